What follows belongs to an exercise in optimizing a design on an open flow for small area, a short achievable clock period and few clock cycles per item; a production flow would make more cautious choices. Function was checked by simulation only, so behaviour that the tests miss may differ from the original. The runs stand in the order in which they began. Some may have run side by side, so a run need not build on the results above it, and the first need not be the original design. Not every run is shown, and edits may drop behaviour that the tests do not exercise. Power figures rest on the tool's default switching activity, not on a simulated workload.

`flow/design.v`:
```
`timescale 1ns / 1ps
module mltp (
  input S, CLK, Clr,
  input [7:0] Binput, Qinput,
  output reg [7:0] A, Q,
  output reg R  
);
  always @(posedge CLK)
    if (S) {A, Q} <= Binput * Qinput;
  always @(posedge CLK or negedge Clr)
    if (~Clr) R <= 1'b0;
    else if (S) R <= 1'b1;
endmodule
```
`flow/run.sh`:
```
#!/bin/bash
# synth_recipe.tcl (not shown) runs the flow's synth.tcl, then flattens the netlist and writes it again
# the make line also repeats each setting of config.mk as NAME=value (left out here)
make -C /OpenROAD-flow-scripts/flow DESIGN_CONFIG=/design/flow/config.mk WORK_HOME=/design/flow/orfs CLKGATE_MAP_FILE= SYNTH_SCRIPT=/design/flow/synth_recipe.tcl finish
```
`flow/config.mk`:
```
export PLATFORM = sky130hd
export DESIGN_NAME = mltp
export DESIGN_NICKNAME = mltp
export VERILOG_FILES = /design/flow/design.v
export SDC_FILE = /design/flow/constraint.sdc
export NUM_CORES = 4
export LEC_CHECK = 0
export CAP_MARGIN = 20
export CORE_MARGIN = 2
export CORE_UTILIZATION = 40
export SLEW_MARGIN = 20
```
`flow/constraint.sdc`:
```
create_clock -name core_clock -period 5.0 [get_ports {CLK}]
set_input_delay 1.0000 -clock core_clock [delete_from_list [all_inputs] [get_ports {CLK}]]
set_output_delay 1.0000 -clock core_clock [all_outputs]
set_load 0.01 [all_outputs]
```
==> results of run 1 <==
[stage by stage]
step                cells  hold slack, ns    TNS (ns)
floorplan             261           0.512           0
global placement      411           0.453       -2.50
detailed placement    411           0.460       -2.84
CTS                   415           0.481           0
global route          415           0.506  -0.0000946
finish                415           0.476           0
[what timing repair did]
action | 4_1_cts | 5_1_grt
resized for setup | 11 | 16
buffers inserted | 0 | 0
endpoints found under the setup margin | 6 | 6
endpoints found under the hold margin | 0 | 0
pin swaps | 1 | 4
[cell usage in the layout (no fill, tap or decap), drive strengths merged, types with 7 or more instances in the layout]
cell type and n:
inv 49, and2 48, buf 38, fa 36, ha 36, clkdlybuf4s50 23, nand2 23, edfxtp 16
xnor2 7
[path summary, 6_finish.rpt]
kind | end | depth (start not counted)
min in group asynchronous | R | 1
hold / removal | R | 1
setup reg to reg | R | 1
max in group asynchronous | R | 1
hold reg to reg | R | 1
setup / recovery | A[3] | 16
[flip-flops by register name, indices dropped and copies added, names as in the netlist]
| name | flops |
|---|---|
| A | 8 |
| R | 1 |
| Q | 8 |
[worst max-delay path: stages]
cell and delay, ns:
dlygate4sd2_1 0.31, and2_4 0.17, fa_1 0.50, inv_1 0.05
fa_1 0.48, inv_1 0.06, fa_1 0.53, inv_1 0.06
fa_1 0.52, inv_1 0.04, ha_1 0.30, and2_4 0.16
a221oi_4 0.28, nand2_1 0.11, a31oi_1 0.21, xnor2_1 0.08
[power breakdown]
part           switching, mW  internal [mW]
combinational          0.444          0.523
clock                 0.0561         0.0562
sequential            0.0129          0.241
[kinds of logic after synthesis]
| kind of cell | Yosys count |
|---|---|
| DFF | 17 |
| AOI/OAI and AO/OA | 23 |
| xor gates and xnor gates | 11 |
| and+or+nand+nor | 89 |
| buffers and inverters | 49 |
| adders and majority gates | 72 |
[layer usage]
layer / share of wire / global-route usage
met5: 0 / 0
met3: 0.026 / 0.0272
met4: 0.0059 / 0.0216
met1: 0.43 / 0.201
met2: 0.54 / 0.291
[area by class of cell]
cell class,count,area [µm²],area share
clock buffer,3,41.3,0.0120
multi-input combinational,195,1980,0.576
inverter,49,184,0.0536
clock inverter,1,7.51,0.00219
tap,77,96.3,0.0281
timing repair buffer,73,618,0.180
sequential,17,505,0.147
==> run_results.csv, run 1 <==
group,metric,value,unit
status,outcome,"complete, no violations",
yosys,syn-cell-area,0.00262,mm²
timing,tightest_slew,0.792,ns
power_and_ir_drop,p_leak,1.72,nW
power_and_ir_drop,p_total,1.33,mW
critical_path,r2r_slack,4.22,ns
placement,routabilityCongestion,0.790,
grt,overflow,0,
yosys,yosys_warnings,1,
die,ioPinCount,36,
critical_path,r2r_start,"R",
yosys,yosysMostFrequentCell,"inv_1",
routing,avgViaCountPerCell,4.85,
grt,grt_pass1_wl,9.34,mm
finish,syn_to_final_growth,30.9,%
grt,track_usage,0.159,
critical_path,end_kind,"flip-flop",
yosys,synth_compound_area_frac,0.0655,
timing,slew_headroom,0.470,
yosys,ys_seq_area_frac,0.193,
critical_path,critPathMaxFanout,5,
yosys,async_flop_share,0.0588,
die,die_area,0.00721,mm²
yosys,syn_area_per_cell,10.0,µm²
yosys,yosys.area_share.adder,0.447,
cts,clock_latency,0.26,ns
timing,slew_viol_final,0,
timing,timing.final.crit_share,0.965,
cts,htreeDepth,1,
timing,hold_viol,0,
cts,cts.clk_slew.worst_paths,0.08,ns
finish,stdcell_area,0.00343,mm²
placement,pre_cts_ws,-0.459,ns
cts,hold_buffers,0,
yosys,yosys.area.top_type,"fa_1",
finish,antennaDiodeCount,0,
timing,skew,0,ns
grt,first_global_vias,2167,
finish,nFillCells,582,
routing,drtIter0Drc,47,
routing,wl,5.30,mm
yosys,synth_top_family_by_area,"adder cells",
routing,wl_per_cell,12.8,µm
cts,cts_sinks,17,
power_and_ir_drop,pwr_density_cell,389,mW/mm²
die,core_area,0.00635,mm²
job,cap_violations,0,
yosys,synth_top_area_frac,0.275,
placement,placement.cell_area,0.00335,mm²
grt,grt_start_max_net_pins,18,
yosys,synth_nets,352,
yosys,yosys_most_used_dff,"edfxtp_1",
critical_path,required,5.02,ns
routing,drcViolationCount,0,
placement,numPortBuffers,35,
die,fp.dieW,84.9,µm
finish,fin_util,0.540,
grt,antenna_found_initial,0,
routing,postRouteAntennaNets,0,
yosys,ys_top_cells_by_area,"fa_1 (28%), edfxtp_1 (18%), ha_1 (17%), and2_1 (11%), inv_1 (7.0%)",
timing,fin_ws,0.174,ns
finish,fin_nets,430,
yosys,synth_edf_count,16,
cts,ctsLongestPathBuffers,2,
routing,vias,2012,
die,rows,29,
worst_hold_path,hold_start,"R",
die,die_y,84.9,µm
cts,cts-root-buf,"clkbuf_8",
critical_path,cp-startpoint,"Binput[4]",
yosys,yosysUniqueCellTypes,31,
yosys,synth_common_cells,"inv_1 (49), and2_1 (47), fa_1 (36), ha_1 (36), nand2_1 (23)",
critical_path,critical_path_class,"input pin to flip-flop",
yosys,yosys.area_share.simple,0.187,
cts,cts_tree,"yes",
routing,detail_route.first_pass.iterations,4,
cts,numCtsBuffers,3,
critical_path,startpoint_type,"input pin",
power_and_ir_drop,max-vdd-ir-drop,207,µV
placement,hpwl,4.64,mm
timing,setup_viol,0,
timing,max_clock_freq,207,MHz
worst_hold_path,hold_path.class,"flip-flop to flip-flop",
timing,period_needed,4.83,ns
yosys,synth-seq-cells,17,
yosys,synth-xor-area-share,0.0368,
die,initial_utilization,0.412,
yosys,synth_mux_area_frac,0,
critical_path,arrival,4.85,ns
finish,drive_gt1_frac,0.172,
yosys,synthCells,261,
Testbench counts, summed over its fixed seeds: cycles 2,048, products 2,048.
==> run 2, diff against run 1 <==
==> flow/design.v (replaced) <==
`timescale 1ns / 1ps
module mltp (
  input S, CLK, Clr,
  input [7:0] Binput, Qinput,
  output [7:0] A, Q,
  output reg R  
);
  reg [7:0] B, M;
  always @(posedge CLK)
    if (S) begin
      B <= Binput;
      M <= Qinput;
    end
  assign {A, Q} = B * M;
  always @(posedge CLK or negedge Clr)
    if (~Clr) R <= 1'b0;
    else if (S) R <= 1'b1;
endmodule
==> run_results.csv, run 2 <==
group,metric,value,unit
grt,grt_pass1_wl,9.22,mm
routing,wl_per_cell,12.2,µm
critical_path,critical_path_class,"flip-flop to output port",
timing,timing.final.crit_share,1.06,
routing,drtIter0Drc,40,
yosys,synth_edf_count,16,
yosys,synth_top_area_frac,0.275,
timing,fin_ws,-0.287,ns
power_and_ir_drop,p_total,2.15,mW
cts,htreeDepth,1,
routing,vias,1991,
critical_path,end_kind,"output port",
critical_path,startpoint_type,"flip-flop",
routing,wl,5.28,mm
cts,ctsLongestPathBuffers,2,
timing,grt_setup_unrepaired,"yes",
yosys,synth-xor-area-share,0.0368,
yosys,ys_seq_area_frac,0.193,
timing,slew_viol_final,0,
cts,numCtsBuffers,3,
die,fp.dieW,84.9,µm
die,initial_utilization,0.412,
finish,antennaDiodeCount,0,
yosys,synthCells,261,
timing,slew_headroom,0.530,
power_and_ir_drop,intPower,1.24,mW
routing,postRouteAntennaNets,0,
power_and_ir_drop,p_leak,1.82,nW
finish,fin_nets,448,
yosys,synth_compound_area_frac,0.0655,
timing,skew,0,ns
yosys,async_flop_share,0.0588,
power_and_ir_drop,seqPwrFrac,0.084,
finish,mostFrequentLayoutCells,"buf_4 (45), inv_1 (41), and2_1 (39)",
power_and_ir_drop,p_comb_frac,0.870,
grt,overflow,0,
finish,final_common_cell,"buf_4",
critical_path,crit_path_frequent_cell,"fa_1",
yosys,synth_common_cells,"inv_1 (49), and2_1 (47), fa_1 (36), ha_1 (36), nand2_1 (23)",
status,outcome,"complete, but fails checks",
yosys,yosys.area_share.simple,0.187,
critical_path,required,4.00,ns
yosys,syn-cell-area,0.00262,mm²
yosys,synth_nets,352,
placement,routabilityCongestion,0.820,
yosys,yosysMostFrequentCell,"inv_1",
cts,cts.clk_slew.worst_paths,0.06,ns
worst_hold_path,hold_path.class,"flip-flop to flip-flop",
yosys,syn_area_per_cell,10.0,µm²
grt,track_usage,0.153,
yosys,yosys_most_used_dff,"edfxtp_1",
power_and_ir_drop,max-vdd-ir-drop,700,µV
die,die_y,84.9,µm
critical_path,arrival,4.29,ns
placement,hpwl,4.41,mm
placement,numPortBuffers,35,
yosys,yosys_warnings,1,
routing,detail_route.first_pass.iterations,4,
timing,tightest_slew,0.703,ns
power_and_ir_drop,pwr_density_cell,576,mW/mm²
power_and_ir_drop,p_sw,905,µW
die,rows,29,
power_and_ir_drop,clock_power_share,0.045,
grt,grt_start_max_net_pins,18,
cts,cts-root-buf,"clkbuf_8",
critical_path,cp-startpoint,"M[2]",
worst_hold_path,hold_start,"R",
cts,cts_tree,"yes",
status,so_faults,"setup timing",
critical_path,r2r_start,"R",
job,cap_violations,0,
timing,hold_viol,0,
cts,cts_sinks,17,
critical_path,path_buf_inv,5,
timing,max_clock_freq,189,MHz
grt,antenna_found_initial,0,
critical_path,critPathMaxStageDelay,0.54,ns
critical_path,crit_path_cell_trace,"and2_4 -> fa_1 -> inv_2 -> fa_1 -> inv_1 -> fa_1 -> inv_1 -> fa_1 -> inv_2 -> ha_4 -> and2_4 -> a221oi_4 -> nand3_2 -> and3_1 -> a211oi_2 -> buf_2",
power_and_ir_drop,switching_share,0.421,
routing,drcViolationCount,0,
timing,tns,-1.30,ns
critical_path,critPathMaxFanout,3,
critical_path,cp_top_family,"adder cells",
die,ioPinCount,36,
yosys,synth_top_family_by_area,"adder cells",
grt,first_global_vias,2143,
timing,setup_viol,7,
yosys,yosysUniqueCellTypes,31,
yosys,yosys.area_share.adder,0.447,
timing,period_needed,5.29,ns
die,core_area,0.00635,mm²
yosys,yosys.area.top_type,"fa_1",
cts,clock_latency,0.24,ns
die,die_area,0.00721,mm²
yosys,synth_mux_area_frac,0,
yosys,ys_top_cells_by_area,"fa_1 (28%), edfxtp_1 (18%), ha_1 (17%), and2_1 (11%), inv_1 (7.0%)",
finish,drive_gt1_frac,0.326,
finish,syn_to_final_growth,42.5,%
yosys,synth-seq-cells,17,
routing,avgViaCountPerCell,4.60,
critical_path,crit_slowest_cell,"fa_1",
run 2: cell types whose count changed in the layout (fill, tap and decap cells not counted), moves of 7 or more:
cell and change:
buf_2 +9, buf_4 +7, buf_6 +11, inv_1 -8
inv_2 +8
run 2: path summary, 6_finish.rpt:
path | to | slack [ns] | cells past startpoint
min in group asynchronous | R | 0.89 | 1
max in group asynchronous | R | 4.02 | 1
max | A[7] | -0.29 | 16
min | R | 0.48 | 1
min reg2reg | R | 0.48 | 1
max reg2reg | R | 4.22 | 1
run 2: repair_timing:
action	CTS	global route
buffers inserted	12	0
resized for setup	77	17
hold endpoints to repair	0	0
pin swaps	45	21
endpoints found under the setup margin	11	10
hold buffers	0	0
run 2: cell type report:
type                    instances  area [µm²]
clock buffers                   4        45.0
fillers                       535        2620
inverters                      49         184
multi-input cells             195        2140
flip-flops and latches         17         505
well taps                      77        96.3
repair buffers                 91         764
run 2: kinds of logic (layout without fill, tap and decap cells):
kind of cell / after synthesis / after routing
compound gates: 23 / 23
xor+xnor: 11 / 11
simple gates: 89 / 89
flops: 17 / 17
buf+inv: 49 / 144
fa+ha+maj: 72 / 72
run 2: power by group through the flow:
stage                     registers (mW)  logic (mW)  clock network [mW]
final                              0.181        1.87              0.0971
after global placement             0.185        1.69                   0
after floorplan                    0.183       0.968                   0
after CTS                          0.181        1.79              0.0996
after detailed placement           0.185        1.72                   0
after global routing               0.183        2.08               0.107
run 2: routing by layer:
| layer | vias to the layer above | global-route usage | wire (µm) |
|---|---|---|---|
| met3 | 0 | 0.00875 | 122 |
| li1 | 1026 | - | - |
| met1 | 932 | 0.198 | 2430 |
| met5 | - | 0 | 0 |
| met4 | 0 | 0.0130 | 0 |
| met2 | 33 | 0.291 | 2730 |
run 2: stage by stage:
step                utilization  cell area [µm²]  setup slack [ns]  cells  hold slack, ns
floorplan                     -             2650            0.0227    261           0.512
CTS                       0.576             3660            -0.318    434           0.479
detailed placement        0.541             3440            -0.603    419           0.454
global route              0.588             3730            -0.439    433           0.511
finish                    0.588             3730            -0.287    433           0.479
global placement          0.541             3440            -0.595    419           0.452
Testbench counts for the RTL of run 2, summed over its fixed seeds: cycles 2,048, products 2,048.
==> run 3, diff against run 2 <==
==> flow/design.v (replaced) <==
`timescale 1ns / 1ps
module mltp (
  input S, CLK, Clr,
  input [7:0] Binput, Qinput,
  output [7:0] A, Q,
  output reg R  
);
  wire pp0_0, pp0_1, pp0_2, pp0_3, pp0_4, pp0_5, pp0_6, pp0_7, pp1_0, pp1_1, pp1_2, pp1_3, pp1_4, pp1_5, pp1_6, pp1_7, pp2_0, pp2_1, pp2_2, pp2_3, pp2_4, pp2_5, pp2_6, pp2_7, pp3_0, pp3_1, pp3_2, pp3_3, pp3_4, pp3_5, pp3_6, pp3_7, pp4_0, pp4_1, pp4_2, pp4_3, pp4_4, pp4_5, pp4_6, pp4_7, pp5_0, pp5_1, pp5_2, pp5_3, pp5_4, pp5_5, pp5_6, pp5_7, pp6_0, pp6_1, pp6_2, pp6_3, pp6_4, pp6_5, pp6_6, pp6_7, pp7_0, pp7_1, pp7_2, pp7_3, pp7_4, pp7_5, pp7_6, pp7_7, s1, c2, s3, c4, s5, c6, s7, c8, s9, c10, s11, c12, s13, c14, s15, c16, s17, c18, s19, c20, s21, c22, s23, c24, s25, c26, s27, c28, s29, c30, s31, c32, s33, c34, s35, c36, s37, c38, s39, c40, s41, c42, s43, c44, s45, c46, s47, c48, s49, c50, s51, c52, s53, c54, s55, c56, s57, c58, s59, c60, s61, c62, s63, c64, s65, c66, s67, c68, s69, c70, s71, c72, s73, c74, s75, c76, s77, c78, s79, c80, s81, c82, s83, c84, s85, c86, s87, c88, s89, c90, s91, c92, s93, c94;
  assign pp0_0 = Binput[0] & Qinput[0];
  assign pp0_1 = Binput[0] & Qinput[1];
  assign pp0_2 = Binput[0] & Qinput[2];
  assign pp0_3 = Binput[0] & Qinput[3];
  assign pp0_4 = Binput[0] & Qinput[4];
  assign pp0_5 = Binput[0] & Qinput[5];
  assign pp0_6 = Binput[0] & Qinput[6];
  assign pp0_7 = Binput[0] & Qinput[7];
  assign pp1_0 = Binput[1] & Qinput[0];
  assign pp1_1 = Binput[1] & Qinput[1];
  assign pp1_2 = Binput[1] & Qinput[2];
  assign pp1_3 = Binput[1] & Qinput[3];
  assign pp1_4 = Binput[1] & Qinput[4];
  assign pp1_5 = Binput[1] & Qinput[5];
  assign pp1_6 = Binput[1] & Qinput[6];
  assign pp1_7 = Binput[1] & Qinput[7];
  assign pp2_0 = Binput[2] & Qinput[0];
  assign pp2_1 = Binput[2] & Qinput[1];
  assign pp2_2 = Binput[2] & Qinput[2];
  assign pp2_3 = Binput[2] & Qinput[3];
  assign pp2_4 = Binput[2] & Qinput[4];
  assign pp2_5 = Binput[2] & Qinput[5];
  assign pp2_6 = Binput[2] & Qinput[6];
  assign pp2_7 = Binput[2] & Qinput[7];
  assign pp3_0 = Binput[3] & Qinput[0];
  assign pp3_1 = Binput[3] & Qinput[1];
  assign pp3_2 = Binput[3] & Qinput[2];
  assign pp3_3 = Binput[3] & Qinput[3];
  assign pp3_4 = Binput[3] & Qinput[4];
  assign pp3_5 = Binput[3] & Qinput[5];
  assign pp3_6 = Binput[3] & Qinput[6];
  assign pp3_7 = Binput[3] & Qinput[7];
  assign pp4_0 = Binput[4] & Qinput[0];
  assign pp4_1 = Binput[4] & Qinput[1];
  assign pp4_2 = Binput[4] & Qinput[2];
  assign pp4_3 = Binput[4] & Qinput[3];
  assign pp4_4 = Binput[4] & Qinput[4];
  assign pp4_5 = Binput[4] & Qinput[5];
  assign pp4_6 = Binput[4] & Qinput[6];
  assign pp4_7 = Binput[4] & Qinput[7];
  assign pp5_0 = Binput[5] & Qinput[0];
  assign pp5_1 = Binput[5] & Qinput[1];
  assign pp5_2 = Binput[5] & Qinput[2];
  assign pp5_3 = Binput[5] & Qinput[3];
  assign pp5_4 = Binput[5] & Qinput[4];
  assign pp5_5 = Binput[5] & Qinput[5];
  assign pp5_6 = Binput[5] & Qinput[6];
  assign pp5_7 = Binput[5] & Qinput[7];
  assign pp6_0 = Binput[6] & Qinput[0];
  assign pp6_1 = Binput[6] & Qinput[1];
  assign pp6_2 = Binput[6] & Qinput[2];
  assign pp6_3 = Binput[6] & Qinput[3];
  assign pp6_4 = Binput[6] & Qinput[4];
  assign pp6_5 = Binput[6] & Qinput[5];
  assign pp6_6 = Binput[6] & Qinput[6];
  assign pp6_7 = Binput[6] & Qinput[7];
  assign pp7_0 = Binput[7] & Qinput[0];
  assign pp7_1 = Binput[7] & Qinput[1];
  assign pp7_2 = Binput[7] & Qinput[2];
  assign pp7_3 = Binput[7] & Qinput[3];
  assign pp7_4 = Binput[7] & Qinput[4];
  assign pp7_5 = Binput[7] & Qinput[5];
  assign pp7_6 = Binput[7] & Qinput[6];
  assign pp7_7 = Binput[7] & Qinput[7];
  assign s1 = pp0_2 ^ pp1_1;
  assign c2 = pp0_2 & pp1_1;
  assign s3 = pp0_3 ^ pp1_2 ^ pp2_1;
  assign c4 = (pp0_3 & pp1_2) | (pp2_1 & (pp0_3 ^ pp1_2));
  assign s5 = pp3_0 ^ c2;
  assign c6 = pp3_0 & c2;
  assign s7 = pp0_4 ^ pp1_3 ^ pp2_2;
  assign c8 = (pp0_4 & pp1_3) | (pp2_2 & (pp0_4 ^ pp1_3));
  assign s9 = pp3_1 ^ pp4_0 ^ c4;
  assign c10 = (pp3_1 & pp4_0) | (c4 & (pp3_1 ^ pp4_0));
  assign s11 = c6 ^ s7;
  assign c12 = c6 & s7;
  assign s13 = pp0_5 ^ pp1_4 ^ pp2_3;
  assign c14 = (pp0_5 & pp1_4) | (pp2_3 & (pp0_5 ^ pp1_4));
  assign s15 = pp3_2 ^ pp4_1 ^ pp5_0;
  assign c16 = (pp3_2 & pp4_1) | (pp5_0 & (pp3_2 ^ pp4_1));
  assign s17 = c8 ^ s13 ^ s15;
  assign c18 = (c8 & s13) | (s15 & (c8 ^ s13));
  assign s19 = c12 ^ c10;
  assign c20 = c12 & c10;
  assign s21 = pp0_6 ^ pp1_5 ^ pp2_4;
  assign c22 = (pp0_6 & pp1_5) | (pp2_4 & (pp0_6 ^ pp1_5));
  assign s23 = pp3_3 ^ pp4_2 ^ pp5_1;
  assign c24 = (pp3_3 & pp4_2) | (pp5_1 & (pp3_3 ^ pp4_2));
  assign s25 = pp6_0 ^ c14 ^ c16;
  assign c26 = (pp6_0 & c14) | (c16 & (pp6_0 ^ c14));
  assign s27 = s21 ^ s23 ^ c18;
  assign c28 = (s21 & s23) | (c18 & (s21 ^ s23));
  assign s29 = s25 ^ c20;
  assign c30 = s25 & c20;
  assign s31 = pp0_7 ^ pp1_6 ^ pp2_5;
  assign c32 = (pp0_7 & pp1_6) | (pp2_5 & (pp0_7 ^ pp1_6));
  assign s33 = pp3_4 ^ pp4_3 ^ pp5_2;
  assign c34 = (pp3_4 & pp4_3) | (pp5_2 & (pp3_4 ^ pp4_3));
  assign s35 = pp6_1 ^ pp7_0 ^ c22;
  assign c36 = (pp6_1 & pp7_0) | (c22 & (pp6_1 ^ pp7_0));
  assign s37 = c24 ^ s31 ^ s33;
  assign c38 = (c24 & s31) | (s33 & (c24 ^ s31));
  assign s39 = c26 ^ s35 ^ s37;
  assign c40 = (c26 & s35) | (s37 & (c26 ^ s35));
  assign s41 = c28 ^ c30;
  assign c42 = c28 & c30;
  assign s43 = pp1_7 ^ pp2_6 ^ pp3_5;
  assign c44 = (pp1_7 & pp2_6) | (pp3_5 & (pp1_7 ^ pp2_6));
  assign s45 = pp4_4 ^ pp5_3 ^ pp6_2;
  assign c46 = (pp4_4 & pp5_3) | (pp6_2 & (pp4_4 ^ pp5_3));
  assign s47 = pp7_1 ^ c32 ^ c34;
  assign c48 = (pp7_1 & c32) | (c34 & (pp7_1 ^ c32));
  assign s49 = s43 ^ s45 ^ c36;
  assign c50 = (s43 & s45) | (c36 & (s43 ^ s45));
  assign s51 = c38 ^ s47 ^ s49;
  assign c52 = (c38 & s47) | (s49 & (c38 ^ s47));
  assign s53 = c40 ^ c42;
  assign c54 = c40 & c42;
  assign s55 = pp2_7 ^ pp3_6 ^ pp4_5;
  assign c56 = (pp2_7 & pp3_6) | (pp4_5 & (pp2_7 ^ pp3_6));
  assign s57 = pp5_4 ^ pp6_3 ^ pp7_2;
  assign c58 = (pp5_4 & pp6_3) | (pp7_2 & (pp5_4 ^ pp6_3));
  assign s59 = c44 ^ c46 ^ s55;
  assign c60 = (c44 & c46) | (s55 & (c44 ^ c46));
  assign s61 = s57 ^ c48 ^ s59;
  assign c62 = (s57 & c48) | (s59 & (s57 ^ c48));
  assign s63 = c50 ^ s61 ^ c52;
  assign c64 = (c50 & s61) | (c52 & (c50 ^ s61));
  assign s65 = pp3_7 ^ pp4_6 ^ pp5_5;
  assign c66 = (pp3_7 & pp4_6) | (pp5_5 & (pp3_7 ^ pp4_6));
  assign s67 = pp6_4 ^ pp7_3 ^ c56;
  assign c68 = (pp6_4 & pp7_3) | (c56 & (pp6_4 ^ pp7_3));
  assign s69 = c58 ^ s65 ^ s67;
  assign c70 = (c58 & s65) | (s67 & (c58 ^ s65));
  assign s71 = c60 ^ s69 ^ c62;
  assign c72 = (c60 & s69) | (c62 & (c60 ^ s69));
  assign s73 = pp4_7 ^ pp5_6 ^ pp6_5;
  assign c74 = (pp4_7 & pp5_6) | (pp6_5 & (pp4_7 ^ pp5_6));
  assign s75 = pp7_4 ^ c66 ^ s73;
  assign c76 = (pp7_4 & c66) | (s73 & (pp7_4 ^ c66));
  assign s77 = c68 ^ s75 ^ c70;
  assign c78 = (c68 & s75) | (c70 & (c68 ^ s75));
  assign s79 = pp5_7 ^ pp6_6 ^ pp7_5;
  assign c80 = (pp5_7 & pp6_6) | (pp7_5 & (pp5_7 ^ pp6_6));
  assign s81 = c74 ^ s79 ^ c76;
  assign c82 = (c74 & s79) | (c76 & (c74 ^ s79));
  assign s83 = pp6_7 ^ pp7_6 ^ c80;
  assign c84 = (pp6_7 & pp7_6) | (c80 & (pp6_7 ^ pp7_6));
  assign s85 = pp0_1 ^ pp1_0;
  assign c86 = pp0_1 & pp1_0;
  assign s87 = pp2_0 ^ c86 ^ s1;
  assign c88 = (pp2_0 & c86) | (s1 & (pp2_0 ^ c86));
  assign s89 = s3 ^ s5 ^ c88;
  assign c90 = (s3 & s5) | (c88 & (s3 ^ s5));
  assign s91 = s11 ^ s9 ^ c90;
  assign c92 = (s11 & s9) | (c90 & (s11 ^ s9));
  assign s93 = s17 ^ s19 ^ c92;
  assign c94 = (s17 & s19) | (c92 & (s17 ^ s19));
  reg r_lo0, r_lo1, r_lo2, r_lo3, r_lo4, r_lo5, r_cin, r_a6, r_b6, r_a7, r_b7, r_a8, r_b8, r_a9, r_b9, r_a10, r_b10, r_a11, r_b11, r_a12, r_b12, r_a13, r_b13, r_a14, r_b14;
  always @(posedge CLK)
    if (S) begin
      r_lo0 <= pp0_0;
      r_lo1 <= s85;
      r_lo2 <= s87;
      r_lo3 <= s89;
      r_lo4 <= s91;
      r_lo5 <= s93;
      r_cin <= c94;
      r_a6 <= s27;
      r_b6 <= s29;
      r_a7 <= s39;
      r_b7 <= s41;
      r_a8 <= s51;
      r_b8 <= s53;
      r_a9 <= c54;
      r_b9 <= s63;
      r_a10 <= s71;
      r_b10 <= c64;
      r_a11 <= s77;
      r_b11 <= c72;
      r_a12 <= s81;
      r_b12 <= c78;
      r_a13 <= s83;
      r_b13 <= c82;
      r_a14 <= pp7_7;
      r_b14 <= c84;
    end
  wire [9:0] hi = {1'b0, r_a14, r_a13, r_a12, r_a11, r_a10, r_a9, r_a8, r_a7, r_a6} + {1'b0, r_b14, r_b13, r_b12, r_b11, r_b10, r_b9, r_b8, r_b7, r_b6} + r_cin;
  assign {A, Q} = {hi, r_lo5, r_lo4, r_lo3, r_lo2, r_lo1, r_lo0};
  always @(posedge CLK or negedge Clr)
    if (~Clr) R <= 1'b0;
    else if (S) R <= 1'b1;
endmodule
==> run_results.csv, run 3 <==
group,metric,value,unit
status,outcome,"complete, no violations",
yosys,synth_nets,307,
grt,grt_pass1_wl,7.83,mm
timing,setup_viol,0,
cts,numCtsBuffers,3,
finish,mostFrequentLayoutCells,"inv_1 (45), nand2_1 (41), fa_1 (41)",
cts,hold_buffers,0,
yosys,yosys.area.top_type,"fa_1",
finish,register_area,776,µm²
critical_path,cp-startpoint,"Qinput[6]",
yosys,synthCells,231,
critical_path,arrival,3.84,ns
routing,postRouteAntennaNets,0,
finish,drive_gt1_frac,0.0303,
cts,cts-root-buf,"clkbuf_8",
timing,skew,0,ns
routing,vias,1615,
finish,nFillCells,607,
grt,first_global_vias,1723,
yosys,yosys_most_used_dff,"edfxtp_1",
timing,hold_viol,0,
die,initial_utilization,0.408,
placement,hpwl,3.62,mm
cts,htreeDepth,1,
timing,slew_viol_final,0,
die,fp.dieW,83.8,µm
cts,ctsLongestPathBuffers,2,
yosys,syn_area_per_cell,11.0,µm²
cts,cts.clk_slew.worst_paths,0.08,ns
placement,numPortBuffers,35,
grt,antenna_found_initial,0,
cts,clock_latency,0.26,ns
cts,cts_resized,0,
timing,tightest_slew,0.540,ns
yosys,synth_edf_count,25,
yosys,yosysMostFrequentCell,"inv_1",
die,rows,29,
yosys,synth_top_area_frac,0.323,
grt,overflow,0,
critical_path,r2r_slack,4.22,ns
finish,final_common_cell,"inv_1",
placement,placement.cell_area,0.00295,mm²
yosys,ys_top_cells_by_area,"fa_1 (32%), edfxtp_1 (29%), ha_1 (7.9%), inv_1 (6.6%), and2_1 (6.1%)",
job,cap_violations,0,
finish,multi_input_area,0.00156,mm²
critical_path,timing.rr.end,"R",
grt,track_usage,0.136,
critical_path,endpoint,"r_b9",
power_and_ir_drop,max-vdd-ir-drop,277,µV
cts,post_cts_buffers,0,
yosys,syn-cell-area,0.00254,mm²
finish,syn_to_final_growth,17.4,%
timing,grt_setup_unrepaired,"no",
yosys,yosys_warnings,1,
die,die_area,0.00702,mm²
routing,detail_route.first_pass.iterations,4,
yosys,ys_seq_area_frac,0.305,
routing,avgViaCountPerCell,4.74,
power_and_ir_drop,p_leak,1.33,nW
yosys,async_flop_share,0.0385,
routing,drcViolationCount,0,
timing,max_clock_freq,261,MHz
critical_path,end_kind,"flip-flop",
timing,timing.final.crit_share,0.767,
critical_path,critPathMaxFanout,8,
die,die_y,83.8,µm
finish,antennaDiodeCount,0,
cts,cts_tree,"yes",
yosys,synth_common_cells,"inv_1 (45), fa_1 (41), nand2_1 (41), and2_1 (25), edfxtp_1 (25)",
yosys,synth-seq-cells,26,
grt,grt_start_max_net_pins,27,
cts,cts_sinks,26,
critical_path,r2r_cells,1,
routing,drtIter0Drc,98,
worst_hold_path,hold_path.class,"flip-flop to flip-flop",
routing,wl_per_cell,12.8,µm
placement,routabilityCongestion,0.817,
critical_path,startpoint_type,"input pin",
yosys,yosysUniqueCellTypes,28,
finish,stdcell_area,0.00299,mm²
finish,fin_nets,341,
timing,period_needed,3.84,ns
die,ioPinCount,36,
timing,tns,0,ns
routing,wl,4.38,mm
critical_path,critical_path_class,"input pin to flip-flop",
critical_path,required,5.01,ns
timing,slew_headroom,0.640,
power_and_ir_drop,pwr_density_cell,344,mW/mm²
die,core_area,0.00624,mm²
critical_path,r2r_start,"R",
==> run 3: changes by cell type after synthesis, sizes merged, moves of 5 or more <==
| cell | previous run | this run |
|---|---|---|
| edfxtp | 16 | 25 |
| ha | 36 | 16 |
| and2 | 48 | 25 |
| fa | 36 | 41 |
| nand2 | 23 | 41 |
| buf | 0 | 6 |
==> run 3: kinds of logic (layout without fill, tap and decap cells) <==
| family | Yosys count | in the layout | share of synthesized area |
|---|---|---|---|
| flip-flops | 26 | 26 | 0.305 |
| buffers and inverters | 51 | 84 | 0.0841 |
| XOR/XNOR | 6 | 6 | 0.0207 |
| AO/OA/AOI/OAI | 17 | 17 | 0.0497 |
| adder cells (fa/ha/maj) | 57 | 57 | 0.401 |
| AND/OR/NAND/NOR | 74 | 74 | 0.140 |
==> run 3: metrics by stage <==
stage	worst slack [ns]	instances	hold slack (ns)	power (mW)	util
2_1_floorplan	1.61	231	0.512	0.685	-
3_3_place_gp	0.957	337	0.456	0.919	0.472
3_5_place_dp	0.881	337	0.460	0.928	0.472
4_1_cts	1.16	341	0.482	1.05	0.479
5_1_grt	1.02	341	0.500	1.12	0.479
6_report	1.16	341	0.478	1.03	0.479
==> run 3: worst max-delay path: stages <==
cell and delay (ns):
clkdlybuf4s50_1 0.56, and2_1 0.23, fa_1 0.42, inv_1 0.08, fa_1 0.15, inv_1 0.05
fa_1 0.47, inv_1 0.05, fa_1 0.36, inv_1 0.07, fa_1 0.40
==> run 3: worst min path at each step <==
stage          end  slack [ns]  cells past startpoint  startpoint
4_1_cts          R        0.48                      1           R
3_3_place_gp     R        0.46                      1           R
6_report         R        0.48                      1           R
5_1_grt          R        0.50                      1           R
2_1_floorplan    R        0.51                      1           R
3_5_place_dp     R        0.46                      1           R
==> run 3: layout make-up <==
class	instances	share of cell area
clock buffer	4	0.0151
timing repair buffer	35	0.116
sequential	26	0.260
multi-input combinational	154	0.521
inverter	45	0.0566
tap	77	0.0323
==> run 3: power by group <==
| part | switching [mW] | total (mW) | internal, mW |
|---|---|---|---|
| clock network | 0.0582 | 0.115 | 0.0569 |
| logic | 0.287 | 0.596 | 0.309 |
| registers | 0.0141 | 0.318 | 0.304 |
==> run 3: metal layers <==
metal / vias to the layer above / wire [µm] / global-route usage
met4: 0 / 61 / 0.0396
met5: - / 0 / 0
li1: 782 / - / -
met2: 29 / 2090 / 0.228
met3: 5 / 146 / 0.00791
met1: 799 / 2080 / 0.193
Testbench counts for the RTL of run 3, summed over its fixed seeds: cycles 2,048, products 2,048.
==> run 4, diff against run 3 <==
--- a/flow/design.v
+++ b/flow/design.v
@@ -71,98 +71,51 @@
   assign pp7_6 = Binput[7] & Qinput[6];
   assign pp7_7 = Binput[7] & Qinput[7];
-  assign s1 = pp0_2 ^ pp1_1;
-  assign c2 = pp0_2 & pp1_1;
-  assign s3 = pp0_3 ^ pp1_2 ^ pp2_1;
-  assign c4 = (pp0_3 & pp1_2) | (pp2_1 & (pp0_3 ^ pp1_2));
-  assign s5 = pp3_0 ^ c2;
-  assign c6 = pp3_0 & c2;
-  assign s7 = pp0_4 ^ pp1_3 ^ pp2_2;
-  assign c8 = (pp0_4 & pp1_3) | (pp2_2 & (pp0_4 ^ pp1_3));
-  assign s9 = pp3_1 ^ pp4_0 ^ c4;
-  assign c10 = (pp3_1 & pp4_0) | (c4 & (pp3_1 ^ pp4_0));
-  assign s11 = c6 ^ s7;
-  assign c12 = c6 & s7;
-  assign s13 = pp0_5 ^ pp1_4 ^ pp2_3;
-  assign c14 = (pp0_5 & pp1_4) | (pp2_3 & (pp0_5 ^ pp1_4));
-  assign s15 = pp3_2 ^ pp4_1 ^ pp5_0;
-  assign c16 = (pp3_2 & pp4_1) | (pp5_0 & (pp3_2 ^ pp4_1));
-  assign s17 = c8 ^ s13 ^ s15;
-  assign c18 = (c8 & s13) | (s15 & (c8 ^ s13));
-  assign s19 = c12 ^ c10;
-  assign c20 = c12 & c10;
-  assign s21 = pp0_6 ^ pp1_5 ^ pp2_4;
-  assign c22 = (pp0_6 & pp1_5) | (pp2_4 & (pp0_6 ^ pp1_5));
-  assign s23 = pp3_3 ^ pp4_2 ^ pp5_1;
-  assign c24 = (pp3_3 & pp4_2) | (pp5_1 & (pp3_3 ^ pp4_2));
-  assign s25 = pp6_0 ^ c14 ^ c16;
-  assign c26 = (pp6_0 & c14) | (c16 & (pp6_0 ^ c14));
-  assign s27 = s21 ^ s23 ^ c18;
-  assign c28 = (s21 & s23) | (c18 & (s21 ^ s23));
-  assign s29 = s25 ^ c20;
-  assign c30 = s25 & c20;
-  assign s31 = pp0_7 ^ pp1_6 ^ pp2_5;
-  assign c32 = (pp0_7 & pp1_6) | (pp2_5 & (pp0_7 ^ pp1_6));
-  assign s33 = pp3_4 ^ pp4_3 ^ pp5_2;
-  assign c34 = (pp3_4 & pp4_3) | (pp5_2 & (pp3_4 ^ pp4_3));
-  assign s35 = pp6_1 ^ pp7_0 ^ c22;
-  assign c36 = (pp6_1 & pp7_0) | (c22 & (pp6_1 ^ pp7_0));
-  assign s37 = c24 ^ s31 ^ s33;
-  assign c38 = (c24 & s31) | (s33 & (c24 ^ s31));
-  assign s39 = c26 ^ s35 ^ s37;
-  assign c40 = (c26 & s35) | (s37 & (c26 ^ s35));
-  assign s41 = c28 ^ c30;
-  assign c42 = c28 & c30;
-  assign s43 = pp1_7 ^ pp2_6 ^ pp3_5;
-  assign c44 = (pp1_7 & pp2_6) | (pp3_5 & (pp1_7 ^ pp2_6));
-  assign s45 = pp4_4 ^ pp5_3 ^ pp6_2;
-  assign c46 = (pp4_4 & pp5_3) | (pp6_2 & (pp4_4 ^ pp5_3));
-  assign s47 = pp7_1 ^ c32 ^ c34;
-  assign c48 = (pp7_1 & c32) | (c34 & (pp7_1 ^ c32));
-  assign s49 = s43 ^ s45 ^ c36;
-  assign c50 = (s43 & s45) | (c36 & (s43 ^ s45));
-  assign s51 = c38 ^ s47 ^ s49;
-  assign c52 = (c38 & s47) | (s49 & (c38 ^ s47));
-  assign s53 = c40 ^ c42;
-  assign c54 = c40 & c42;
-  assign s55 = pp2_7 ^ pp3_6 ^ pp4_5;
-  assign c56 = (pp2_7 & pp3_6) | (pp4_5 & (pp2_7 ^ pp3_6));
-  assign s57 = pp5_4 ^ pp6_3 ^ pp7_2;
-  assign c58 = (pp5_4 & pp6_3) | (pp7_2 & (pp5_4 ^ pp6_3));
-  assign s59 = c44 ^ c46 ^ s55;
-  assign c60 = (c44 & c46) | (s55 & (c44 ^ c46));
-  assign s61 = s57 ^ c48 ^ s59;
-  assign c62 = (s57 & c48) | (s59 & (s57 ^ c48));
-  assign s63 = c50 ^ s61 ^ c52;
-  assign c64 = (c50 & s61) | (c52 & (c50 ^ s61));
-  assign s65 = pp3_7 ^ pp4_6 ^ pp5_5;
-  assign c66 = (pp3_7 & pp4_6) | (pp5_5 & (pp3_7 ^ pp4_6));
-  assign s67 = pp6_4 ^ pp7_3 ^ c56;
-  assign c68 = (pp6_4 & pp7_3) | (c56 & (pp6_4 ^ pp7_3));
-  assign s69 = c58 ^ s65 ^ s67;
-  assign c70 = (c58 & s65) | (s67 & (c58 ^ s65));
-  assign s71 = c60 ^ s69 ^ c62;
-  assign c72 = (c60 & s69) | (c62 & (c60 ^ s69));
-  assign s73 = pp4_7 ^ pp5_6 ^ pp6_5;
-  assign c74 = (pp4_7 & pp5_6) | (pp6_5 & (pp4_7 ^ pp5_6));
-  assign s75 = pp7_4 ^ c66 ^ s73;
-  assign c76 = (pp7_4 & c66) | (s73 & (pp7_4 ^ c66));
-  assign s77 = c68 ^ s75 ^ c70;
-  assign c78 = (c68 & s75) | (c70 & (c68 ^ s75));
-  assign s79 = pp5_7 ^ pp6_6 ^ pp7_5;
-  assign c80 = (pp5_7 & pp6_6) | (pp7_5 & (pp5_7 ^ pp6_6));
-  assign s81 = c74 ^ s79 ^ c76;
-  assign c82 = (c74 & s79) | (c76 & (c74 ^ s79));
-  assign s83 = pp6_7 ^ pp7_6 ^ c80;
-  assign c84 = (pp6_7 & pp7_6) | (c80 & (pp6_7 ^ pp7_6));
-  assign s85 = pp0_1 ^ pp1_0;
-  assign c86 = pp0_1 & pp1_0;
-  assign s87 = pp2_0 ^ c86 ^ s1;
-  assign c88 = (pp2_0 & c86) | (s1 & (pp2_0 ^ c86));
-  assign s89 = s3 ^ s5 ^ c88;
-  assign c90 = (s3 & s5) | (c88 & (s3 ^ s5));
-  assign s91 = s11 ^ s9 ^ c90;
-  assign c92 = (s11 & s9) | (c90 & (s11 ^ s9));
-  assign s93 = s17 ^ s19 ^ c92;
-  assign c94 = (s17 & s19) | (c92 & (s17 ^ s19));
+  mltp_ha u_s1 (.a(pp0_2), .b(pp1_1), .s(s1), .co(c2));
+  mltp_fa u_s3 (.a(pp0_3), .b(pp1_2), .c(pp2_1), .s(s3), .co(c4));
+  mltp_ha u_s5 (.a(pp3_0), .b(c2), .s(s5), .co(c6));
+  mltp_fa u_s7 (.a(pp0_4), .b(pp1_3), .c(pp2_2), .s(s7), .co(c8));
+  mltp_fa u_s9 (.a(pp3_1), .b(pp4_0), .c(c4), .s(s9), .co(c10));
+  mltp_ha u_s11 (.a(c6), .b(s7), .s(s11), .co(c12));
+  mltp_fa u_s13 (.a(pp0_5), .b(pp1_4), .c(pp2_3), .s(s13), .co(c14));
+  mltp_fa u_s15 (.a(pp3_2), .b(pp4_1), .c(pp5_0), .s(s15), .co(c16));
+  mltp_fa u_s17 (.a(c8), .b(s13), .c(s15), .s(s17), .co(c18));
+  mltp_ha u_s19 (.a(c12), .b(c10), .s(s19), .co(c20));
+  mltp_fa u_s21 (.a(pp0_6), .b(pp1_5), .c(pp2_4), .s(s21), .co(c22));
+  mltp_fa u_s23 (.a(pp3_3), .b(pp4_2), .c(pp5_1), .s(s23), .co(c24));
+  mltp_fa u_s25 (.a(pp6_0), .b(c14), .c(c16), .s(s25), .co(c26));
+  mltp_fa u_s27 (.a(s21), .b(s23), .c(c18), .s(s27), .co(c28));
+  mltp_ha u_s29 (.a(s25), .b(c20), .s(s29), .co(c30));
+  mltp_fa u_s31 (.a(pp0_7), .b(pp1_6), .c(pp2_5), .s(s31), .co(c32));
+  mltp_fa u_s33 (.a(pp3_4), .b(pp4_3), .c(pp5_2), .s(s33), .co(c34));
+  mltp_fa u_s35 (.a(pp6_1), .b(pp7_0), .c(c22), .s(s35), .co(c36));
+  mltp_fa u_s37 (.a(c24), .b(s31), .c(s33), .s(s37), .co(c38));
+  mltp_fa u_s39 (.a(c26), .b(s35), .c(s37), .s(s39), .co(c40));
+  mltp_ha u_s41 (.a(c28), .b(c30), .s(s41), .co(c42));
+  mltp_fa u_s43 (.a(pp1_7), .b(pp2_6), .c(pp3_5), .s(s43), .co(c44));
+  mltp_fa u_s45 (.a(pp4_4), .b(pp5_3), .c(pp6_2), .s(s45), .co(c46));
+  mltp_fa u_s47 (.a(pp7_1), .b(c32), .c(c34), .s(s47), .co(c48));
+  mltp_fa u_s49 (.a(s43), .b(s45), .c(c36), .s(s49), .co(c50));
+  mltp_fa u_s51 (.a(c38), .b(s47), .c(s49), .s(s51), .co(c52));
+  mltp_ha u_s53 (.a(c40), .b(c42), .s(s53), .co(c54));
+  mltp_fa u_s55 (.a(pp2_7), .b(pp3_6), .c(pp4_5), .s(s55), .co(c56));
+  mltp_fa u_s57 (.a(pp5_4), .b(pp6_3), .c(pp7_2), .s(s57), .co(c58));
+  mltp_fa u_s59 (.a(c44), .b(c46), .c(s55), .s(s59), .co(c60));
+  mltp_fa u_s61 (.a(s57), .b(c48), .c(s59), .s(s61), .co(c62));
+  mltp_fa u_s63 (.a(c50), .b(s61), .c(c52), .s(s63), .co(c64));
+  mltp_fa u_s65 (.a(pp3_7), .b(pp4_6), .c(pp5_5), .s(s65), .co(c66));
+  mltp_fa u_s67 (.a(pp6_4), .b(pp7_3), .c(c56), .s(s67), .co(c68));
+  mltp_fa u_s69 (.a(c58), .b(s65), .c(s67), .s(s69), .co(c70));
+  mltp_fa u_s71 (.a(c60), .b(s69), .c(c62), .s(s71), .co(c72));
+  mltp_fa u_s73 (.a(pp4_7), .b(pp5_6), .c(pp6_5), .s(s73), .co(c74));
+  mltp_fa u_s75 (.a(pp7_4), .b(c66), .c(s73), .s(s75), .co(c76));
+  mltp_fa u_s77 (.a(c68), .b(s75), .c(c70), .s(s77), .co(c78));
+  mltp_fa u_s79 (.a(pp5_7), .b(pp6_6), .c(pp7_5), .s(s79), .co(c80));
+  mltp_fa u_s81 (.a(c74), .b(s79), .c(c76), .s(s81), .co(c82));
+  mltp_fa u_s83 (.a(pp6_7), .b(pp7_6), .c(c80), .s(s83), .co(c84));
+  mltp_ha u_s85 (.a(pp0_1), .b(pp1_0), .s(s85), .co(c86));
+  mltp_fa u_s87 (.a(pp2_0), .b(c86), .c(s1), .s(s87), .co(c88));
+  mltp_fa u_s89 (.a(s3), .b(s5), .c(c88), .s(s89), .co(c90));
+  mltp_fa u_s91 (.a(s11), .b(s9), .c(c90), .s(s91), .co(c92));
+  mltp_fa u_s93 (.a(s17), .b(s19), .c(c92), .s(s93), .co(c94));
   reg r_lo0, r_lo1, r_lo2, r_lo3, r_lo4, r_lo5, r_cin, r_a6, r_b6, r_a7, r_b7, r_a8, r_b8, r_a9, r_b9, r_a10, r_b10, r_a11, r_b11, r_a12, r_b12, r_a13, r_b13, r_a14, r_b14;
   always @(posedge CLK)
@@ -200,2 +153,10 @@
     else if (S) R <= 1'b1;
 endmodule
+module mltp_fa (input a, b, c, output s, co);
+  assign s = a ^ b ^ c;
+  assign co = (a & b) | (c & (a ^ b));
+endmodule
+module mltp_ha (input a, b, output s, co);
+  assign s = a ^ b;
+  assign co = a & b;
+endmodule
--- a/flow/config.mk
+++ b/flow/config.mk
@@ -10,2 +10,4 @@
 export CORE_UTILIZATION = 40
 export SLEW_MARGIN = 20
+export SYNTH_HIERARCHICAL = 1
+export SYNTH_MINIMUM_KEEP_SIZE = 0
==> run_results.csv, run 4 <==
group,metric,value,unit
power_and_ir_drop,p_total,1.03,mW
critical_path,crit_path_frequent_cell,"fa_1",
power_and_ir_drop,pwr_density_cell,352,mW/mm²
critical_path,crit_slowest_cell,"clkdlybuf4s50_1",
grt,first_global_vias,1406,
yosys,synth_compound_area_frac,0.0322,
grt,grt_pass1_wl,6.91,mm
critical_path,required,5.02,ns
yosys,syn-cell-area,0.00248,mm²
cts,hold_buffers,0,
grt,overflow,0,
grt,antenna_found_initial,0,
cts,cts_resized,0,
finish,drive_gt1_frac,0.0398,
yosys,yosysUniqueCellTypes,24,
placement,routabilityCongestion,0.808,
timing,grt_setup_unrepaired,"no",
cts,cts_sinks,26,
timing,timing.final.crit_share,0.776,
critical_path,crit_path_cell_trace,"clkdlybuf4s50_1 -> and2_1 -> fa_1 -> fa_1 -> fa_1 -> fa_1 -> fa_1",
timing,hold_viol,0,
critical_path,startpoint_type,"input pin",
power_and_ir_drop,seqPwrFrac,0.307,
die,die_y,82.8,µm
cts,clock_latency,0.27,ns
cts,post_cts_buffers,0,
finish,syn_to_final_growth,18.1,%
cts,cts-root-buf,"clkbuf_8",
finish,final_common_cell,"and2_1",
die,fp.dieW,82.8,µm
routing,postRouteAntennaNets,0,
power_and_ir_drop,p_sw,345,µW
finish,mostFrequentLayoutCells,"and2_1 (64), fa_1 (41), clkdlybuf4s50_1 (34)",
yosys,yosys_warnings,7,
critical_path,arrival,3.89,ns
power_and_ir_drop,p_leak,1.22,nW
yosys,yosys.area_share.simple,0.188,
power_and_ir_drop,p_comb_frac,0.561,
worst_hold_path,hold_path.class,"flip-flop to flip-flop",
cts,htreeDepth,1,
power_and_ir_drop,intPower,686,µW
yosys,ys_top_cells_by_area,"fa_1 (33%), edfxtp_1 (30%), and2_1 (16%), ha_1 (8.1%), buf_4 (1.8%)",
yosys,synth_nets,269,
yosys,synth_mux_area_frac,0,
yosys,synth_edf_count,25,
power_and_ir_drop,clock_power_share,0.132,
timing,skew,0,ns
die,ioPinCount,36,
routing,drcViolationCount,0,
yosys,synth_top_family_by_area,"adder cells",
timing,slew_headroom,0.635,
yosys,yosys_most_used_dff,"edfxtp_1",
yosys,synth-seq-cells,26,
critical_path,critPathMaxFanout,8,
routing,drtIter0Drc,43,
yosys,syn_area_per_cell,12.9,µm²
yosys,synth_top_area_frac,0.330,
placement,hpwl,3.40,mm
cts,cts.clk_slew.worst_paths,0.09,ns
finish,nFillCells,548,
job,cap_violations,0,
grt,grt_start_max_net_pins,27,
finish,antennaDiodeCount,0,
die,rows,28,
yosys,yosys.area_share.adder,0.411,
routing,vias,1435,
yosys,ys_seq_area_frac,0.312,
routing,wl,4.02,mm
timing,max_clock_freq,258,MHz
cts,ctsLongestPathBuffers,2,
critical_path,critical_path_class,"input pin to flip-flop",
timing,tightest_slew,0.548,ns
timing,tns,0,ns
cts,cts_tree,"yes",
power_and_ir_drop,max-vdd-ir-drop,210,µV
yosys,synthCells,193,
timing,setup_viol,0,
critical_path,critPathMaxStageDelay,0.51,ns
routing,avgViaCountPerCell,4.77,
finish,fin_nets,303,
die,initial_utilization,0.417,
critical_path,end_kind,"flip-flop",
cts,numCtsBuffers,3,
placement,numPortBuffers,35,
timing,slew_viol_final,0,
routing,wl_per_cell,13.3,µm
die,die_area,0.00686,mm²
yosys,yosysMostFrequentCell,"and2_1",
grt,track_usage,0.134,
die,core_area,0.00596,mm²
yosys,synth-xor-area-share,0.0247,
power_and_ir_drop,switching_share,0.335,
yosys,synth_common_cells,"and2_1 (64), fa_1 (41), edfxtp_1 (25), ha_1 (16), inv_1 (9)",
status,outcome,"complete, no violations",
routing,detail_route.first_pass.iterations,3,
yosys,yosys.area.top_type,"fa_1",
yosys,async_flop_share,0.0385,
timing,period_needed,3.88,ns
-- run 4: cell families (layout without fill, tap and decap cells) --
family,Yosys count,after routing
DFF,26,26
AOI/OAI and AO/OA,11,11
xor gates and xnor gates,7,7
and+or+nand+nor,77,77
buffers and inverters,15,48
adders and majority gates,57,57
-- run 4: power by group through the flow --
stage	sequential, mW	combinational, mW	clock (mW)
2_1_floorplan	0.318	0.354	0
3_5_place_dp	0.323	0.589	0
3_3_place_gp	0.322	0.579	0
5_1_grt	0.322	0.652	0.147
6_report	0.316	0.578	0.136
4_1_cts	0.318	0.589	0.139
-- run 4: final timing paths --
kind	from	end	slack, ns	cells after the start
worst max-delay path	Qinput[6]	r_b9	1.12	7
worst min-delay path	R	R	0.48	1
worst max register to register	R	R	4.22	1
worst min register to register	R	R	0.48	1
max in group asynchronous	Clr	R	4.04	1
min in group asynchronous	Clr	R	0.86	1
-- run 4: metal layers --
layer  global-route usage  vias up  routed length (µm)
met2                0.197       25                1720
met5                    0        -                   0
met1                0.211      713                2150
li1                     -      693                   -
met4               0.0492        0                  51
met3              0.00758        4                  93
-- run 4: modules after synthesis (local to each module, per instance) --
module	cells	flip-flops and latches	area [µm²]
mltp	146	26	1600
mltp_ha	1	0	12.5
mltp_fa	1	0	20.0
-- run 4: worst max-delay path: cells and delay by family --
kind | cells | cell delay, ns
buf+inv | 1 | 0.51
simple gates | 1 | 0.23
fa+ha+maj | 5 | 2.15
-- run 4: area by class of cell --
type | instances | area [µm²] | area share
Multi-Input combinational cell | 152 | 1630 | 0.555
Sequential cell | 26 | 776 | 0.265
Tap cell | 75 | 93.8 | 0.0320
Timing Repair Buffer | 35 | 345 | 0.118
Clock buffer | 4 | 55.1 | 0.0188
Inverter | 9 | 33.8 | 0.0115
-- run 4: through the flow --
step	hold slack (ns)	setup slack, ns	cells	area (µm²)	util
final	0.481	1.12	301	2930	0.492
after global routing	0.508	1.03	301	2930	0.492
after CTS	0.482	1.13	301	2940	0.493
after detailed placement	0.461	0.829	297	2880	0.484
after global placement	0.453	0.894	297	2880	0.484
after floorplan	0.512	1.53	193	2480	-
Testbench counts for the RTL of run 4, summed over its fixed seeds: cycles 2,048, products 2,048.
==> run 5, diff against run 4 <==
--- a/flow/config.mk
+++ b/flow/config.mk
@@ -9,4 +9,5 @@
 export CORE_MARGIN = 2
 export CORE_UTILIZATION = 40
+export SETUP_SLACK_MARGIN = 1.5
 export SLEW_MARGIN = 20
 export SYNTH_HIERARCHICAL = 1
==> run_results.csv, run 5 <==
group,metric,value,unit
power_and_ir_drop,p_leak,1.25,nW
die,die_y,82.8,µm
yosys,ys_seq_area_frac,0.312,
die,core_area,0.00596,mm²
critical_path,critPathMaxFanout,8,
yosys,yosysMostFrequentCell,"and2_1",
timing,period_needed,3.49,ns
grt,gr-usage-met1,0.217,
cts,cts-root-buf,"clkbuf_8",
routing,wl,4.03,mm
routing,postRouteAntennaNets,0,
timing,tns,0,ns
job,cap_violations,0,
grt,grt_pass1_wl,7.00,mm
yosys,synth_top_area_frac,0.330,
routing,detail_route.first_pass.iterations,4,
grt,grt_start_max_net_pins,27,
grt,first_global_vias,1415,
cts,ctsLongestPathBuffers,2,
routing,drtIter0Drc,45,
critical_path,r2r_slack,4.22,ns
yosys,yosys_most_used_dff,"edfxtp_1",
yosys,synth_edf_count,25,
critical_path,r2r_start,"R",
cts,cts_tree,"yes",
routing,vias,1439,
yosys,syn-cell-area,0.00248,mm²
cts,hold_buffers,0,
critical_path,critical_path_class,"input pin to flip-flop",
timing,skew,0,ns
cts,post_cts_buffers,0,
yosys,syn_area_per_cell,12.9,µm²
finish,final_common_cell,"and2_1",
cts,cts.clk_slew.worst_paths,0.09,ns
critical_path,startpoint_type,"input pin",
power_and_ir_drop,max-vdd-ir-drop,216,µV
yosys,synthCells,193,
yosys,yosys_warnings,7,
critical_path,endpoint,"r_b9",
yosys,synth_nets,269,
grt,track_usage,0.136,
worst_hold_path,hold_start,"R",
yosys,synth_common_cells,"and2_1 (64), fa_1 (41), edfxtp_1 (25), ha_1 (16), inv_1 (9)",
critical_path,end_kind,"flip-flop",
yosys,async_flop_share,0.0385,
timing,grt_setup_unrepaired,"yes",
yosys,ys_top_cells_by_area,"fa_1 (33%), edfxtp_1 (30%), and2_1 (16%), ha_1 (8.1%), buf_4 (1.8%)",
placement,placement.cell_area,0.00288,mm²
finish,stdcell_area,0.00292,mm²
timing,fin_ws,1.51,ns
timing,setup_viol,0,
cts,cts_sinks,26,
placement,pre_cts_ws,0.829,ns
grt,use_met3,0.00758,
die,die_area,0.00686,mm²
yosys,yosys.area.top_type,"fa_1",
finish,mostFrequentLayoutCells,"and2_1 (63), fa_1 (38), edfxtp_1 (25)",
grt,met2_usage,0.197,
power_and_ir_drop,pwr_density_cell,348,mW/mm²
die,ioPinCount,36,
finish,drive_gt1_frac,0.0619,
finish,fin_nets,303,
finish,syn_to_final_growth,17.7,%
worst_hold_path,hold_path.class,"flip-flop to flip-flop",
status,outcome,"complete, no violations",
placement,hpwl,3.40,mm
critical_path,cp-startpoint,"Binput[0]",
yosys,synth-seq-cells,26,
timing,slew_headroom,0.630,
critical_path,arrival,3.50,ns
placement,numPortBuffers,35,
cts,numCtsBuffers,3,
cts,htreeDepth,1,
timing,hold_viol,0,
critical_path,timing.rr.end,"R",
cts,clock_latency,0.27,ns
routing,drcViolationCount,0,
timing,tightest_slew,0.555,ns
timing,max_clock_freq,287,MHz
critical_path,required,5.02,ns
die,fp.dieW,82.8,µm
routing,wl_per_cell,13.4,µm
critical_path,r2r_cells,1,
timing,timing.final.crit_share,0.697,
routing,avgViaCountPerCell,4.78,
die,initial_utilization,0.417,
grt,antenna_found_initial,0,
yosys,yosysUniqueCellTypes,24,
die,rows,28,
grt,busiest_layer,"met1",
grt,overflow,0,
finish,antennaDiodeCount,0,
timing,slew_viol_final,0,
placement,routabilityCongestion,0.808,
run 5: cell type report:
type                    count  area, µm²
clock buffers               4       55.1
fillers                   555       3030
inverters                   9       33.8
multi-input cells         152       1640
flip-flops and latches     26        776
well taps                  75       93.8
repair buffers             35        327
run 5: Yosys stat by module, one instance, submodules excluded:
module | cells inside | cell area (µm²)
mltp_ha | 1 | 12.5
mltp | 146 | 1600
mltp_fa | 1 | 20.0
run 5: where the power goes:
group | total, mW | internal [mW] | leakage, nW | switching, mW
Clock | 0.136 | 0.0704 | 0.0288 | 0.0652
Sequential | 0.316 | 0.303 | 0.251 | 0.0130
Combinational | 0.565 | 0.298 | 0.969 | 0.267
Total | 1.02 | 0.672 | 1.25 | 0.345
run 5: per-layer routing:
metal | up-vias | share of wire | routed length, µm
met1 | 717 | 0.54 | 2160
met4 | 0 | 0.016 | 64
li1 | 693 | - | -
met2 | 24 | 0.43 | 1720
met3 | 5 | 0.022 | 89
met5 | - | 0 | 0
run 5: worst min-delay path by stage:
stage,endpoint,slack (ns),cells past startpoint
2_1_floorplan,R,0.51,1
3_3_place_gp,R,0.45,1
3_5_place_dp,R,0.46,1
4_1_cts,R,0.48,1
5_1_grt,R,0.51,1
6_report,R,0.48,1
run 5: what timing repair did:
action                                 4_1_cts  5_1_grt
setup endpoints to repair                   11        4
endpoints found under the hold margin        0        0
gates resized for setup                     20        7
run 5: cells by family after synthesis:
logic type / count (synthesis) / share of synthesized area
buffers and inverters: 15 / 0.0317
adder cells (fa/ha/maj): 57 / 0.411
flip-flops: 26 / 0.312
AND/OR/NAND/NOR: 77 / 0.188
XOR/XNOR: 7 / 0.0247
AO/OA/AOI/OAI: 11 / 0.0322
run 5: metrics by stage:
| stage | util | instances | hold WS (ns) | total power [mW] |
|---|---|---|---|---|
| after global routing | 0.491 | 301 | 0.508 | 1.11 |
| final | 0.491 | 301 | 0.481 | 1.02 |
| after global placement | 0.484 | 297 | 0.453 | 0.900 |
| after CTS | 0.491 | 301 | 0.482 | 1.03 |
| after detailed placement | 0.484 | 297 | 0.461 | 0.911 |
| after floorplan | - | 193 | 0.512 | 0.672 |
run 5: critical path, stage by stage:
cell	delay, ns
dlygate4sd2_1	0.30
and2_4	0.17
fa_2	0.40
fa_2	0.36
fa_1	0.45
fa_1	0.40
fa_1	0.44
==> run 6, diff against run 5 <==
--- a/flow/config.mk
+++ b/flow/config.mk
@@ -8,5 +8,5 @@
 export CAP_MARGIN = 20
 export CORE_MARGIN = 2
-export CORE_UTILIZATION = 40
+export CORE_UTILIZATION = 60
 export SETUP_SLACK_MARGIN = 1.5
 export SLEW_MARGIN = 20
==> run_results.csv, run 6 <==
group,metric,value,unit
status,outcome,"complete, no violations",
yosys,synth_edf_count,25,
finish,drive_gt1_frac,0.0664,
timing,timing.final.crit_share,0.697,
yosys,synthCells,193,
yosys,yosys_warnings,7,
routing,vias,1475,
yosys,yosysMostFrequentCell,"and2_1",
critical_path,critical_path_class,"input pin to flip-flop",
power_and_ir_drop,p_total,1.07,mW
timing,slew_headroom,0.636,
die,die_area,0.00467,mm²
yosys,syn_area_per_cell,12.9,µm²
die,die_y,68.3,µm
yosys,yosys.area.top_type,"fa_1",
finish,nFillCells,269,
grt,track_usage,0.220,
placement,placedCellCount,272,
die,ioPinCount,36,
timing,tns,0,ns
routing,wl,4.36,mm
finish,syn_to_final_growth,17.2,%
cts,numCtsBuffers,3,
die,fp.dieW,68.3,µm
routing,detail_route.first_pass.iterations,4,
cts,cts-root-buf,"clkbuf_8",
power_and_ir_drop,max-vdd-ir-drop,208,µV
placement,pre_cts_ws,0.880,ns
finish,register_area,776,µm²
critical_path,required,5.02,ns
finish,antennaDiodeCount,0,
worst_hold_path,hold_start,"R",
grt,antenna_found_initial,0,
finish,fin_cells,276,
critical_path,startpoint_type,"input pin",
worst_hold_path,min_path_cells,1,
cts,cts_tree,"yes",
critical_path,timing.rr.end,"R",
timing,tightest_slew,0.546,ns
cts,clock_latency,0.27,ns
yosys,synth_common_cells,"and2_1 (64), fa_1 (41), edfxtp_1 (25), ha_1 (16), inv_1 (9)",
yosys,synth_nets,269,
power_and_ir_drop,pwr_density_cell,368,mW/mm²
yosys,synth_top_area_frac,0.330,
critical_path,end_kind,"flip-flop",
finish,multi_input_area,0.00164,mm²
timing,period_needed,3.48,ns
die,initial_utilization,0.621,
cts,cts.clk_slew.worst_paths,0.09,ns
critical_path,r2r_start,"R",
cts,htreeDepth,1,
grt,first_global_vias,1522,
yosys,synth-seq-cells,26,
routing,drcViolationCount,0,
routing,avgViaCountPerCell,5.34,
critical_path,critPathMaxFanout,8,
timing,fin_ws,1.52,ns
finish,fin_nets,303,
finish,final_common_cell,"and2_1",
worst_hold_path,hold_path.class,"flip-flop to flip-flop",
timing,grt_setup_unrepaired,"yes",
die,core_area,0.00400,mm²
routing,postRouteAntennaNets,0,
grt,overflow,0,
timing,max_clock_freq,287,MHz
routing,drtIter0Drc,29,
critical_path,r2r_slack,4.22,ns
die,rows,23,
worst_hold_path,whs_endpoint,"R",
finish,mostFrequentLayoutCells,"and2_1 (63), fa_1 (37), edfxtp_1 (25)",
critical_path,arrival,3.50,ns
grt,grt_start_max_net_pins,27,
timing,setup_viol,0,
yosys,ys_top_cells_by_area,"fa_1 (33%), edfxtp_1 (30%), and2_1 (16%), ha_1 (8.1%), buf_4 (1.8%)",
critical_path,r2r_cells,1,
cts,cts_sinks,26,
routing,wl_per_cell,15.8,µm
yosys,yosys_most_used_dff,"edfxtp_1",
yosys,yosysUniqueCellTypes,24,
yosys,syn-cell-area,0.00248,mm²
timing,skew,0,ns
cts,hold_buffers,0,
yosys,ys_seq_area_frac,0.312,
grt,grt_pass1_wl,7.18,mm
power_and_ir_drop,p_leak,1.26,nW
cts,ctsLongestPathBuffers,2,
timing,hold_viol,0,
yosys,async_flop_share,0.0385,
timing,slew_viol_final,0,
cts,cts_resized,20,
placement,numPortBuffers,35,
placement,routabilityCongestion,0.888,
job,cap_violations,0,
placement,hpwl,3.64,mm
cts,post_cts_buffers,0,
==> run 6: metrics by stage <==
| stage | hold slack [ns] | util | instance area [µm²] |
|---|---|---|---|
| after floorplan | 0.512 | - | 2480 |
| after global placement | 0.452 | 0.713 | 2850 |
| after detailed placement | 0.471 | 0.713 | 2850 |
| after CTS | 0.492 | 0.728 | 2910 |
| after global routing | 0.523 | 0.728 | 2910 |
| final | 0.480 | 0.728 | 2910 |
==> run 6: worst max path at each step <==
stage                         start  endpoint  slack (ns)
after floorplan           Qinput[6]      r_b9        1.53
after global placement    Qinput[6]      r_b9        0.93
after detailed placement  Binput[0]      r_b9        0.88
after CTS                 Qinput[6]      r_b9        1.45
after global routing      Qinput[6]      r_b9        1.46
final                     Qinput[6]      r_b9        1.52
==> run 6: kinds of logic (layout without fill, tap and decap cells) <==
group | after synthesis | count (layout) | share of synthesized area
and+or+nand+nor | 77 | 77 | 0.188
DFF | 26 | 26 | 0.312
AOI/OAI and AO/OA | 11 | 11 | 0.0322
adders and majority gates | 57 | 57 | 0.411
buffers and inverters | 15 | 48 | 0.0317
xor gates and xnor gates | 7 | 7 | 0.0247
==> run 6: per-module statistics from Yosys, one instance, submodules excluded <==
module / area (µm²) / flops+latches / cells inside / copies in the design
mltp: 1600 / 26 / 146 / 1
mltp_fa: 20.0 / 0 / 1 / 39
mltp_ha: 12.5 / 0 / 1 / 8
==> run 6: final cells by class <==
class	instances	share of cell area
clock buffers	3	0.0142
inverters	9	0.0116
clock inverters	1	0.0103
repair buffers	35	0.112
flip-flops and latches	26	0.266
well taps	50	0.0215
multi-input cells	152	0.564
==> run 6: where the power goes <==
part / switching, mW / leakage [nW] / total [mW] / internal [mW]
logic: 0.277 / 0.978 / 0.581 / 0.304
registers: 0.0153 / 0.251 / 0.319 / 0.304
clock network: 0.0633 / 0.0357 / 0.170 / 0.107
==> run 6: worst max-delay path, stage by stage <==
cell           delay [ns]
dlygate4sd2_1        0.29
and2_4               0.19
fa_2                 0.39
fa_2                 0.35
fa_1                 0.45
fa_1                 0.39
fa_1                 0.43
==> run 6: metal layers <==
metal | vias to the layer above | GRT usage | wire, µm
met5 | - | 0 | 0
met4 | 0 | 0.0825 | 77
met3 | 5 | 0.0181 | 135
met2 | 42 | 0.377 | 2200
met1 | 735 | 0.294 | 1940
li1 | 693 | - | -
==> run 7, diff against run 6 <==
--- a/flow/config.mk
+++ b/flow/config.mk
@@ -8,6 +8,6 @@
 export CAP_MARGIN = 20
 export CORE_MARGIN = 2
-export CORE_UTILIZATION = 60
-export SETUP_SLACK_MARGIN = 1.5
+export CORE_UTILIZATION = 40
+export SETUP_SLACK_MARGIN = 2.0
 export SLEW_MARGIN = 20
 export SYNTH_HIERARCHICAL = 1
==> run_results.csv, run 7 <==
group,metric,value,unit
status,outcome,"complete, no violations",
yosys,yosys_most_used_dff,"edfxtp_1",
routing,drcViolationCount,0,
worst_hold_path,hold_start,"R",
yosys,synthCells,193,
grt,overflow,0,
timing,setup_viol,0,
placement,hpwl,3.52,mm
power_and_ir_drop,p_leak,1.27,nW
timing,tns,0,ns
timing,grt_setup_unrepaired,"yes",
finish,fin_nets,309,
timing,hold_viol,0,
timing,slew_headroom,0.637,
critical_path,startpoint_type,"input pin",
placement,placement.cell_area,0.00294,mm²
routing,vias,1441,
cts,ctsLongestPathBuffers,2,
finish,syn_to_final_growth,24.1,%
yosys,async_flop_share,0.0385,
power_and_ir_drop,pwr_density_cell,331,mW/mm²
worst_hold_path,whs_endpoint,"R",
timing,max_clock_freq,309,MHz
grt,first_global_vias,1423,
yosys,yosys_warnings,7,
die,rows,28,
yosys,synth_edf_count,25,
placement,routabilityCongestion,0.819,
critical_path,path_buf_inv,1,
timing,slew_viol_final,0,
critical_path,required,5.01,ns
routing,wl_per_cell,13.9,µm
grt,antenna_found_initial,0,
critical_path,cp_top_family,"adder cells",
yosys,synth_top_area_frac,0.330,
yosys,syn_area_per_cell,12.9,µm²
worst_hold_path,min_path_cells,1,
yosys,yosysUniqueCellTypes,24,
yosys,yosys.area.top_type,"fa_1",
grt,grt_start_max_net_pins,27,
yosys,syn-cell-area,0.00248,mm²
critical_path,critical_path_class,"input pin to flip-flop",
die,die_area,0.00686,mm²
grt,track_usage,0.138,
timing,skew,0,ns
power_and_ir_drop,max-vdd-ir-drop,266,µV
timing,timing.final.crit_share,0.647,
critical_path,critPathMaxStageDelay,0.54,ns
routing,detail_route.first_pass.iterations,4,
yosys,synth_common_cells,"and2_1 (64), fa_1 (41), edfxtp_1 (25), ha_1 (16), inv_1 (9)",
critical_path,crit_path_frequent_cell,"fa_2",
critical_path,end_kind,"flip-flop",
yosys,yosysMostFrequentCell,"and2_1",
finish,antennaDiodeCount,0,
cts,cts_tree,"yes",
critical_path,r2r_start,"R",
grt,grt_pass1_wl,7.15,mm
cts,numCtsBuffers,3,
finish,mostFrequentLayoutCells,"and2_1 (51), edfxtp_1 (25), fa_2 (23)",
critical_path,r2r_cells,1,
critical_path,critPathMaxFanout,8,
finish,fin_cells,307,
finish,stdcell_area,0.00308,mm²
routing,avgViaCountPerCell,4.69,
critical_path,timing.rr.end,"R",
cts,cts-root-buf,"clkbuf_8",
power_and_ir_drop,p_total,1.02,mW
routing,postRouteAntennaNets,0,
die,die_y,82.8,µm
finish,final_common_cell,"and2_1",
cts,clock_latency,0.26,ns
yosys,ys_seq_area_frac,0.312,
job,cap_violations,0,
critical_path,r2r_slack,4.23,ns
critical_path,crit_path_cell_trace,"buf_4 -> and2_4 -> fa_2 -> fa_1 -> fa_2 -> fa_2",
timing,tightest_slew,0.544,ns
yosys,ys_top_cells_by_area,"fa_1 (33%), edfxtp_1 (30%), and2_1 (16%), ha_1 (8.1%), buf_4 (1.8%)",
die,core_area,0.00596,mm²
cts,hold_buffers,0,
yosys,synth_nets,269,
worst_hold_path,hold_path.class,"flip-flop to flip-flop",
yosys,synth-seq-cells,26,
routing,wl,4.28,mm
cts,cts.clk_slew.worst_paths,0.08,ns
placement,numPortBuffers,35,
die,initial_utilization,0.417,
cts,htreeDepth,1,
critical_path,arrival,3.24,ns
cts,cts_sinks,26,
die,fp.dieW,82.8,µm
placement,placedCellCount,297,
die,ioPinCount,36,
routing,drtIter0Drc,45,
finish,drive_gt1_frac,0.349,
critical_path,crit_slowest_cell,"fa_2",
timing,period_needed,3.23,ns
run 7: cell count changes in the layout (fill, tap and decap cells not counted), sizes merged:
cell / before / now
buf: 1 / 24
dlygate4sd2: 15 / 3
clkdlybuf4s50: 16 / 9
clkbuf: 4 / 8
bufinv: 1 / 0
dlymetal6s2s: 2 / 1
run 7: kinds of logic (layout without fill, tap and decap cells):
| family | after synthesis | count (layout) | share of synthesized area |
|---|---|---|---|
| flip-flops | 26 | 26 | 0.312 |
| AO/OA/AOI/OAI | 11 | 11 | 0.0322 |
| AND/OR/NAND/NOR | 77 | 77 | 0.188 |
| buffers and inverters | 15 | 54 | 0.0317 |
| XOR/XNOR | 7 | 7 | 0.0247 |
| adder cells (fa/ha/maj) | 57 | 57 | 0.411 |
run 7: routing by layer:
| layer | global-route usage | wire, µm |
|---|---|---|
| met1 | 0.211 | 2130 |
| met2 | 0.211 | 1980 |
| met4 | 0.0475 | 55 |
| met5 | 0 | 0 |
| met3 | 0.00758 | 113 |
run 7: worst max-delay path by stage:
stage	depth (start not counted)	end	from	slack (ns)
2_1_floorplan	5	r_b9	Binput[2]	1.67
3_3_place_gp	7	r_b9	Qinput[6]	1.01
3_5_place_dp	7	r_b9	Qinput[6]	0.96
4_1_cts	9	A[6]	r_cin	1.73
5_1_grt	7	r_b9	Binput[0]	1.73
6_report	6	r_b9	Binput[4]	1.77
run 7: per-module statistics from Yosys (local to each module, per instance):
module,cell area [µm²],flip-flops and latches,cells
mltp,1600,26,146
mltp_ha,12.5,0,1
mltp_fa,20.0,0,1
run 7: final cells by class:
cell class	count	area [µm²]
flip-flops and latches	26	776
well taps	75	93.8
fillers	534	2870
multi-input cells	152	1780
repair buffers	41	355
clock buffers	4	45.0
inverters	9	33.8
run 7: power breakdown:
part | leakage (nW) | internal, mW | switching (mW)
Sequential | 0.251 | 0.304 | 0.0172
Clock | 0.0228 | 0.0568 | 0.0594
Combinational | 0.993 | 0.301 | 0.282
run 7: stage by stage:
| stage | hold slack (ns) | setup slack (ns) | utilization |
|---|---|---|---|
| finish | 0.473 | 1.77 | 0.518 |
| global route | 0.503 | 1.73 | 0.518 |
| CTS | 0.477 | 1.73 | 0.505 |
| detailed placement | 0.457 | 0.958 | 0.493 |
| global placement | 0.455 | 1.01 | 0.493 |
| floorplan | 0.512 | 1.67 | - |
run 7: repair_timing:
action | in CTS | in global routing
setup endpoints to repair | 27 | 14
pin swaps | 16 | 19
resized for setup | 115 | 30
buffers inserted | 3 | 3
==> run 8, diff against run 7 <==
--- a/flow/config.mk
+++ b/flow/config.mk
@@ -9,5 +9,5 @@
 export CORE_MARGIN = 2
 export CORE_UTILIZATION = 40
-export SETUP_SLACK_MARGIN = 2.0
+export SETUP_SLACK_MARGIN = 2.5
 export SLEW_MARGIN = 20
 export SYNTH_HIERARCHICAL = 1
==> run_results.csv, run 8 <==
group,metric,value,unit
yosys,ys_seq_area_frac,0.312,
finish,antennaDiodeCount,0,
cts,htreeDepth,1,
placement,numPortBuffers,35,
critical_path,required,5.00,ns
power_and_ir_drop,p_total,1.08,mW
timing,tightest_slew,0.539,ns
yosys,synth_common_cells,"and2_1 (64), fa_1 (41), edfxtp_1 (25), ha_1 (16), inv_1 (9)",
worst_hold_path,hold_path.class,"flip-flop to flip-flop",
timing,slew_headroom,0.640,
yosys,synth-seq-cells,26,
power_and_ir_drop,p_comb_frac,0.597,
die,die_y,82.8,µm
routing,vias,1442,
critical_path,end_kind,"flip-flop",
finish,final_common_cell,"and2_1",
power_and_ir_drop,intPower,695,µW
grt,antenna_found_initial,0,
yosys,synth_top_area_frac,0.330,
grt,first_global_vias,1573,
job,cap_violations,0,
cts,ctsLongestPathBuffers,2,
critical_path,arrival,3.26,ns
cts,cts.clk_slew.worst_paths,0.08,ns
power_and_ir_drop,max-vdd-ir-drop,231,µV
timing,timing.final.crit_share,0.650,
finish,fin_nets,311,
timing,setup_viol,0,
yosys,synth_nets,269,
cts,hold_buffers,0,
power_and_ir_drop,p_leak,1.30,nW
power_and_ir_drop,pwr_density_cell,336,mW/mm²
finish,register_area,776,µm²
cts,cts-root-buf,"clkbuf_8",
critical_path,r2r_cells,1,
die,initial_utilization,0.417,
timing,grt_setup_unrepaired,"yes",
grt,track_usage,0.149,
cts,cts_tree,"yes",
yosys,yosysMostFrequentCell,"and2_1",
placement,routabilityCongestion,0.815,
cts,clock_latency,0.26,ns
critical_path,startpoint_type,"input pin",
finish,drive_gt1_frac,0.466,
finish,syn_to_final_growth,29.2,%
power_and_ir_drop,seqPwrFrac,0.295,
placement,hpwl,3.68,mm
routing,avgViaCountPerCell,4.67,
critical_path,r2r_start,"R",
worst_hold_path,whs_endpoint,"R",
routing,drcViolationCount,0,
finish,mostFrequentLayoutCells,"and2_1 (43), fa_2 (28), edfxtp_1 (25)",
routing,postRouteAntennaNets,0,
grt,grt_pass1_wl,7.62,mm
grt,grt_start_max_net_pins,27,
yosys,yosys_warnings,7,
yosys,yosysUniqueCellTypes,24,
timing,skew,0,ns
grt,overflow,0,
yosys,async_flop_share,0.0385,
critical_path,r2r_slack,4.22,ns
yosys,ys_top_cells_by_area,"fa_1 (33%), edfxtp_1 (30%), and2_1 (16%), ha_1 (8.1%), buf_4 (1.8%)",
critical_path,critical_path_class,"input pin to flip-flop",
power_and_ir_drop,p_sw,384,µW
worst_hold_path,min_path_cells,1,
routing,detail_route.first_pass.iterations,4,
critical_path,timing.rr.end,"R",
timing,slew_viol_final,0,
yosys,yosys_most_used_dff,"edfxtp_1",
die,fp.dieW,82.8,µm
finish,multi_input_area,0.00186,mm²
status,outcome,"complete, no violations",
routing,wl,4.51,mm
worst_hold_path,hold_start,"R",
yosys,synth_edf_count,25,
cts,cts_sinks,26,
die,die_area,0.00686,mm²
critical_path,critPathMaxFanout,2,
die,rows,28,
cts,numCtsBuffers,3,
yosys,synthCells,193,
routing,drtIter0Drc,62,
timing,tns,0,ns
yosys,syn-cell-area,0.00248,mm²
timing,period_needed,3.25,ns
power_and_ir_drop,clock_power_share,0.108,
timing,hold_viol,0,
timing,max_clock_freq,308,MHz
die,core_area,0.00596,mm²
finish,nFillCells,538,
yosys,yosys.area.top_type,"fa_1",
routing,wl_per_cell,14.6,µm
yosys,syn_area_per_cell,12.9,µm²
die,ioPinCount,36,
power_and_ir_drop,switching_share,0.356,
run 8: cell counts after synthesis:
Identical to the previous run, type by type.
run 8: final cells by class:
| type | count | area share |
|---|---|---|
| Clock buffer | 4 | 0.0140 |
| Inverter | 9 | 0.0105 |
| Timing Repair Buffer | 43 | 0.125 |
| Sequential cell | 26 | 0.242 |
| Multi-Input combinational cell | 152 | 0.580 |
| Tap cell | 75 | 0.0292 |
run 8: worst max path at each step:
stage	from	endpoint	slack, ns	cells past startpoint
after detailed placement	Binput[0]	r_b9	1.0	7
after global routing	Binput[0]	r_b9	1.73	7
after CTS	Binput[0]	r_b9	1.76	7
after floorplan	Binput[2]	r_b9	1.67	5
final	Binput[0]	r_b9	1.75	7
after global placement	Binput[2]	r_b9	1.01	6
run 8: cell families after synthesis:
family,synth area share
flip-flops,0.312
buffers and inverters,0.0317
AND/OR/NAND/NOR,0.188
AO/OA/AOI/OAI,0.0322
adder cells (fa/ha/maj),0.411
XOR/XNOR,0.0247
run 8: modules after synthesis (local to each module, per instance):
module,copies in the design,cells inside,flip-flops and latches,cell area (µm²)
mltp,1,146,26,1600
mltp_fa,39,1,0,20.0
mltp_ha,8,1,0,12.5
run 8: stage by stage:
| step | area [µm²] | cells | setup slack [ns] | hold WS, ns | utilization |
|---|---|---|---|---|---|
| 2_1_floorplan | 2600 | 193 | 1.67 | 0.512 | - |
| 3_3_place_gp | 3000 | 297 | 1.01 | 0.452 | 0.504 |
| 3_5_place_dp | 3000 | 297 | 0.996 | 0.460 | 0.504 |
| 4_1_cts | 3120 | 307 | 1.76 | 0.478 | 0.524 |
| 5_1_grt | 3210 | 309 | 1.73 | 0.500 | 0.539 |
| 6_report | 3210 | 309 | 1.75 | 0.477 | 0.539 |
run 8: worst max-delay path, cell delays in order:
cell and delay, ns:
buf_8 0.10, and2_4 0.15, fa_2 0.40, fa_2 0.35, fa_1 0.45, fa_2 0.36, fa_2 0.45
run 8: timing repair:
| action | in CTS | in global routing |
|---|---|---|
| setup buffers | 6 | 2 |
| endpoints found under the setup margin | 31 | 28 |
| gates resized for setup | 148 | 29 |
| pin swaps | 27 | 18 |
run 8: power groups by stage:
stage          registers, mW  logic, mW  clock network, mW
3_5_place_dp           0.324      0.633                  0
6_report               0.319      0.644              0.116
4_1_cts                0.320      0.616              0.121
5_1_grt                0.323      0.727              0.131
3_3_place_gp           0.322      0.619                  0
2_1_floorplan          0.319      0.390                  0
run 8: per-layer routing:
layer | part of all wire | vias up | global-route usage
met5 | 0 | - | 0
met4 | 0.0078 | 0 | 0.0443
met3 | 0.021 | 2 | 0.00649
met2 | 0.45 | 27 | 0.236
met1 | 0.52 | 704 | 0.225
li1 | - | 709 | -
==> run 9, diff against run 8 <==
--- a/flow/design.v
+++ b/flow/design.v
@@ -76,5 +76,5 @@
   mltp_fa u_s7 (.a(pp0_4), .b(pp1_3), .c(pp2_2), .s(s7), .co(c8));
   mltp_fa u_s9 (.a(pp3_1), .b(pp4_0), .c(c4), .s(s9), .co(c10));
-  mltp_ha u_s11 (.a(c6), .b(s7), .s(s11), .co(c12));
+  mltp_ha u_s11 (.a(s7), .b(c6), .s(s11), .co(c12));
   mltp_fa u_s13 (.a(pp0_5), .b(pp1_4), .c(pp2_3), .s(s13), .co(c14));
   mltp_fa u_s15 (.a(pp3_2), .b(pp4_1), .c(pp5_0), .s(s15), .co(c16));
@@ -85,5 +85,5 @@
   mltp_fa u_s25 (.a(pp6_0), .b(c14), .c(c16), .s(s25), .co(c26));
   mltp_fa u_s27 (.a(s21), .b(s23), .c(c18), .s(s27), .co(c28));
-  mltp_ha u_s29 (.a(s25), .b(c20), .s(s29), .co(c30));
+  mltp_fa u_s29 (.a(s25), .b(c20), .c(s27), .s(s29), .co(c30));
   mltp_fa u_s31 (.a(pp0_7), .b(pp1_6), .c(pp2_5), .s(s31), .co(c32));
   mltp_fa u_s33 (.a(pp3_4), .b(pp4_3), .c(pp5_2), .s(s33), .co(c34));
@@ -91,5 +91,5 @@
   mltp_fa u_s37 (.a(c24), .b(s31), .c(s33), .s(s37), .co(c38));
   mltp_fa u_s39 (.a(c26), .b(s35), .c(s37), .s(s39), .co(c40));
-  mltp_ha u_s41 (.a(c28), .b(c30), .s(s41), .co(c42));
+  mltp_ha u_s41 (.a(c28), .b(s39), .s(s41), .co(c42));
   mltp_fa u_s43 (.a(pp1_7), .b(pp2_6), .c(pp3_5), .s(s43), .co(c44));
   mltp_fa u_s45 (.a(pp4_4), .b(pp5_3), .c(pp6_2), .s(s45), .co(c46));
@@ -118,5 +118,5 @@
   mltp_fa u_s91 (.a(s11), .b(s9), .c(c90), .s(s91), .co(c92));
   mltp_fa u_s93 (.a(s17), .b(s19), .c(c92), .s(s93), .co(c94));
-  reg r_lo0, r_lo1, r_lo2, r_lo3, r_lo4, r_lo5, r_cin, r_a6, r_b6, r_a7, r_b7, r_a8, r_b8, r_a9, r_b9, r_a10, r_b10, r_a11, r_b11, r_a12, r_b12, r_a13, r_b13, r_a14, r_b14;
+  reg r_lo0, r_lo1, r_lo2, r_lo3, r_lo4, r_lo5, r6_0, r6_1, r7_0, r7_1, r8_0, r8_1, r9_0, r9_1, r10_0, r10_1, r11_0, r11_1, r12_0, r12_1, r13_0, r13_1, r14_0, r14_1;
   always @(posedge CLK)
     if (S) begin
@@ -127,25 +127,24 @@
       r_lo4 <= s91;
       r_lo5 <= s93;
-      r_cin <= c94;
-      r_a6 <= s27;
-      r_b6 <= s29;
-      r_a7 <= s39;
-      r_b7 <= s41;
-      r_a8 <= s51;
-      r_b8 <= s53;
-      r_a9 <= c54;
-      r_b9 <= s63;
-      r_a10 <= s71;
-      r_b10 <= c64;
-      r_a11 <= s77;
-      r_b11 <= c72;
-      r_a12 <= s81;
-      r_b12 <= c78;
-      r_a13 <= s83;
-      r_b13 <= c82;
-      r_a14 <= pp7_7;
-      r_b14 <= c84;
+      r6_0 <= s29;
+      r6_1 <= c94;
+      r7_0 <= s41;
+      r7_1 <= c30;
+      r8_0 <= s51;
+      r8_1 <= s53;
+      r9_0 <= c54;
+      r9_1 <= s63;
+      r10_0 <= s71;
+      r10_1 <= c64;
+      r11_0 <= s77;
+      r11_1 <= c72;
+      r12_0 <= s81;
+      r12_1 <= c78;
+      r13_0 <= s83;
+      r13_1 <= c82;
+      r14_0 <= pp7_7;
+      r14_1 <= c84;
     end
-  wire [9:0] hi = {1'b0, r_a14, r_a13, r_a12, r_a11, r_a10, r_a9, r_a8, r_a7, r_a6} + {1'b0, r_b14, r_b13, r_b12, r_b11, r_b10, r_b9, r_b8, r_b7, r_b6} + r_cin;
+  wire [9:0] hi = {1'b0, r14_0, r13_0, r12_0, r11_0, r10_0, r9_0, r8_0, r7_0, r6_0} + {1'b0, r14_1, r13_1, r12_1, r11_1, r10_1, r9_1, r8_1, r7_1, r6_1};
   assign {A, Q} = {hi, r_lo5, r_lo4, r_lo3, r_lo2, r_lo1, r_lo0};
   always @(posedge CLK or negedge Clr)
--- a/flow/config.mk
+++ b/flow/config.mk
@@ -9,5 +9,5 @@
 export CORE_MARGIN = 2
 export CORE_UTILIZATION = 40
-export SETUP_SLACK_MARGIN = 2.5
+export SETUP_SLACK_MARGIN = 2.0
 export SLEW_MARGIN = 20
 export SYNTH_HIERARCHICAL = 1
==> run_results.csv, run 9 <==
group,metric,value,unit
status,outcome,"complete, no violations",
routing,wl_per_cell,14.0,µm
timing,fin_ws,1.74,ns
grt,grt_pass1_wl,7.00,mm
placement,numPortBuffers,35,
worst_hold_path,hold_path.class,"flip-flop to flip-flop",
worst_hold_path,min_path_cells,1,
critical_path,required,5.01,ns
yosys,synth-seq-cells,25,
routing,avgViaCountPerCell,4.69,
timing,tightest_slew,1.06,ns
finish,syn_to_final_growth,28.6,%
cts,hold_buffers,0,
power_and_ir_drop,max-vdd-ir-drop,266,µV
yosys,ys_top_cells_by_area,"fa_1 (34%), edfxtp_1 (30%), and2_1 (16%), ha_1 (8.2%), buf_4 (1.8%)",
yosys,yosys.area_share.simple,0.187,
critical_path,critPathMaxFanout,3,
cts,ctsLongestPathBuffers,2,
timing,timing.final.crit_share,0.653,
critical_path,r2r_slack,4.22,ns
yosys,yosys.area.top_type,"fa_1",
timing,skew,0,ns
routing,wl,4.19,mm
finish,final_common_cell,"and2_1",
yosys,synth_mux_area_frac,0,
finish,nFillCells,524,
power_and_ir_drop,pwr_density_cell,350,mW/mm²
grt,first_global_vias,1435,
grt,track_usage,0.138,
finish,drive_gt1_frac,0.338,
timing,setup_viol,0,
power_and_ir_drop,p_leak,1.26,nW
finish,fin_nets,302,
die,core_area,0.00592,mm²
routing,vias,1408,
yosys,ys_seq_area_frac,0.306,
yosys,yosys_most_used_dff,"edfxtp_1",
yosys,synth_nets,261,
finish,stdcell_area,0.00314,mm²
timing,slew_headroom,0.291,
timing,period_needed,3.26,ns
yosys,synth_top_area_frac,0.336,
critical_path,critical_path_class,"input pin to flip-flop",
timing,tns,0,ns
yosys,synthCells,185,
worst_hold_path,hold_start,"R",
critical_path,arrival,3.28,ns
yosys,yosysUniqueCellTypes,26,
placement,hpwl,3.46,mm
cts,clock_latency,0.27,ns
routing,postRouteAntennaNets,0,
yosys,synth_compound_area_frac,0.0390,
yosys,async_flop_share,0.0400,
cts,cts_sinks,25,
finish,mostFrequentLayoutCells,"and2_1 (50), edfxtp_1 (24), fa_1 (21)",
yosys,yosysMostFrequentCell,"and2_1",
finish,antennaDiodeCount,0,
die,die_y,82.1,µm
placement,placement.cell_area,0.00291,mm²
grt,grt_start_max_net_pins,26,
cts,htreeDepth,1,
worst_hold_path,whs_endpoint,"R",
grt,use_met3,0.00652,
cts,cts_tree,"yes",
yosys,syn_area_per_cell,13.2,µm²
critical_path,r2r_start,"R",
yosys,yosys_warnings,7,
yosys,synth_common_cells,"and2_1 (64), fa_1 (41), edfxtp_1 (24), ha_1 (16), buf_4 (6)",
finish,fin_cells,300,
critical_path,startpoint_type,"input pin",
cts,cts-root-buf,"clkbuf_8",
routing,drcViolationCount,0,
timing,slew_viol_final,0,
yosys,syn-cell-area,0.00244,mm²
cts,cts.clk_slew.worst_paths,0.08,ns
grt,antenna_found_initial,0,
timing,max_clock_freq,306,MHz
yosys,synth-xor-area-share,0.0251,
grt,gr-usage-met1,0.218,
yosys,yosys.area_share.adder,0.418,
timing,hold_viol,0,
grt,met2_usage,0.200,
placement,pre_cts_ws,0.956,ns
die,initial_utilization,0.412,
grt,busiest_layer,"met1",
placement,placedCellCount,289,
die,rows,28,
yosys,synth_top_family_by_area,"adder cells",
job,cap_violations,0,
cts,numCtsBuffers,3,
die,ioPinCount,36,
critical_path,timing.rr.end,"R",
critical_path,r2r_cells,1,
placement,routabilityCongestion,0.784,
routing,detail_route.first_pass.iterations,4,
timing,holdWs,0.478,ns
grt,overflow,0,
die,die_area,0.00674,mm²
timing,grt_setup_unrepaired,"yes",
critical_path,end_kind,"flip-flop",
yosys,synth_edf_count,24,
die,fp.dieW,82.1,µm
routing,drtIter0Drc,57,
## run 9: cell count changes after synthesis, moves of 2 or more
| cell | delta |
|---|---|
| inv_1 | -5 |
| nand3_1 | -2 |
| nor2_1 | -2 |
| o21a_1 | +2 |
| xnor2_1 | -2 |
| xor2_1 | +2 |
## run 9: metal layers
metal  share of wire  up-vias
li1                -      687
met1            0.53      688
met4           0.017        0
met2            0.43       28
met5               0        -
met3           0.022        5
## run 9: kinds of logic after synthesis
kind of cell | Yosys count
AOI/OAI and AO/OA | 13
and+or+nand+nor | 73
buffers and inverters | 10
DFF | 25
xor gates and xnor gates | 7
adders and majority gates | 57
## run 9: worst max-delay path by stage
stage	start	to	slack, ns	depth (start not counted)
6_report	Qinput[4]	r9_1	1.74	7
2_1_floorplan	Binput[2]	r9_1	1.67	5
4_1_cts	Binput[1]	r9_1	1.65	7
3_3_place_gp	Binput[0]	r9_1	0.99	7
5_1_grt	Qinput[4]	r9_1	1.70	7
3_5_place_dp	Binput[0]	r9_1	0.96	7
## run 9: where the power goes
group | leakage [nW] | switching (mW) | internal (mW)
clock | 0.0228 | 0.0594 | 0.0569
sequential | 0.241 | 0.0211 | 0.300
combinational | 0.995 | 0.308 | 0.352
total | 1.26 | 0.389 | 0.708
## run 9: worst max-delay path: stages
cell	delay [ns]
buf_12	0.10
and2_4	0.15
fa_2	0.40
fa_2	0.37
fa_1	0.47
fa_2	0.36
fa_2	0.43
## run 9: what timing repair did
item	CTS	global route
setup buffers	4	3
pin swaps	15	18
gates resized for setup	109	24
setup endpoints to repair	24	18
## run 9: cell type report
cell class              count  area [µm²]  area share
multi-input cells         150        1830       0.584
flip-flops and latches     25         746       0.238
repair buffers             42         405       0.129
well taps                  75        93.8      0.0299
clock buffers               4        45.0      0.0144
inverters                   4        15.0     0.00479
## run 9: Yosys stat by module, one instance, submodules excluded
| module | copies in the design | cell area, µm² | flops+latches |
|---|---|---|---|
| mltp_ha | 7 | 12.5 | 0 |
| mltp_fa | 40 | 20.0 | 0 |
| mltp | 1 | 1550 | 25 |
## run 9: through the flow
step                      power (mW)  utilization
after floorplan                0.701            -
after global placement         0.940        0.491
after detailed placement       0.948        0.491
after CTS                       1.10        0.518
after global routing            1.20        0.530
final                           1.10        0.530
Testbench counts for the RTL of run 9, summed over its fixed seeds: cycles 2,048, products 2,048.
==> run 10, diff against run 9 <==
--- a/flow/design.v
+++ b/flow/design.v
@@ -6,5 +6,5 @@
   output reg R  
 );
-  wire pp0_0, pp0_1, pp0_2, pp0_3, pp0_4, pp0_5, pp0_6, pp0_7, pp1_0, pp1_1, pp1_2, pp1_3, pp1_4, pp1_5, pp1_6, pp1_7, pp2_0, pp2_1, pp2_2, pp2_3, pp2_4, pp2_5, pp2_6, pp2_7, pp3_0, pp3_1, pp3_2, pp3_3, pp3_4, pp3_5, pp3_6, pp3_7, pp4_0, pp4_1, pp4_2, pp4_3, pp4_4, pp4_5, pp4_6, pp4_7, pp5_0, pp5_1, pp5_2, pp5_3, pp5_4, pp5_5, pp5_6, pp5_7, pp6_0, pp6_1, pp6_2, pp6_3, pp6_4, pp6_5, pp6_6, pp6_7, pp7_0, pp7_1, pp7_2, pp7_3, pp7_4, pp7_5, pp7_6, pp7_7, s1, c2, s3, c4, s5, c6, s7, c8, s9, c10, s11, c12, s13, c14, s15, c16, s17, c18, s19, c20, s21, c22, s23, c24, s25, c26, s27, c28, s29, c30, s31, c32, s33, c34, s35, c36, s37, c38, s39, c40, s41, c42, s43, c44, s45, c46, s47, c48, s49, c50, s51, c52, s53, c54, s55, c56, s57, c58, s59, c60, s61, c62, s63, c64, s65, c66, s67, c68, s69, c70, s71, c72, s73, c74, s75, c76, s77, c78, s79, c80, s81, c82, s83, c84, s85, c86, s87, c88, s89, c90, s91, c92, s93, c94;
+  wire pp0_0, pp0_1, pp0_2, pp0_3, pp0_4, pp0_5, pp0_6, pp0_7, pp1_0, pp1_1, pp1_2, pp1_3, pp1_4, pp1_5, pp1_6, pp1_7, pp2_0, pp2_1, pp2_2, pp2_3, pp2_4, pp2_5, pp2_6, pp2_7, pp3_0, pp3_1, pp3_2, pp3_3, pp3_4, pp3_5, pp3_6, pp3_7, pp4_0, pp4_1, pp4_2, pp4_3, pp4_4, pp4_5, pp4_6, pp4_7, pp5_0, pp5_1, pp5_2, pp5_3, pp5_4, pp5_5, pp5_6, pp5_7, pp6_0, pp6_1, pp6_2, pp6_3, pp6_4, pp6_5, pp6_6, pp6_7, pp7_0, pp7_1, pp7_2, pp7_3, pp7_4, pp7_5, pp7_6, pp7_7, s1, c2, s3, c4, s5, c6, s7, c8, s9, c10, s11, c12, s13, c14, s15, c16, s17, c18, s19, c20, s21, c22, s23, c24, s25, c26, s27, c28, s29, c30, s31, c32, s33, c34, s35, c36, s37, c38, s39, c40, s41, c42, s43, c44, s45, c46, s47, c48, s49, c50, s51, c52, s53, c54, s55, c56, s57, c58, s59, c60, s61, c62, s63, c64, s65, c66, s67, c68, s69, c70, s71, c72, s73, c74, s75, c76, s77, c78, s79, c80, s81, c82, s83, c84, s85, c86, s87, c88, s89, c90, s91, c92, s93, c94, s95, c96, s97, c98, s99, c100, s101, c102, s103, c104, s105, c106;
   assign pp0_0 = Binput[0] & Qinput[0];
   assign pp0_1 = Binput[0] & Qinput[1];
@@ -97,54 +97,61 @@
   mltp_fa u_s49 (.a(s43), .b(s45), .c(c36), .s(s49), .co(c50));
   mltp_fa u_s51 (.a(c38), .b(s47), .c(s49), .s(s51), .co(c52));
-  mltp_ha u_s53 (.a(c40), .b(c42), .s(s53), .co(c54));
-  mltp_fa u_s55 (.a(pp2_7), .b(pp3_6), .c(pp4_5), .s(s55), .co(c56));
-  mltp_fa u_s57 (.a(pp5_4), .b(pp6_3), .c(pp7_2), .s(s57), .co(c58));
-  mltp_fa u_s59 (.a(c44), .b(c46), .c(s55), .s(s59), .co(c60));
-  mltp_fa u_s61 (.a(s57), .b(c48), .c(s59), .s(s61), .co(c62));
-  mltp_fa u_s63 (.a(c50), .b(s61), .c(c52), .s(s63), .co(c64));
-  mltp_fa u_s65 (.a(pp3_7), .b(pp4_6), .c(pp5_5), .s(s65), .co(c66));
-  mltp_fa u_s67 (.a(pp6_4), .b(pp7_3), .c(c56), .s(s67), .co(c68));
-  mltp_fa u_s69 (.a(c58), .b(s65), .c(s67), .s(s69), .co(c70));
-  mltp_fa u_s71 (.a(c60), .b(s69), .c(c62), .s(s71), .co(c72));
-  mltp_fa u_s73 (.a(pp4_7), .b(pp5_6), .c(pp6_5), .s(s73), .co(c74));
-  mltp_fa u_s75 (.a(pp7_4), .b(c66), .c(s73), .s(s75), .co(c76));
-  mltp_fa u_s77 (.a(c68), .b(s75), .c(c70), .s(s77), .co(c78));
-  mltp_fa u_s79 (.a(pp5_7), .b(pp6_6), .c(pp7_5), .s(s79), .co(c80));
-  mltp_fa u_s81 (.a(c74), .b(s79), .c(c76), .s(s81), .co(c82));
-  mltp_fa u_s83 (.a(pp6_7), .b(pp7_6), .c(c80), .s(s83), .co(c84));
-  mltp_ha u_s85 (.a(pp0_1), .b(pp1_0), .s(s85), .co(c86));
-  mltp_fa u_s87 (.a(pp2_0), .b(c86), .c(s1), .s(s87), .co(c88));
-  mltp_fa u_s89 (.a(s3), .b(s5), .c(c88), .s(s89), .co(c90));
-  mltp_fa u_s91 (.a(s11), .b(s9), .c(c90), .s(s91), .co(c92));
-  mltp_fa u_s93 (.a(s17), .b(s19), .c(c92), .s(s93), .co(c94));
-  reg r_lo0, r_lo1, r_lo2, r_lo3, r_lo4, r_lo5, r6_0, r6_1, r7_0, r7_1, r8_0, r8_1, r9_0, r9_1, r10_0, r10_1, r11_0, r11_1, r12_0, r12_1, r13_0, r13_1, r14_0, r14_1;
+  mltp_fa u_s53 (.a(pp2_7), .b(pp3_6), .c(pp4_5), .s(s53), .co(c54));
+  mltp_fa u_s55 (.a(pp5_4), .b(pp6_3), .c(pp7_2), .s(s55), .co(c56));
+  mltp_fa u_s57 (.a(c44), .b(c46), .c(s53), .s(s57), .co(c58));
+  mltp_fa u_s59 (.a(s55), .b(c48), .c(s57), .s(s59), .co(c60));
+  mltp_ha u_s61 (.a(c50), .b(s59), .s(s61), .co(c62));
+  mltp_fa u_s63 (.a(pp3_7), .b(pp4_6), .c(pp5_5), .s(s63), .co(c64));
+  mltp_fa u_s65 (.a(pp6_4), .b(pp7_3), .c(c54), .s(s65), .co(c66));
+  mltp_fa u_s67 (.a(c56), .b(s63), .c(s65), .s(s67), .co(c68));
+  mltp_fa u_s69 (.a(c58), .b(s67), .c(c60), .s(s69), .co(c70));
+  mltp_fa u_s71 (.a(pp4_7), .b(pp5_6), .c(pp6_5), .s(s71), .co(c72));
+  mltp_fa u_s73 (.a(pp7_4), .b(c64), .c(s71), .s(s73), .co(c74));
+  mltp_fa u_s75 (.a(c66), .b(s73), .c(c68), .s(s75), .co(c76));
+  mltp_fa u_s77 (.a(pp5_7), .b(pp6_6), .c(pp7_5), .s(s77), .co(c78));
+  mltp_fa u_s79 (.a(c72), .b(s77), .c(c74), .s(s79), .co(c80));
+  mltp_fa u_s81 (.a(pp6_7), .b(pp7_6), .c(c78), .s(s81), .co(c82));
+  mltp_ha u_s83 (.a(pp0_1), .b(pp1_0), .s(s83), .co(c84));
+  mltp_fa u_s85 (.a(pp2_0), .b(c84), .c(s1), .s(s85), .co(c86));
+  mltp_fa u_s87 (.a(s3), .b(s5), .c(c86), .s(s87), .co(c88));
+  mltp_fa u_s89 (.a(s11), .b(s9), .c(c88), .s(s89), .co(c90));
+  mltp_fa u_s91 (.a(s17), .b(s19), .c(c90), .s(s91), .co(c92));
+  reg r_lo0, r_lo1, r_lo2, r_lo3, r_lo4, r_lo5, r6_0, r6_1, r7_0, r7_1, r8_0, r8_1, r8_2, r9_0, r9_1, r10_0, r10_1, r11_0, r11_1, r12_0, r12_1, r13_0, r13_1, r14_0, r14_1;
   always @(posedge CLK)
     if (S) begin
       r_lo0 <= pp0_0;
-      r_lo1 <= s85;
-      r_lo2 <= s87;
-      r_lo3 <= s89;
-      r_lo4 <= s91;
-      r_lo5 <= s93;
+      r_lo1 <= s83;
+      r_lo2 <= s85;
+      r_lo3 <= s87;
+      r_lo4 <= s89;
+      r_lo5 <= s91;
       r6_0 <= s29;
-      r6_1 <= c94;
+      r6_1 <= c92;
       r7_0 <= s41;
       r7_1 <= c30;
-      r8_0 <= s51;
-      r8_1 <= s53;
-      r9_0 <= c54;
-      r9_1 <= s63;
-      r10_0 <= s71;
-      r10_1 <= c64;
-      r11_0 <= s77;
-      r11_1 <= c72;
-      r12_0 <= s81;
-      r12_1 <= c78;
-      r13_0 <= s83;
-      r13_1 <= c82;
+      r8_0 <= c40;
+      r8_1 <= c42;
+      r8_2 <= s51;
+      r9_0 <= s61;
+      r9_1 <= c52;
+      r10_0 <= c62;
+      r10_1 <= s69;
+      r11_0 <= s75;
+      r11_1 <= c70;
+      r12_0 <= s79;
+      r12_1 <= c76;
+      r13_0 <= s81;
+      r13_1 <= c80;
       r14_0 <= pp7_7;
-      r14_1 <= c84;
+      r14_1 <= c82;
     end
-  wire [9:0] hi = {1'b0, r14_0, r13_0, r12_0, r11_0, r10_0, r9_0, r8_0, r7_0, r6_0} + {1'b0, r14_1, r13_1, r12_1, r11_1, r10_1, r9_1, r8_1, r7_1, r6_1};
+  mltp_ha u_s93 (.a(r8_0), .b(r8_1), .s(s93), .co(c94));
+  mltp_ha u_s95 (.a(r9_0), .b(r9_1), .s(s95), .co(c96));
+  mltp_ha u_s97 (.a(r10_0), .b(r10_1), .s(s97), .co(c98));
+  mltp_ha u_s99 (.a(r11_0), .b(r11_1), .s(s99), .co(c100));
+  mltp_ha u_s101 (.a(r12_0), .b(r12_1), .s(s101), .co(c102));
+  mltp_ha u_s103 (.a(r13_0), .b(r13_1), .s(s103), .co(c104));
+  mltp_ha u_s105 (.a(r14_0), .b(r14_1), .s(s105), .co(c106));
+  wire [9:0] hi = {c106, c104, c102, c100, c98, c96, c94, r8_2, r7_0, r6_0} + {1'b0, s105, s103, s101, s99, s97, s95, s93, r7_1, r6_1};
   assign {A, Q} = {hi, r_lo5, r_lo4, r_lo3, r_lo2, r_lo1, r_lo0};
   always @(posedge CLK or negedge Clr)
==> run_results.csv, run 10 <==
group,metric,value,unit
yosys,yosysUniqueCellTypes,21,
yosys,syn_area_per_cell,12.8,µm²
timing,setup_viol,0,
worst_hold_path,hold_path.class,"flip-flop to flip-flop",
finish,fin_nets,324,
routing,met3WireLength,134,µm
grt,grt_pass1_wl,8.20,mm
power_and_ir_drop,max-vdd-ir-drop,263,µV
cts,cts_tree,"yes",
finish,drive_gt1_frac,0.344,
cts,cts-root-buf,"clkbuf_8",
grt,first_global_vias,1644,
yosys,synth_edf_count,25,
yosys,yosys_most_used_dff,"edfxtp_1",
yosys,yosys.area.top_type,"fa_1",
die,rows,29,
timing,tightest_slew,0.540,ns
yosys,yosys_warnings,7,
power_and_ir_drop,pwr_density_cell,405,mW/mm²
yosys,yosysMostFrequentCell,"and2_1",
grt,grt_start_max_net_pins,27,
die,die_area,0.00706,mm²
die,initial_utilization,0.408,
yosys,ys_seq_area_frac,0.303,
grt,antenna_found_initial,0,
cts,ctsLongestPathBuffers,2,
timing,timing.final.crit_share,0.620,
placement,placedCellCount,306,
routing,drcViolationCount,0,
critical_path,end_kind,"output port",
cts,numCtsBuffers,3,
critical_path,required,4.00,ns
grt,overflow,0,
routing,wl_met1,2.46,mm
routing,postRouteAntennaNets,0,
routing,vias,1557,
finish,fin_cells,318,
timing,hold_viol,0,
timing,skew,0,ns
yosys,synth-seq-cells,26,
finish,mostFrequentLayoutCells,"and2_1 (53), edfxtp_1 (25), fa_1 (23)",
routing,detail_route.first_pass.iterations,4,
job,cap_violations,0,
timing,period_needed,3.10,ns
routing,wl_met2,2.20,mm
timing,max_clock_freq,323,MHz
routing,drtIter0Drc,43,
placement,numPortBuffers,35,
status,outcome,"complete, no violations",
cts,clock_latency,0.26,ns
timing,slew_headroom,0.640,
yosys,synth_common_cells,"and2_1 (65), fa_1 (40), edfxtp_1 (25), ha_1 (23), xnor2_1 (7)",
yosys,ys_top_cells_by_area,"fa_1 (31%), edfxtp_1 (29%), and2_1 (16%), ha_1 (11%), xnor2_1 (2.4%)",
critical_path,startpoint_type,"flip-flop",
yosys,synthCells,200,
routing,wl,4.83,mm
power_and_ir_drop,p_total,1.34,mW
cts,htreeDepth,1,
yosys,synth_nets,282,
placement,hpwl,3.68,mm
cts,hold_buffers,0,
finish,syn_to_final_growth,28.9,%
routing,avgViaCountPerCell,4.90,
die,core_area,0.00628,mm²
timing,slew_viol_final,0,
critical_path,arrival,2.10,ns
cts,cts_sinks,26,
yosys,syn-cell-area,0.00256,mm²
grt,track_usage,0.145,
power_and_ir_drop,p_leak,1.34,nW
yosys,async_flop_share,0.0385,
die,die_y,84,µm
yosys,synth_top_area_frac,0.313,
finish,antennaDiodeCount,0,
critical_path,critPathMaxFanout,4,
routing,wl_per_cell,15.2,µm
timing,grt_setup_unrepaired,"yes",
placement,routabilityCongestion,0.817,
die,ioPinCount,36,
die,fp.dieW,84,µm
routing,top_layer_used,"met4",
cts,cts.clk_slew.worst_paths,0.09,ns
timing,tns,0,ns
critical_path,critical_path_class,"flip-flop to output port",
finish,final_common_cell,"and2_1",
## run 10: worst paths after layout
kind                       startpoint    to  slack [ns]  cells past startpoint
setup / recovery                 r9_1  A[6]        1.90                      8
hold / removal                      R     R        0.48                      1
setup reg to reg                    R     R        4.22                      1
hold reg to reg                     R     R        0.48                      1
max in group asynchronous         Clr     R        4.04                      1
min in group asynchronous         Clr     R        0.86                      1
## run 10: metal layers
metal,track usage,vias up
met5,0,-
met4,0.0352,0
met3,0.0109,2
met2,0.224,33
met1,0.224,775
li1,-,747
## run 10: per-module statistics from Yosys, one instance, submodules excluded
module	flops+latches	cell area, µm²	cells
mltp	26	1600	147
mltp_fa	0	20.0	1
mltp_ha	0	12.5	1
## run 10: kinds of logic (layout without fill, tap and decap cells)
family                     Yosys count  after routing  synth area share
adders and majority gates           63             63             0.425
DFF                                 26             26             0.303
AOI/OAI and AO/OA                   13             13            0.0357
and+or+nand+nor                     78             78             0.182
buffers and inverters               12             53            0.0264
xor gates and xnor gates             8              8            0.0274
## run 10: stage by stage
stage / area, µm² / setup WS (ns) / utilization / hold WS (ns)
floorplan: 2590 / 1.81 / - / 0.512
global placement: 2990 / 1.11 / 0.477 / 0.454
detailed placement: 2990 / 1.11 / 0.477 / 0.457
CTS: 3260 / 1.79 / 0.519 / 0.479
global route: 3300 / 1.81 / 0.526 / 0.499
finish: 3300 / 1.90 / 0.526 / 0.475
## run 10: power by group
part           internal, mW  switching [mW]  leakage [nW]
Combinational         0.453           0.385          1.06
Sequential            0.307          0.0249         0.251
Clock                 0.107          0.0603        0.0357
## run 10: layout make-up
class / count / area (µm²)
multi-input cells: 162 / 1960
well taps: 77 / 96.3
fillers: 549 / 2980
clock inverters: 1 / 30.0
clock buffers: 3 / 41.3
flip-flops and latches: 26 / 776
repair buffers: 43 / 374
inverters: 6 / 22.5
## run 10: critical path, cell delays in order, from the launching register on
cell,delay (ns)
edfxtp_1,0.42
ha_4,0.30
ha_4,0.21
buf_6,0.11
o211ai_1,0.19
a21oi_2,0.07
a221oi_2,0.24
xnor2_1,0.14
buf_2,0.15
## run 10: what timing repair did
action,4_1_cts,5_1_grt
buffers inserted,7,1
setup endpoints to repair,26,15
pin swaps,31,20
resized for setup,141,9
Testbench counts for the RTL of run 10, summed over its fixed seeds: cycles 2,048, products 2,048.
==> run 11, diff against run 10 <==
==> flow/design.v: back to that of run 4 <==
==> flow/flow/run.sh (new file) <==
#!/bin/bash
# The standard layout (standard.sh, unchanged synthesis), with two layout
# settings changed: the port buffers are plain buffers (buf_2) instead of the
# delay cells buffer_ports picks by default, and the resizer may swap a cell
# for one of another footprint (MATCH_CELL_FOOTPRINT=0), so it can size them.
# The full output of make (every ORFS step, each also logged under
# orfs/logs/) goes to make.log.
set -euo pipefail
bash standard.sh MATCH_CELL_FOOTPRINT=0 \
  "BUFFER_PORTS_ARGS=-buffer_cell sky130_fd_sc_hd__buf_2" finish > make.log 2>&1
==> flow/standard.sh (new file) <==
#!/bin/bash
# synth_recipe.tcl (not shown) runs the flow's synth.tcl, then flattens the netlist and writes it again
# the make line also repeats each setting of config.mk as NAME=value (left out here)
make -C /OpenROAD-flow-scripts/flow DESIGN_CONFIG=/design/flow/config.mk WORK_HOME=/design/flow/orfs CLKGATE_MAP_FILE= SYNTH_SCRIPT=/design/flow/synth_recipe.tcl "${@:-finish}"
removed: flow/run.sh
==> run_results.csv, run 11 <==
group,metric,value,unit
finish,drive_gt1_frac,0.357,
yosys,synth_common_cells,"and2_1 (64), fa_1 (41), edfxtp_1 (25), ha_1 (16), inv_1 (9)",
timing,grt_setup_unrepaired,"yes",
yosys,yosysUniqueCellTypes,24,
power_and_ir_drop,seqPwrFrac,0.328,
routing,postRouteAntennaNets,0,
grt,gr-usage-met1,0.200,
placement,hpwl,3.68,mm
yosys,yosysMostFrequentCell,"and2_1",
critical_path,r2r_cells,1,
timing,slew_viol_final,0,
cts,ctsLongestPathBuffers,2,
yosys,yosys.area.top_type,"fa_1",
yosys,synth_nets,269,
routing,drtIter0Drc,57,
yosys,syn-cell-area,0.00248,mm²
grt,met2_usage,0.228,
job,cap_violations,0,
power_and_ir_drop,p_leak,1.24,nW
critical_path,cp-startpoint,"Binput[0]",
finish,antennaDiodeCount,0,
timing,hold_viol,0,
routing,drcViolationCount,0,
finish,fin_cells,305,
critical_path,startpoint_type,"input pin",
yosys,async_flop_share,0.0385,
grt,use_met3,0.00758,
power_and_ir_drop,p_comb_frac,0.556,
critical_path,endpoint,"r_b9",
power_and_ir_drop,clock_power_share,0.116,
finish,mostFrequentLayoutCells,"and2_1 (54), buf_2 (27), edfxtp_1 (25)",
cts,clock_latency,0.26,ns
worst_hold_path,hold_path.class,"flip-flop to flip-flop",
yosys,ys_top_cells_by_area,"fa_1 (33%), edfxtp_1 (30%), and2_1 (16%), ha_1 (8.1%), buf_4 (1.8%)",
critical_path,required,5.01,ns
timing,period_needed,3.21,ns
die,core_area,0.00596,mm²
die,fp.dieW,82.8,µm
die,ioPinCount,36,
critical_path,critical_path_class,"input pin to flip-flop",
cts,cts_sinks,26,
yosys,syn_area_per_cell,12.9,µm²
grt,grt_start_max_net_pins,27,
yosys,synthCells,193,
grt,grt_pass1_wl,7.10,mm
timing,skew,0,ns
power_and_ir_drop,intPower,623,µW
finish,stdcell_area,0.00293,mm²
grt,antenna_found_initial,0,
die,die_y,82.8,µm
timing,setup_viol,0,
timing,timing.final.crit_share,0.642,
yosys,ys_seq_area_frac,0.312,
timing,slew_headroom,0.643,
critical_path,critPathMaxFanout,4,
critical_path,r2r_slack,4.23,ns
placement,placement.cell_area,0.00276,mm²
die,rows,28,
cts,cts_tree,"yes",
routing,wl,4.31,mm
routing,vias,1429,
finish,final_common_cell,"and2_1",
grt,busiest_layer,"met2",
placement,routabilityCongestion,0.823,
critical_path,timing.rr.end,"R",
placement,placedCellCount,297,
power_and_ir_drop,p_sw,348,µW
routing,detail_route.first_pass.iterations,4,
yosys,synth_edf_count,25,
cts,cts.clk_slew.worst_paths,0.08,ns
yosys,yosys_most_used_dff,"edfxtp_1",
cts,htreeDepth,1,
cts,hold_buffers,0,
routing,avgViaCountPerCell,4.69,
finish,syn_to_final_growth,18.1,%
finish,fin_nets,307,
cts,numCtsBuffers,3,
critical_path,arrival,3.22,ns
grt,overflow,0,
critical_path,end_kind,"flip-flop",
grt,first_global_vias,1481,
power_and_ir_drop,switching_share,0.358,
timing,max_clock_freq,311,MHz
timing,tightest_slew,0.536,ns
die,initial_utilization,0.417,
power_and_ir_drop,pwr_density_cell,331,mW/mm²
timing,tns,0,ns
yosys,yosys_warnings,7,
yosys,synth-seq-cells,26,
power_and_ir_drop,max-vdd-ir-drop,234,µV
critical_path,r2r_start,"R",
grt,track_usage,0.139,
yosys,synth_top_area_frac,0.330,
die,die_area,0.00686,mm²
cts,cts-root-buf,"clkbuf_8",
status,outcome,"complete, no violations",
routing,wl_per_cell,14.1,µm
placement,numPortBuffers,35,
-- run 11: timing repair --
| item | CTS | global route |
|---|---|---|
| resized for setup | 30 | 12 |
| endpoints found under the hold margin | 0 | 0 |
| pin swaps | 7 | 15 |
| setup buffers | 2 | 2 |
| setup endpoints to repair | 9 | 13 |
-- run 11: area by class of cell --
cell class                      count  area, µm²
Tap cell                           75       93.8
Fill cell                         556       3020
Multi-Input combinational cell    152       1730
Inverter                            9       33.8
Sequential cell                    26        776
Clock buffer                        4       45.0
Timing Repair Buffer               39        259
-- run 11: cells by family after synthesis --
logic type	synth area share
flops	0.312
compound gates	0.0322
simple gates	0.188
xor+xnor	0.0247
buf+inv	0.0317
fa+ha+maj	0.411
-- run 11: modules after synthesis, one instance, submodules excluded --
module   times used  flops+latches  cells  cell area (µm²)
mltp              1             26    146             1600
mltp_fa          39              0      1             20.0
mltp_ha           8              0      1             12.5
-- run 11: how the worst min path moves through the flow --
stage,start,to,cells past startpoint,slack (ns)
5_1_grt,Clr,R,1,0.49
4_1_cts,R,R,1,0.48
6_report,R,R,1,0.47
3_3_place_gp,R,R,1,0.45
3_5_place_dp,R,R,1,0.46
2_1_floorplan,R,R,1,0.51
-- run 11: worst max-delay path, cell delays in order --
cell and delay, ns:
buf_8 0.10, and2_4 0.15, fa_2 0.39, fa_2 0.35, fa_1 0.46, fa_2 0.35, fa_2 0.41
-- run 11: per-layer routing --
metal / part of all wire / vias up / wire [µm]
met4: 0.0095 / 0 / 41
met1: 0.48 / 707 / 2070
met5: 0 / - / 0
met3: 0.022 / 2 / 93
met2: 0.49 / 18 / 2110
li1: - / 702 / -
-- run 11: per-stage QoR --
step           utilization  total power [mW]  hold slack (ns)  setup WS [ns]
2_1_floorplan            -             0.682            0.512           1.67
3_3_place_gp         0.464             0.824            0.449           1.50
3_5_place_dp         0.464             0.843            0.456           1.45
4_1_cts              0.486             0.970            0.477           1.80
5_1_grt              0.492              1.06            0.485           1.75
6_report             0.492             0.970            0.467           1.79
-- run 11: power groups by stage --
| stage | logic (mW) | registers [mW] | clock network, mW |
|---|---|---|---|
| floorplan | 0.363 | 0.318 | 0 |
| global placement | 0.502 | 0.322 | 0 |
| detailed placement | 0.519 | 0.324 | 0 |
| CTS | 0.534 | 0.320 | 0.117 |
| global route | 0.611 | 0.324 | 0.124 |
| finish | 0.539 | 0.318 | 0.113 |
Testbench counts for the RTL of run 11, summed over its fixed seeds: cycles 2,048, products 2,048.
==> run 12, diff against run 11 <==
==> flow/design.v (replaced) <==
`timescale 1ns / 1ps
module mltp (
  input S, CLK, Clr,
  input [7:0] Binput, Qinput,
  output [7:0] A, Q,
  output reg R  
);
  wire pp0_0, pp0_1, pp0_2, pp0_3, pp0_4, pp0_5, pp0_6, pp0_7, pp1_0, pp1_1, pp1_2, pp1_3, pp1_4, pp1_5, pp1_6, pp1_7, pp2_0, pp2_1, pp2_2, pp2_3, pp2_4, pp2_5, pp2_6, pp2_7, pp3_0, pp3_1, pp3_2, pp3_3, pp3_4, pp3_5, pp3_6, pp3_7, pp4_0, pp4_1, pp4_2, pp4_3, pp4_4, pp4_5, pp4_6, pp4_7, pp5_0, pp5_1, pp5_2, pp5_3, pp5_4, pp5_5, pp5_6, pp5_7, pp6_0, pp6_1, pp6_2, pp6_3, pp6_4, pp6_5, pp6_6, pp6_7, pp7_0, pp7_1, pp7_2, pp7_3, pp7_4, pp7_5, pp7_6, pp7_7, s1, c2, s3, c4, s5, c6, s7, c8, s9, c10, s11, c12, s13, c14, s15, c16, s17, c18, s19, c20, s21, c22, s23, c24, s25, c26, s27, c28, s29, c30, s31, c32, s33, c34, s35, c36, s37, c38, s39, c40, s41, c42, s43, c44, s45, c46, s47, c48, s49, c50, s51, c52, s53, c54, s55, c56, s57, c58, s59, c60, s61, c62, s63, c64, s65, c66, s67, c68, s69, c70, s71, c72, s73, c74, s75, c76, s77, c78, s79, c80, s81, c82, s83, c84, s85, c86, s87, c88, s89, c90, s91, c92, s93, c94;
  assign pp0_0 = ~(Binput[0] & Qinput[0]);
  assign pp0_1 = ~(Binput[0] & Qinput[1]);
  assign pp0_2 = ~(Binput[0] & Qinput[2]);
  assign pp0_3 = ~(Binput[0] & Qinput[3]);
  assign pp0_4 = ~(Binput[0] & Qinput[4]);
  assign pp0_5 = ~(Binput[0] & Qinput[5]);
  assign pp0_6 = ~(Binput[0] & Qinput[6]);
  assign pp0_7 = ~(Binput[0] & Qinput[7]);
  assign pp1_0 = ~(Binput[1] & Qinput[0]);
  assign pp1_1 = ~(Binput[1] & Qinput[1]);
  assign pp1_2 = ~(Binput[1] & Qinput[2]);
  assign pp1_3 = ~(Binput[1] & Qinput[3]);
  assign pp1_4 = ~(Binput[1] & Qinput[4]);
  assign pp1_5 = ~(Binput[1] & Qinput[5]);
  assign pp1_6 = ~(Binput[1] & Qinput[6]);
  assign pp1_7 = ~(Binput[1] & Qinput[7]);
  assign pp2_0 = ~(Binput[2] & Qinput[0]);
  assign pp2_1 = ~(Binput[2] & Qinput[1]);
  assign pp2_2 = ~(Binput[2] & Qinput[2]);
  assign pp2_3 = ~(Binput[2] & Qinput[3]);
  assign pp2_4 = ~(Binput[2] & Qinput[4]);
  assign pp2_5 = ~(Binput[2] & Qinput[5]);
  assign pp2_6 = ~(Binput[2] & Qinput[6]);
  assign pp2_7 = ~(Binput[2] & Qinput[7]);
  assign pp3_0 = ~(Binput[3] & Qinput[0]);
  assign pp3_1 = ~(Binput[3] & Qinput[1]);
  assign pp3_2 = ~(Binput[3] & Qinput[2]);
  assign pp3_3 = ~(Binput[3] & Qinput[3]);
  assign pp3_4 = ~(Binput[3] & Qinput[4]);
  assign pp3_5 = ~(Binput[3] & Qinput[5]);
  assign pp3_6 = ~(Binput[3] & Qinput[6]);
  assign pp3_7 = ~(Binput[3] & Qinput[7]);
  assign pp4_0 = ~(Binput[4] & Qinput[0]);
  assign pp4_1 = ~(Binput[4] & Qinput[1]);
  assign pp4_2 = ~(Binput[4] & Qinput[2]);
  assign pp4_3 = ~(Binput[4] & Qinput[3]);
  assign pp4_4 = ~(Binput[4] & Qinput[4]);
  assign pp4_5 = ~(Binput[4] & Qinput[5]);
  assign pp4_6 = ~(Binput[4] & Qinput[6]);
  assign pp4_7 = ~(Binput[4] & Qinput[7]);
  assign pp5_0 = ~(Binput[5] & Qinput[0]);
  assign pp5_1 = ~(Binput[5] & Qinput[1]);
  assign pp5_2 = ~(Binput[5] & Qinput[2]);
  assign pp5_3 = ~(Binput[5] & Qinput[3]);
  assign pp5_4 = ~(Binput[5] & Qinput[4]);
  assign pp5_5 = ~(Binput[5] & Qinput[5]);
  assign pp5_6 = ~(Binput[5] & Qinput[6]);
  assign pp5_7 = ~(Binput[5] & Qinput[7]);
  assign pp6_0 = ~(Binput[6] & Qinput[0]);
  assign pp6_1 = ~(Binput[6] & Qinput[1]);
  assign pp6_2 = ~(Binput[6] & Qinput[2]);
  assign pp6_3 = ~(Binput[6] & Qinput[3]);
  assign pp6_4 = ~(Binput[6] & Qinput[4]);
  assign pp6_5 = ~(Binput[6] & Qinput[5]);
  assign pp6_6 = ~(Binput[6] & Qinput[6]);
  assign pp6_7 = ~(Binput[6] & Qinput[7]);
  assign pp7_0 = ~(Binput[7] & Qinput[0]);
  assign pp7_1 = ~(Binput[7] & Qinput[1]);
  assign pp7_2 = ~(Binput[7] & Qinput[2]);
  assign pp7_3 = ~(Binput[7] & Qinput[3]);
  assign pp7_4 = ~(Binput[7] & Qinput[4]);
  assign pp7_5 = ~(Binput[7] & Qinput[5]);
  assign pp7_6 = ~(Binput[7] & Qinput[6]);
  assign pp7_7 = ~(Binput[7] & Qinput[7]);
  mltp_xnor u_s1 (.a(pp0_2), .b(pp1_1), .y(s1));
  mltp_or u_c2 (.a(pp0_2), .b(pp1_1), .y(c2));
  mltp_fa u_s3 (.a(pp0_3), .b(pp1_2), .c(pp2_1), .s(s3), .co(c4));
  mltp_xnor u_s5 (.a(pp3_0), .b(c2), .y(s5));
  mltp_or u_c6 (.a(pp3_0), .b(c2), .y(c6));
  mltp_fa u_s7 (.a(pp0_4), .b(pp1_3), .c(pp2_2), .s(s7), .co(c8));
  mltp_fa u_s9 (.a(pp3_1), .b(pp4_0), .c(c4), .s(s9), .co(c10));
  mltp_xnor u_s11 (.a(s7), .b(c6), .y(s11));
  mltp_or u_c12 (.a(s7), .b(c6), .y(c12));
  mltp_fa u_s13 (.a(pp0_5), .b(pp1_4), .c(pp2_3), .s(s13), .co(c14));
  mltp_fa u_s15 (.a(pp3_2), .b(pp4_1), .c(pp5_0), .s(s15), .co(c16));
  mltp_fa u_s17 (.a(c8), .b(s13), .c(s15), .s(s17), .co(c18));
  mltp_xnor u_s19 (.a(c12), .b(c10), .y(s19));
  mltp_or u_c20 (.a(c12), .b(c10), .y(c20));
  mltp_fa u_s21 (.a(pp0_6), .b(pp1_5), .c(pp2_4), .s(s21), .co(c22));
  mltp_fa u_s23 (.a(pp3_3), .b(pp4_2), .c(pp5_1), .s(s23), .co(c24));
  mltp_fa u_s25 (.a(pp6_0), .b(c14), .c(c16), .s(s25), .co(c26));
  mltp_fa u_s27 (.a(s21), .b(s23), .c(c18), .s(s27), .co(c28));
  mltp_fa u_s29 (.a(s25), .b(c20), .c(s27), .s(s29), .co(c30));
  mltp_fa u_s31 (.a(pp0_7), .b(pp1_6), .c(pp2_5), .s(s31), .co(c32));
  mltp_fa u_s33 (.a(pp3_4), .b(pp4_3), .c(pp5_2), .s(s33), .co(c34));
  mltp_fa u_s35 (.a(pp6_1), .b(pp7_0), .c(c22), .s(s35), .co(c36));
  mltp_fa u_s37 (.a(c24), .b(s31), .c(s33), .s(s37), .co(c38));
  mltp_fa u_s39 (.a(c26), .b(s35), .c(s37), .s(s39), .co(c40));
  mltp_xnor u_s41 (.a(c28), .b(s39), .y(s41));
  mltp_or u_c42 (.a(c28), .b(s39), .y(c42));
  mltp_fa u_s43 (.a(pp1_7), .b(pp2_6), .c(pp3_5), .s(s43), .co(c44));
  mltp_fa u_s45 (.a(pp4_4), .b(pp5_3), .c(pp6_2), .s(s45), .co(c46));
  mltp_fa u_s47 (.a(pp7_1), .b(c32), .c(c34), .s(s47), .co(c48));
  mltp_fa u_s49 (.a(s43), .b(s45), .c(c36), .s(s49), .co(c50));
  mltp_fa u_s51 (.a(c38), .b(s47), .c(s49), .s(s51), .co(c52));
  mltp_xnor u_s53 (.a(c40), .b(c42), .y(s53));
  mltp_or u_c54 (.a(c40), .b(c42), .y(c54));
  mltp_fa u_s55 (.a(pp2_7), .b(pp3_6), .c(pp4_5), .s(s55), .co(c56));
  mltp_fa u_s57 (.a(pp5_4), .b(pp6_3), .c(pp7_2), .s(s57), .co(c58));
  mltp_fa u_s59 (.a(c44), .b(c46), .c(s55), .s(s59), .co(c60));
  mltp_fa u_s61 (.a(s57), .b(c48), .c(s59), .s(s61), .co(c62));
  mltp_fa u_s63 (.a(c50), .b(s61), .c(c52), .s(s63), .co(c64));
  mltp_fa u_s65 (.a(pp3_7), .b(pp4_6), .c(pp5_5), .s(s65), .co(c66));
  mltp_fa u_s67 (.a(pp6_4), .b(pp7_3), .c(c56), .s(s67), .co(c68));
  mltp_fa u_s69 (.a(c58), .b(s65), .c(s67), .s(s69), .co(c70));
  mltp_fa u_s71 (.a(c60), .b(s69), .c(c62), .s(s71), .co(c72));
  mltp_fa u_s73 (.a(pp4_7), .b(pp5_6), .c(pp6_5), .s(s73), .co(c74));
  mltp_fa u_s75 (.a(pp7_4), .b(c66), .c(s73), .s(s75), .co(c76));
  mltp_fa u_s77 (.a(c68), .b(s75), .c(c70), .s(s77), .co(c78));
  mltp_fa u_s79 (.a(pp5_7), .b(pp6_6), .c(pp7_5), .s(s79), .co(c80));
  mltp_fa u_s81 (.a(c74), .b(s79), .c(c76), .s(s81), .co(c82));
  mltp_fa u_s83 (.a(pp6_7), .b(pp7_6), .c(c80), .s(s83), .co(c84));
  mltp_xnor u_s85 (.a(pp0_1), .b(pp1_0), .y(s85));
  mltp_or u_c86 (.a(pp0_1), .b(pp1_0), .y(c86));
  mltp_fa u_s87 (.a(pp2_0), .b(c86), .c(s1), .s(s87), .co(c88));
  mltp_fa u_s89 (.a(s3), .b(s5), .c(c88), .s(s89), .co(c90));
  mltp_fa u_s91 (.a(s11), .b(s9), .c(c90), .s(s91), .co(c92));
  mltp_fa u_s93 (.a(s17), .b(s19), .c(c92), .s(s93), .co(c94));
  reg r_lo0, r_lo1, r_lo2, r_lo3, r_lo4, r_lo5, r6_0, r6_1, r7_0, r7_1, r8_0, r8_1, r9_0, r9_1, r10_0, r10_1, r11_0, r11_1, r12_0, r12_1, r13_0, r13_1, r14_0, r14_1;
  always @(posedge CLK)
    if (S) begin
      r_lo0 <= pp0_0;
      r_lo1 <= s85;
      r_lo2 <= s87;
      r_lo3 <= s89;
      r_lo4 <= s91;
      r_lo5 <= s93;
      r6_0 <= s29;
      r6_1 <= c94;
      r7_0 <= s41;
      r7_1 <= c30;
      r8_0 <= s51;
      r8_1 <= s53;
      r9_0 <= c54;
      r9_1 <= s63;
      r10_0 <= s71;
      r10_1 <= c64;
      r11_0 <= s77;
      r11_1 <= c72;
      r12_0 <= s81;
      r12_1 <= c78;
      r13_0 <= s83;
      r13_1 <= c82;
      r14_0 <= pp7_7;
      r14_1 <= c84;
    end
  wire [9:0] hi_n = {1'b1, r14_0, r13_0, r12_0, r11_0, r10_0, r9_0, r8_0, r7_0, r6_0} + {1'b1, r14_1, r13_1, r12_1, r11_1, r10_1, r9_1, r8_1, r7_1, r6_1} + 1'b1;
  wire [9:0] hi = ~hi_n;
  assign {A, Q} = {hi, ~r_lo5, ~r_lo4, ~r_lo3, ~r_lo2, ~r_lo1, ~r_lo0};
  always @(posedge CLK or negedge Clr)
    if (~Clr) R <= 1'b0;
    else if (S) R <= 1'b1;
endmodule
module mltp_fa (input a, b, c, output s, co);
  assign s = a ^ b ^ c;
  assign co = (a & b) | (c & (a ^ b));
endmodule
module mltp_xnor (input a, b, output y);
  assign y = ~(a ^ b);
endmodule
module mltp_or (input a, b, output y);
  assign y = a | b;
endmodule
==> flow/run.sh (new file) <==
#!/bin/bash
# synth_recipe.tcl (not shown) runs the flow's synth.tcl, then flattens the netlist and writes it again
# the make line also repeats each setting of config.mk as NAME=value (left out here)
make -C /OpenROAD-flow-scripts/flow DESIGN_CONFIG=/design/flow/config.mk WORK_HOME=/design/flow/orfs CLKGATE_MAP_FILE= SYNTH_SCRIPT=/design/flow/synth_recipe.tcl finish
removed: flow/flow/run.sh
removed: flow/standard.sh
==> run_results.csv, run 12 <==
group,metric,value,unit
status,outcome,"complete, no violations",
cts,cts.clk_slew.worst_paths,0.08,ns
routing,postRouteAntennaNets,0,
timing,grt_setup_unrepaired,"yes",
finish,drive_gt1_frac,0.374,
critical_path,arrival,3.14,ns
power_and_ir_drop,max-vdd-ir-drop,202,µV
die,die_area,0.00648,mm²
yosys,ys_seq_area_frac,0.319,
finish,nFillCells,496,
worst_hold_path,hold_path.class,"flip-flop to flip-flop",
yosys,yosysMostFrequentCell,"nand2_1",
die,ioPinCount,36,
die,initial_utilization,0.420,
finish,mostFrequentLayoutCells,"nand2_1 (48), edfxtp_1 (24), fa_2 (21)",
timing,timing.final.crit_share,0.623,
cts,cts_sinks,25,
timing,slew_viol_final,0,
routing,avgViaCountPerCell,4.79,
yosys,yosys_most_used_dff,"edfxtp_1",
cts,ctsLongestPathBuffers,2,
yosys,async_flop_share,0.0400,
yosys,yosysUniqueCellTypes,27,
timing,tns,0,ns
placement,routabilityCongestion,0.854,
yosys,synth_common_cells,"nand2_1 (67), fa_1 (41), edfxtp_1 (24), clkbuf_1 (16), xnor2_1 (12)",
critical_path,r2r_start,"R",
cts,hold_buffers,0,
placement,hpwl,3.37,mm
die,fp.dieW,80.5,µm
critical_path,critPathMaxFanout,7,
timing,holdWs,0.471,ns
cts,numCtsBuffers,3,
critical_path,timing.rr.end,"R",
grt,antenna_found_initial,0,
worst_hold_path,whs_endpoint,"R",
die,core_area,0.00557,mm²
critical_path,startpoint_type,"input pin",
routing,vias,1524,
timing,skew,0,ns
cts,clock_latency,0.27,ns
yosys,yosys.area.top_type,"fa_1",
cts,cts_tree,"yes",
power_and_ir_drop,pwr_density_cell,356,mW/mm²
die,rows,27,
cts,cts-root-buf,"clkbuf_8",
timing,slew_headroom,0.634,
worst_hold_path,hold_start,"R",
routing,wl_per_cell,13.4,µm
grt,grt_pass1_wl,7.45,mm
cts,htreeDepth,1,
finish,final_common_cell,"nand2_1",
finish,syn_to_final_growth,35.4,%
finish,fin_nets,316,
critical_path,r2r_cells,1,
yosys,synth-seq-cells,25,
yosys,synth_edf_count,24,
yosys,syn_area_per_cell,11.1,µm²
timing,period_needed,3.12,ns
yosys,synth_top_area_frac,0.351,
placement,numPortBuffers,35,
routing,drcViolationCount,0,
routing,drtIter0Drc,40,
timing,setup_viol,0,
power_and_ir_drop,p_leak,1.18,nW
critical_path,critical_path_class,"input pin to flip-flop",
routing,detail_route.first_pass.iterations,4,
yosys,ys_top_cells_by_area,"fa_1 (35%), edfxtp_1 (31%), nand2_1 (11%), ha_1 (4.8%), xnor2_1 (4.5%)",
finish,antennaDiodeCount,0,
grt,first_global_vias,1590,
routing,wl,4.26,mm
worst_hold_path,min_path_cells,1,
yosys,synthCells,210,
job,cap_violations,0,
critical_path,r2r_slack,4.23,ns
critical_path,required,5.02,ns
yosys,syn-cell-area,0.00234,mm²
grt,grt_start_max_net_pins,26,
die,die_y,80.5,µm
critical_path,end_kind,"flip-flop",
timing,hold_viol,0,
yosys,synth_nets,279,
grt,overflow,0,
timing,tightest_slew,0.550,ns
grt,track_usage,0.150,
yosys,yosys_warnings,7,
finish,fin_util,0.569,
timing,max_clock_freq,321,MHz
-- run 12: cell types whose count changed in the layout (fill, tap and decap cells not counted), sizes merged, moves of 3 or more --
| cell | previous run | this run |
|---|---|---|
| ha | 16 | 9 |
| a21oi | 5 | 2 |
| and2 | 64 | 1 |
| or2 | 1 | 8 |
| buf | 39 | 32 |
| nand2 | 3 | 67 |
| xnor2 | 5 | 12 |
| clkdlybuf4s50 | 0 | 10 |
-- run 12: cell families after synthesis --
logic type,count (synthesis),synth area share
DFF,25,0.319
and+or+nand+nor,81,0.145
AOI/OAI and AO/OA,13,0.0422
buffers and inverters,27,0.0433
adders and majority gates,50,0.399
xor gates and xnor gates,14,0.0524
-- run 12: worst max path at each step --
stage / from / endpoint / slack (ns) / depth (start not counted)
2_1_floorplan: Binput[2] / r9_1 / 1.65 / 6
3_3_place_gp: Qinput[7] / r9_1 / 0.92 / 6
3_5_place_dp: Qinput[6] / r9_1 / 0.90 / 6
4_1_cts: Binput[3] / r9_1 / 1.89 / 6
5_1_grt: r6_1 / A[4] / 1.83 / 9
6_report: Binput[4] / r9_1 / 1.88 / 6
-- run 12: per-module statistics from Yosys, one instance, submodules excluded --
| module | times used | flip-flops and latches | cells | area, µm² |
|---|---|---|---|---|
| mltp | 1 | 25 | 156 | 1440 |
| mltp_or | 7 | 0 | 1 | 6.26 |
| mltp_fa | 40 | 0 | 1 | 20.0 |
| mltp_xnor | 7 | 0 | 1 | 8.76 |
-- run 12: area by class of cell --
class | instances | area (µm²) | share of cell area
tap | 72 | 90.1 | 0.0284
clock buffer | 4 | 45.0 | 0.0142
multi-input combinational | 158 | 1710 | 0.541
sequential | 25 | 746 | 0.235
timing repair buffer | 48 | 534 | 0.169
inverter | 11 | 41.3 | 0.0130
-- run 12: worst max-delay path, stage by stage --
cell and delay [ns]:
buf_12 0.10, nand2_4 0.05, fa_2 0.56, fa_1 0.44, fa_2 0.56, fa_2 0.43
-- run 12: routing by layer --
metal  part of all wire  vias up  wire (µm)  track usage
met1               0.49      748       2090        0.215
met2               0.46       32       1950        0.242
li1                   -      735          -            -
met4              0.024        0        102       0.0610
met3              0.029        9        122      0.00674
met5                  0        -          0            0
-- run 12: metrics by stage --
stage                     power (mW)  area (µm²)  worst slack (ns)  cells
final                           1.13        3170              1.88    318
after global routing            1.23        3170              1.83    318
after floorplan                0.736        2660              1.65    210
after global placement         0.966        2800             0.923    301
after CTS                       1.10        3000              1.89    311
after detailed placement       0.974        2800             0.904    301
-- run 12: timing repair --
action                     CTS  global route
setup endpoints to repair   25            13
pin swaps                   10            12
setup buffers                6             7
resized for setup          150            35
-- run 12: power breakdown --
| group | switching [mW] | internal, mW |
|---|---|---|
| clock network | 0.0599 | 0.0570 |
| registers | 0.0185 | 0.299 |
| logic | 0.327 | 0.366 |
| total | 0.406 | 0.722 |
Testbench counts for the RTL of run 12, summed over its fixed seeds: cycles 2,048, products 2,048.
==> run 13, diff against run 12 <==
==> flow/flow/run.sh (new file) <==
#!/bin/bash
# The standard layout (standard.sh, unchanged synthesis), with two layout
# settings changed: the port buffers are plain buffers (buf_2) instead of the
# delay cells buffer_ports picks by default, and the resizer may swap a cell
# for one of another footprint (MATCH_CELL_FOOTPRINT=0), so it can size them.
# The full output of make (every ORFS step, each also logged under
# orfs/logs/) goes to make.log.
set -euo pipefail
bash standard.sh MATCH_CELL_FOOTPRINT=0 \
  "BUFFER_PORTS_ARGS=-buffer_cell sky130_fd_sc_hd__buf_2" finish > make.log 2>&1
==> flow/standard.sh (new file) <==
#!/bin/bash
# synth_recipe.tcl (not shown) runs the flow's synth.tcl, then flattens the netlist and writes it again
# the make line also repeats each setting of config.mk as NAME=value (left out here)
make -C /OpenROAD-flow-scripts/flow DESIGN_CONFIG=/design/flow/config.mk WORK_HOME=/design/flow/orfs CLKGATE_MAP_FILE= SYNTH_SCRIPT=/design/flow/synth_recipe.tcl "${@:-finish}"
removed: flow/run.sh
==> run_results.csv, run 13 <==
group,metric,value,unit
placement,placement.cell_area,0.00262,mm²
yosys,syn-cell-area,0.00234,mm²
timing,period_needed,3.09,ns
cts,ctsLongestPathBuffers,2,
routing,avgViaCountPerCell,4.75,
worst_hold_path,hold_path.class,"flip-flop to flip-flop",
power_and_ir_drop,intPower,690,µW
cts,cts.clk_slew.worst_paths,0.08,ns
finish,stdcell_area,0.00302,mm²
routing,drcViolationCount,0,
timing,timing.final.crit_share,0.619,
finish,drive_gt1_frac,0.398,
grt,overflow,0,
routing,detail_route.first_pass.iterations,4,
routing,postRouteAntennaNets,0,
yosys,yosys.area.top_type,"fa_1",
power_and_ir_drop,p_sw,403,µW
cts,numCtsBuffers,3,
cts,cts_sinks,25,
power_and_ir_drop,p_total,1.09,mW
power_and_ir_drop,max-vdd-ir-drop,219,µV
die,core_area,0.00557,mm²
grt,grt_pass1_wl,7.10,mm
die,ioPinCount,36,
yosys,synthCells,210,
routing,wl_per_cell,13.8,µm
cts,cts_tree,"yes",
power_and_ir_drop,switching_share,0.368,
routing,wl_met2,2.08,mm
placement,routabilityCongestion,0.833,
critical_path,arrival,3.10,ns
die,die_y,80.5,µm
yosys,yosysUniqueCellTypes,27,
grt,first_global_vias,1501,
critical_path,timing.rr.end,"R",
finish,mostFrequentLayoutCells,"nand2_1 (52), edfxtp_1 (24), fa_1 (23)",
placement,hpwl,3.47,mm
routing,top_layer_used,"met4",
die,rows,27,
critical_path,cp-startpoint,"Binput[2]",
yosys,syn_area_per_cell,11.1,µm²
finish,final_common_cell,"nand2_1",
status,outcome,"complete, no violations",
routing,wl,4.38,mm
yosys,ys_top_cells_by_area,"fa_1 (35%), edfxtp_1 (31%), nand2_1 (11%), ha_1 (4.8%), xnor2_1 (4.5%)",
critical_path,crit_path_frequent_cell,"fa_2",
die,fp.dieW,80.5,µm
critical_path,r2r_cells,1,
timing,slew_headroom,0.645,
yosys,synth_common_cells,"nand2_1 (67), fa_1 (41), edfxtp_1 (24), clkbuf_1 (16), xnor2_1 (12)",
critical_path,end_kind,"flip-flop",
cts,cts-root-buf,"clkbuf_8",
timing,slew_viol_final,0,
power_and_ir_drop,seqPwrFrac,0.294,
cts,htreeDepth,1,
yosys,synth_top_area_frac,0.351,
critical_path,critPathMaxFanout,8,
routing,met3WireLength,172,µm
routing,wl_met1,2.07,mm
critical_path,endpoint,"r9_1",
critical_path,r2r_start,"R",
timing,skew,0,ns
critical_path,r2r_slack,4.23,ns
finish,fin_cells,318,
critical_path,crit_path_cell_trace,"buf_6 -> nand2_1 -> fa_2 -> fa_2 -> fa_1 -> fa_2 -> fa_2",
yosys,ys_seq_area_frac,0.319,
critical_path,startpoint_type,"input pin",
finish,fin_nets,316,
job,cap_violations,0,
power_and_ir_drop,p_comb_frac,0.603,
critical_path,critical_path_class,"input pin to flip-flop",
cts,clock_latency,0.26,ns
timing,hold_viol,0,
grt,track_usage,0.144,
yosys,yosys_most_used_dff,"edfxtp_1",
routing,drtIter0Drc,67,
power_and_ir_drop,p_leak,1.14,nW
cts,hold_buffers,0,
grt,grt_start_max_net_pins,26,
timing,tns,0,ns
critical_path,crit_slowest_cell,"fa_1",
grt,antenna_found_initial,0,
die,die_area,0.00648,mm²
yosys,synth_edf_count,24,
power_and_ir_drop,pwr_density_cell,362,mW/mm²
timing,grt_setup_unrepaired,"yes",
timing,holdWs,0.468,ns
finish,antennaDiodeCount,0,
yosys,synth-seq-cells,25,
yosys,synth_nets,279,
timing,tightest_slew,0.532,ns
yosys,yosys_warnings,7,
yosys,async_flop_share,0.0400,
critical_path,critPathMaxStageDelay,0.46,ns
power_and_ir_drop,clock_power_share,0.103,
routing,vias,1510,
critical_path,required,5.01,ns
placement,placedCellCount,301,
yosys,yosysMostFrequentCell,"nand2_1",
finish,syn_to_final_growth,29.1,%
die,initial_utilization,0.420,
placement,numPortBuffers,35,
timing,max_clock_freq,323,MHz
timing,setup_viol,0,
==> run 13: changes by cell type in the layout (fill, tap and decap cells not counted), sizes merged <==
| cell | delta |
|---|---|
| clkdlybuf4s50 | -10 |
| dlymetal6s2s | -1 |
| clkdlybuf4s15 | -1 |
| dlygate4sd2 | -2 |
| clkbuf | -1 |
| buf | +15 |
==> run 13: worst min-delay path by stage <==
stage               startpoint  to  cells after the start
floorplan                    R   R                      1
global placement             R   R                      1
detailed placement           R   R                      1
CTS                          R   R                      1
global route               Clr   R                      1
finish                       R   R                      1
==> run 13: layout make-up <==
type                       count  area, µm²
multi-input combinational    158       1670
fill                         497       2550
inverter                      11       41.3
sequential                    25        746
timing repair buffer          48        425
clock buffer                   4       45.0
tap                           72       90.1
==> run 13: cell families after synthesis <==
logic type                 synth area share
xor gates and xnor gates             0.0524
DFF                                   0.319
buffers and inverters                0.0433
AOI/OAI and AO/OA                    0.0422
adders and majority gates             0.399
and+or+nand+nor                       0.145
==> run 13: what timing repair did <==
item	4_1_cts	5_1_grt
buffers inserted	5	8
gates resized for setup	62	16
endpoints found under the setup margin	10	11
pin swaps	18	9
==> run 13: per-module statistics from Yosys, one instance, submodules excluded <==
module | times used | cells
mltp_xnor | 7 | 1
mltp_fa | 40 | 1
mltp_or | 7 | 1
mltp | 1 | 156
==> run 13: metal layers <==
metal  global-route usage  vias up
li1                     -      733
met1                0.211      734
met2                0.225       37
met3               0.0157        6
met4               0.0492        0
met5                    0        -
==> run 13: power by group through the flow <==
| stage | Sequential (mW) | Combinational, mW | Clock [mW] |
|---|---|---|---|
| global route | 0.326 | 0.741 | 0.125 |
| floorplan | 0.316 | 0.413 | 0 |
| detailed placement | 0.321 | 0.565 | 0 |
| global placement | 0.320 | 0.556 | 0 |
| finish | 0.321 | 0.659 | 0.112 |
| CTS | 0.319 | 0.607 | 0.117 |
==> run 13: worst max-delay path: cells and delay by family <==
family                     cells  cell delay [ns]
adders and majority gates      5             1.89
and+or+nand+nor                1             0.09
buffers and inverters          1             0.11
==> run 13: stage by stage <==
stage,setup WS [ns],util
after global routing,1.85,0.542
after global placement,1.47,0.471
after floorplan,1.63,-
final,1.91,0.542
after CTS,1.92,0.515
after detailed placement,1.45,0.471
==> run 14, diff against run 13 <==
--- a/flow/config.mk
+++ b/flow/config.mk
@@ -9,5 +9,5 @@
 export CORE_MARGIN = 2
 export CORE_UTILIZATION = 40
-export SETUP_SLACK_MARGIN = 2.0
+export SETUP_SLACK_MARGIN = 1.7
 export SLEW_MARGIN = 20
 export SYNTH_HIERARCHICAL = 1
==> run_results.csv, run 14 <==
group,metric,value,unit
placement,placedCellCount,301,
timing,grt_setup_unrepaired,"no",
routing,avgViaCountPerCell,4.84,
yosys,synthCells,210,
cts,cts_tree,"yes",
critical_path,r2r_slack,4.23,ns
timing,tightest_slew,0.516,ns
timing,setup_viol,0,
status,outcome,"complete, no violations",
die,ioPinCount,36,
critical_path,crit_path_cell_trace,"buf_2 -> nand2_1 -> fa_2 -> fa_2 -> fa_1 -> fa_2 -> fa_1",
finish,final_common_cell,"nand2_1",
critical_path,critical_path_class,"input pin to flip-flop",
yosys,synth_edf_count,24,
critical_path,crit_slowest_cell,"fa_1",
critical_path,critPathMaxFanout,8,
grt,first_global_vias,1490,
cts,ctsLongestPathBuffers,2,
critical_path,required,5.01,ns
yosys,syn-cell-area,0.00234,mm²
finish,drive_gt1_frac,0.232,
critical_path,arrival,3.25,ns
critical_path,critPathMaxStageDelay,0.46,ns
power_and_ir_drop,p_total,974,µW
die,die_area,0.00648,mm²
routing,drtIter0Drc,76,
grt,antenna_found_initial,0,
timing,skew,0,ns
timing,slew_viol_final,0,
power_and_ir_drop,max-vdd-ir-drop,217,µV
cts,htreeDepth,1,
worst_hold_path,hold_path.class,"flip-flop to flip-flop",
finish,fin_util,0.471,
yosys,synth_nets,279,
critical_path,startpoint_type,"input pin",
yosys,yosys_most_used_dff,"edfxtp_1",
die,core_area,0.00557,mm²
grt,grt_pass1_wl,6.84,mm
yosys,yosys_warnings,7,
yosys,synth_common_cells,"nand2_1 (67), fa_1 (41), edfxtp_1 (24), clkbuf_1 (16), xnor2_1 (12)",
grt,track_usage,0.135,
die,rows,27,
cts,cts_sinks,25,
finish,syn_to_final_growth,12.1,%
placement,numPortBuffers,35,
yosys,syn_area_per_cell,11.1,µm²
power_and_ir_drop,pwr_density_cell,371,mW/mm²
placement,hpwl,3.40,mm
finish,mostFrequentLayoutCells,"nand2_1 (62), fa_1 (35), buf_2 (35)",
critical_path,crit_path_frequent_cell,"fa_2",
die,fp.dieW,80.5,µm
yosys,yosysMostFrequentCell,"nand2_1",
grt,grt_start_max_net_pins,26,
cts,numCtsBuffers,3,
routing,vias,1477,
cts,cts-root-buf,"clkbuf_8",
yosys,async_flop_share,0.0400,
placement,routabilityCongestion,0.865,
cts,post_cts_buffers,0,
yosys,yosysUniqueCellTypes,27,
die,die_y,80.5,µm
routing,detail_route.first_pass.iterations,4,
cts,hold_buffers,0,
timing,timing.final.crit_share,0.647,
grt,overflow,0,
finish,antennaDiodeCount,0,
cts,cts_resized,0,
yosys,ys_top_cells_by_area,"fa_1 (35%), edfxtp_1 (31%), nand2_1 (11%), ha_1 (4.8%), xnor2_1 (4.5%)",
routing,postRouteAntennaNets,0,
timing,period_needed,3.23,ns
die,initial_utilization,0.420,
yosys,ys_seq_area_frac,0.319,
timing,tns,0,ns
finish,fin_cells,305,
cts,cts.clk_slew.worst_paths,0.08,ns
critical_path,path_buf_inv,1,
critical_path,cp_top_family,"adder cells",
job,cap_violations,0,
yosys,yosys.area.top_type,"fa_1",
timing,slew_headroom,0.656,
finish,fin_nets,303,
timing,max_clock_freq,309,MHz
routing,wl_per_cell,13.2,µm
critical_path,end_kind,"flip-flop",
routing,drcViolationCount,0,
routing,wl,4.04,mm
yosys,synth_top_area_frac,0.351,
power_and_ir_drop,p_leak,0.994,nW
timing,hold_viol,0,
cts,clock_latency,0.26,ns
yosys,synth-seq-cells,25,
run 14: kinds of logic after synthesis:
| group | Yosys count | share of synthesized area |
|---|---|---|
| compound gates | 13 | 0.0422 |
| xor+xnor | 14 | 0.0524 |
| simple gates | 81 | 0.145 |
| fa+ha+maj | 50 | 0.399 |
| buf+inv | 27 | 0.0433 |
| flops | 25 | 0.319 |
run 14: worst paths after layout:
path	start	end	cells past startpoint
min in group asynchronous	Clr	R	1
max	Qinput[5]	r9_1	7
min reg2reg	R	R	1
max in group asynchronous	Clr	R	1
min	R	R	1
max reg2reg	R	R	1
run 14: area by class of cell:
| cell class | count | area [µm²] |
|---|---|---|
| clock buffers | 3 | 41.3 |
| clock inverters | 1 | 5.00 |
| fillers | 538 | 2950 |
| inverters | 11 | 41.3 |
| multi-input cells | 158 | 1530 |
| flip-flops and latches | 25 | 746 |
| well taps | 72 | 90.1 |
| repair buffers | 35 | 175 |
run 14: where the power goes:
group	switching, mW	leakage [nW]	internal, mW
sequential	0.0159	0.246	0.299
combinational	0.294	0.722	0.251
clock	0.0586	0.0255	0.0556
total	0.369	0.994	0.606
run 14: stage by stage:
stage | worst slack (ns) | instance area [µm²] | hold WS, ns
2_1_floorplan | 1.63 | 2450 | 0.512
3_3_place_gp | 1.49 | 2580 | 0.451
3_5_place_dp | 1.46 | 2580 | 0.457
4_1_cts | 1.77 | 2630 | 0.478
5_1_grt | 1.71 | 2630 | 0.481
6_report | 1.77 | 2630 | 0.472
run 14: layer usage:
layer | vias up | global-route usage | wire length (µm)
li1 | 707 | - | -
met1 | 730 | 0.195 | 1970
met2 | 36 | 0.222 | 1880
met3 | 4 | 0.00899 | 138
met4 | 0 | 0.0356 | 46
met5 | - | 0 | 0
run 14: per-module statistics from Yosys, one instance, submodules excluded:
module | copies in the design | cells | flip-flops and latches
mltp_fa | 40 | 1 | 0
mltp_or | 7 | 1 | 0
mltp_xnor | 7 | 1 | 0
mltp | 1 | 156 | 25
==> run 15, diff against run 14 <==
--- a/flow/design.v
+++ b/flow/design.v
@@ -71,46 +71,46 @@
   assign pp7_6 = ~(Binput[7] & Qinput[6]);
   assign pp7_7 = ~(Binput[7] & Qinput[7]);
-  mltp_xnor u_s1 (.a(pp0_2), .b(pp1_1), .y(s1));
-  mltp_or u_c2 (.a(pp0_2), .b(pp1_1), .y(c2));
-  mltp_fa u_s3 (.a(pp0_3), .b(pp1_2), .c(pp2_1), .s(s3), .co(c4));
-  mltp_xnor u_s5 (.a(pp3_0), .b(c2), .y(s5));
-  mltp_or u_c6 (.a(pp3_0), .b(c2), .y(c6));
-  mltp_fa u_s7 (.a(pp0_4), .b(pp1_3), .c(pp2_2), .s(s7), .co(c8));
-  mltp_fa u_s9 (.a(pp3_1), .b(pp4_0), .c(c4), .s(s9), .co(c10));
-  mltp_xnor u_s11 (.a(s7), .b(c6), .y(s11));
-  mltp_or u_c12 (.a(s7), .b(c6), .y(c12));
-  mltp_fa u_s13 (.a(pp0_5), .b(pp1_4), .c(pp2_3), .s(s13), .co(c14));
-  mltp_fa u_s15 (.a(pp3_2), .b(pp4_1), .c(pp5_0), .s(s15), .co(c16));
-  mltp_fa u_s17 (.a(c8), .b(s13), .c(s15), .s(s17), .co(c18));
-  mltp_xnor u_s19 (.a(c12), .b(c10), .y(s19));
-  mltp_or u_c20 (.a(c12), .b(c10), .y(c20));
-  mltp_fa u_s21 (.a(pp0_6), .b(pp1_5), .c(pp2_4), .s(s21), .co(c22));
-  mltp_fa u_s23 (.a(pp3_3), .b(pp4_2), .c(pp5_1), .s(s23), .co(c24));
-  mltp_fa u_s25 (.a(pp6_0), .b(c14), .c(c16), .s(s25), .co(c26));
-  mltp_fa u_s27 (.a(s21), .b(s23), .c(c18), .s(s27), .co(c28));
-  mltp_fa u_s29 (.a(s25), .b(c20), .c(s27), .s(s29), .co(c30));
-  mltp_fa u_s31 (.a(pp0_7), .b(pp1_6), .c(pp2_5), .s(s31), .co(c32));
-  mltp_fa u_s33 (.a(pp3_4), .b(pp4_3), .c(pp5_2), .s(s33), .co(c34));
-  mltp_fa u_s35 (.a(pp6_1), .b(pp7_0), .c(c22), .s(s35), .co(c36));
-  mltp_fa u_s37 (.a(c24), .b(s31), .c(s33), .s(s37), .co(c38));
-  mltp_fa u_s39 (.a(c26), .b(s35), .c(s37), .s(s39), .co(c40));
-  mltp_xnor u_s41 (.a(c28), .b(s39), .y(s41));
-  mltp_or u_c42 (.a(c28), .b(s39), .y(c42));
-  mltp_fa u_s43 (.a(pp1_7), .b(pp2_6), .c(pp3_5), .s(s43), .co(c44));
-  mltp_fa u_s45 (.a(pp4_4), .b(pp5_3), .c(pp6_2), .s(s45), .co(c46));
-  mltp_fa u_s47 (.a(pp7_1), .b(c32), .c(c34), .s(s47), .co(c48));
-  mltp_fa u_s49 (.a(s43), .b(s45), .c(c36), .s(s49), .co(c50));
-  mltp_fa u_s51 (.a(c38), .b(s47), .c(s49), .s(s51), .co(c52));
-  mltp_xnor u_s53 (.a(c40), .b(c42), .y(s53));
-  mltp_or u_c54 (.a(c40), .b(c42), .y(c54));
+  mltp_xnor u_s1 (.a(pp0_7), .b(pp1_6), .y(s1));
+  mltp_or u_c2 (.a(pp0_7), .b(pp1_6), .y(c2));
+  mltp_xnor u_s3 (.a(pp1_7), .b(pp2_6), .y(s3));
+  mltp_or u_c4 (.a(pp1_7), .b(pp2_6), .y(c4));
+  mltp_xnor u_s5 (.a(pp0_2), .b(pp1_1), .y(s5));
+  mltp_or u_c6 (.a(pp0_2), .b(pp1_1), .y(c6));
+  mltp_fa u_s7 (.a(pp0_3), .b(pp1_2), .c(pp2_1), .s(s7), .co(c8));
+  mltp_xnor u_s9 (.a(pp3_0), .b(c6), .y(s9));
+  mltp_or u_c10 (.a(pp3_0), .b(c6), .y(c10));
+  mltp_fa u_s11 (.a(pp0_4), .b(pp1_3), .c(pp2_2), .s(s11), .co(c12));
+  mltp_fa u_s13 (.a(pp3_1), .b(pp4_0), .c(c8), .s(s13), .co(c14));
+  mltp_xnor u_s15 (.a(s11), .b(c10), .y(s15));
+  mltp_or u_c16 (.a(s11), .b(c10), .y(c16));
+  mltp_fa u_s17 (.a(pp0_5), .b(pp1_4), .c(pp2_3), .s(s17), .co(c18));
+  mltp_fa u_s19 (.a(pp3_2), .b(pp4_1), .c(pp5_0), .s(s19), .co(c20));
+  mltp_fa u_s21 (.a(c12), .b(s17), .c(s19), .s(s21), .co(c22));
+  mltp_xnor u_s23 (.a(c14), .b(c16), .y(s23));
+  mltp_or u_c24 (.a(c14), .b(c16), .y(c24));
+  mltp_fa u_s25 (.a(pp0_6), .b(pp1_5), .c(pp2_4), .s(s25), .co(c26));
+  mltp_fa u_s27 (.a(pp3_3), .b(pp4_2), .c(pp5_1), .s(s27), .co(c28));
+  mltp_fa u_s29 (.a(pp6_0), .b(c18), .c(c20), .s(s29), .co(c30));
+  mltp_fa u_s31 (.a(s25), .b(s27), .c(s29), .s(s31), .co(c32));
+  mltp_fa u_s33 (.a(c22), .b(c24), .c(s31), .s(s33), .co(c34));
+  mltp_fa u_s35 (.a(pp2_5), .b(pp3_4), .c(pp4_3), .s(s35), .co(c36));
+  mltp_fa u_s37 (.a(pp5_2), .b(pp6_1), .c(pp7_0), .s(s37), .co(c38));
+  mltp_fa u_s39 (.a(s1), .b(c26), .c(c28), .s(s39), .co(c40));
+  mltp_fa u_s41 (.a(s35), .b(s37), .c(c30), .s(s41), .co(c42));
+  mltp_fa u_s43 (.a(s39), .b(c32), .c(s41), .s(s43), .co(c44));
+  mltp_fa u_s45 (.a(pp3_5), .b(pp4_4), .c(pp5_3), .s(s45), .co(c46));
+  mltp_fa u_s47 (.a(pp6_2), .b(pp7_1), .c(c2), .s(s47), .co(c48));
+  mltp_fa u_s49 (.a(s3), .b(c36), .c(c38), .s(s49), .co(c50));
+  mltp_fa u_s51 (.a(s45), .b(s47), .c(c40), .s(s51), .co(c52));
+  mltp_fa u_s53 (.a(s49), .b(c42), .c(s51), .s(s53), .co(c54));
   mltp_fa u_s55 (.a(pp2_7), .b(pp3_6), .c(pp4_5), .s(s55), .co(c56));
   mltp_fa u_s57 (.a(pp5_4), .b(pp6_3), .c(pp7_2), .s(s57), .co(c58));
-  mltp_fa u_s59 (.a(c44), .b(c46), .c(s55), .s(s59), .co(c60));
-  mltp_fa u_s61 (.a(s57), .b(c48), .c(s59), .s(s61), .co(c62));
-  mltp_fa u_s63 (.a(c50), .b(s61), .c(c52), .s(s63), .co(c64));
+  mltp_fa u_s59 (.a(c4), .b(c46), .c(s55), .s(s59), .co(c60));
+  mltp_fa u_s61 (.a(s57), .b(c48), .c(c50), .s(s61), .co(c62));
+  mltp_fa u_s63 (.a(s59), .b(c52), .c(s61), .s(s63), .co(c64));
   mltp_fa u_s65 (.a(pp3_7), .b(pp4_6), .c(pp5_5), .s(s65), .co(c66));
   mltp_fa u_s67 (.a(pp6_4), .b(pp7_3), .c(c56), .s(s67), .co(c68));
   mltp_fa u_s69 (.a(c58), .b(s65), .c(s67), .s(s69), .co(c70));
-  mltp_fa u_s71 (.a(c60), .b(s69), .c(c62), .s(s71), .co(c72));
+  mltp_fa u_s71 (.a(c60), .b(c62), .c(s69), .s(s71), .co(c72));
   mltp_fa u_s73 (.a(pp4_7), .b(pp5_6), .c(pp6_5), .s(s73), .co(c74));
   mltp_fa u_s75 (.a(pp7_4), .b(c66), .c(s73), .s(s75), .co(c76));
@@ -121,8 +121,8 @@
   mltp_xnor u_s85 (.a(pp0_1), .b(pp1_0), .y(s85));
   mltp_or u_c86 (.a(pp0_1), .b(pp1_0), .y(c86));
-  mltp_fa u_s87 (.a(pp2_0), .b(c86), .c(s1), .s(s87), .co(c88));
-  mltp_fa u_s89 (.a(s3), .b(s5), .c(c88), .s(s89), .co(c90));
-  mltp_fa u_s91 (.a(s11), .b(s9), .c(c90), .s(s91), .co(c92));
-  mltp_fa u_s93 (.a(s17), .b(s19), .c(c92), .s(s93), .co(c94));
+  mltp_fa u_s87 (.a(pp2_0), .b(c86), .c(s5), .s(s87), .co(c88));
+  mltp_fa u_s89 (.a(s7), .b(s9), .c(c88), .s(s89), .co(c90));
+  mltp_fa u_s91 (.a(s15), .b(s13), .c(c90), .s(s91), .co(c92));
+  mltp_fa u_s93 (.a(s21), .b(s23), .c(c92), .s(s93), .co(c94));
   reg r_lo0, r_lo1, r_lo2, r_lo3, r_lo4, r_lo5, r6_0, r6_1, r7_0, r7_1, r8_0, r8_1, r9_0, r9_1, r10_0, r10_1, r11_0, r11_1, r12_0, r12_1, r13_0, r13_1, r14_0, r14_1;
   always @(posedge CLK)
@@ -134,14 +134,14 @@
       r_lo4 <= s91;
       r_lo5 <= s93;
-      r6_0 <= s29;
+      r6_0 <= s33;
       r6_1 <= c94;
-      r7_0 <= s41;
-      r7_1 <= c30;
-      r8_0 <= s51;
+      r7_0 <= c34;
+      r7_1 <= s43;
+      r8_0 <= c44;
       r8_1 <= s53;
       r9_0 <= c54;
       r9_1 <= s63;
-      r10_0 <= s71;
-      r10_1 <= c64;
+      r10_0 <= c64;
+      r10_1 <= s71;
       r11_0 <= s77;
       r11_1 <= c72;
==> run_results.csv, run 15 <==
group,metric,value,unit
die,ioPinCount,36,
critical_path,crit_slowest_cell,"fa_1",
critical_path,end_kind,"flip-flop",
cts,post_cts_buffers,0,
cts,numCtsBuffers,3,
placement,routabilityCongestion,0.836,
cts,hold_buffers,0,
yosys,yosysMostFrequentCell,"nand2_1",
yosys,syn_area_per_cell,11.1,µm²
critical_path,critPathMaxStageDelay,0.42,ns
yosys,ys_top_cells_by_area,"fa_1 (35%), edfxtp_1 (31%), nand2_1 (11%), ha_1 (4.8%), xnor2_1 (4.5%)",
cts,cts_tree,"yes",
yosys,yosys_most_used_dff,"edfxtp_1",
timing,slew_viol_final,0,
worst_hold_path,hold_path.class,"flip-flop to flip-flop",
finish,fin_nets,303,
timing,tns,0,ns
yosys,synth_top_area_frac,0.351,
critical_path,required,5.00,ns
die,die_y,80.5,µm
critical_path,crit_path_frequent_cell,"fa_1",
routing,drcViolationCount,0,
grt,use_met3,0.00899,
grt,antenna_found_initial,0,
finish,syn_to_final_growth,10.8,%
critical_path,critPathMaxFanout,8,
cts,clock_latency,0.25,ns
power_and_ir_drop,p_leak,0.984,nW
job,cap_violations,0,
grt,met2_usage,0.208,
timing,hold_viol,0,
yosys,ys_seq_area_frac,0.319,
timing,holdWs,0.487,ns
die,rows,27,
grt,grt_start_max_net_pins,26,
yosys,synth_common_cells,"nand2_1 (67), fa_1 (41), edfxtp_1 (24), clkbuf_1 (16), xnor2_1 (12)",
routing,detail_route.first_pass.iterations,4,
grt,track_usage,0.134,
cts,cts-root-buf,"clkbuf_8",
critical_path,crit_path_cell_trace,"buf_2 -> nand2_1 -> or2_1 -> fa_1 -> fa_1 -> fa_1 -> fa_1",
cts,cts_resized,0,
timing,max_clock_freq,317,MHz
power_and_ir_drop,p_total,909,µW
power_and_ir_drop,max-vdd-ir-drop,194,µV
timing,period_needed,3.16,ns
finish,final_common_cell,"nand2_1",
yosys,synthCells,210,
cts,cts.clk_slew.worst_paths,0.07,ns
yosys,yosysUniqueCellTypes,27,
timing,timing.final.crit_share,0.632,
die,core_area,0.00557,mm²
power_and_ir_drop,pwr_density_cell,350,mW/mm²
yosys,yosys.area.top_type,"fa_1",
finish,antennaDiodeCount,0,
timing,setup_viol,0,
grt,grt_pass1_wl,6.62,mm
yosys,syn-cell-area,0.00234,mm²
yosys,async_flop_share,0.0400,
timing,grt_setup_unrepaired,"no",
finish,drive_gt1_frac,0.185,
grt,first_global_vias,1403,
routing,avgViaCountPerCell,4.67,
routing,drtIter0Drc,51,
die,initial_utilization,0.420,
critical_path,startpoint_type,"input pin",
finish,mostFrequentLayoutCells,"nand2_1 (67), fa_1 (40), buf_2 (35)",
placement,numPortBuffers,35,
grt,overflow,0,
yosys,synth_edf_count,24,
grt,busiest_layer,"met2",
timing,tightest_slew,0.489,ns
routing,postRouteAntennaNets,0,
cts,htreeDepth,1,
die,fp.dieW,80.5,µm
yosys,synth-seq-cells,25,
critical_path,critical_path_class,"input pin to flip-flop",
grt,gr-usage-met1,0.196,
routing,vias,1424,
yosys,synth_nets,279,
placement,hpwl,3.38,mm
routing,wl_per_cell,12.8,µm
routing,wl,3.91,mm
critical_path,arrival,3.16,ns
yosys,yosys_warnings,7,
cts,ctsLongestPathBuffers,2,
die,die_area,0.00648,mm²
timing,slew_headroom,0.674,
timing,skew,0,ns
status,outcome,"complete, no violations",
cts,cts_sinks,25,
run 15: cell count changes in the layout (fill, tap and decap cells not counted):
| cell | delta |
|---|---|
| clkinv_2 | -1 |
| fa_2 | -5 |
| nand2_1 | +5 |
| nand2_4 | -1 |
| clkbuf_1 | +1 |
| fa_1 | +5 |
| nand2_2 | -4 |
run 15: worst max-delay path: cells and delay by family:
| kind | cells | cell delay [ns] |
|---|---|---|
| fa+ha+maj | 4 | 1.65 |
| buf+inv | 1 | 0.16 |
| simple gates | 2 | 0.34 |
run 15: metrics by stage:
| step | utilization | cells | area, µm² | setup slack [ns] |
|---|---|---|---|---|
| after floorplan | - | 210 | 2360 | 1.69 |
| after global placement | 0.457 | 301 | 2550 | 1.61 |
| after detailed placement | 0.457 | 301 | 2550 | 1.57 |
| after CTS | 0.465 | 305 | 2590 | 1.85 |
| after global routing | 0.465 | 305 | 2590 | 1.74 |
| final | 0.465 | 305 | 2590 | 1.84 |
run 15: per-module statistics from Yosys, one instance, submodules excluded:
module / times used / cell area [µm²]
mltp: 1 / 1440
mltp_fa: 40 / 20.0
mltp_or: 7 / 6.26
mltp_xnor: 7 / 8.76
run 15: final cells by class:
| class | instances | area (µm²) |
|---|---|---|
| well taps | 72 | 90.1 |
| fillers | 533 | 2980 |
| multi-input cells | 158 | 1500 |
| inverters | 11 | 41.3 |
| flip-flops and latches | 25 | 746 |
| clock buffers | 4 | 45.0 |
| repair buffers | 35 | 175 |
run 15: logic make-up (layout without fill, tap and decap cells):
kind of cell               Yosys count  count (layout)  synth area share
xor gates and xnor gates            14              14            0.0524
AOI/OAI and AO/OA                   13              13            0.0422
and+or+nand+nor                     81              81             0.145
adders and majority gates           50              50             0.399
buffers and inverters               27              50            0.0433
DFF                                 25              25             0.319
run 15: worst paths after layout:
check / end / slack (ns) / cells past startpoint / startpoint
max reg2reg: R / 4.21 / 1 / R
min in group asynchronous: R / 0.50 / 1 / Clr
max in group asynchronous: R / 4.41 / 1 / Clr
min reg2reg: R / 0.49 / 1 / R
max: r_lo5 / 1.84 / 7 / Binput[1]
min: R / 0.49 / 1 / R
run 15: where the power goes:
group          internal (mW)  leakage (nW)  switching [mW]  total, mW
registers              0.294         0.246          0.0146      0.309
logic                  0.224         0.715           0.266      0.490
clock network         0.0567        0.0228          0.0532      0.110
total                  0.575         0.984           0.333      0.909
run 15: metal layers:
metal / share of wire / vias up / wire length (µm)
met4: 0.016 / 0 / 63
met5: 0 / - / 0
met1: 0.48 / 678 / 1860
met2: 0.47 / 31 / 1850
li1: - / 711 / -
met3: 0.034 / 4 / 134
Testbench counts for the RTL of run 15, summed over its fixed seeds: cycles 2,048, products 2,048.
==> run 16, diff against run 15 <==
--- a/flow/config.mk
+++ b/flow/config.mk
@@ -9,5 +9,5 @@
 export CORE_MARGIN = 2
 export CORE_UTILIZATION = 40
-export SETUP_SLACK_MARGIN = 1.7
+export SETUP_SLACK_MARGIN = 1.3
 export SLEW_MARGIN = 20
 export SYNTH_HIERARCHICAL = 1
==> run_results.csv, run 16 <==
group,metric,value,unit
status,outcome,"complete, no violations",
grt,overflow,0,
die,fp.dieW,80.5,µm
critical_path,arrival,3.12,ns
yosys,async_flop_share,0.0400,
critical_path,cp-startpoint,"Binput[2]",
critical_path,critPathMaxStageDelay,0.51,ns
routing,detail_route.first_pass.iterations,4,
power_and_ir_drop,p_comb_frac,0.541,
timing,max_clock_freq,320,MHz
power_and_ir_drop,p_sw,342,µW
yosys,synth-seq-cells,25,
grt,track_usage,0.146,
placement,placement.cell_area,0.00255,mm²
yosys,yosys_warnings,7,
cts,cts_tree,"yes",
yosys,yosysMostFrequentCell,"nand2_1",
critical_path,critPathMaxFanout,8,
power_and_ir_drop,seqPwrFrac,0.337,
power_and_ir_drop,max-vdd-ir-drop,186,µV
timing,hold_viol,0,
die,rows,27,
critical_path,crit_path_cell_trace,"buf_2 -> nand2_1 -> fa_1 -> fa_1 -> fa_1 -> fa_1",
finish,mostFrequentLayoutCells,"nand2_1 (67), fa_1 (41), buf_2 (35)",
routing,wl_per_cell,13.5,µm
placement,routabilityCongestion,0.812,
grt,grt_pass1_wl,7.15,mm
timing,slew_viol_final,0,
yosys,syn_area_per_cell,11.1,µm²
cts,clock_latency,0.26,ns
routing,vias,1470,
yosys,synthCells,210,
cts,cts_sinks,25,
cts,post_cts_buffers,0,
timing,slew_headroom,0.660,
routing,avgViaCountPerCell,4.82,
critical_path,r2r_start,"R",
power_and_ir_drop,clock_power_share,0.122,
routing,postRouteAntennaNets,0,
finish,syn_to_final_growth,10.7,%
finish,fin_nets,303,
timing,period_needed,3.12,ns
critical_path,critical_path_class,"input pin to flip-flop",
finish,fin_cells,305,
worst_hold_path,hold_start,"R",
die,initial_utilization,0.420,
routing,drtIter0Drc,37,
yosys,synth_common_cells,"nand2_1 (67), fa_1 (41), edfxtp_1 (24), clkbuf_1 (16), xnor2_1 (12)",
timing,holdWs,0.470,ns
timing,timing.final.crit_share,0.624,
yosys,synth_nets,279,
critical_path,required,5.00,ns
timing,tns,0,ns
finish,antennaDiodeCount,0,
grt,antenna_found_initial,0,
timing,setup_viol,0,
placement,numPortBuffers,35,
die,die_y,80.5,µm
die,die_area,0.00648,mm²
yosys,syn-cell-area,0.00234,mm²
yosys,synth_edf_count,24,
timing,skew,0,ns
yosys,yosysUniqueCellTypes,27,
critical_path,end_kind,"flip-flop",
cts,cts_resized,0,
cts,htreeDepth,1,
power_and_ir_drop,pwr_density_cell,355,mW/mm²
worst_hold_path,hold_path.class,"flip-flop to flip-flop",
power_and_ir_drop,p_leak,0.984,nW
finish,final_common_cell,"nand2_1",
cts,cts-root-buf,"clkbuf_8",
die,ioPinCount,36,
routing,drcViolationCount,0,
cts,ctsLongestPathBuffers,2,
timing,tightest_slew,0.510,ns
yosys,yosys_most_used_dff,"edfxtp_1",
yosys,ys_top_cells_by_area,"fa_1 (35%), edfxtp_1 (31%), nand2_1 (11%), ha_1 (4.8%), xnor2_1 (4.5%)",
power_and_ir_drop,intPower,578,µW
cts,numCtsBuffers,3,
critical_path,crit_path_frequent_cell,"fa_1",
power_and_ir_drop,switching_share,0.372,
yosys,synth_top_area_frac,0.351,
finish,stdcell_area,0.00259,mm²
cts,hold_buffers,0,
yosys,ys_seq_area_frac,0.319,
grt,first_global_vias,1536,
critical_path,startpoint_type,"input pin",
critical_path,cp_top_family,"adder cells",
timing,grt_setup_unrepaired,"no",
routing,wl,4.11,mm
die,core_area,0.00557,mm²
placement,hpwl,3.43,mm
placement,placedCellCount,301,
critical_path,crit_slowest_cell,"fa_1",
critical_path,path_buf_inv,1,
grt,grt_start_max_net_pins,26,
job,cap_violations,0,
yosys,yosys.area.top_type,"fa_1",
finish,drive_gt1_frac,0.180,
cts,cts.clk_slew.worst_paths,0.08,ns
run 16: logic make-up (layout without fill, tap and decap cells):
group | count (synthesis) | in the layout | synth area share
flops | 25 | 25 | 0.319
fa+ha+maj | 50 | 50 | 0.399
xor+xnor | 14 | 14 | 0.0524
compound gates | 13 | 13 | 0.0422
buf+inv | 27 | 50 | 0.0433
simple gates | 81 | 81 | 0.145
run 16: worst paths after layout:
check | end | slack (ns) | depth (start not counted)
setup / recovery | r10_1 | 1.88 | 6
hold / removal | R | 0.47 | 1
setup reg to reg | R | 4.23 | 1
hold reg to reg | R | 0.47 | 1
max in group asynchronous | R | 4.42 | 1
min in group asynchronous | R | 0.49 | 1
run 16: power by group through the flow:
| stage | Clock, mW | Sequential (mW) | Combinational, mW |
|---|---|---|---|
| finish | 0.112 | 0.310 | 0.498 |
| detailed placement | 0 | 0.316 | 0.505 |
| global placement | 0 | 0.314 | 0.493 |
| global route | 0.125 | 0.316 | 0.568 |
| CTS | 0.116 | 0.311 | 0.507 |
| floorplan | 0 | 0.311 | 0.354 |
run 16: metrics by stage:
stage,power [mW],worst slack [ns],util
after CTS,0.934,1.87,0.465
final,0.920,1.88,0.465
after global placement,0.808,1.60,0.457
after floorplan,0.665,1.59,-
after global routing,1.01,1.74,0.465
after detailed placement,0.820,1.59,0.457
run 16: modules after synthesis, one instance, submodules excluded:
| module | cell area [µm²] | flops+latches |
|---|---|---|
| mltp_xnor | 8.76 | 0 |
| mltp | 1440 | 25 |
| mltp_fa | 20.0 | 0 |
| mltp_or | 6.26 | 0 |
run 16: area by class of cell:
class,instances,area (µm²)
well taps,72,90.1
clock buffers,4,45.0
repair buffers,35,175
flip-flops and latches,25,746
fillers,530,2980
inverters,11,41.3
multi-input cells,158,1490
run 16: metal layers:
| metal | global-route usage | wire length (µm) | up-vias |
|---|---|---|---|
| met2 | 0.235 | 1990 | 22 |
| li1 | - | - | 706 |
| met5 | 0 | 0 | - |
| met3 | 0.0135 | 129 | 4 |
| met1 | 0.202 | 1920 | 738 |
| met4 | 0.0610 | 70 | 0 |
==> run 17, diff against run 16 <==
==> flow/flow/run.sh (replaced) <==
#!/bin/bash
# The standard layout (standard.sh, unchanged synthesis), with two layout
# settings changed: the port buffers are plain buffers (buf_1) instead of the
# delay cells buffer_ports picks by default, and the resizer may swap a cell
# for one of another footprint (MATCH_CELL_FOOTPRINT=0), so it can size them.
# The full output of make (every ORFS step, each also logged under
# orfs/logs/) goes to make.log.
set -euo pipefail
bash standard.sh MATCH_CELL_FOOTPRINT=0 \
  "BUFFER_PORTS_ARGS=-buffer_cell sky130_fd_sc_hd__buf_1" finish > make.log 2>&1
==> run_results.csv, run 17 <==
group,metric,value,unit
placement,routabilityCongestion,0.835,
yosys,synth_nets,279,
status,outcome,"complete, no violations",
timing,skew,0,ns
cts,cts.clk_slew.worst_paths,0.07,ns
grt,antenna_found_initial,0,
placement,numPortBuffers,35,
grt,track_usage,0.141,
die,die_area,0.00648,mm²
timing,grt_setup_unrepaired,"no",
critical_path,crit_path_frequent_cell,"fa_1",
finish,fin_cells,307,
critical_path,critPathMaxFanout,8,
power_and_ir_drop,pwr_density_cell,350,mW/mm²
die,fp.dieW,80.5,µm
yosys,synth_common_cells,"nand2_1 (67), fa_1 (41), edfxtp_1 (24), clkbuf_1 (16), xnor2_1 (12)",
critical_path,required,5.01,ns
critical_path,crit_slowest_cell,"fa_1",
critical_path,crit_path_cell_trace,"buf_1 -> nand2_1 -> or2_1 -> fa_1 -> fa_1 -> fa_1 -> fa_1",
yosys,yosys_warnings,7,
yosys,synth_top_area_frac,0.351,
power_and_ir_drop,p_leak,0.899,nW
job,cap_violations,0,
routing,vias,1472,
critical_path,critical_path_class,"input pin to flip-flop",
cts,post_cts_buffers,0,
yosys,synth_edf_count,24,
timing,tightest_slew,0.407,ns
timing,timing.final.crit_share,0.662,
power_and_ir_drop,max-vdd-ir-drop,131,µV
routing,wl,4.07,mm
die,die_y,80.5,µm
cts,cts-root-buf,"clkbuf_8",
finish,mostFrequentLayoutCells,"nand2_1 (67), fa_1 (41), buf_1 (35)",
die,core_area,0.00557,mm²
timing,hold_viol,0,
yosys,yosys.area.top_type,"fa_1",
yosys,syn-cell-area,0.00234,mm²
yosys,yosysUniqueCellTypes,27,
cts,clock_latency,0.26,ns
critical_path,critPathMaxStageDelay,0.43,ns
placement,hpwl,3.45,mm
grt,grt_pass1_wl,6.94,mm
placement,placedCellCount,303,
cts,cts_resized,0,
yosys,synthCells,210,
yosys,ys_seq_area_frac,0.319,
routing,drtIter0Drc,41,
cts,cts_tree,"yes",
cts,numCtsBuffers,3,
grt,overflow,0,
yosys,yosysMostFrequentCell,"nand2_1",
cts,hold_buffers,0,
finish,final_common_cell,"nand2_1",
grt,first_global_vias,1495,
finish,nFillCells,551,
finish,antennaDiodeCount,0,
routing,wl_per_cell,13.3,µm
critical_path,startpoint_type,"input pin",
die,rows,27,
cts,cts_sinks,25,
yosys,syn_area_per_cell,11.1,µm²
finish,fin_nets,305,
routing,avgViaCountPerCell,4.79,
die,ioPinCount,36,
finish,multi_input_area,0.00149,mm²
timing,tns,0,ns
critical_path,end_kind,"flip-flop",
grt,grt_start_max_net_pins,26,
timing,max_clock_freq,302,MHz
finish,register_area,746,µm²
timing,period_needed,3.31,ns
yosys,ys_top_cells_by_area,"fa_1 (35%), edfxtp_1 (31%), nand2_1 (11%), ha_1 (4.8%), xnor2_1 (4.5%)",
yosys,synth-seq-cells,25,
timing,slew_headroom,0.728,
yosys,async_flop_share,0.0400,
finish,drive_gt1_frac,0.0383,
finish,syn_to_final_growth,9.46,%
yosys,yosys_most_used_dff,"edfxtp_1",
worst_hold_path,hold_path.class,"input pin to async pin",
die,initial_utilization,0.420,
timing,setup_viol,0,
routing,detail_route.first_pass.iterations,5,
routing,drcViolationCount,0,
timing,slew_viol_final,0,
routing,postRouteAntennaNets,0,
critical_path,arrival,3.32,ns
cts,htreeDepth,1,
cts,ctsLongestPathBuffers,2,
==> run 17: cell counts after synthesis <==
Identical to the previous run, type by type.
==> run 17: layer usage <==
layer | part of all wire | global-route usage
met1 | 0.49 | 0.201
met2 | 0.46 | 0.222
met3 | 0.032 | 0.0124
met4 | 0.018 | 0.0610
met5 | 0 | 0
==> run 17: worst paths after layout <==
path                       slack [ns]  endpoint       from  cells past startpoint
min in group core_clock          0.48         R          R                      1
min reg2reg                      0.48         R          R                      1
max                              1.69     r_lo5  Qinput[0]                      7
min                              0.48         R        Clr                      1
max in group asynchronous        4.42         R        Clr                      1
max reg2reg                      4.22         R          R                      1
==> run 17: per-stage QoR <==
step	utilization	cell area (µm²)	power (mW)	hold slack [ns]	setup WS [ns]
after floorplan	-	2340	0.665	0.512	1.59
after global placement	0.452	2520	0.787	0.453	1.42
after detailed placement	0.452	2520	0.800	0.462	1.40
after CTS	0.460	2560	0.910	0.478	1.69
after global routing	0.460	2560	0.982	0.474	1.58
final	0.460	2560	0.896	0.476	1.69
==> run 17: cell type report <==
class	instances	share of cell area
Inverter	11	0.0161
Multi-Input combinational cell	158	0.583
Sequential cell	25	0.291
Tap cell	72	0.0352
Timing Repair Buffer	37	0.0571
Clock buffer	4	0.0176
==> run 17: Yosys stat by module (local to each module, per instance) <==
module	cells inside	cell area, µm²	copies in the design
mltp	156	1440	1
mltp_xnor	1	8.76	7
mltp_fa	1	20.0	40
mltp_or	1	6.26	7
==> run 17: cells by family (layout without fill, tap and decap cells) <==
family,after synthesis,in the layout,synth area share
and+or+nand+nor,81,81,0.145
adders and majority gates,50,50,0.399
buffers and inverters,27,52,0.0433
DFF,25,25,0.319
xor gates and xnor gates,14,14,0.0524
AOI/OAI and AO/OA,13,13,0.0422
==> run 17: power breakdown <==
part	leakage [nW]	switching [mW]	internal, mW
Sequential	0.246	0.0149	0.294
Clock	0.0228	0.0547	0.0568
Combinational	0.631	0.272	0.203
==> run 17: worst max-delay path, delay by kind of cell <==
kind,cells,cell delay (ns)
adders and majority gates,4,1.64
and+or+nand+nor,2,0.40
buffers and inverters,1,0.28
==> run 18, diff against run 17 <==
==> flow/design.v (replaced) <==
`timescale 1ns / 1ps
module mltp (
  input S, CLK, Clr,
  input [7:0] Binput, Qinput,
  output [7:0] A, Q,
  output reg R  
);
  wire pp0_0, pp0_1, pp0_2, pp0_3, pp0_4, pp0_5, pp0_6, pp0_7, pp1_0, pp1_1, pp1_2, pp1_3, pp1_4, pp1_5, pp1_6, pp1_7, pp2_0, pp2_1, pp2_2, pp2_3, pp2_4, pp2_5, pp2_6, pp2_7, pp3_0, pp3_1, pp3_2, pp3_3, pp3_4, pp3_5, pp3_6, pp3_7, pp4_0, pp4_1, pp4_2, pp4_3, pp4_4, pp4_5, pp4_6, pp4_7, pp5_0, pp5_1, pp5_2, pp5_3, pp5_4, pp5_5, pp5_6, pp5_7, pp6_0, pp6_1, pp6_2, pp6_3, pp6_4, pp6_5, pp6_6, pp6_7, pp7_0, pp7_1, pp7_2, pp7_3, pp7_4, pp7_5, pp7_6, pp7_7, s1, c2, s3, c4, s5, c6, s7, c8, s9, c10, s11, c12, s13, c14, s15, c16, s17, c18, s19, c20, s21, c22, s23, c24, s25, c26, s27, c28, s29, c30, s31, c32, s33, c34, s35, c36, s37, c38, s39, c40, s41, c42, s43, c44, s45, c46, s47, c48, s49, c50, s51, c52, s53, c54, s55, c56, s57, c58, s59, c60, s61, c62, s63, c64, s65, c66, s67, c68, s69, c70, s71, c72, s73, c74, s75, c76, s77, c78, s79, c80, s81, c82, s83, c84, s85, c86, s87, c88, s89, c90, s91, c92, s93, c94;
  assign pp0_0 = Binput[0] & Qinput[0];
  assign pp0_1 = Binput[0] & Qinput[1];
  assign pp0_2 = Binput[0] & Qinput[2];
  assign pp0_3 = Binput[0] & Qinput[3];
  assign pp0_4 = Binput[0] & Qinput[4];
  assign pp0_5 = Binput[0] & Qinput[5];
  assign pp0_6 = Binput[0] & Qinput[6];
  assign pp0_7 = Binput[0] & Qinput[7];
  assign pp1_0 = Binput[1] & Qinput[0];
  assign pp1_1 = Binput[1] & Qinput[1];
  assign pp1_2 = Binput[1] & Qinput[2];
  assign pp1_3 = Binput[1] & Qinput[3];
  assign pp1_4 = Binput[1] & Qinput[4];
  assign pp1_5 = Binput[1] & Qinput[5];
  assign pp1_6 = Binput[1] & Qinput[6];
  assign pp1_7 = Binput[1] & Qinput[7];
  assign pp2_0 = Binput[2] & Qinput[0];
  assign pp2_1 = Binput[2] & Qinput[1];
  assign pp2_2 = Binput[2] & Qinput[2];
  assign pp2_3 = Binput[2] & Qinput[3];
  assign pp2_4 = Binput[2] & Qinput[4];
  assign pp2_5 = Binput[2] & Qinput[5];
  assign pp2_6 = Binput[2] & Qinput[6];
  assign pp2_7 = Binput[2] & Qinput[7];
  assign pp3_0 = Binput[3] & Qinput[0];
  assign pp3_1 = Binput[3] & Qinput[1];
  assign pp3_2 = Binput[3] & Qinput[2];
  assign pp3_3 = Binput[3] & Qinput[3];
  assign pp3_4 = Binput[3] & Qinput[4];
  assign pp3_5 = Binput[3] & Qinput[5];
  assign pp3_6 = Binput[3] & Qinput[6];
  assign pp3_7 = Binput[3] & Qinput[7];
  assign pp4_0 = Binput[4] & Qinput[0];
  assign pp4_1 = Binput[4] & Qinput[1];
  assign pp4_2 = Binput[4] & Qinput[2];
  assign pp4_3 = Binput[4] & Qinput[3];
  assign pp4_4 = Binput[4] & Qinput[4];
  assign pp4_5 = Binput[4] & Qinput[5];
  assign pp4_6 = Binput[4] & Qinput[6];
  assign pp4_7 = Binput[4] & Qinput[7];
  assign pp5_0 = Binput[5] & Qinput[0];
  assign pp5_1 = Binput[5] & Qinput[1];
  assign pp5_2 = Binput[5] & Qinput[2];
  assign pp5_3 = Binput[5] & Qinput[3];
  assign pp5_4 = Binput[5] & Qinput[4];
  assign pp5_5 = Binput[5] & Qinput[5];
  assign pp5_6 = Binput[5] & Qinput[6];
  assign pp5_7 = Binput[5] & Qinput[7];
  assign pp6_0 = Binput[6] & Qinput[0];
  assign pp6_1 = Binput[6] & Qinput[1];
  assign pp6_2 = Binput[6] & Qinput[2];
  assign pp6_3 = Binput[6] & Qinput[3];
  assign pp6_4 = Binput[6] & Qinput[4];
  assign pp6_5 = Binput[6] & Qinput[5];
  assign pp6_6 = Binput[6] & Qinput[6];
  assign pp6_7 = Binput[6] & Qinput[7];
  assign pp7_0 = Binput[7] & Qinput[0];
  assign pp7_1 = Binput[7] & Qinput[1];
  assign pp7_2 = Binput[7] & Qinput[2];
  assign pp7_3 = Binput[7] & Qinput[3];
  assign pp7_4 = Binput[7] & Qinput[4];
  assign pp7_5 = Binput[7] & Qinput[5];
  assign pp7_6 = Binput[7] & Qinput[6];
  assign pp7_7 = Binput[7] & Qinput[7];
  mltp_ha u_s1 (.a(pp0_7), .b(pp1_6), .s(s1), .co(c2));
  mltp_ha u_s3 (.a(pp1_7), .b(pp2_6), .s(s3), .co(c4));
  mltp_ha u_s5 (.a(pp0_2), .b(pp1_1), .s(s5), .co(c6));
  mltp_fa u_s7 (.a(pp0_3), .b(pp1_2), .c(pp2_1), .s(s7), .co(c8));
  mltp_ha u_s9 (.a(pp3_0), .b(c6), .s(s9), .co(c10));
  mltp_fa u_s11 (.a(pp0_4), .b(pp1_3), .c(pp2_2), .s(s11), .co(c12));
  mltp_fa u_s13 (.a(pp3_1), .b(pp4_0), .c(c8), .s(s13), .co(c14));
  mltp_ha u_s15 (.a(s11), .b(c10), .s(s15), .co(c16));
  mltp_fa u_s17 (.a(pp0_5), .b(pp1_4), .c(pp2_3), .s(s17), .co(c18));
  mltp_fa u_s19 (.a(pp3_2), .b(pp4_1), .c(pp5_0), .s(s19), .co(c20));
  mltp_fa u_s21 (.a(c12), .b(s17), .c(s19), .s(s21), .co(c22));
  mltp_ha u_s23 (.a(c14), .b(c16), .s(s23), .co(c24));
  mltp_fa u_s25 (.a(pp0_6), .b(pp1_5), .c(pp2_4), .s(s25), .co(c26));
  mltp_fa u_s27 (.a(pp3_3), .b(pp4_2), .c(pp5_1), .s(s27), .co(c28));
  mltp_fa u_s29 (.a(pp6_0), .b(c18), .c(c20), .s(s29), .co(c30));
  mltp_fa u_s31 (.a(s25), .b(s27), .c(c22), .s(s31), .co(c32));
  mltp_fa u_s33 (.a(s29), .b(c24), .c(s31), .s(s33), .co(c34));
  mltp_fa u_s35 (.a(pp2_5), .b(pp3_4), .c(pp4_3), .s(s35), .co(c36));
  mltp_fa u_s37 (.a(pp5_2), .b(pp6_1), .c(pp7_0), .s(s37), .co(c38));
  mltp_fa u_s39 (.a(s1), .b(c26), .c(c28), .s(s39), .co(c40));
  mltp_fa u_s41 (.a(s35), .b(s37), .c(c30), .s(s41), .co(c42));
  mltp_fa u_s43 (.a(s39), .b(c32), .c(s41), .s(s43), .co(c44));
  mltp_fa u_s45 (.a(pp3_5), .b(pp4_4), .c(pp5_3), .s(s45), .co(c46));
  mltp_fa u_s47 (.a(pp6_2), .b(pp7_1), .c(c2), .s(s47), .co(c48));
  mltp_fa u_s49 (.a(s3), .b(c36), .c(c38), .s(s49), .co(c50));
  mltp_fa u_s51 (.a(s45), .b(s47), .c(c40), .s(s51), .co(c52));
  mltp_fa u_s53 (.a(s49), .b(c42), .c(s51), .s(s53), .co(c54));
  mltp_fa u_s55 (.a(pp2_7), .b(pp3_6), .c(pp4_5), .s(s55), .co(c56));
  mltp_fa u_s57 (.a(pp5_4), .b(pp6_3), .c(pp7_2), .s(s57), .co(c58));
  mltp_fa u_s59 (.a(c4), .b(c46), .c(s55), .s(s59), .co(c60));
  mltp_fa u_s61 (.a(s57), .b(c48), .c(c50), .s(s61), .co(c62));
  mltp_fa u_s63 (.a(s59), .b(c52), .c(s61), .s(s63), .co(c64));
  mltp_fa u_s65 (.a(pp3_7), .b(pp4_6), .c(pp5_5), .s(s65), .co(c66));
  mltp_fa u_s67 (.a(pp6_4), .b(pp7_3), .c(c56), .s(s67), .co(c68));
  mltp_fa u_s69 (.a(c58), .b(s65), .c(c60), .s(s69), .co(c70));
  mltp_fa u_s71 (.a(s67), .b(c62), .c(s69), .s(s71), .co(c72));
  mltp_fa u_s73 (.a(pp4_7), .b(pp5_6), .c(pp6_5), .s(s73), .co(c74));
  mltp_fa u_s75 (.a(pp7_4), .b(c66), .c(s73), .s(s75), .co(c76));
  mltp_fa u_s77 (.a(c68), .b(s75), .c(c70), .s(s77), .co(c78));
  mltp_fa u_s79 (.a(pp5_7), .b(pp6_6), .c(pp7_5), .s(s79), .co(c80));
  mltp_fa u_s81 (.a(c74), .b(s79), .c(c76), .s(s81), .co(c82));
  mltp_fa u_s83 (.a(pp6_7), .b(pp7_6), .c(c80), .s(s83), .co(c84));
  mltp_ha u_s85 (.a(pp0_1), .b(pp1_0), .s(s85), .co(c86));
  mltp_fa u_s87 (.a(pp2_0), .b(c86), .c(s5), .s(s87), .co(c88));
  mltp_fa u_s89 (.a(s7), .b(s9), .c(c88), .s(s89), .co(c90));
  mltp_fa u_s91 (.a(s15), .b(s13), .c(c90), .s(s91), .co(c92));
  mltp_fa u_s93 (.a(s21), .b(s23), .c(c92), .s(s93), .co(c94));
  reg r_lo0, r_lo1, r_lo2, r_lo3, r_lo4, r_lo5, r6_0, r6_1, r7_0, r7_1, r8_0, r8_1, r9_0, r9_1, r10_0, r10_1, r11_0, r11_1, r12_0, r12_1, r13_0, r13_1, r14_0, r14_1;
  always @(posedge CLK)
    if (S) begin
      r_lo0 <= pp0_0;
      r_lo1 <= s85;
      r_lo2 <= s87;
      r_lo3 <= s89;
      r_lo4 <= s91;
      r_lo5 <= s93;
      r6_0 <= s33;
      r6_1 <= c94;
      r7_0 <= c34;
      r7_1 <= s43;
      r8_0 <= c44;
      r8_1 <= s53;
      r9_0 <= c54;
      r9_1 <= s63;
      r10_0 <= c64;
      r10_1 <= s71;
      r11_0 <= c72;
      r11_1 <= s77;
      r12_0 <= s81;
      r12_1 <= c78;
      r13_0 <= s83;
      r13_1 <= c82;
      r14_0 <= pp7_7;
      r14_1 <= c84;
    end
  wire [9:0] hi = {1'b0, r14_0, r13_0, r12_0, r11_0, r10_0, r9_0, r8_0, r7_0, r6_0} + {1'b0, r14_1, r13_1, r12_1, r11_1, r10_1, r9_1, r8_1, r7_1, r6_1};
  assign {A, Q} = {hi, r_lo5, r_lo4, r_lo3, r_lo2, r_lo1, r_lo0};
  always @(posedge CLK or negedge Clr)
    if (~Clr) R <= 1'b0;
    else if (S) R <= 1'b1;
endmodule
module mltp_fa (input a, b, c, output s, co);
  assign s = a ^ b ^ c;
  assign co = (a & b) | (c & (a ^ b));
endmodule
module mltp_ha (input a, b, output s, co);
  assign s = a ^ b;
  assign co = a & b;
endmodule
==> flow/flow/run.sh (replaced) <==
#!/bin/bash
# The standard layout (standard.sh, unchanged synthesis), with two layout
# settings changed: the port buffers are plain buffers (buf_2) instead of the
# delay cells buffer_ports picks by default, and the resizer may swap a cell
# for one of another footprint (MATCH_CELL_FOOTPRINT=0), so it can size them.
# The full output of make (every ORFS step, each also logged under
# orfs/logs/) goes to make.log.
set -euo pipefail
bash standard.sh MATCH_CELL_FOOTPRINT=0 \
  "BUFFER_PORTS_ARGS=-buffer_cell sky130_fd_sc_hd__buf_2" finish > make.log 2>&1
==> run_results.csv, run 18 <==
group,metric,value,unit
status,outcome,"complete, no violations",
yosys,yosys_most_used_dff,"edfxtp_1",
yosys,synth_common_cells,"and2_1 (64), fa_1 (41), edfxtp_1 (24), ha_1 (16), buf_4 (6)",
yosys,synth_top_area_frac,0.336,
finish,final_common_cell,"and2_1",
die,rows,28,
job,cap_violations,0,
cts,cts_tree,"yes",
timing,timing.final.crit_share,0.644,
finish,syn_to_final_growth,11.0,%
critical_path,crit_slowest_cell,"fa_1",
finish,fin_util,0.458,
cts,hold_buffers,0,
power_and_ir_drop,p_leak,1.19,nW
yosys,synth-seq-cells,25,
finish,drive_gt1_frac,0.193,
critical_path,end_kind,"flip-flop",
worst_hold_path,hold_path.class,"flip-flop to flip-flop",
yosys,synthCells,185,
grt,antenna_found_initial,0,
timing,hold_viol,0,
critical_path,critPathMaxFanout,8,
placement,placedCellCount,289,
yosys,yosys_warnings,7,
placement,placement.cell_area,0.00266,mm²
routing,wl,4.11,mm
cts,cts-root-buf,"clkbuf_8",
yosys,syn_area_per_cell,13.2,µm²
yosys,syn-cell-area,0.00244,mm²
die,initial_utilization,0.412,
grt,grt_pass1_wl,7.05,mm
cts,ctsLongestPathBuffers,2,
cts,htreeDepth,1,
timing,skew,0,ns
yosys,ys_top_cells_by_area,"fa_1 (34%), edfxtp_1 (30%), and2_1 (16%), ha_1 (8.2%), buf_4 (1.8%)",
timing,slew_headroom,0.667,
yosys,async_flop_share,0.0400,
routing,postRouteAntennaNets,0,
placement,hpwl,3.49,mm
die,ioPinCount,36,
critical_path,required,5.01,ns
grt,track_usage,0.142,
die,fp.dieW,82.1,µm
routing,drtIter0Drc,59,
yosys,yosysUniqueCellTypes,26,
yosys,synth_edf_count,24,
die,core_area,0.00592,mm²
timing,max_clock_freq,311,MHz
cts,numCtsBuffers,3,
routing,avgViaCountPerCell,4.73,
critical_path,crit_path_frequent_cell,"fa_1",
grt,grt_start_max_net_pins,26,
cts,cts_resized,0,
finish,antennaDiodeCount,0,
cts,clock_latency,0.26,ns
routing,vias,1386,
placement,routabilityCongestion,0.736,
routing,wl_per_cell,14.0,µm
routing,drcViolationCount,0,
finish,fin_cells,293,
finish,fin_nets,295,
timing,grt_setup_unrepaired,"no",
power_and_ir_drop,pwr_density_cell,331,mW/mm²
critical_path,crit_path_cell_trace,"buf_2 -> and2_1 -> ha_1 -> fa_1 -> fa_1 -> fa_1 -> fa_1",
critical_path,critPathMaxStageDelay,0.42,ns
grt,first_global_vias,1471,
timing,tns,0,ns
finish,nFillCells,573,
yosys,yosys.area.top_type,"fa_1",
yosys,ys_seq_area_frac,0.306,
cts,cts_sinks,25,
die,die_area,0.00674,mm²
yosys,synth_nets,261,
timing,setup_viol,0,
yosys,yosysMostFrequentCell,"and2_1",
power_and_ir_drop,max-vdd-ir-drop,177,µV
finish,mostFrequentLayoutCells,"and2_1 (64), fa_1 (41), buf_2 (35)",
die,die_y,82.1,µm
placement,numPortBuffers,35,
critical_path,critical_path_class,"input pin to flip-flop",
finish,stdcell_area,0.00271,mm²
timing,fin_ws,1.78,ns
cts,cts.clk_slew.worst_paths,0.08,ns
placement,pre_cts_ws,1.51,ns
critical_path,startpoint_type,"input pin",
cts,post_cts_buffers,0,
timing,period_needed,3.22,ns
grt,overflow,0,
timing,slew_viol_final,0,
critical_path,arrival,3.23,ns
routing,detail_route.first_pass.iterations,4,
timing,tightest_slew,0.500,ns
==> run 18: cell types whose count changed after synthesis, moves of 6 or more <==
cell,change
nand2_1,-65
and2_1,+64
clkbuf_1,-16
xnor2_1,-9
ha_1,+7
inv_1,-7
buf_4,+6
or2_1,-6
==> run 18: worst max-delay path, delay by kind of cell <==
kind / cells / cell delay [ns]
buffers and inverters: 1 / 0.14
and+or+nand+nor: 1 / 0.16
adders and majority gates: 5 / 1.92
==> run 18: final cells by class <==
type,instances,area [µm²],share of cell area
tap,75,93.8,0.0346
multi-input combinational,150,1630,0.603
inverter,4,15.0,0.00554
clock buffer,4,45.0,0.0166
sequential,25,746,0.275
timing repair buffer,35,175,0.0647
==> run 18: Yosys stat by module, one instance, submodules excluded <==
module,copies in the design,cells inside,cell area (µm²)
mltp_ha,7,1,12.5
mltp_fa,40,1,20.0
mltp,1,138,1550
==> run 18: cell families after synthesis <==
group / count (synthesis) / synth area share
flops: 25 / 0.306
xor+xnor: 7 / 0.0251
fa+ha+maj: 57 / 0.418
compound gates: 13 / 0.0390
simple gates: 73 / 0.187
buf+inv: 10 / 0.0246
==> run 18: path summary, 6_finish.rpt <==
| kind | start | to | slack, ns | depth (start not counted) |
|---|---|---|---|---|
| setup / recovery | Qinput[2] | r_lo5 | 1.78 | 7 |
| hold / removal | R | R | 0.47 | 1 |
| setup reg to reg | R | R | 4.23 | 1 |
| hold reg to reg | R | R | 0.47 | 1 |
| max in group asynchronous | Clr | R | 4.42 | 1 |
| min in group asynchronous | Clr | R | 0.49 | 1 |
==> run 18: where the power goes <==
group | leakage (nW) | switching, mW | internal (mW)
sequential | 0.242 | 0.0127 | 0.294
clock | 0.0228 | 0.0547 | 0.0568
combinational | 0.921 | 0.255 | 0.224
total | 1.19 | 0.322 | 0.575
==> run 18: per-layer routing <==
layer | up-vias | track usage | wire (µm)
met1 | 688 | 0.207 | 2130
met5 | - | 0 | 0
met2 | 23 | 0.222 | 1830
li1 | 671 | - | -
met4 | 0 | 0.0550 | 65
met3 | 4 | 0.00978 | 83
==> run 18: stage by stage <==
| step | hold WS (ns) | total power [mW] |
|---|---|---|
| floorplan | 0.512 | 0.653 |
| global placement | 0.449 | 0.787 |
| detailed placement | 0.459 | 0.799 |
| CTS | 0.476 | 0.912 |
| global route | 0.489 | 0.988 |
| finish | 0.468 | 0.897 |
Testbench counts for the RTL of run 18, summed over its fixed seeds: cycles 2,048, products 2,048.
==> run 19, diff against run 18 <==
==> flow/design.v (replaced) <==
`timescale 1ns / 1ps
module mltp (
  input S, CLK, Clr,
  input [7:0] Binput, Qinput,
  output [7:0] A, Q,
  output reg R  
);
  wire pp0_0, pp0_1, pp0_2, pp0_3, pp0_4, pp0_5, pp0_6, pp0_7, pp1_0, pp1_1, pp1_2, pp1_3, pp1_4, pp1_5, pp1_6, pp1_7, pp2_0, pp2_1, pp2_2, pp2_3, pp2_4, pp2_5, pp2_6, pp2_7, pp3_0, pp3_1, pp3_2, pp3_3, pp3_4, pp3_5, pp3_6, pp3_7, pp4_0, pp4_1, pp4_2, pp4_3, pp4_4, pp4_5, pp4_6, pp4_7, pp5_0, pp5_1, pp5_2, pp5_3, pp5_4, pp5_5, pp5_6, pp5_7, pp6_0, pp6_1, pp6_2, pp6_3, pp6_4, pp6_5, pp6_6, pp6_7, pp7_0, pp7_1, pp7_2, pp7_3, pp7_4, pp7_5, pp7_6, pp7_7, s1, c2, s3, c4, s5, c6, s7, c8, s9, c10, s11, c12, s13, c14, s15, c16, s17, c18, s19, c20, s21, c22, s23, c24, s25, c26, s27, c28, s29, c30, s31, c32, s33, c34, s35, c36, s37, c38, s39, c40, s41, c42, s43, c44, s45, c46, s47, c48, s49, c50, s51, c52, s53, c54, s55, c56, s57, c58, s59, c60, s61, c62, s63, c64, s65, c66, s67, c68, s69, c70, s71, c72, s73, c74, s75, c76, s77, c78, s79, c80, s81, c82, s83, c84, s85, c86, s87, c88, s89, c90, s91, c92;
  assign pp0_0 = ~(Binput[0] & Qinput[0]);
  assign pp0_1 = ~(Binput[0] & Qinput[1]);
  assign pp0_2 = ~(Binput[0] & Qinput[2]);
  assign pp0_3 = ~(Binput[0] & Qinput[3]);
  assign pp0_4 = ~(Binput[0] & Qinput[4]);
  assign pp0_5 = ~(Binput[0] & Qinput[5]);
  assign pp0_6 = ~(Binput[0] & Qinput[6]);
  assign pp0_7 = ~(Binput[0] & Qinput[7]);
  assign pp1_0 = ~(Binput[1] & Qinput[0]);
  assign pp1_1 = ~(Binput[1] & Qinput[1]);
  assign pp1_2 = ~(Binput[1] & Qinput[2]);
  assign pp1_3 = ~(Binput[1] & Qinput[3]);
  assign pp1_4 = ~(Binput[1] & Qinput[4]);
  assign pp1_5 = ~(Binput[1] & Qinput[5]);
  assign pp1_6 = ~(Binput[1] & Qinput[6]);
  assign pp1_7 = ~(Binput[1] & Qinput[7]);
  assign pp2_0 = ~(Binput[2] & Qinput[0]);
  assign pp2_1 = ~(Binput[2] & Qinput[1]);
  assign pp2_2 = ~(Binput[2] & Qinput[2]);
  assign pp2_3 = ~(Binput[2] & Qinput[3]);
  assign pp2_4 = ~(Binput[2] & Qinput[4]);
  assign pp2_5 = ~(Binput[2] & Qinput[5]);
  assign pp2_6 = ~(Binput[2] & Qinput[6]);
  assign pp2_7 = ~(Binput[2] & Qinput[7]);
  assign pp3_0 = ~(Binput[3] & Qinput[0]);
  assign pp3_1 = ~(Binput[3] & Qinput[1]);
  assign pp3_2 = ~(Binput[3] & Qinput[2]);
  assign pp3_3 = ~(Binput[3] & Qinput[3]);
  assign pp3_4 = ~(Binput[3] & Qinput[4]);
  assign pp3_5 = ~(Binput[3] & Qinput[5]);
  assign pp3_6 = ~(Binput[3] & Qinput[6]);
  assign pp3_7 = ~(Binput[3] & Qinput[7]);
  assign pp4_0 = ~(Binput[4] & Qinput[0]);
  assign pp4_1 = ~(Binput[4] & Qinput[1]);
  assign pp4_2 = ~(Binput[4] & Qinput[2]);
  assign pp4_3 = ~(Binput[4] & Qinput[3]);
  assign pp4_4 = ~(Binput[4] & Qinput[4]);
  assign pp4_5 = ~(Binput[4] & Qinput[5]);
  assign pp4_6 = ~(Binput[4] & Qinput[6]);
  assign pp4_7 = ~(Binput[4] & Qinput[7]);
  assign pp5_0 = ~(Binput[5] & Qinput[0]);
  assign pp5_1 = ~(Binput[5] & Qinput[1]);
  assign pp5_2 = ~(Binput[5] & Qinput[2]);
  assign pp5_3 = ~(Binput[5] & Qinput[3]);
  assign pp5_4 = ~(Binput[5] & Qinput[4]);
  assign pp5_5 = ~(Binput[5] & Qinput[5]);
  assign pp5_6 = ~(Binput[5] & Qinput[6]);
  assign pp5_7 = ~(Binput[5] & Qinput[7]);
  assign pp6_0 = ~(Binput[6] & Qinput[0]);
  assign pp6_1 = ~(Binput[6] & Qinput[1]);
  assign pp6_2 = ~(Binput[6] & Qinput[2]);
  assign pp6_3 = ~(Binput[6] & Qinput[3]);
  assign pp6_4 = ~(Binput[6] & Qinput[4]);
  assign pp6_5 = ~(Binput[6] & Qinput[5]);
  assign pp6_6 = ~(Binput[6] & Qinput[6]);
  assign pp6_7 = ~(Binput[6] & Qinput[7]);
  assign pp7_0 = ~(Binput[7] & Qinput[0]);
  assign pp7_1 = ~(Binput[7] & Qinput[1]);
  assign pp7_2 = ~(Binput[7] & Qinput[2]);
  assign pp7_3 = ~(Binput[7] & Qinput[3]);
  assign pp7_4 = ~(Binput[7] & Qinput[4]);
  assign pp7_5 = ~(Binput[7] & Qinput[5]);
  assign pp7_6 = ~(Binput[7] & Qinput[6]);
  assign pp7_7 = ~(Binput[7] & Qinput[7]);
  mltp_xnor u_s1 (.a(pp0_6), .b(pp1_5), .y(s1));
  mltp_or u_c2 (.a(pp0_6), .b(pp1_5), .y(c2));
  mltp_fa u_s3 (.a(pp0_7), .b(pp1_6), .c(pp2_5), .s(s3), .co(c4));
  mltp_xnor u_s5 (.a(pp3_4), .b(pp4_3), .y(s5));
  mltp_or u_c6 (.a(pp3_4), .b(pp4_3), .y(c6));
  mltp_fa u_s7 (.a(pp1_7), .b(pp2_6), .c(pp3_5), .s(s7), .co(c8));
  mltp_xnor u_s9 (.a(pp4_4), .b(pp5_3), .y(s9));
  mltp_or u_c10 (.a(pp4_4), .b(pp5_3), .y(c10));
  mltp_fa u_s11 (.a(pp2_7), .b(pp3_6), .c(pp4_5), .s(s11), .co(c12));
  mltp_xnor u_s13 (.a(pp0_2), .b(pp1_1), .y(s13));
  mltp_or u_c14 (.a(pp0_2), .b(pp1_1), .y(c14));
  mltp_fa u_s15 (.a(pp0_3), .b(pp1_2), .c(pp2_1), .s(s15), .co(c16));
  mltp_xnor u_s17 (.a(pp3_0), .b(c14), .y(s17));
  mltp_or u_c18 (.a(pp3_0), .b(c14), .y(c18));
  mltp_fa u_s19 (.a(pp0_4), .b(pp1_3), .c(pp2_2), .s(s19), .co(c20));
  mltp_fa u_s21 (.a(pp3_1), .b(pp4_0), .c(c16), .s(s21), .co(c22));
  mltp_xnor u_s23 (.a(s19), .b(c18), .y(s23));
  mltp_or u_c24 (.a(s19), .b(c18), .y(c24));
  mltp_fa u_s25 (.a(pp0_5), .b(pp1_4), .c(pp2_3), .s(s25), .co(c26));
  mltp_fa u_s27 (.a(pp3_2), .b(pp4_1), .c(pp5_0), .s(s27), .co(c28));
  mltp_fa u_s29 (.a(c20), .b(s25), .c(s27), .s(s29), .co(c30));
  mltp_fa u_s31 (.a(c22), .b(c24), .c(s29), .s(s31), .co(c32));
  mltp_fa u_s33 (.a(pp2_4), .b(pp3_3), .c(pp4_2), .s(s33), .co(c34));
  mltp_fa u_s35 (.a(pp5_1), .b(pp6_0), .c(s1), .s(s35), .co(c36));
  mltp_fa u_s37 (.a(c26), .b(c28), .c(s33), .s(s37), .co(c38));
  mltp_fa u_s39 (.a(s35), .b(c30), .c(s37), .s(s39), .co(c40));
  mltp_fa u_s41 (.a(pp5_2), .b(pp6_1), .c(pp7_0), .s(s41), .co(c42));
  mltp_fa u_s43 (.a(c2), .b(s5), .c(c34), .s(s43), .co(c44));
  mltp_fa u_s45 (.a(s3), .b(s41), .c(c36), .s(s45), .co(c46));
  mltp_fa u_s47 (.a(s43), .b(c38), .c(s45), .s(s47), .co(c48));
  mltp_fa u_s49 (.a(pp6_2), .b(pp7_1), .c(c6), .s(s49), .co(c50));
  mltp_fa u_s51 (.a(s9), .b(c4), .c(c42), .s(s51), .co(c52));
  mltp_fa u_s53 (.a(s7), .b(s49), .c(c44), .s(s53), .co(c54));
  mltp_fa u_s55 (.a(s51), .b(c46), .c(s53), .s(s55), .co(c56));
  mltp_fa u_s57 (.a(pp5_4), .b(pp6_3), .c(pp7_2), .s(s57), .co(c58));
  mltp_fa u_s59 (.a(c10), .b(c8), .c(s11), .s(s59), .co(c60));
  mltp_fa u_s61 (.a(s57), .b(c50), .c(c52), .s(s61), .co(c62));
  mltp_fa u_s63 (.a(s59), .b(c54), .c(s61), .s(s63), .co(c64));
  mltp_fa u_s65 (.a(pp3_7), .b(pp4_6), .c(pp5_5), .s(s65), .co(c66));
  mltp_fa u_s67 (.a(pp6_4), .b(pp7_3), .c(c12), .s(s67), .co(c68));
  mltp_fa u_s69 (.a(c58), .b(s65), .c(s67), .s(s69), .co(c70));
  mltp_fa u_s71 (.a(c60), .b(c62), .c(s69), .s(s71), .co(c72));
  mltp_fa u_s73 (.a(pp4_7), .b(pp5_6), .c(pp6_5), .s(s73), .co(c74));
  mltp_fa u_s75 (.a(pp7_4), .b(c66), .c(s73), .s(s75), .co(c76));
  mltp_fa u_s77 (.a(c68), .b(s75), .c(c70), .s(s77), .co(c78));
  mltp_fa u_s79 (.a(pp5_7), .b(pp6_6), .c(pp7_5), .s(s79), .co(c80));
  mltp_fa u_s81 (.a(c74), .b(s79), .c(c76), .s(s81), .co(c82));
  mltp_fa u_s83 (.a(pp6_7), .b(pp7_6), .c(c80), .s(s83), .co(c84));
  mltp_xnor u_s85 (.a(pp0_1), .b(pp1_0), .y(s85));
  mltp_or u_c86 (.a(pp0_1), .b(pp1_0), .y(c86));
  mltp_fa u_s87 (.a(pp2_0), .b(c86), .c(s13), .s(s87), .co(c88));
  mltp_fa u_s89 (.a(s15), .b(s17), .c(c88), .s(s89), .co(c90));
  mltp_fa u_s91 (.a(s23), .b(s21), .c(c90), .s(s91), .co(c92));
  reg r_lo0, r_lo1, r_lo2, r_lo3, r_lo4, r5_0, r5_1, r6_0, r6_1, r7_0, r7_1, r8_0, r8_1, r9_0, r9_1, r10_0, r10_1, r11_0, r11_1, r12_0, r12_1, r13_0, r13_1, r14_0, r14_1;
  always @(posedge CLK)
    if (S) begin
      r_lo0 <= pp0_0;
      r_lo1 <= s85;
      r_lo2 <= s87;
      r_lo3 <= s89;
      r_lo4 <= s91;
      r5_0 <= s31;
      r5_1 <= c92;
      r6_0 <= c32;
      r6_1 <= s39;
      r7_0 <= c40;
      r7_1 <= s47;
      r8_0 <= c48;
      r8_1 <= s55;
      r9_0 <= c56;
      r9_1 <= s63;
      r10_0 <= c64;
      r10_1 <= s71;
      r11_0 <= s77;
      r11_1 <= c72;
      r12_0 <= s81;
      r12_1 <= c78;
      r13_0 <= s83;
      r13_1 <= c82;
      r14_0 <= pp7_7;
      r14_1 <= c84;
    end
  wire [10:0] hi_n = {1'b1, r14_0, r13_0, r12_0, r11_0, r10_0, r9_0, r8_0, r7_0, r6_0, r5_0} + {1'b1, r14_1, r13_1, r12_1, r11_1, r10_1, r9_1, r8_1, r7_1, r6_1, r5_1} + 1'b1;
  wire [10:0] hi = ~hi_n;
  assign {A, Q} = {hi, ~r_lo4, ~r_lo3, ~r_lo2, ~r_lo1, ~r_lo0};
  always @(posedge CLK or negedge Clr)
    if (~Clr) R <= 1'b0;
    else if (S) R <= 1'b1;
endmodule
module mltp_fa (input a, b, c, output s, co);
  assign s = a ^ b ^ c;
  assign co = (a & b) | (c & (a ^ b));
endmodule
module mltp_xnor (input a, b, output y);
  assign y = ~(a ^ b);
endmodule
module mltp_or (input a, b, output y);
  assign y = a | b;
endmodule
==> run_results.csv, run 19 <==
group,metric,value,unit
status,outcome,"complete, no violations",
yosys,async_flop_share,0.0385,
cts,post_cts_buffers,0,
critical_path,r2r_cells,1,
routing,avgViaCountPerCell,4.82,
timing,slew_viol_final,0,
timing,slew_headroom,0.646,
cts,ctsLongestPathBuffers,2,
power_and_ir_drop,switching_share,0.367,
yosys,synth_top_area_frac,0.332,
grt,overflow,0,
critical_path,end_kind,"output port",
power_and_ir_drop,p_sw,344,µW
grt,grt_pass1_wl,6.84,mm
routing,wl_per_cell,12.8,µm
routing,drtIter0Drc,67,
grt,grt_start_max_net_pins,27,
cts,hold_buffers,0,
die,core_area,0.00589,mm²
cts,clock_latency,0.25,ns
finish,stdcell_area,0.00267,mm²
timing,tns,0,ns
critical_path,required,4.00,ns
yosys,yosys_warnings,7,
placement,placement.cell_area,0.00262,mm²
placement,hpwl,3.40,mm
power_and_ir_drop,max-vdd-ir-drop,158,µV
power_and_ir_drop,p_leak,1.02,nW
worst_hold_path,hold_path.class,"flip-flop to flip-flop",
cts,cts_tree,"yes",
placement,pre_cts_ws,1.64,ns
finish,mostFrequentLayoutCells,"nand2_1 (64), fa_1 (40), buf_2 (35)",
yosys,ys_seq_area_frac,0.322,
critical_path,r2r_start,"R",
routing,drcViolationCount,0,
die,rows,28,
power_and_ir_drop,clock_power_share,0.120,
timing,hold_viol,0,
yosys,synthCells,219,
die,die_y,81.7,µm
worst_hold_path,hold_start,"R",
grt,antenna_found_initial,0,
yosys,ys_top_cells_by_area,"fa_1 (33%), edfxtp_1 (31%), nand2_1 (10%), ha_1 (5.2%), xnor2_1 (4.0%)",
critical_path,critPathMaxFanout,3,
routing,detail_route.first_pass.iterations,4,
die,initial_utilization,0.410,
yosys,yosysUniqueCellTypes,32,
critical_path,crit_path_cell_trace,"inv_1 -> ha_1 -> inv_1 -> fa_1 -> a211oi_1 -> nor2_1 -> o22a_1 -> a31oi_1 -> buf_2",
timing,max_clock_freq,315,MHz
cts,cts-root-buf,"clkbuf_8",
die,ioPinCount,36,
yosys,synth_nets,288,
finish,antennaDiodeCount,0,
yosys,syn-cell-area,0.00241,mm²
critical_path,r2r_slack,4.23,ns
worst_hold_path,whs_endpoint,"R",
power_and_ir_drop,pwr_density_cell,352,mW/mm²
yosys,yosys.area.top_type,"fa_1",
timing,holdWs,0.471,ns
power_and_ir_drop,intPower,594,µW
cts,htreeDepth,1,
yosys,synth_edf_count,25,
critical_path,crit_slowest_cell,"fa_1",
timing,grt_setup_unrepaired,"no",
cts,cts_sinks,26,
yosys,syn_area_per_cell,11.0,µm²
yosys,synth-seq-cells,26,
job,cap_violations,0,
critical_path,critPathMaxStageDelay,0.42,ns
timing,fin_ws,1.82,ns
finish,syn_to_final_growth,10.5,%
critical_path,crit_path_frequent_cell,"inv_1",
critical_path,critical_path_class,"flip-flop to output port",
die,fp.dieW,81.7,µm
timing,tightest_slew,0.532,ns
critical_path,arrival,2.18,ns
power_and_ir_drop,p_comb_frac,0.543,
grt,track_usage,0.133,
timing,timing.final.crit_share,0.636,
finish,drive_gt1_frac,0.161,
critical_path,path_buf_inv,3,
critical_path,timing.rr.end,"R",
timing,period_needed,3.18,ns
yosys,yosysMostFrequentCell,"nand2_1",
grt,first_global_vias,1443,
cts,cts.clk_slew.worst_paths,0.08,ns
placement,numPortBuffers,35,
power_and_ir_drop,p_total,938,µW
yosys,yosys_most_used_dff,"edfxtp_1",
worst_hold_path,min_path_cells,1,
timing,setup_viol,0,
routing,postRouteAntennaNets,0,
critical_path,startpoint_type,"flip-flop",
critical_path,cp_top_family,"compound AO/OA/AOI/OAI gates",
routing,wl,4.04,mm
finish,final_common_cell,"nand2_1",
yosys,synth_common_cells,"nand2_1 (64), fa_1 (40), edfxtp_1 (25), clkbuf_1 (15), xnor2_1 (11)",
power_and_ir_drop,seqPwrFrac,0.337,
placement,routabilityCongestion,0.777,
finish,fin_nets,312,
finish,nFillCells,566,
die,die_area,0.00667,mm²
timing,skew,0,ns
cts,cts_resized,0,
routing,vias,1527,
cts,numCtsBuffers,3,
## run 19: changes by cell type in the layout (fill, tap and decap cells not counted), sizes merged, moves of 2 or more
cell	before	now
a21o	2	4
nor2	1	3
and2	64	1
o21ai	1	4
nand2	2	64
xnor2	3	11
inv	4	9
or2	2	8
ha	16	10
## run 19: how the worst max path moves through the flow
stage	cells past startpoint	from	end	slack [ns]
floorplan	6	Binput[2]	r10_1	1.64
global placement	6	Binput[2]	r10_1	1.68
detailed placement	6	Binput[2]	r10_1	1.64
CTS	9	r5_1	A[7]	1.79
global route	9	r5_1	A[7]	1.68
finish	9	r5_1	A[7]	1.82
## run 19: Yosys stat by module, one instance, submodules excluded
module,area [µm²],cells inside
mltp,1530,166
mltp_fa,20.0,1
mltp_or,6.26,1
mltp_xnor,8.76,1
## run 19: kinds of logic after synthesis
group,after synthesis,share of synthesized area
compound gates,20,0.0555
xor+xnor,14,0.0508
simple gates,84,0.149
fa+ha+maj,50,0.384
buf+inv,25,0.0389
flops,26,0.322
## run 19: layout make-up
| class | instances | area [µm²] | share of cell area |
|---|---|---|---|
| Multi-Input combinational cell | 168 | 1540 | 0.579 |
| Sequential cell | 26 | 776 | 0.291 |
| Timing Repair Buffer | 35 | 175 | 0.0657 |
| Tap cell | 75 | 93.8 | 0.0352 |
| Clock buffer | 4 | 45.0 | 0.0169 |
| Inverter | 9 | 33.8 | 0.0127 |
## run 19: per-layer routing
layer	share of wire	vias up	GRT usage
met5	0	-	0
met4	0.0079	0	0.0383
met3	0.043	2	0.0121
met2	0.47	41	0.209
met1	0.48	735	0.198
li1	-	749	-
## run 19: through the flow
step                cells   util
floorplan             219      -
global placement      313  0.445
detailed placement    313  0.445
CTS                   317  0.453
global route          317  0.453
finish                317  0.453
## run 19: power by group through the flow
stage	sequential (mW)	combinational, mW	clock, mW
finish	0.316	0.510	0.112
global route	0.321	0.581	0.127
CTS	0.317	0.518	0.117
detailed placement	0.322	0.517	0
global placement	0.321	0.511	0
floorplan	0.318	0.369	0
Testbench counts for the RTL of run 19, summed over its fixed seeds: cycles 2,048, products 2,048.
==> run 20, diff against run 19 <==
==> flow/design.v: back to that of run 15 <==
--- a/flow/config.mk
+++ b/flow/config.mk
@@ -9,4 +9,5 @@
 export CORE_MARGIN = 2
 export CORE_UTILIZATION = 40
+export CTS_BUF_LIST = sky130_fd_sc_hd__clkbuf_4
 export SETUP_SLACK_MARGIN = 1.3
 export SLEW_MARGIN = 20
==> run_results.csv, run 20 <==
group,metric,value,unit
yosys,yosys_most_used_dff,"edfxtp_1",
cts,hold_buffers,0,
cts,cts-root-buf,"clkbuf_4",
yosys,synth_top_area_frac,0.351,
timing,slew_viol_final,0,
routing,avgViaCountPerCell,4.89,
yosys,synth-seq-cells,25,
cts,cts_sinks,25,
critical_path,crit_path_cell_trace,"inv_1 -> ha_1 -> inv_1 -> fa_1 -> a21o_1 -> a21oi_4 -> o211ai_1 -> xnor2_1 -> buf_2",
finish,mostFrequentLayoutCells,"nand2_1 (67), fa_1 (41), buf_2 (35)",
routing,top_layer_used,"met4",
yosys,ys_seq_area_frac,0.319,
grt,grt_pass1_wl,7.08,mm
timing,grt_setup_unrepaired,"no",
finish,fin_nets,303,
grt,track_usage,0.143,
die,initial_utilization,0.420,
cts,htreeDepth,1,
critical_path,path_buf_inv,3,
power_and_ir_drop,max-vdd-ir-drop,187,µV
timing,period_needed,3.15,ns
routing,drcViolationCount,0,
routing,wl_met2,1.97,mm
die,core_area,0.00557,mm²
routing,drtIter0Drc,44,
cts,ctsLongestPathBuffers,2,
timing,max_clock_freq,317,MHz
critical_path,cp_top_family,"adder cells",
yosys,yosys.area.top_type,"fa_1",
critical_path,crit_path_frequent_cell,"inv_1",
cts,cts.clk_slew.worst_paths,0.12,ns
routing,detail_route.first_pass.iterations,6,
die,fp.dieW,80.5,µm
critical_path,crit_slowest_cell,"fa_1",
die,die_area,0.00648,mm²
worst_hold_path,hold_path.class,"input pin to async pin",
job,cap_violations,0,
yosys,synth_edf_count,24,
placement,numPortBuffers,35,
finish,syn_to_final_growth,10.0,%
timing,fin_ws,1.85,ns
power_and_ir_drop,p_leak,0.979,nW
timing,setup_viol,0,
timing,skew,0,ns
yosys,ys_top_cells_by_area,"fa_1 (35%), edfxtp_1 (31%), nand2_1 (11%), ha_1 (4.8%), xnor2_1 (4.5%)",
yosys,yosys_warnings,7,
routing,vias,1492,
critical_path,required,4.00,ns
yosys,syn_area_per_cell,11.1,µm²
status,outcome,"complete, no violations",
yosys,yosysUniqueCellTypes,27,
timing,tns,0,ns
cts,numCtsBuffers,3,
critical_path,end_kind,"output port",
critical_path,critPathMaxFanout,3,
finish,drive_gt1_frac,0.185,
finish,fin_cells,305,
grt,antenna_found_initial,0,
timing,slew_headroom,0.666,
cts,cts_tree,"yes",
placement,pre_cts_ws,1.59,ns
grt,overflow,0,
routing,met3WireLength,136,µm
cts,post_cts_buffers,0,
critical_path,critPathMaxStageDelay,0.39,ns
timing,hold_viol,0,
cts,cts_resized,0,
finish,antennaDiodeCount,0,
critical_path,arrival,2.15,ns
grt,first_global_vias,1527,
die,ioPinCount,36,
power_and_ir_drop,pwr_density_cell,347,mW/mm²
placement,placedCellCount,301,
timing,tightest_slew,0.501,ns
grt,grt_start_max_net_pins,26,
routing,wl_per_cell,13.3,µm
die,rows,27,
yosys,async_flop_share,0.0400,
placement,hpwl,3.43,mm
routing,wl_met1,1.91,mm
cts,clock_latency,0.30,ns
finish,stdcell_area,0.00258,mm²
die,die_y,80.5,µm
critical_path,critical_path_class,"flip-flop to output port",
routing,postRouteAntennaNets,0,
yosys,synth_nets,279,
placement,placement.cell_area,0.00255,mm²
timing,timing.final.crit_share,0.631,
finish,final_common_cell,"nand2_1",
yosys,synth_common_cells,"nand2_1 (67), fa_1 (41), edfxtp_1 (24), clkbuf_1 (16), xnor2_1 (12)",
routing,wl,4.07,mm
critical_path,startpoint_type,"flip-flop",
yosys,synthCells,210,
placement,routabilityCongestion,0.812,
yosys,yosysMostFrequentCell,"nand2_1",
yosys,syn-cell-area,0.00234,mm²
run 20: cell families (layout without fill, tap and decap cells):
logic type,after synthesis,count (layout),synth area share
AOI/OAI and AO/OA,13,13,0.0422
xor gates and xnor gates,14,14,0.0524
adders and majority gates,50,50,0.399
buffers and inverters,27,50,0.0433
DFF,25,25,0.319
and+or+nand+nor,81,81,0.145
run 20: per-stage QoR:
step	total power, mW	hold slack, ns	util
2_1_floorplan	0.665	0.512	-
3_3_place_gp	0.808	0.449	0.457
3_5_place_dp	0.820	0.458	0.457
4_1_cts	0.908	0.428	0.462
5_1_grt	0.984	0.406	0.462
6_report	0.893	0.444	0.462
run 20: Yosys stat by module (local to each module, per instance):
module,flip-flops and latches,cells
mltp,25,156
mltp_fa,0,1
mltp_or,0,1
mltp_xnor,0,1
run 20: worst paths after layout:
path | from | end | slack, ns | cells after the start
worst max-delay path | r6_0 | A[4] | 1.85 | 9
worst min-delay path | Clr | R | 0.44 | 1
worst max register to register | R | R | 4.22 | 1
worst min register to register | R | R | 0.48 | 1
max in group asynchronous | Clr | R | 4.48 | 1
min in group core_clock | R | R | 0.48 | 1
run 20: cell type report:
class / count / area [µm²]
inverter: 11 / 41.3
tap: 72 / 90.1
sequential: 25 / 746
multi-input combinational: 158 / 1490
clock buffer: 4 / 30.0
fill: 538 / 3000
timing repair buffer: 35 / 175
run 20: layer usage:
metal / GRT usage / vias up
met5: 0 / -
met3: 0.0135 / 4
met2: 0.229 / 32
met4: 0.0559 / 0
met1: 0.203 / 747
li1: - / 709
run 20: report_power, final:
group / switching (mW) / total (mW) / internal [mW]
logic: 0.270 / 0.496 / 0.226
clock network: 0.0513 / 0.0878 / 0.0365
registers: 0.0152 / 0.309 / 0.294
total: 0.336 / 0.893 / 0.557
Testbench counts for the RTL of run 20, summed over its fixed seeds: cycles 2,048, products 2,048.
==> run 21, diff against run 20 <==
--- a/flow/config.mk
+++ b/flow/config.mk
@@ -8,6 +8,6 @@
 export CAP_MARGIN = 20
 export CORE_MARGIN = 2
-export CORE_UTILIZATION = 40
-export CTS_BUF_LIST = sky130_fd_sc_hd__clkbuf_4
+export CORE_UTILIZATION = 65
+export PLACE_DENSITY = 0.8
 export SETUP_SLACK_MARGIN = 1.3
 export SLEW_MARGIN = 20
==> run_results.csv, run 21 <==
group,metric,value,unit
status,outcome,"complete, no violations",
routing,wl_per_cell,14.7,µm
yosys,yosys_warnings,7,
power_and_ir_drop,clock_power_share,0.091,
routing,detail_route.first_pass.iterations,5,
yosys,ys_seq_area_frac,0.319,
yosys,yosysMostFrequentCell,"nand2_1",
yosys,yosysUniqueCellTypes,27,
timing,tightest_slew,0.493,ns
routing,postRouteAntennaNets,0,
routing,wl,4.11,mm
timing,timing.final.crit_share,0.647,
cts,htreeDepth,1,
cts,cts_sinks,25,
power_and_ir_drop,p_leak,0.976,nW
routing,vias,1514,
finish,final_common_cell,"nand2_1",
grt,antenna_found_initial,0,
yosys,synth_edf_count,24,
routing,avgViaCountPerCell,5.43,
finish,mostFrequentLayoutCells,"nand2_1 (67), fa_1 (41), buf_2 (35)",
yosys,synth_common_cells,"nand2_1 (67), fa_1 (41), edfxtp_1 (24), clkbuf_1 (16), xnor2_1 (12)",
yosys,syn-cell-area,0.00234,mm²
timing,skew,0,ns
die,die_area,0.00410,mm²
timing,fin_ws,1.77,ns
yosys,synth-seq-cells,25,
cts,cts_tree,"yes",
timing,holdWs,0.442,ns
power_and_ir_drop,switching_share,0.383,
power_and_ir_drop,p_comb_frac,0.565,
cts,cts-root-buf,"clkbuf_4",
die,rows,21,
grt,grt_pass1_wl,7.30,mm
power_and_ir_drop,intPower,553,µW
die,core_area,0.00339,mm²
power_and_ir_drop,p_sw,343,µW
power_and_ir_drop,p_total,896,µW
grt,overflow,0,
finish,syn_to_final_growth,8.50,%
cts,clock_latency,0.30,ns
die,fp.dieW,64.0,µm
yosys,ys_top_cells_by_area,"fa_1 (35%), edfxtp_1 (31%), nand2_1 (11%), ha_1 (4.8%), xnor2_1 (4.5%)",
cts,post_cts_buffers,0,
die,ioPinCount,36,
critical_path,critPathMaxFanout,3,
timing,tns,0,ns
critical_path,cp_top_family,"adder cells",
critical_path,critPathMaxStageDelay,0.41,ns
worst_hold_path,hold_path.class,"input pin to async pin",
power_and_ir_drop,max-vdd-ir-drop,126,µV
power_and_ir_drop,pwr_density_cell,353,mW/mm²
yosys,yosys_most_used_dff,"edfxtp_1",
timing,max_clock_freq,309,MHz
placement,pre_cts_ws,1.55,ns
routing,drtIter0Drc,70,
power_and_ir_drop,seqPwrFrac,0.345,
yosys,syn_area_per_cell,11.1,µm²
yosys,synthCells,210,
timing,period_needed,3.23,ns
placement,placement.cell_area,0.00251,mm²
critical_path,path_buf_inv,3,
critical_path,required,4.00,ns
finish,nFillCells,231,
cts,cts.clk_slew.worst_paths,0.12,ns
timing,slew_viol_final,0,
critical_path,end_kind,"output port",
grt,grt_start_max_net_pins,26,
cts,hold_buffers,0,
yosys,async_flop_share,0.0400,
yosys,yosys.area.top_type,"fa_1",
finish,multi_input_area,0.00149,mm²
critical_path,crit_path_frequent_cell,"inv_1",
routing,drcViolationCount,0,
placement,hpwl,3.55,mm
timing,setup_viol,0,
job,cap_violations,0,
finish,stdcell_area,0.00254,mm²
grt,track_usage,0.234,
die,die_y,64.0,µm
placement,routabilityCongestion,0.909,
grt,first_global_vias,1577,
cts,ctsLongestPathBuffers,2,
cts,numCtsBuffers,3,
finish,register_area,746,µm²
finish,antennaDiodeCount,0,
critical_path,crit_path_cell_trace,"inv_1 -> ha_1 -> inv_1 -> fa_1 -> a21o_1 -> a21oi_4 -> o211ai_1 -> xnor2_1 -> buf_2",
critical_path,critical_path_class,"flip-flop to output port",
yosys,synth_nets,279,
critical_path,startpoint_type,"flip-flop",
critical_path,crit_slowest_cell,"fa_1",
timing,slew_headroom,0.671,
yosys,synth_top_area_frac,0.351,
timing,grt_setup_unrepaired,"no",
timing,hold_viol,0,
die,initial_utilization,0.691,
critical_path,arrival,2.23,ns
finish,fin_nets,303,
cts,cts_resized,0,
finish,drive_gt1_frac,0.180,
placement,numPortBuffers,35,
[run 21: cell families after synthesis]
logic type | share of synthesized area
DFF | 0.319
and+or+nand+nor | 0.145
xor gates and xnor gates | 0.0524
adders and majority gates | 0.399
AOI/OAI and AO/OA | 0.0422
buffers and inverters | 0.0433
[run 21: power by group through the flow]
stage                     logic [mW]  clock network (mW)  registers [mW]
after floorplan                0.354                   0           0.311
final                          0.506              0.0812           0.309
after global placement         0.482                   0           0.313
after global routing           0.568              0.0930           0.315
after CTS                      0.511              0.0826           0.309
after detailed placement       0.513                   0           0.314
[run 21: final timing paths]
kind	startpoint	endpoint	slack, ns	cells after the start
hold reg to reg	R	R	0.49	1
setup reg to reg	R	R	4.22	1
min in group core_clock	R	R	0.49	1
setup / recovery	r6_1	A[4]	1.77	9
hold / removal	Clr	R	0.44	1
max in group asynchronous	Clr	R	4.48	1
[run 21: area by class of cell]
type,count,share of cell area
Tap cell,46,0.0227
Inverter,11,0.0163
Multi-Input combinational cell,158,0.588
Sequential cell,25,0.294
Clock buffer,4,0.0103
Timing Repair Buffer,35,0.0690
[run 21: metal layers]
metal	GRT usage	up-vias	wire length (µm)
met5	0	-	0
met4	0.0462	0	30
met3	0.0299	4	273
met2	0.408	70	2050
met1	0.320	729	1760
li1	-	711	-
[run 21: metrics by stage]
step                      utilization  instances
after CTS                       0.749        279
final                           0.749        279
after global placement          0.742        275
after floorplan                     -        210
after global routing            0.749        279
after detailed placement        0.742        275
[run 21: Yosys stat by module (local to each module, per instance)]
module / cell area, µm² / cells
mltp_xnor: 8.76 / 1
mltp_fa: 20.0 / 1
mltp: 1440 / 156
mltp_or: 6.26 / 1
==> run 22, diff against run 21 <==
==> flow/design.v (replaced) <==
`timescale 1ns / 1ps
module mltp (
  input S, CLK, Clr,
  input [7:0] Binput, Qinput,
  output [7:0] A, Q,
  output reg R  
);
  wire pp0_0, pp0_1, pp0_2, pp0_3, pp0_4, pp0_5, pp0_6, pp0_7, pp1_0, pp1_1, pp1_2, pp1_3, pp1_4, pp1_5, pp1_6, pp1_7, pp2_0, pp2_1, pp2_2, pp2_3, pp2_4, pp2_5, pp2_6, pp2_7, pp3_0, pp3_1, pp3_2, pp3_3, pp3_4, pp3_5, pp3_6, pp3_7, pp4_0, pp4_1, pp4_2, pp4_3, pp4_4, pp4_5, pp4_6, pp4_7, pp5_0, pp5_1, pp5_2, pp5_3, pp5_4, pp5_5, pp5_6, pp5_7, pp6_0, pp6_1, pp6_2, pp6_3, pp6_4, pp6_5, pp6_6, pp6_7, pp7_0, pp7_1, pp7_2, pp7_3, pp7_4, pp7_5, pp7_6, pp7_7, s1, c2, s3, c4, s5, c6, s7, c8, s9, c10, s11, c12, s13, c14, s15, c16, s17, c18, s19, c20, s21, c22, s23, c24, s25, c26, s27, c28, s29, c30, s31, c32, s33, c34, s35, c36, s37, c38, s39, c40, s41, c42, s43, c44, s45, c46, s47, c48, s49, c50, s51, c52, s53, c54, s55, c56, s57, c58, s59, c60, s61, c62, s63, c64, s65, c66, s67, c68, s69, c70, s71, c72, s73, c74, s75, c76, s77, c78, s79, c80, s81, c82, s83, c84, s85, c86, s87, c88, s89, c90;
  assign pp0_0 = ~(Binput[0] & Qinput[0]);
  assign pp0_1 = ~(Binput[0] & Qinput[1]);
  assign pp0_2 = ~(Binput[0] & Qinput[2]);
  assign pp0_3 = ~(Binput[0] & Qinput[3]);
  assign pp0_4 = ~(Binput[0] & Qinput[4]);
  assign pp0_5 = ~(Binput[0] & Qinput[5]);
  assign pp0_6 = ~(Binput[0] & Qinput[6]);
  assign pp0_7 = ~(Binput[0] & Qinput[7]);
  assign pp1_0 = ~(Binput[1] & Qinput[0]);
  assign pp1_1 = ~(Binput[1] & Qinput[1]);
  assign pp1_2 = ~(Binput[1] & Qinput[2]);
  assign pp1_3 = ~(Binput[1] & Qinput[3]);
  assign pp1_4 = ~(Binput[1] & Qinput[4]);
  assign pp1_5 = ~(Binput[1] & Qinput[5]);
  assign pp1_6 = ~(Binput[1] & Qinput[6]);
  assign pp1_7 = ~(Binput[1] & Qinput[7]);
  assign pp2_0 = ~(Binput[2] & Qinput[0]);
  assign pp2_1 = ~(Binput[2] & Qinput[1]);
  assign pp2_2 = ~(Binput[2] & Qinput[2]);
  assign pp2_3 = ~(Binput[2] & Qinput[3]);
  assign pp2_4 = ~(Binput[2] & Qinput[4]);
  assign pp2_5 = ~(Binput[2] & Qinput[5]);
  assign pp2_6 = ~(Binput[2] & Qinput[6]);
  assign pp2_7 = ~(Binput[2] & Qinput[7]);
  assign pp3_0 = ~(Binput[3] & Qinput[0]);
  assign pp3_1 = ~(Binput[3] & Qinput[1]);
  assign pp3_2 = ~(Binput[3] & Qinput[2]);
  assign pp3_3 = ~(Binput[3] & Qinput[3]);
  assign pp3_4 = ~(Binput[3] & Qinput[4]);
  assign pp3_5 = ~(Binput[3] & Qinput[5]);
  assign pp3_6 = ~(Binput[3] & Qinput[6]);
  assign pp3_7 = ~(Binput[3] & Qinput[7]);
  assign pp4_0 = ~(Binput[4] & Qinput[0]);
  assign pp4_1 = ~(Binput[4] & Qinput[1]);
  assign pp4_2 = ~(Binput[4] & Qinput[2]);
  assign pp4_3 = ~(Binput[4] & Qinput[3]);
  assign pp4_4 = ~(Binput[4] & Qinput[4]);
  assign pp4_5 = ~(Binput[4] & Qinput[5]);
  assign pp4_6 = ~(Binput[4] & Qinput[6]);
  assign pp4_7 = ~(Binput[4] & Qinput[7]);
  assign pp5_0 = ~(Binput[5] & Qinput[0]);
  assign pp5_1 = ~(Binput[5] & Qinput[1]);
  assign pp5_2 = ~(Binput[5] & Qinput[2]);
  assign pp5_3 = ~(Binput[5] & Qinput[3]);
  assign pp5_4 = ~(Binput[5] & Qinput[4]);
  assign pp5_5 = ~(Binput[5] & Qinput[5]);
  assign pp5_6 = ~(Binput[5] & Qinput[6]);
  assign pp5_7 = ~(Binput[5] & Qinput[7]);
  assign pp6_0 = ~(Binput[6] & Qinput[0]);
  assign pp6_1 = ~(Binput[6] & Qinput[1]);
  assign pp6_2 = ~(Binput[6] & Qinput[2]);
  assign pp6_3 = ~(Binput[6] & Qinput[3]);
  assign pp6_4 = ~(Binput[6] & Qinput[4]);
  assign pp6_5 = ~(Binput[6] & Qinput[5]);
  assign pp6_6 = ~(Binput[6] & Qinput[6]);
  assign pp6_7 = ~(Binput[6] & Qinput[7]);
  assign pp7_0 = ~(Binput[7] & Qinput[0]);
  assign pp7_1 = ~(Binput[7] & Qinput[1]);
  assign pp7_2 = ~(Binput[7] & Qinput[2]);
  assign pp7_3 = ~(Binput[7] & Qinput[3]);
  assign pp7_4 = ~(Binput[7] & Qinput[4]);
  assign pp7_5 = ~(Binput[7] & Qinput[5]);
  assign pp7_6 = ~(Binput[7] & Qinput[6]);
  assign pp7_7 = ~(Binput[7] & Qinput[7]);
  mltp_xnor u_s1 (.a(pp0_6), .b(pp1_5), .y(s1));
  mltp_or u_c2 (.a(pp0_6), .b(pp1_5), .y(c2));
  mltp_fa u_s3 (.a(pp0_7), .b(pp1_6), .c(pp2_5), .s(s3), .co(c4));
  mltp_xnor u_s5 (.a(pp3_4), .b(pp4_3), .y(s5));
  mltp_or u_c6 (.a(pp3_4), .b(pp4_3), .y(c6));
  mltp_fa u_s7 (.a(pp1_7), .b(pp2_6), .c(pp3_5), .s(s7), .co(c8));
  mltp_xnor u_s9 (.a(pp4_4), .b(pp5_3), .y(s9));
  mltp_or u_c10 (.a(pp4_4), .b(pp5_3), .y(c10));
  mltp_fa u_s11 (.a(pp2_7), .b(pp3_6), .c(pp4_5), .s(s11), .co(c12));
  mltp_fa u_s13 (.a(pp0_2), .b(pp1_1), .c(pp2_0), .s(s13), .co(c14));
  mltp_fa u_s15 (.a(pp0_3), .b(pp1_2), .c(pp2_1), .s(s15), .co(c16));
  mltp_fa u_s17 (.a(pp3_0), .b(c14), .c(s15), .s(s17), .co(c18));
  mltp_fa u_s19 (.a(pp0_4), .b(pp1_3), .c(pp2_2), .s(s19), .co(c20));
  mltp_fa u_s21 (.a(pp3_1), .b(pp4_0), .c(c16), .s(s21), .co(c22));
  mltp_fa u_s23 (.a(s19), .b(s21), .c(c18), .s(s23), .co(c24));
  mltp_fa u_s25 (.a(pp0_5), .b(pp1_4), .c(pp2_3), .s(s25), .co(c26));
  mltp_fa u_s27 (.a(pp3_2), .b(pp4_1), .c(pp5_0), .s(s27), .co(c28));
  mltp_fa u_s29 (.a(c20), .b(s25), .c(s27), .s(s29), .co(c30));
  mltp_fa u_s31 (.a(c22), .b(s29), .c(c24), .s(s31), .co(c32));
  mltp_fa u_s33 (.a(pp2_4), .b(pp3_3), .c(pp4_2), .s(s33), .co(c34));
  mltp_fa u_s35 (.a(pp5_1), .b(pp6_0), .c(s1), .s(s35), .co(c36));
  mltp_fa u_s37 (.a(c26), .b(c28), .c(s33), .s(s37), .co(c38));
  mltp_fa u_s39 (.a(s35), .b(c30), .c(s37), .s(s39), .co(c40));
  mltp_fa u_s41 (.a(pp5_2), .b(pp6_1), .c(pp7_0), .s(s41), .co(c42));
  mltp_fa u_s43 (.a(c2), .b(s5), .c(c34), .s(s43), .co(c44));
  mltp_fa u_s45 (.a(s3), .b(s41), .c(c36), .s(s45), .co(c46));
  mltp_fa u_s47 (.a(s43), .b(c38), .c(s45), .s(s47), .co(c48));
  mltp_fa u_s49 (.a(pp6_2), .b(pp7_1), .c(c6), .s(s49), .co(c50));
  mltp_fa u_s51 (.a(s9), .b(c4), .c(c42), .s(s51), .co(c52));
  mltp_fa u_s53 (.a(s7), .b(s49), .c(c44), .s(s53), .co(c54));
  mltp_fa u_s55 (.a(s51), .b(c46), .c(s53), .s(s55), .co(c56));
  mltp_fa u_s57 (.a(pp5_4), .b(pp6_3), .c(pp7_2), .s(s57), .co(c58));
  mltp_fa u_s59 (.a(c10), .b(c8), .c(s11), .s(s59), .co(c60));
  mltp_fa u_s61 (.a(s57), .b(c50), .c(c52), .s(s61), .co(c62));
  mltp_fa u_s63 (.a(s59), .b(c54), .c(s61), .s(s63), .co(c64));
  mltp_fa u_s65 (.a(pp3_7), .b(pp4_6), .c(pp5_5), .s(s65), .co(c66));
  mltp_fa u_s67 (.a(pp6_4), .b(pp7_3), .c(c12), .s(s67), .co(c68));
  mltp_fa u_s69 (.a(c58), .b(s65), .c(s67), .s(s69), .co(c70));
  mltp_fa u_s71 (.a(c60), .b(c62), .c(s69), .s(s71), .co(c72));
  mltp_fa u_s73 (.a(pp4_7), .b(pp5_6), .c(pp6_5), .s(s73), .co(c74));
  mltp_fa u_s75 (.a(pp7_4), .b(c66), .c(s73), .s(s75), .co(c76));
  mltp_fa u_s77 (.a(c68), .b(s75), .c(c70), .s(s77), .co(c78));
  mltp_fa u_s79 (.a(pp5_7), .b(pp6_6), .c(pp7_5), .s(s79), .co(c80));
  mltp_fa u_s81 (.a(c74), .b(s79), .c(c76), .s(s81), .co(c82));
  mltp_fa u_s83 (.a(pp6_7), .b(pp7_6), .c(c80), .s(s83), .co(c84));
  mltp_xnor u_s85 (.a(pp0_1), .b(pp1_0), .y(s85));
  mltp_or u_c86 (.a(pp0_1), .b(pp1_0), .y(c86));
  mltp_xnor u_s87 (.a(c86), .b(s13), .y(s87));
  mltp_or u_c88 (.a(c86), .b(s13), .y(c88));
  mltp_xnor u_s89 (.a(c88), .b(s17), .y(s89));
  mltp_or u_c90 (.a(c88), .b(s17), .y(c90));
  reg r_lo0, r_lo1, r_lo2, r_lo3, r4_0, r4_1, r5_0, r6_0, r6_1, r7_0, r7_1, r8_0, r8_1, r9_0, r9_1, r10_0, r10_1, r11_0, r11_1, r12_0, r12_1, r13_0, r13_1, r14_0, r14_1;
  always @(posedge CLK)
    if (S) begin
      r_lo0 <= pp0_0;
      r_lo1 <= s85;
      r_lo2 <= s87;
      r_lo3 <= s89;
      r4_0 <= c90;
      r4_1 <= s23;
      r5_0 <= s31;
      r6_0 <= s39;
      r6_1 <= c32;
      r7_0 <= c40;
      r7_1 <= s47;
      r8_0 <= c48;
      r8_1 <= s55;
      r9_0 <= c56;
      r9_1 <= s63;
      r10_0 <= c64;
      r10_1 <= s71;
      r11_0 <= s77;
      r11_1 <= c72;
      r12_0 <= s81;
      r12_1 <= c78;
      r13_0 <= s83;
      r13_1 <= c82;
      r14_0 <= pp7_7;
      r14_1 <= c84;
    end
  wire [11:0] hi_n = {1'b1, r14_0, r13_0, r12_0, r11_0, r10_0, r9_0, r8_0, r7_0, r6_0, r5_0, r4_0} + {1'b1, r14_1, r13_1, r12_1, r11_1, r10_1, r9_1, r8_1, r7_1, r6_1, 1'b1, r4_1} + 1'b1;
  wire [11:0] hi = ~hi_n;
  assign {A, Q} = {hi, ~r_lo3, ~r_lo2, ~r_lo1, ~r_lo0};
  always @(posedge CLK or negedge Clr)
    if (~Clr) R <= 1'b0;
    else if (S) R <= 1'b1;
endmodule
module mltp_fa (input a, b, c, output s, co);
  assign s = a ^ b ^ c;
  assign co = (a & b) | (c & (a ^ b));
endmodule
module mltp_xnor (input a, b, output y);
  assign y = ~(a ^ b);
endmodule
module mltp_or (input a, b, output y);
  assign y = a | b;
endmodule
--- a/flow/config.mk
+++ b/flow/config.mk
@@ -8,6 +8,5 @@
 export CAP_MARGIN = 20
 export CORE_MARGIN = 2
-export CORE_UTILIZATION = 65
-export PLACE_DENSITY = 0.8
+export CORE_UTILIZATION = 40
 export SETUP_SLACK_MARGIN = 1.3
 export SLEW_MARGIN = 20
==> run_results.csv, run 22 <==
group,metric,value,unit
yosys,syn_area_per_cell,11.0,µm²
placement,routabilityCongestion,0.811,
yosys,async_flop_share,0.0385,
critical_path,end_kind,"output port",
critical_path,startpoint_type,"flip-flop",
die,rows,28,
yosys,synth_edf_count,25,
die,die_y,81.5,µm
cts,cts.clk_slew.worst_paths,0.08,ns
yosys,synth-seq-cells,26,
yosys,synth_compound_area_frac,0.0593,
yosys,yosysUniqueCellTypes,31,
routing,drtIter0Drc,38,
die,die_area,0.00665,mm²
yosys,yosys.area_share.simple,0.149,
critical_path,required,4.00,ns
cts,post_cts_buffers,0,
timing,max_clock_freq,310,MHz
yosys,synth_top_area_frac,0.325,
placement,hpwl,3.48,mm
routing,vias,1530,
finish,drive_gt1_frac,0.174,
worst_hold_path,hold_path.class,"flip-flop to flip-flop",
routing,postRouteAntennaNets,0,
power_and_ir_drop,max-vdd-ir-drop,205,µV
placement,placedCellCount,312,
yosys,synth_nets,287,
job,cap_violations,0,
grt,overflow,0,
yosys,ys_top_cells_by_area,"fa_1 (32%), edfxtp_1 (31%), nand2_1 (10%), ha_1 (5.7%), xnor2_1 (3.6%)",
grt,track_usage,0.138,
cts,cts-root-buf,"clkbuf_8",
routing,avgViaCountPerCell,4.84,
yosys,synth_common_cells,"nand2_1 (65), fa_1 (39), edfxtp_1 (25), clkbuf_1 (16), ha_1 (11)",
die,initial_utilization,0.411,
cts,clock_latency,0.26,ns
power_and_ir_drop,intPower,618,µW
grt,antenna_found_initial,0,
finish,antennaDiodeCount,0,
critical_path,critical_path_class,"flip-flop to output port",
cts,cts_sinks,26,
timing,tns,0,ns
yosys,synth-xor-area-share,0.0510,
yosys,yosys_warnings,7,
timing,hold_viol,0,
critical_path,critPathMaxFanout,4,
yosys,yosysMostFrequentCell,"nand2_1",
power_and_ir_drop,switching_share,0.372,
power_and_ir_drop,p_sw,366,µW
cts,ctsLongestPathBuffers,2,
routing,wl,4.12,mm
placement,numPortBuffers,35,
finish,nFillCells,554,
grt,grt_pass1_wl,7.04,mm
yosys,synth_top_family_by_area,"adder cells",
timing,slew_viol_final,0,
yosys,synth_mux_area_frac,0,
timing,tightest_slew,0.521,ns
yosys,ys_seq_area_frac,0.323,
finish,mostFrequentLayoutCells,"nand2_1 (65), fa_1 (39), buf_2 (35)",
timing,slew_headroom,0.652,
timing,setup_viol,0,
power_and_ir_drop,p_total,984,µW
cts,htreeDepth,1,
timing,period_needed,3.23,ns
yosys,yosys_most_used_dff,"edfxtp_1",
timing,timing.final.crit_share,0.645,
yosys,yosys.area_share.adder,0.382,
cts,cts_resized,0,
die,core_area,0.00585,mm²
finish,fin_cells,316,
cts,hold_buffers,0,
timing,skew,0,ns
critical_path,arrival,2.23,ns
finish,fin_nets,311,
routing,detail_route.first_pass.iterations,6,
finish,final_common_cell,"nand2_1",
finish,syn_to_final_growth,10.6,%
routing,wl_per_cell,13.0,µm
yosys,synthCells,218,
yosys,syn-cell-area,0.00240,mm²
yosys,yosys.area.top_type,"fa_1",
die,ioPinCount,36,
power_and_ir_drop,seqPwrFrac,0.321,
power_and_ir_drop,pwr_density_cell,370,mW/mm²
status,outcome,"complete, no violations",
timing,grt_setup_unrepaired,"no",
power_and_ir_drop,p_leak,1.01,nW
routing,drcViolationCount,0,
cts,numCtsBuffers,3,
grt,first_global_vias,1521,
cts,cts_tree,"yes",
die,fp.dieW,81.5,µm
power_and_ir_drop,p_comb_frac,0.564,
power_and_ir_drop,clock_power_share,0.115,
grt,grt_start_max_net_pins,27,
## run 22: cell types whose count changed after synthesis, moves of 2 or more
cell	previous run	this run
inv_1	11	7
nand2_1	67	65
nor2_1	1	3
xnor2_1	12	10
a21oi_1	1	5
fa_1	41	39
xor2_1	2	4
o21ai_0	2	4
nor3_1	0	2
ha_1	9	11
o21a_1	0	2
## run 22: path summary, 6_finish.rpt
kind                       start  endpoint  slack (ns)  depth (start not counted)
max in group asynchronous    Clr         R        4.42                          1
min in group asynchronous    Clr         R        0.50                          1
min                            R         R        0.47                          1
min reg2reg                    R         R        0.47                          1
max                         r6_0      A[4]        1.77                          7
max reg2reg                    R         R        4.23                          1
## run 22: modules after synthesis, one instance, submodules excluded
module     times used  cells inside
mltp_fa            39             1
mltp_or             6             1
mltp_xnor           6             1
mltp                1           167
## run 22: critical path, cell delays in order (launching register included)
cell      delay, ns
edfxtp_1       0.37
ha_1           0.36
nor2b_4        0.15
o31a_1         0.26
or2_1          0.23
a221o_1        0.33
xnor2_1        0.13
buf_2          0.14
## run 22: layer usage
layer	part of all wire	GRT usage
met5	0	0
met4	0.0085	0.0508
met3	0.037	0.0110
met2	0.48	0.227
met1	0.48	0.193
## run 22: kinds of logic (layout without fill, tap and decap cells)
logic type,after synthesis,in the layout
AO/OA/AOI/OAI,21,21
XOR/XNOR,14,14
adder cells (fa/ha/maj),50,50
flip-flops,26,26
buffers and inverters,23,46
AND/OR/NAND/NOR,84,84
## run 22: area by class of cell
class                      instances  area [µm²]  share of cell area
multi-input combinational        169        1540               0.580
sequential                        26         776               0.292
timing repair buffer              35         175              0.0659
tap                               75        93.8              0.0353
clock buffer                       4        45.0              0.0169
inverter                           7        26.3             0.00988
## run 22: per-stage QoR
stage	hold WS (ns)	area, µm²	worst slack, ns	utilization
finish	0.469	2660	1.77	0.454
global route	0.487	2660	1.64	0.454
CTS	0.473	2660	1.74	0.454
detailed placement	0.454	2610	1.64	0.447
global placement	0.449	2610	1.65	0.447
floorplan	0.512	2400	1.64	-
## run 22: power by group through the flow
stage | logic (mW) | clock network (mW) | registers [mW]
floorplan | 0.403 | 0 | 0.317
finish | 0.555 | 0.113 | 0.316
detailed placement | 0.563 | 0 | 0.322
global placement | 0.553 | 0 | 0.321
global route | 0.635 | 0.126 | 0.320
CTS | 0.565 | 0.117 | 0.317
Testbench counts for the RTL of run 22, summed over its fixed seeds: cycles 2,048, products 2,048.
==> run 23, diff against run 22 <==
==> flow/design.v: back to that of run 15 <==
--- a/flow/config.mk
+++ b/flow/config.mk
@@ -9,5 +9,5 @@
 export CORE_MARGIN = 2
 export CORE_UTILIZATION = 40
-export SETUP_SLACK_MARGIN = 1.3
+export SETUP_SLACK_MARGIN = 1.95
 export SLEW_MARGIN = 20
 export SYNTH_HIERARCHICAL = 1
==> run_results.csv, run 23 <==
group,metric,value,unit
critical_path,r2r_start,"R",
power_and_ir_drop,p_comb_frac,0.556,
yosys,ys_seq_area_frac,0.319,
yosys,ys_top_cells_by_area,"fa_1 (35%), edfxtp_1 (31%), nand2_1 (11%), ha_1 (4.8%), xnor2_1 (4.5%)",
timing,setup_viol,0,
yosys,yosys_most_used_dff,"edfxtp_1",
power_and_ir_drop,switching_share,0.369,
placement,pre_cts_ws,1.61,ns
cts,cts.clk_slew.worst_paths,0.07,ns
cts,numCtsBuffers,3,
timing,tns,0,ns
routing,drtIter0Drc,58,
timing,max_clock_freq,331,MHz
grt,overflow,0,
finish,drive_gt1_frac,0.302,
timing,skew,0,ns
critical_path,critical_path_class,"input pin to flip-flop",
timing,hold_viol,0,
yosys,synth-seq-cells,25,
critical_path,required,5.00,ns
power_and_ir_drop,clock_power_share,0.115,
grt,grt_pass1_wl,6.73,mm
power_and_ir_drop,p_sw,351,µW
critical_path,arrival,3.03,ns
finish,register_area,746,µm²
power_and_ir_drop,p_leak,1.01,nW
cts,htreeDepth,1,
critical_path,startpoint_type,"input pin",
die,fp.dieW,80.5,µm
grt,first_global_vias,1415,
finish,antennaDiodeCount,0,
yosys,synth_edf_count,24,
critical_path,end_kind,"flip-flop",
cts,clock_latency,0.26,ns
finish,final_common_cell,"nand2_1",
routing,vias,1470,
yosys,yosysMostFrequentCell,"nand2_1",
power_and_ir_drop,pwr_density_cell,348,mW/mm²
cts,cts-root-buf,"clkbuf_8",
yosys,synth_common_cells,"nand2_1 (67), fa_1 (41), edfxtp_1 (24), clkbuf_1 (16), xnor2_1 (12)",
yosys,syn_area_per_cell,11.1,µm²
yosys,synth_nets,279,
yosys,synth_top_area_frac,0.351,
timing,grt_setup_unrepaired,"yes",
timing,tightest_slew,0.494,ns
finish,fin_cells,307,
yosys,synthCells,210,
grt,track_usage,0.139,
routing,wl,4.15,mm
yosys,yosys.area.top_type,"fa_1",
grt,antenna_found_initial,0,
die,core_area,0.00557,mm²
critical_path,critPathMaxFanout,8,
finish,nFillCells,544,
die,ioPinCount,36,
cts,ctsLongestPathBuffers,2,
timing,fin_ws,1.98,ns
yosys,async_flop_share,0.0400,
critical_path,cp-startpoint,"Qinput[0]",
routing,drcViolationCount,0,
power_and_ir_drop,seqPwrFrac,0.329,
routing,postRouteAntennaNets,0,
timing,timing.final.crit_share,0.605,
die,die_y,80.5,µm
die,rows,27,
timing,period_needed,3.02,ns
finish,fin_util,0.490,
placement,routabilityCongestion,0.887,
finish,multi_input_area,0.00159,mm²
job,cap_violations,0,
cts,cts_sinks,25,
finish,mostFrequentLayoutCells,"nand2_1 (61), fa_1 (26), edfxtp_1 (24)",
placement,placedCellCount,301,
status,outcome,"complete, no violations",
routing,wl_per_cell,13.5,µm
finish,syn_to_final_growth,16.8,%
timing,slew_headroom,0.671,
finish,fin_nets,305,
grt,grt_start_max_net_pins,26,
power_and_ir_drop,max-vdd-ir-drop,157,µV
die,initial_utilization,0.420,
timing,holdWs,0.486,ns
yosys,yosysUniqueCellTypes,27,
cts,cts_tree,"yes",
timing,slew_viol_final,0,
placement,hpwl,3.55,mm
routing,avgViaCountPerCell,4.79,
routing,detail_route.first_pass.iterations,4,
worst_hold_path,hold_start,"R",
die,die_area,0.00648,mm²
power_and_ir_drop,intPower,601,µW
placement,numPortBuffers,35,
yosys,yosys_warnings,7,
worst_hold_path,hold_path.class,"flip-flop to flip-flop",
yosys,syn-cell-area,0.00234,mm²
==> run 23: power groups by stage <==
stage / clock [mW] / combinational (mW) / sequential (mW)
finish: 0.110 / 0.529 / 0.313
global route: 0.120 / 0.598 / 0.318
CTS: 0.114 / 0.511 / 0.312
detailed placement: 0 / 0.510 / 0.316
global placement: 0 / 0.499 / 0.314
floorplan: 0 / 0.368 / 0.311
==> run 23: metal layers <==
metal / track usage / part of all wire
met5: 0 / 0
met1: 0.202 / 0.47
met2: 0.215 / 0.48
met3: 0.0135 / 0.033
met4: 0.0525 / 0.016
==> run 23: cell type report <==
class,instances,area share
Clock buffer,4,0.0165
Timing Repair Buffer,37,0.0815
Tap cell,72,0.0330
Multi-Input combinational cell,158,0.581
Inverter,11,0.0151
Sequential cell,25,0.273
==> run 23: cell families after synthesis <==
logic type                 share of synthesized area
AOI/OAI and AO/OA                             0.0422
xor gates and xnor gates                      0.0524
adders and majority gates                      0.399
buffers and inverters                         0.0433
DFF                                            0.319
and+or+nand+nor                                0.145
==> run 23: repair_timing <==
item	in CTS	in global routing
pin swaps	2	8
setup endpoints to repair	4	11
endpoints found under the hold margin	0	0
setup buffers	0	2
gates resized for setup	12	13
hold buffers	0	0
==> run 23: per-module statistics from Yosys, one instance, submodules excluded <==
module | flops+latches | area, µm² | cells inside | times used
mltp_xnor | 0 | 8.76 | 1 | 7
mltp | 25 | 1440 | 156 | 1
mltp_fa | 0 | 20.0 | 1 | 40
mltp_or | 0 | 6.26 | 1 | 7
==> run 23: final timing paths <==
path / depth (start not counted) / slack [ns] / endpoint
min reg2reg: 1 / 0.49 / R
max reg2reg: 1 / 4.21 / R
min: 1 / 0.49 / R
max in group asynchronous: 1 / 4.41 / R
min in group asynchronous: 1 / 0.50 / R
max: 6 / 1.98 / r6_0
==> run 23: worst max-delay path: stages <==
cell and delay, ns:
clkbuf_4 0.16, nand2_2 0.07, fa_2 0.39, fa_1 0.49, fa_1 0.51, fa_1 0.40
==> run 23: per-stage QoR <==
| step | total power [mW] | cell area (µm²) |
|---|---|---|
| after CTS | 0.937 | 2670 |
| final | 0.952 | 2730 |
| after detailed placement | 0.826 | 2600 |
| after floorplan | 0.679 | 2480 |
| after global routing | 1.04 | 2730 |
| after global placement | 0.814 | 2600 |
Testbench counts for the RTL of run 23, summed over its fixed seeds: cycles 2,048, products 2,048.
==> run 24, diff against run 23 <==
--- a/flow/config.mk
+++ b/flow/config.mk
@@ -9,5 +9,5 @@
 export CORE_MARGIN = 2
 export CORE_UTILIZATION = 40
-export SETUP_SLACK_MARGIN = 1.95
+export SETUP_SLACK_MARGIN = 2.1
 export SLEW_MARGIN = 20
 export SYNTH_HIERARCHICAL = 1
==> run_results.csv, run 24 <==
group,metric,value,unit
status,outcome,"complete, no violations",
job,cap_violations,0,
finish,fin_nets,314,
yosys,async_flop_share,0.0400,
finish,mostFrequentLayoutCells,"nand2_1 (47), edfxtp_1 (24), fa_2 (22)",
timing,slew_headroom,0.669,
cts,cts.clk_slew.worst_paths,0.08,ns
grt,antenna_found_initial,0,
yosys,synth_edf_count,24,
power_and_ir_drop,seqPwrFrac,0.309,
die,die_area,0.00648,mm²
power_and_ir_drop,max-vdd-ir-drop,166,µV
grt,grt_pass1_wl,7.49,mm
timing,setup_viol,0,
critical_path,arrival,2.00,ns
timing,tns,0,ns
critical_path,required,4.00,ns
power_and_ir_drop,clock_power_share,0.107,
cts,cts_sinks,25,
worst_hold_path,hold_path.class,"flip-flop to flip-flop",
cts,numCtsBuffers,3,
yosys,yosysUniqueCellTypes,27,
die,initial_utilization,0.420,
power_and_ir_drop,p_comb_frac,0.584,
critical_path,critPathMaxFanout,4,
yosys,synth_common_cells,"nand2_1 (67), fa_1 (41), edfxtp_1 (24), clkbuf_1 (16), xnor2_1 (12)",
timing,fin_ws,2.00,ns
placement,numPortBuffers,35,
routing,postRouteAntennaNets,0,
placement,routabilityCongestion,0.863,
yosys,synth-seq-cells,25,
yosys,synth_nets,279,
yosys,synth_top_area_frac,0.351,
finish,fin_util,0.550,
routing,detail_route.first_pass.iterations,4,
timing,timing.final.crit_share,0.601,
grt,first_global_vias,1573,
routing,wl_per_cell,13.7,µm
routing,drcViolationCount,0,
yosys,yosys.area.top_type,"fa_1",
timing,period_needed,3.00,ns
placement,placement.cell_area,0.00261,mm²
finish,stdcell_area,0.00306,mm²
yosys,ys_top_cells_by_area,"fa_1 (35%), edfxtp_1 (31%), nand2_1 (11%), ha_1 (4.8%), xnor2_1 (4.5%)",
finish,drive_gt1_frac,0.430,
power_and_ir_drop,pwr_density_cell,333,mW/mm²
yosys,syn-cell-area,0.00234,mm²
yosys,synthCells,210,
die,core_area,0.00557,mm²
routing,vias,1501,
die,ioPinCount,36,
cts,htreeDepth,1,
grt,grt_start_max_net_pins,26,
timing,grt_setup_unrepaired,"yes",
routing,wl,4.33,mm
cts,cts_tree,"yes",
yosys,yosys_warnings,7,
die,die_y,80.5,µm
grt,overflow,0,
timing,hold_viol,0,
finish,syn_to_final_growth,30.9,%
critical_path,critical_path_class,"flip-flop to output port",
placement,pre_cts_ws,1.61,ns
timing,slew_viol_final,0,
placement,hpwl,3.53,mm
yosys,yosys_most_used_dff,"edfxtp_1",
cts,clock_latency,0.25,ns
power_and_ir_drop,p_leak,1.14,nW
critical_path,end_kind,"output port",
die,fp.dieW,80.5,µm
cts,cts-root-buf,"clkbuf_8",
routing,drtIter0Drc,28,
yosys,syn_area_per_cell,11.1,µm²
timing,skew,0,ns
power_and_ir_drop,p_sw,371,µW
finish,antennaDiodeCount,0,
cts,ctsLongestPathBuffers,2,
critical_path,startpoint_type,"flip-flop",
die,rows,27,
routing,avgViaCountPerCell,4.75,
yosys,ys_seq_area_frac,0.319,
power_and_ir_drop,switching_share,0.364,
finish,final_common_cell,"nand2_1",
grt,track_usage,0.150,
timing,max_clock_freq,333,MHz
yosys,yosysMostFrequentCell,"nand2_1",
timing,tightest_slew,0.496,ns
power_and_ir_drop,intPower,648,µW
power_and_ir_drop,p_total,1.02,mW
==> run 24: worst paths after layout <==
check / slack [ns] / to / startpoint / cells past startpoint
max: 2.00 / A[6] / r12_0 / 7
min: 0.48 / R / R / 1
max reg2reg: 4.22 / R / R / 1
min reg2reg: 0.48 / R / R / 1
max in group asynchronous: 4.42 / R / Clr / 1
min in group asynchronous: 0.50 / R / Clr / 1
==> run 24: kinds of logic after synthesis <==
| logic type | after synthesis | synth area share |
|---|---|---|
| AOI/OAI and AO/OA | 13 | 0.0422 |
| xor gates and xnor gates | 14 | 0.0524 |
| adders and majority gates | 50 | 0.399 |
| buffers and inverters | 27 | 0.0433 |
| DFF | 25 | 0.319 |
| and+or+nand+nor | 81 | 0.145 |
==> run 24: power groups by stage <==
stage               Combinational, mW  Clock, mW  Sequential [mW]
finish                          0.595      0.109            0.315
global route                    0.667      0.123            0.321
CTS                             0.554      0.113            0.313
detailed placement              0.518          0            0.314
global placement                0.504          0            0.314
floorplan                       0.372          0            0.311
==> run 24: worst max-delay path, stage by stage, from the launching register on <==
cell      delay (ns)
edfxtp_1        0.42
ha_4            0.27
and2_4          0.17
a221o_1         0.33
a31oi_1         0.20
o21ai_2         0.08
xnor2_1         0.14
buf_2           0.14
==> run 24: timing repair <==
| item | 4_1_cts | 5_1_grt |
|---|---|---|
| hold buffers | 0 | 0 |
| setup buffers | 8 | 3 |
| pin swaps | 17 | 15 |
| setup endpoints to repair | 17 | 15 |
| gates resized for setup | 75 | 27 |
==> run 24: layout make-up <==
| class | count | area, µm² |
|---|---|---|
| fill | 504 | 2510 |
| multi-input combinational | 158 | 1690 |
| sequential | 25 | 746 |
| timing repair buffer | 46 | 450 |
| tap | 72 | 90.1 |
| clock buffer | 4 | 45.0 |
| inverter | 11 | 41.3 |
==> run 24: stage by stage <==
step	hold slack, ns	std cells
2_1_floorplan	0.512	210
3_3_place_gp	0.450	301
3_5_place_dp	0.465	301
4_1_cts	0.482	313
5_1_grt	0.489	316
6_report	0.476	316
==> run 24: metal layers <==
layer  global-route usage  routed length [µm]  vias up
met5                    0                   0        -
met4               0.0356                  40        0
met3              0.00899                 109        2
met2                0.249                2080       21
met1                0.216                2100      746
li1                     -                   -      732
==> run 24: Yosys stat by module, one instance, submodules excluded <==
| module | area, µm² | copies in the design |
|---|---|---|
| mltp | 1440 | 1 |
| mltp_or | 6.26 | 7 |
| mltp_fa | 20.0 | 40 |
| mltp_xnor | 8.76 | 7 |

## port drivers added, routing unchanged
The flow's constraints put no driver on any port. The routed layouts listed below were extracted and timed again, unchanged, in two steps.
Step 1: set_driving_cell puts a clkbuf_16 on CLK and a buf_2 on each other input, an assumption about the parent block.
Step 2 also shifts input and output timing later by t, the mid clock arrival at the registers, as if the neighbouring blocks saw the same clock.
Three values: ideal, step 1, step 2; two values: the first two.
run	t, ns	slack for setup (ns)	worst setup path after step 2	latest minus earliest clock arrival (ns)	worst register clock-pin slew, ns
run 1	0.286	0.174 / 0.184 / -0.103	input to register	0.013 / 0.013	0.08 / 0.08
run 2	0.261	-0.287 / -0.307 / -0.046	register to output	0.006 / 0.006	0.06 / 0.06
run 3	0.288	1.164 / 1.168 / 0.880	input to register	0.003 / 0.003	0.08 / 0.08
run 4	0.292	1.122 / 1.128 / 0.836	input to register	0.002 / 0.002	0.09 / 0.09
run 5	0.291	1.513 / 1.521 / 1.230	input to register	0.003 / 0.002	0.09 / 0.09
run 6	0.296	1.515 / 1.524 / 1.228	input to register	0.007 / 0.006	0.09 / 0.09
run 7	0.281	1.765 / 1.752 / 1.470	input to register	0.003 / 0.003	0.08 / 0.08
run 8	0.282	1.748 / 1.730 / 1.448	input to register	0.008 / 0.008	0.09 / 0.09
run 9	0.286	1.736 / 1.712 / 1.425	input to register	0.004 / 0.005	0.08 / 0.08
run 10	0.285	1.901 / 1.875 / 1.637	input to register	0.009 / 0.009	0.09 / 0.09
run 11	0.280	1.788 / 1.774 / 1.494	input to register	0.003 / 0.004	0.08 / 0.08
run 12	0.292	1.885 / 1.850 / 1.557	input to register	0.005 / 0.005	0.08 / 0.08
run 13	0.281	1.906 / 1.870 / 1.589	input to register	0.002 / 0.002	0.08 / 0.08
run 14	0.283	1.766 / 1.768 / 1.484	input to register	0.003 / 0.003	0.08 / 0.08
run 15	0.282	1.842 / 1.846 / 1.564	input to register	0.004 / 0.004	0.07 / 0.07
run 16	0.285	1.879 / 1.874 / 1.599	input to register	0.003 / 0.004	0.08 / 0.08
run 17	0.286	1.691 / 1.692 / 1.406	input to register	0.002 / 0.002	0.07 / 0.07
run 18	0.284	1.781 / 1.787 / 1.503	input to register	0.004 / 0.004	0.08 / 0.08
run 19	0.279	1.821 / 1.797 / 1.642	input to register	0.003 / 0.003	0.08 / 0.08
run 20	0.323	1.847 / 1.824 / 1.608	input to register	0.001 / 0.002	0.12 / 0.12
run 21	0.319	1.766 / 1.745 / 1.546	input to register	0.008 / 0.007	0.12 / 0.12
run 22	0.282	1.773 / 1.748 / 1.650	input to register	0.002 / 0.002	0.08 / 0.08
run 23	0.281	1.976 / 1.953 / 1.695	input to register	0.002 / 0.002	0.07 / 0.07
run 24	0.276	1.997 / 1.970 / 1.694	input to register	0.002 / 0.002	0.08 / 0.08
Met with ideal ports but missed after step 2: setup timing in run 1. The setup slack of run 12, which loses most, moves by -0.035 ns with the drivers and by -0.328 ns with both steps.
